Background: an optimization exercise with open tools, aiming at small area, a short achievable clock period and few clock cycles. Do not read the settings as production practice.
Where RTL was checked, it was by simulation tests only, not by an equivalence proof against the original.
Runs are listed by start time; runs that overlapped did not see each other's results, and the first one shown may already differ from the original design.
Some runs may be left out. An edit can pass the tests and still lose a function that they never use.
Function not checked in runs 2, 4, 5, 11, 12 and 14: the RTL went through the layout flow alone.
Power is estimated from default activity; no workload was simulated.

==> flow/design.v <==
module ALU(
    clk,
    rst_n,
    valid,
    ready,
    mode,
    in_A,
    in_B,
    out
);
    input         clk, rst_n;
    input         valid;
    input  [1:0]  mode;  
    output        ready;
    input  [31:0] in_A, in_B;
    output [63:0] out;
    parameter IDLE = 3'd0;
    parameter MUL  = 3'd1;
    parameter DIV  = 3'd2;
    parameter AND = 3'd3;
    parameter OR = 3'd4;
    parameter OUT  = 3'd5;
    reg  [ 2:0] state, state_nxt;
    reg  [ 4:0] counter, counter_nxt;
    reg  [63:0] shreg, shreg_nxt;
    reg  [31:0] alu_in, alu_in_nxt;
    reg  [32:0] alu_out;
    reg ready_reg;
    assign ready=ready_reg;
    assign out=shreg;
    always @(*) begin
        case(state)
            IDLE: begin
                ready_reg=0;
                if(valid)
                    if(mode==0)
                        state_nxt = MUL;
                    else if(mode==1)
                        state_nxt = DIV;
                    else if(mode==2)
                        state_nxt = AND;
                    else if(mode==3)
                        state_nxt = OR;
                    else
                        state_nxt = IDLE;
                else
                    state_nxt = IDLE;
            end
            MUL : begin
                if( counter < 31)
                    begin
                        state_nxt = MUL;
                        ready_reg=0;
                    end
                else
                    begin
                        state_nxt = OUT;
                        ready_reg=0;
                    end
            end
            DIV : begin
                if( counter < 31)
                    begin
                        state_nxt = DIV;
                        ready_reg=0;
                    end
                else
                    begin
                        state_nxt = OUT;
                        ready_reg=0;
                    end
            end  
            AND : begin
                state_nxt = OUT;
                ready_reg=0;
            end
            OR  : begin
                state_nxt = OUT;
                ready_reg=0;
            end
            OUT : begin
                state_nxt = IDLE;
                ready_reg=1;
            end
            default : begin
                state_nxt = IDLE;
                ready_reg=0;
            end
        endcase
    end
    always @(*) begin
        case(state)
            MUL: begin
                counter_nxt = counter + 1;
            end
            DIV: begin
                counter_nxt = counter + 1;
            end
            default: counter_nxt = 0;
        endcase 
    end
    always @(*) begin
        case(state)
            IDLE: begin
                if (valid) alu_in_nxt = in_B;
                else       alu_in_nxt = 0;
            end
            OUT : alu_in_nxt = 0;
            default: alu_in_nxt = alu_in;
        endcase
    end
    always @(*) begin
        case(state)
            MUL: begin
                alu_out = shreg[63:32]+ alu_in[31:0];
            end
            DIV : begin
                alu_out = shreg[62:31]- alu_in[31:0];
            end
            AND : begin
                alu_out = shreg[31:0] & alu_in[31:0];
            end
            OR : begin
                alu_out = shreg[31:0] | alu_in[31:0];
            end
            default:begin
                alu_out = 0;
            end
        endcase
    end
    always @(*) begin
        case(state)
            IDLE: begin
                shreg_nxt[63:32]=0;
                if (valid) shreg_nxt[31:0] = in_A;
                else       shreg_nxt[31:0] = 0;
            end
            MUL: begin
                if(shreg[0]==1) begin
                    shreg_nxt[63:31] = alu_out;
                    shreg_nxt[30:0] = shreg[31:1];
                end
                else begin
                    shreg_nxt = shreg >> 1;
                end
            end
            DIV : begin
                if(shreg[62:31] >= alu_in) begin 
                    shreg_nxt[63:32] = alu_out;
                    shreg_nxt[31:1] = shreg[30:0];
                    shreg_nxt[0]=1; 
                end
                else begin
                    shreg_nxt = shreg << 1;
                end
            end
            AND: begin
                shreg_nxt[63:32]=0;
                shreg_nxt[31:0]=alu_out[31:0];
            end
            OR: begin
                shreg_nxt[63:32]=0;
                shreg_nxt[31:0]=alu_out[31:0];
            end
            default: begin
                shreg_nxt = 0;
            end
        endcase
    end
    always @(posedge clk or negedge rst_n) begin
        if (!rst_n) begin
            state <= IDLE;
            alu_in <= 0;
            counter <= 0;
            shreg <= 0;
        end
        else begin
            state <= state_nxt;
            alu_in <= alu_in_nxt;
            counter <= counter_nxt;
            shreg <= shreg_nxt;
        end
    end
endmodule
==> flow/run.sh <==
#!/bin/bash
# synth_recipe.tcl (not shown) runs the flow's synth.tcl, then flattens the netlist and writes it again
# the make line also repeats each setting of config.mk as NAME=value (left out here)
make -C /OpenROAD-flow-scripts/flow DESIGN_CONFIG=/design/flow/config.mk WORK_HOME=/design/flow/orfs CLKGATE_MAP_FILE= SYNTH_SCRIPT=/design/flow/synth_recipe.tcl finish
==> flow/config.mk <==
export PLATFORM = sky130hd
export DESIGN_NAME = ALU
export DESIGN_NICKNAME = ALU
export VERILOG_FILES = /design/flow/design.v
export SDC_FILE = /design/flow/constraint.sdc
export NUM_CORES = 4
export LEC_CHECK = 0
export CAP_MARGIN = 20
export CORE_MARGIN = 2
export CORE_UTILIZATION = 40
export SLEW_MARGIN = 20
==> flow/constraint.sdc <==
create_clock -name core_clock -period 5.0 [get_ports {clk}]
set_input_delay 1.0000 -clock core_clock [delete_from_list [all_inputs] [get_ports {clk}]]
set_output_delay 1.0000 -clock core_clock [all_outputs]
set_load 0.01 [all_outputs]
==> results.json, run 1 <==
{
  "ys.warnings.count": 1,
  "setup_tns_ns": 0,
  "gr-total-overflow": 0,
  "cp-start-kind": "register",
  "path_cells": "inv_1, ha_1, nand4_1, or3_1, a21oi_2, nor3b_2, o41ai_4, o21ai_2, o211a_1, or4_1, nand3_1",
  "hpwl_um": 24500,
  "clk_latency_ns": 0.37,
  "wirelength_um": 33700,
  "finalClockSkew_ns": 0.0131,
  "holdWs_ns": 0.460,
  "insertedDiodeCount": 0,
  "dp_slack_ns": 1.29,
  "synth_enable_flop_cells": 0,
  "layout.nets": 1376,
  "relSlewSlack_pct": 39.5,
  "max_freq_mhz": 264,
  "io_pins": 134,
  "timing.final.crit_share_pct": 75.6,
  "coreArea_um2": 22800,
  "die_w_um": 157,
  "area_delta_synth_final_pct": 20.9,
  "slowest_delay_ns": 0.61,
  "synth.distinct_cells": 71,
  "synth-seq-area-share_pct": 27.8,
  "dieArea_um2": 24600,
  "grt_max_degree": 53,
  "syn_nets": 1281,
  "die_y_um": 157,
  "multi_input_area_um2": 6310,
  "root_buffer": "clkbuf_16",
  "drive_above_1_share_pct": 4.75,
  "vias": 9660,
  "yosysTopAreaCell": "dfrtp_1",
  "synth.cell_area_um2": 9360,
  "end_kind": "register",
  "io_buffers": 133,
  "yosys.area.top_type_share_pct": 27.8,
  "cts_setup_buffers": 0,
  "clk_path_buf_depth": 2,
  "slew_viol_final": 0,
  "rsz0062_at_grt": "false",
  "routabilityCongestion": 0.967,
  "finalSetupViolations": 0,
  "min_path_type": "register to register",
  "synthArstFlopShare_pct": 100,
  "antenna_found_initial": 0,
  "grt_pass1_vias": 9300,
  "tritoncts": "done",
  "syn_avg_cell_area_um2": 8.19,
  "synthCells": 1143,
  "hold_violations": 0,
  "layout_min_cycle_time_ns": 3.78,
  "synth_ff_type": "dfrtp_1",
  "cp_slowest_cell": "or4_1",
  "num_rows": 55,
  "r2r_slack_ns": 1.22,
  "crit_required_ns": 5.30,
  "tightest_slew_ns": 0.905,
  "clk_pin_slew_ns": 0.08,
  "synth_area_leaders": "dfrtp_1 (28%), ha_1 (9.0%), a21oi_1 (6.8%)",
  "ff_latch_area_um2": 2600,
  "layout_setup_ws_ns": 1.22,
  "arrival_ns": 4.08,
  "fillers": 2246,
  "synth_most_common_cell": "a21oi_1",
  "initial_core_util_pct": 41.1,
  "drc": 0,
  "wl_per_cell_um": 21.6,
  "status": "finished clean",
  "cts_made_buffers": 9,
  "cts_num_sinks": 104,
  "maxCapViolCount": 0,
  "drt_first_pass_iters": 8,
  "cts_hold_buf": 0,
  "cp_max_fo": 19,
  "grt_pass1_wl_um": 52800,
  "crit_type": "register to register",
  "viasPerCell": 6.21,
  "cts_resized": 0,
  "synth_seq_cells": 104,
  "grt_use_total_pct": 27.5,
  "cts_max_level": 3,
  "netlist_top_cells_count": "a21oi_1 (128), dfrtp_1 (104), nand2_1 (83), nor2_1 (71), ha_1 (67)",
  "ant_nets": 0,
  "drt_iter0_drc": 906
}
[path summary, 6_finish.rpt]
path / end / cells past startpoint / start
hold / removal: counter[0]$_DFF_PN0_ / 1 / counter[0]$_DFF_PN0_
setup reg to reg: shreg[53]$_DFF_PN0_ / 11 / alu_in[10]$_DFFE_PN0P_
hold reg to reg: counter[0]$_DFF_PN0_ / 1 / counter[0]$_DFF_PN0_
min in group asynchronous: alu_in[14]$_DFFE_PN0P_ / 1 / rst_n
setup / recovery: shreg[53]$_DFF_PN0_ / 11 / alu_in[10]$_DFFE_PN0P_
max in group asynchronous: shreg[57]$_DFF_PN0_ / 2 / rst_n
[layout make-up]
type	instances	area share (%)
Sequential cell	104	23.0
Tap cell	313	3.46
Timing Repair Buffer	155	13.2
Inverter	49	1.63
Clock inverter	6	0.796
Clock buffer	10	2.11
Multi-Input combinational cell	919	55.8
[stage by stage]
step	instance area, um^2	std cells	util [%]
after floorplan	9360	1143	-
after global placement	11000	1540	48.2
after detailed placement	11000	1540	48.2
after CTS	11300	1556	49.6
after global routing	11300	1556	49.7
final	11300	1556	49.7
[critical path, delay by kind of cell (launching register included)]
family          cells  cell delay (ns)
simple gates        5             1.39
compound gates      4             1.35
fa+ha+maj           1             0.45
flops               1             0.44
buf+inv             1             0.08
[cells in the final DEF, fill, tap and decap left out, drive strengths merged, types with 10 or more instances in the layout]
cell           instances
xnor2                 33
nand2                 83
ha                    67
a211oi                11
or3                   18
nand3                 33
buf                   23
o211ai                30
mux2i                 34
a22o                  32
dfrtp                104
a31oi                 21
a21o                  25
clkbuf                10
xor2                  18
nor2b                 13
a22oi                 48
nand2b                11
a21oi                129
nand4                 10
and3                  21
o21ai                 63
inv                   51
o22ai                 25
clkdlybuf4s50        132
nor2                  71
[cell families (layout without fill, tap and decap cells)]
kind of cell / after synthesis / after routing / synth area share (%)
AO/OA/AOI/OAI: 472 / 472 / 34.0
AND/OR/NAND/NOR: 292 / 292 / 15.1
XOR/XNOR: 51 / 51 / 4.77
multiplexers: 35 / 35 / 3.76
buffers and inverters: 120 / 220 / 5.12
flip-flops: 104 / 104 / 27.8
adder cells (fa/ha/maj): 69 / 69 / 9.39
[routing by layer]
metal  up-vias  routed length (um)  track usage [%]
met5         -                   0                0
met4         0                 819             8.87
met3        57                2040             4.13
met2       361               15400             43.7
met1      4692               15400             38.3
li1       4550                   -                -
[flip-flops by register name (all words and copies together), names as in the netlist]
| signal | count |
|---|---|
| alu_in | 32 |
| counter | 5 |
| shreg | 64 |
| state | 3 |
Testbench counts, summed over its fixed seeds: cycles 59,665.
Power of run 1 is not shown: the default activity estimate is doubtful for this run.
==> inputs of run 2 (changes only) <==
==> flow/design.v (replaced) <==
module ALU(
    clk,
    rst_n,
    valid,
    ready,
    mode,
    in_A,
    in_B,
    out
);
    input         clk, rst_n;
    input         valid;
    input  [1:0]  mode;  
    output        ready;
    input  [31:0] in_A, in_B;
    output [63:0] out;
    localparam S_IDLE = 3'd0;
    localparam S_PREP = 3'd1;
    localparam S_MUL  = 3'd2;
    localparam S_DIV  = 3'd3;
    localparam S_DONE = 3'd4;
    reg  [2:0]  state;
    reg         isdiv;
    reg  [4:0]  cnt;       
    reg  [63:0] X;         
    reg  [31:0] Y;         
    assign ready = (state == S_DONE);
    assign out   = X;
    function [5:0] clz32;
        input [31:0] v;
        reg   [31:0] t;
        reg          z16, z8, z4, z2, z1;
        begin
            z16 = ~|v[31:16];  t = z16 ? {v[15:0], 16'd0} : v;
            z8  = ~|t[31:24];  t = z8  ? {t[23:0],  8'd0} : t;
            z4  = ~|t[31:28];  t = z4  ? {t[27:0],  4'd0} : t;
            z2  = ~|t[31:30];  t = z2  ? {t[29:0],  2'd0} : t;
            z1  = ~t[31];
            clz32 = (v == 32'd0) ? 6'd32 : {1'b0, z16, z8, z4, z2, z1};
        end
    endfunction
    wire [31:0] A = X[31:0];
    wire [31:0] B = Y;
    wire [5:0]  za = clz32(A);
    wire [5:0]  zb = clz32(B);
    wire        a_short = (za >= zb);           
    wire [31:0] M  = a_short ? A : B;           
    wire [31:0] C  = a_short ? B : A;           
    wire [5:0]  zm = a_short ? za : zb;
    wire [4:0]  dsh = zb[4:0] - za[4:0];        
    wire [4:0]  sh  = isdiv ? dsh : zm[4:0];
    wire [31:0] sin = isdiv ? B : M;
    wire [31:0] shl = sin << sh;
    wire [63:0] madd = {X[62:0], 1'b0} + (X[63] ? {32'd0, Y} : 64'd0);
    wire [32:0] dsub = {1'b0, X[63:32]} - {1'b0, Y};
    wire        q    = ~dsub[32];
    always @(posedge clk or negedge rst_n) begin
        if (!rst_n) begin
            state <= S_IDLE;
        end else begin
            case (state)
                S_IDLE: if (valid) state <= mode[1] ? S_DONE : S_PREP;
                S_PREP: begin
                    if (isdiv) begin
                        if (zb[5] || za > zb) state <= S_DONE;
                        else                  state <= S_DIV;
                    end else begin
                        if (zm[5] || zm[4:0] == 5'd31) state <= S_DONE;
                        else                           state <= S_MUL;
                    end
                end
                S_MUL:  if (cnt == 5'd0) state <= S_DONE;
                S_DIV:  if (cnt == 5'd0) state <= S_DONE;
                default: state <= S_IDLE;
            endcase
        end
    end
    always @(posedge clk) begin
        case (state)
            S_IDLE: begin
                isdiv <= mode[0];
                Y     <= in_B;
                X     <= {32'd0, (mode == 2'd2) ? (in_A & in_B) :
                                 (mode == 2'd3) ? (in_A | in_B) : in_A};
            end
            S_PREP: begin
                if (isdiv) begin
                    cnt <= dsh;
                    Y   <= shl;
                    if (zb[5]) X <= {A, 32'hFFFF_FFFF};
                    else       X <= {A, 32'd0};
                end else begin
                    cnt <= 5'd30 - zm[4:0];
                    Y   <= C;
                    if (zm[5]) X <= 64'd0;
                    else       X <= {shl[30:0], 1'b0, C};
                end
            end
            S_MUL: begin
                cnt <= cnt - 5'd1;
                X   <= madd;
            end
            S_DIV: begin
                cnt <= cnt - 5'd1;
                Y   <= Y >> 1;
                X   <= {q ? dsub[31:0] : X[63:32], X[30:0], q};
            end
            default: ;
        endcase
    end
endmodule
==> results.json, run 2 <==
{
  "drt_first_pass_iters": 8,
  "synth_compound_area_share_pct": 33.7,
  "synth_area_leaders": "edfxtp_1 (21%), ha_1 (6.7%), a21oi_1 (6.3%)",
  "setup_tns_ns": -37.29,
  "layout_min_cycle_time_ns": 5.80,
  "largestRegisters": "X: 64 flops, Y: 32 flops, cnt: 5 flops",
  "ys.warnings.count": 1,
  "grt_pass1_vias": 17800,
  "dieArea_um2": 37700,
  "synth_enable_flop_cells": 102,
  "viasPerCell": 6.61,
  "yosys.area.top_type_share_pct": 21.2,
  "layout.nets": 2570,
  "clk_path_buf_depth": 2,
  "coreArea_um2": 35600,
  "ant_nets": 0,
  "min_path_type": "register to register",
  "cp-start-kind": "register",
  "vias": 19100,
  "die_y_um": 194,
  "yosys.area_share.adder_pct": 7.16,
  "holdCritStartpoint": "cnt[0]$_DFFE_PN_",
  "grt_pass1_wl_um": 122000,
  "root_buffer": "clkbuf_16",
  "path_cells": "nor4_4, buf_4, nand3_4, mux2_4, buf_6, a21o_1, o211ai_1, nand2b_1, o22ai_4, ha_4, nand2b_4, a21o_1, a221oi_4, buf_6, o211ai_1, buf_4, nand3_4, mux2i_2, a311o_1, buf_6, mux2i_4, a21oi_4, a221oi_4, a31oi_1",
  "clk_latency_ns": 0.39,
  "timing.final.crit_share_pct": 116,
  "cp_max_fo": 5,
  "crit_type": "register to register",
  "synth_top_family_by_area": "compound AO/OA/AOI/OAI gates",
  "num_rows": 69,
  "end_kind": "register",
  "syn_nets": 2017,
  "synthArstFlopShare_pct": 2.86,
  "tritoncts": "done",
  "syn_avg_cell_area_um2": 7.75,
  "relSlewSlack_pct": 12.9,
  "synth_most_common_cell": "a21oi_1",
  "insertedDiodeCount": 0,
  "area_delta_synth_final_pct": 54.6,
  "cpMostUsedCell": "buf_6",
  "rsz0062_at_grt": "true",
  "yosysTopAreaCell": "edfxtp_1",
  "slew_viol_final": 0,
  "cts_made_buffers": 9,
  "io_buffers": 133,
  "clk_pin_slew_ns": 0.08,
  "hold_violations": 0,
  "synth_seq_cells": 105,
  "max_freq_mhz": 172,
  "synth.cell_area_um2": 14500,
  "cts_max_level": 3,
  "met1_usage_pct": 57.9,
  "largest_reg_flops": 64,
  "die_w_um": 194,
  "initial_core_util_pct": 40.7,
  "layout_common_cells": "buf_4 (450), nand2_1 (144), nor2_1 (142), a21oi_1 (142), clkdlybuf4s50_1 (133)",
  "gr-total-overflow": 0,
  "check-failures": "negative setup slack",
  "netlist_top_cells_count": "a21oi_1 (181), o21ai_0 (167), nor2_1 (161), nand2_1 (154), edfxtp_1 (102)",
  "cts_hold_buf": 0,
  "r2r_slack_ns": -0.80,
  "hold_depth": 1,
  "drt_iter0_drc": 2619,
  "reg2reg_depth": 24,
  "synth.mux.area_fraction_pct": 7.15,
  "status": "complete, but fails checks",
  "hold_end": "cnt[0]$_DFFE_PN_",
  "synth_ff_type": "edfxtp_1",
  "slowest_delay_ns": 0.45,
  "r2r-end": "Y[28]$_DFFE_PP_",
  "finalClockSkew_ns": 0.0134,
  "layout_setup_ws_ns": -0.804,
  "final_common_cell": "buf_4",
  "wirelength_um": 86700,
  "grt_use_total_pct": 44.1,
  "synthCells": 1867,
  "io_pins": 134,
  "synth-xor-area-share_pct": 5.75,
  "synth-simple-area-share_pct": 19.1,
  "busiest_layer": "met2",
  "crit_required_ns": 5.08,
  "wl_per_cell_um": 30.0,
  "maxCapViolCount": 0,
  "cts_num_sinks": 105,
  "globalRouteMet3Util_pct": 9.58,
  "largest-register": "X",
  "fillers": 3208,
  "routabilityCongestion": 1.05,
  "drc": 0,
  "finalSetupViolations": 69,
  "cp_slowest_cell": "a311o_1",
  "arrival_ns": 5.88,
  "rr_startpoint": "X[22]$_DFFE_PP_",
  "synth.distinct_cells": 101,
  "startpoint": "X[22]$_DFFE_PP_",
  "drive_above_1_share_pct": 34.4,
  "synth-seq-area-share_pct": 21.7,
  "hpwl_um": 66300,
  "tightest_slew_ns": 1.30,
  "grt_max_degree": 103,
  "grtUsageMet2_pct": 66.3,
  "antenna_found_initial": 3
}
## run 2: changes by cell type in the layout (fill, tap and decap cells not counted), sizes merged, moves of 30 or more
cell and delta:
dfrtp -101, edfxtp +102, and2 +30, mux2i +36, buf +494, nor3 +45
a22o -31, nor2 +92, o21ai +119, a21oi +54, a211oi +33, nand2 +72
## run 2: per-layer routing
| metal | up-vias | share of wire [%] |
|---|---|---|
| met5 | - | 0.16 |
| met4 | 6 | 7.4 |
| met3 | 340 | 12 |
| met2 | 1361 | 43 |
| met1 | 9123 | 38 |
| li1 | 8245 | - |
## run 2: per-stage QoR
stage | instance area (um^2) | hold WS (ns) | setup slack (ns) | instances | util, %
CTS | 21200 | 0.670 | -0.703 | 2861 | 59.7
detailed placement | 19600 | 0.656 | -1.41 | 2801 | 55.1
global placement | 19600 | 0.654 | -1.43 | 2801 | 55.1
finish | 22400 | 0.660 | -0.804 | 2886 | 62.9
floorplan | 14700 | 0.584 | -0.189 | 1867 | -
global route | 22400 | 0.671 | -0.962 | 2886 | 62.9
## run 2: cell families after synthesis
kind of cell,count (synthesis)
XOR/XNOR,95
AO/OA/AOI/OAI,733
adder cells (fa/ha/maj),81
buffers and inverters,191
flip-flops,105
multiplexers,94
AND/OR/NAND/NOR,568
## run 2: worst max path at each step
stage / endpoint / slack [ns]
3_3_place_gp: Y[28]$_DFFE_PP_ / -1.43
3_5_place_dp: Y[28]$_DFFE_PP_ / -1.41
6_report: Y[28]$_DFFE_PP_ / -0.80
4_1_cts: X[61]$_DFFE_PP_ / -0.70
5_1_grt: X[61]$_DFFE_PP_ / -0.96
2_1_floorplan: X[63]$_DFFE_PP_ / -0.19
## run 2: final cells by class
cell class / count / area, um^2 / share of cell area (%)
Clock buffer: 10 / 229 / 1.02
Clock inverter: 6 / 66.3 / 0.297
Inverter: 80 / 300 / 1.34
Multi-Input combinational cell: 1571 / 12400 / 55.4
Sequential cell: 105 / 3140 / 14.0
Tap cell: 461 / 577 / 2.58
Timing Repair Buffer: 653 / 5670 / 25.4
## run 2: timing repair
action                     in CTS  in global routing
resized for setup             205                203
buffers inserted               44                 27
setup endpoints to repair     102                 94
pin swaps                      52                 66
cloned                          1                  3
## run 2: critical path, delay by kind of cell (launching register included)
family / cells / cell delay, ns
buffers and inverters: 5 / 0.93
flip-flops: 1 / 0.43
AND/OR/NAND/NOR: 5 / 0.74
adder cells (fa/ha/maj): 1 / 0.24
multiplexers: 3 / 0.61
AO/OA/AOI/OAI: 10 / 2.54
Power of run 2 is not shown: default switching activity piles up to over one toggle a cycle in this logic, so the estimate is an artifact.
==> inputs of run 3 (changes only) <==
==> flow/design.v (replaced) <==
module ALU(
    clk,
    rst_n,
    valid,
    ready,
    mode,
    in_A,
    in_B,
    out
);
    input         clk, rst_n;
    input         valid;
    input  [1:0]  mode;  
    output        ready;
    input  [31:0] in_A, in_B;
    output [63:0] out;
    localparam S_IDLE = 3'd0;
    localparam S_PREP = 3'd1;
    localparam S_MUL  = 3'd2;
    localparam S_DIV  = 3'd3;
    localparam S_DONE = 3'd4;
    reg  [2:0]  state;
    reg         isdiv;     
    reg  [5:0]  za;        
    reg  [5:0]  zb;        
    reg  [4:0]  cnt;       
    reg  [63:0] X;         
    reg  [31:0] Y;         
    assign ready = (state == S_DONE);
    assign out   = X;
    function [5:0] clz32;
        input [31:0] v;
        reg   [3:0]  nib;
        reg   [1:0]  pos;
        integer      k;
        begin
            clz32 = 6'd32;
            for (k = 0; k < 8; k = k + 1) begin
                nib = v[4*k +: 4];
                pos = nib[3] ? 2'd0 : nib[2] ? 2'd1 : nib[1] ? 2'd2 : 2'd3;
                if (|nib) clz32 = {1'b0, 3'd7 - k[2:0], pos};
            end
        end
    endfunction
    wire        swap = (zb > za);               
    wire [5:0]  zm   = swap ? zb : za;          
    wire [4:0]  dsh  = zb[4:0] - za[4:0];       
    wire        fin  = isdiv ? ((za > zb) | zb[5]) : (zm >= 6'd31);
    wire        fill = isdiv ? zb[5] : zm[5];   
    wire [31:0] sin  = (isdiv | swap) ? Y : X[31:0];
    wire [31:0] shl  = sin << (isdiv ? dsh : zm[4:0]);
    wire [31:0] C    = swap ? X[31:0] : Y;      
    function [32:0] add32;
        input [31:0] a, b;
        input        ci;
        reg   [31:0] g, p, gn, pn;
        integer      l, i, j;
        begin
            p = a ^ b;
            g = a & b;
            g[0] = g[0] | (p[0] & ci);
            for (l = 0; l < 5; l = l + 1) begin
                gn = g; pn = p;
                for (i = 0; i < 32; i = i + 1)
                    if ((i >> l) & 1) begin
                        j = ((i >> l) << l) - 1;
                        gn[i] = g[i] | (p[i] & g[j]);
                        pn[i] = p[i] & p[j];
                    end
                g = gn; p = pn;
            end
            add32 = {g[31], a ^ b ^ {g[30:0], ci}};
        end
    endfunction
    function [31:0] inc32;
        input [31:0] a;
        input        ci;
        reg   [31:0] p, pn;
        integer      l, i, j;
        begin
            p = a;
            for (l = 0; l < 5; l = l + 1) begin
                pn = p;
                for (i = 0; i < 32; i = i + 1)
                    if ((i >> l) & 1) begin
                        j = ((i >> l) << l) - 1;
                        pn[i] = p[i] & p[j];
                    end
                p = pn;
            end
            inc32 = a ^ ({p[30:0], 1'b1} & {32{ci}});
        end
    endfunction
    wire [32:0] madd = add32({X[30:0], 1'b0}, Y & {32{X[63]}}, 1'b0);
    wire [31:0] mhi  = inc32(X[62:31], madd[32]);
    wire [31:0] mlo  = madd[31:0];
    wire [32:0] dadd = add32(X[63:32], ~Y, 1'b1);
    wire [31:0] dsub = dadd[31:0];
    wire        q    = dadd[32];                
    always @(posedge clk or negedge rst_n) begin
        if (!rst_n) begin
            state <= S_IDLE;
        end else begin
            case (state)
                S_IDLE: if (valid) state <= mode[1] ? S_DONE : S_PREP;
                S_PREP: state <= fin ? S_DONE : (isdiv ? S_DIV : S_MUL);
                S_MUL, S_DIV: if (&cnt) state <= S_DONE;
                default: state <= S_IDLE;
            endcase
        end
    end
    always @(posedge clk) begin
        case (state)
            S_PREP: begin
                if (isdiv) begin
                    cnt <= ~dsh;
                    Y   <= shl;
                    X   <= {X[63:32], {32{fill}}};
                end else begin
                    cnt <= zm[4:0] + 5'd1;
                    Y   <= C;
                    X   <= {shl[30:0], 1'b0, fill ? 32'd0 : C};
                end
            end
            S_MUL: begin
                cnt <= cnt + 5'd1;
                X   <= {mhi, mlo};
            end
            S_DIV: begin
                cnt <= cnt + 5'd1;
                Y   <= Y >> 1;
                X   <= {q ? dsub : X[63:32], X[30:0], q};
            end
            default: begin  
                isdiv <= mode[0];
                za    <= clz32(in_A);
                zb    <= clz32(in_B);
                Y <= in_B;
                X <= {mode[1] ? 32'd0 : in_A,
                      (mode == 2'd2) ? (in_A & in_B) :
                      (mode == 2'd3) ? (in_A | in_B) : in_A};
            end
        endcase
    end
endmodule
--- a/flow/config.mk
+++ b/flow/config.mk
@@ -8,4 +8,5 @@
 export CAP_MARGIN = 20
 export CORE_MARGIN = 2
 export CORE_UTILIZATION = 40
+export SETUP_SLACK_MARGIN = 2.2
 export SLEW_MARGIN = 20
==> results.json, run 3 <==
{
  "wl_per_cell_um": 28.2,
  "crit_required_ns": 5.17,
  "cp-start-kind": "register",
  "viasPerCell": 6.70,
  "maxCapViolCount": 0,
  "tritoncts": "done",
  "drt_iter0_drc": 2392,
  "arrival_ns": 4.29,
  "synth-seq-area-share_pct": 23.9,
  "die_w_um": 186,
  "hold_depth": 1,
  "setup_tns_ns": 0,
  "syn_nets": 1850,
  "dieArea_um2": 34700,
  "largest-register": "X",
  "fin_cells": 2476,
  "cts_made_buffers": 17,
  "drt_first_pass_iters": 9,
  "synth_enable_flop_cells": 82,
  "hold_violations": 0,
  "cts_num_sinks": 117,
  "synth_seq_cells": 117,
  "synthCells": 1695,
  "finalClockSkew_ns": 0.0134,
  "dp.cells": 2225,
  "status": "finished clean",
  "vias": 16600,
  "rsz0062_at_grt": "true",
  "finalSetupViolations": 0,
  "timing.final.crit_share_pct": 82.2,
  "coreArea_um2": 32600,
  "layout.nets": 2175,
  "area_delta_synth_final_pct": 55.6,
  "holdWs_ns": 0.665,
  "fillers": 2633,
  "io_buffers": 133,
  "ant_nets": 0,
  "final_common_cell": "buf_4",
  "tightest_slew_ns": 1.14,
  "end_kind": "register",
  "min_path_type": "register to register",
  "io_pins": 134,
  "layout_common_cells": "buf_4 (176), a21oi_1 (148), nand2_1 (131)",
  "gr-total-overflow": 0,
  "cp_max_fo": 6,
  "netlist_top_cells_count": "a21oi_1 (176), nor2_1 (152), nand2_1 (147), o21ai_0 (125), mux2i_1 (105)",
  "fin_util_pct": 63.5,
  "initial_core_util_pct": 40.8,
  "drive_above_1_share_pct": 33.8,
  "layout_min_cycle_time_ns": 4.11,
  "ys.warnings.count": 1,
  "largest_reg_flops": 64,
  "cts_max_level": 4,
  "drc": 0,
  "synth_ff_type": "edfxtp_1",
  "clk_pin_slew_ns": 0.06,
  "reg2reg_depth": 16,
  "clk_path_buf_depth": 2,
  "yosysTopAreaCell": "edfxtp_1",
  "die_y_um": 186,
  "wirelength_um": 69800,
  "routabilityCongestion": 0.988,
  "synth_area_leaders": "edfxtp_1 (19%), mux2i_1 (7.9%), ha_1 (7.1%)",
  "synth_most_common_cell": "a21oi_1",
  "relSlewSlack_pct": 24.3,
  "hpwl_um": 46300,
  "crit_type": "register to register",
  "cts_hold_buf": 0,
  "synth.cell_area_um2": 13300,
  "grt_pass1_wl_um": 100000,
  "synth.distinct_cells": 76,
  "num_rows": 66,
  "grt_use_total_pct": 38.0,
  "clk_latency_ns": 0.45,
  "grt_pass1_vias": 16000,
  "synthArstFlopShare_pct": 2.56,
  "syn_avg_cell_area_um2": 7.85,
  "slew_viol_final": 0,
  "grt_max_degree": 33,
  "root_buffer": "clkbuf_16",
  "largestRegisters": "X: 64 flops, Y: 32 flops",
  "max_freq_mhz": 243,
  "yosys.area.top_type_share_pct": 18.5,
  "antenna_found_initial": 3
}
[run 3: cell types whose count changed after synthesis, moves of 17 or more]
cell and change:
o21ai_0 -42, mux2i_1 +36, nor3_1 -33, dfxtp_1 +32, a31oi_1 +22, edfxtp_1 -20, and3_1 +17
[run 3: cell type report]
class                           count  area, um^2  share of cell area [%]
Multi-Input combinational cell   1387       11900                    57.5
Clock buffer                       22         464                    2.24
Clock inverter                     10         176                   0.852
Inverter                           92         345                    1.67
Antenna cell                        1        2.50                  0.0121
Timing Repair Buffer              405        4080                    19.7
Sequential cell                   117        3180                    15.3
Tap cell                          442         553                    2.67
[run 3: what timing repair did]
action	CTS	global route
pin swaps	136	87
endpoints found under the hold margin	0	0
buffers inserted	133	74
gates cloned	9	1
endpoints found under the setup margin	146	145
resized for setup	411	151
[run 3: final timing paths]
| check | to | slack, ns | start |
|---|---|---|---|
| worst max-delay path | X[50]$_DFFE_PP_ | 0.89 | X[63]$_DFFE_PP_ |
| worst min register to register | cnt[0]$_DFFE_PN_ | 0.67 | cnt[0]$_DFFE_PN_ |
| min in group asynchronous | state[0]$_DFFE_PN0P_ | 0.74 | rst_n |
| worst max register to register | X[50]$_DFFE_PP_ | 0.89 | X[63]$_DFFE_PP_ |
| max in group asynchronous | state[1]$_DFFE_PN0P_ | 4.11 | rst_n |
| worst min-delay path | cnt[0]$_DFFE_PN_ | 0.67 | cnt[0]$_DFFE_PN_ |
[run 3: kinds of logic after synthesis]
| kind of cell | Yosys count | synth area share [%] |
|---|---|---|
| muxes | 118 | 9.17 |
| and+or+nand+nor | 496 | 17.4 |
| adders and majority gates | 86 | 8.65 |
| xor gates and xnor gates | 87 | 5.73 |
| AOI/OAI and AO/OA | 597 | 29.1 |
| DFF | 117 | 23.9 |
| buffers and inverters | 194 | 6.12 |
[run 3: stage by stage]
stage	area, um^2	setup WS (ns)
3_3_place_gp	15700	0.0676
5_1_grt	20700	0.859
3_5_place_dp	15700	0.0651
2_1_floorplan	13900	1.61
6_report	20700	0.888
4_1_cts	19400	1.04
[run 3: worst max-delay path, stage by stage, from the launching register on]
cell       delay [ns]
edfxtp_1         0.47
buf_12           0.19
buf_16           0.13
and2_1           0.17
ha_4             0.29
o21a_1           0.18
o21ai_2          0.08
nand4bb_4        0.28
a211o_4          0.41
a211oi_4         0.30
buf_12           0.17
o2111a_2         0.21
buf_12           0.13
nand3_4          0.12
xnor2_1          0.16
a222oi_1         0.37
o31ai_1          0.15
[run 3: routing by layer]
metal / part of all wire (%) / global-route usage, % / vias to the layer above
met4: 6.8 / 22.6 / 2
met1: 37 / 47.8 / 7894
met5: 0.017 / 0 / -
met2: 43 / 57.4 / 1319
met3: 13 / 11.5 / 359
li1: - / - / 7009
Testbench counts for the RTL of run 3, summed over its fixed seeds: cycles 20,171.
Power of run 3 is left out for the same reason.
==> inputs of run 4 (changes only) <==
==> flow/design.v (replaced) <==
module ALU(
    clk,
    rst_n,
    valid,
    ready,
    mode,
    in_A,
    in_B,
    out
);
    input         clk, rst_n;
    input         valid;
    input  [1:0]  mode;  
    output        ready;
    input  [31:0] in_A, in_B;
    output [63:0] out;
    localparam S_IDLE = 2'd0;
    localparam S_MUL  = 2'd1;
    localparam S_DIV  = 2'd2;
    localparam S_DONE = 2'd3;
    reg  [1:0]  state;
    reg  [4:0]  cnt;       
    reg  [63:0] X;
    reg  [31:0] Y;         
    assign ready = (state == S_DONE);
    assign out   = X;
    function [5:0] clz32;
        input [31:0] v;
        reg   [3:0]  nib;
        reg   [1:0]  pos;
        integer      k;
        begin
            clz32 = 6'd32;
            for (k = 0; k < 8; k = k + 1) begin
                nib = v[4*k +: 4];
                pos = nib[3] ? 2'd0 : nib[2] ? 2'd1 : nib[1] ? 2'd2 : 2'd3;
                if (|nib) clz32 = {1'b0, 3'd7 - k[2:0], pos};
            end
        end
    endfunction
    wire [5:0]  za   = clz32(in_A);
    wire [5:0]  zb   = clz32(in_B);
    wire        swap = (zb > za);               
    wire [5:0]  zm   = swap ? zb : za;          
    wire [4:0]  drot = za[4:0] + ~zb[4:0];
    wire        dfin = (za > zb) | zb[5];       
    wire        mfin = (zm >= 6'd31);           
    wire [31:0] rin  = (~mode[0] & swap) ? in_B : in_A;
    wire [4:0]  ramt = mode[0] ? drot : zm[4:0];
    wire [63:0] rdbl = {rin, rin} << ramt;
    wire [31:0] rot  = rdbl[63:32];             
    wire [31:0] tm   = ~(32'hFFFF_FFFF << drot);  
    wire [31:0] C    = swap ? in_A : in_B;      
    wire        isdiv = (state == S_DIV);
    wire [31:0] a_in = {X[30:0], isdiv & X[63]};
    wire [31:0] b_in = isdiv ? ~Y : (Y & {32{X[63]}});
    wire [32:0] sum  = {1'b0, a_in} + {1'b0, b_in} + {32'd0, isdiv};
    wire        q    = X[31] | sum[32];
    wire        cm   = sum[32] & ~isdiv;
    wire [31:0] uinc = X[62:31] + {31'd0, cm};
    wire [31:0] U    = {uinc[31:1], isdiv ? q : uinc[0]};
    wire [31:0] L    = (isdiv & ~q) ? a_in : sum[31:0];
    wire        last = &cnt;
    always @(posedge clk or negedge rst_n) begin
        if (!rst_n) begin
            state <= S_IDLE;
        end else begin
            case (state)
                S_IDLE: if (valid) begin
                    if (mode[1])      state <= S_DONE;
                    else if (mode[0]) state <= dfin ? S_DONE : S_DIV;
                    else              state <= mfin ? S_DONE : S_MUL;
                end
                S_MUL, S_DIV: if (last) state <= S_DONE;
                default: state <= S_IDLE;
            endcase
        end
    end
    always @(posedge clk) begin
        case (state)
            S_MUL, S_DIV: begin
                cnt <= cnt + 5'd1;
                if (isdiv & last) X <= {L, U};
                else              X <= {U, L};
            end
            default: begin  
                if (mode[1]) begin
                    X <= {32'd0, mode[0] ? (in_A | in_B) : (in_A & in_B)};
                end else if (mode[0]) begin
                    cnt <= drot;
                    Y   <= in_B;
                    if (dfin) X <= {in_A, {32{zb[5]}}};
                    else      X <= {rot & ~tm, rot & tm};
                end else begin
                    cnt <= zm[4:0] + 5'd1;
                    Y   <= C;
                    X   <= {rot[30:0], 1'b0, zm[5] ? 32'd0 : C};
                end
            end
        endcase
    end
endmodule
--- a/flow/config.mk
+++ b/flow/config.mk
@@ -8,5 +8,4 @@
 export CAP_MARGIN = 20
 export CORE_MARGIN = 2
 export CORE_UTILIZATION = 40
-export SETUP_SLACK_MARGIN = 2.2
 export SLEW_MARGIN = 20
==> results.json, run 4 <==
{
  "yosysTopAreaCell": "dfxtp_1",
  "check-failures": "negative setup slack",
  "slew_viol_final": 0,
  "min_path_type": "register to register",
  "synth-seq-area-share_pct": 18.7,
  "initial_core_util_pct": 40.3,
  "crit_required_ns": 5.29,
  "largest_reg_flops": 64,
  "rsz0062_at_grt": "true",
  "cts_made_buffers": 9,
  "netlist_top_cells_count": "nand2_1 (251), nor2_1 (129), a21oi_1 (128), o21ai_0 (118), clkbuf_1 (116)",
  "die_w_um": 185,
  "fillers": 2708,
  "maxCapViolCount": 0,
  "p_clk_share_pct": 6.6,
  "root_buffer": "clkbuf_16",
  "wirelength_um": 78000,
  "drt_iter0_drc": 2219,
  "synthCells": 1771,
  "yosys.area.top_type_share_pct": 9.81,
  "antenna_found_initial": 6,
  "area_delta_synth_final_pct": 69.6,
  "fin_cells": 2813,
  "drt_first_pass_iters": 9,
  "grt_max_degree": 92,
  "pwr-share-seq_pct": 15.1,
  "p_switching_w": 0.00571,
  "grt_pass1_wl_um": 111000,
  "p_leak_nw": 9.10,
  "synth.cell_area_um2": 13100,
  "die_y_um": 185,
  "wl_per_cell_um": 27.7,
  "grt_use_total_pct": 44.3,
  "tightest_slew_ns": 1.13,
  "status": "complete, but fails checks",
  "finalClockSkew_ns": 0.00953,
  "end_kind": "register",
  "clk_pin_slew_ns": 0.07,
  "arrival_ns": 5.75,
  "cts_hold_buf": 0,
  "dp_slack_ns": -1.31,
  "dieArea_um2": 34100,
  "layout_min_cycle_time_ns": 5.46,
  "finalSetupViolations": 63,
  "largestRegisters": "X: 64 flops, Y: 32 flops, cnt: 5 flops",
  "largest-register": "X",
  "coreArea_um2": 32400,
  "cp_max_fo": 6,
  "ff_latch_area_um2": 2440,
  "viasPerCell": 6.43,
  "ant_nets": 0,
  "grt_pass1_vias": 17100,
  "drive_above_1_share_pct": 44.2,
  "synthArstFlopShare_pct": 1.94,
  "hold_violations": 0,
  "drc": 0,
  "final_common_cell": "buf_4",
  "cts_num_sinks": 103,
  "synth_enable_flop_cells": 37,
  "clk_latency_ns": 0.37,
  "layout_common_cells": "buf_4 (503), nand2_1 (224), nor2_1 (107)",
  "multi_input_area_um2": 12300,
  "max-vdd-ir-drop_v": 0.000349,
  "relSlewSlack_pct": 24.9,
  "gr-total-overflow": 0,
  "vias": 18100,
  "dp.cells": 2690,
  "p_sw_share_pct": 50.3,
  "clk_path_buf_depth": 2,
  "busiest_layer": "met2",
  "cts_max_level": 3,
  "crit_type": "input port to register",
  "synth.distinct_cells": 85,
  "synth_seq_cells": 103,
  "internal-power_w": 0.00565,
  "routabilityCongestion": 1.05,
  "pwr_density_cell_nw_per_um2": 513,
  "tritoncts": "done",
  "synth_ff_type": "dfxtp_1",
  "timing.final.crit_share_pct": 109,
  "syn_nets": 1889,
  "synth_area_leaders": "dfxtp_1 (9.8%), edfxtp_1 (8.5%), nand2_1 (7.2%)",
  "grtUsageMet2_pct": 68.7,
  "layout.nets": 2482,
  "hpwl_um": 60100,
  "max_freq_mhz": 183,
  "ys.warnings.count": 1,
  "met1_usage_pct": 54.0,
  "cp-start-kind": "input port",
  "num_rows": 66,
  "layout_setup_ws_ns": -0.462,
  "io_buffers": 133,
  "synth_most_common_cell": "nand2_1",
  "comb_power_share_pct": 78.3,
  "syn_avg_cell_area_um2": 7.37,
  "io_pins": 134,
  "globalRouteMet3Util_pct": 9.33
}
==> run 4: changes by cell type in the layout (fill, tap and decap cells not counted), moves of 23 or more <==
cell and change:
a31oi_1 -28, edfxtp_1 -45, clkdlybuf4s50_1 -37, nand2_1 +93, a21oi_1 -52, o211ai_1 +43
mux2_2 +33, inv_1 -39, buf_4 +327, a22oi_2 +44, o21ai_1 -23, a221oi_1 +25
dfxtp_1 +32, maj3_1 +27
==> run 4: cells by family (layout without fill, tap and decap cells) <==
family | Yosys count | after routing | share of synthesized area (%)
compound gates | 609 | 609 | 32.1
xor+xnor | 66 | 66 | 4.43
fa+ha+maj | 76 | 76 | 6.94
buf+inv | 190 | 788 | 6.06
flops | 103 | 103 | 18.7
mux | 134 | 134 | 10.9
other cells | 0 | 2 | 0
simple gates | 593 | 593 | 20.9
==> run 4: metal layers <==
layer	vias up	wire, um	share of wire (%)
met3	383	7730	9.9
met1	8585	29300	38
met5	-	50	0.064
li1	7873	-	-
met4	8	7020	9.0
met2	1238	33900	43
==> run 4: repair_timing <==
action,in CTS,in global routing
pin swaps,118,110
setup buffers,50,62
cloned,3,2
resized for setup,395,254
setup endpoints to repair,67,65
==> run 4: area by class of cell <==
| class | count | share of cell area (%) |
|---|---|---|
| sequential | 103 | 11.0 |
| timing repair buffer | 730 | 28.7 |
| clock inverter | 7 | 0.367 |
| clock buffer | 9 | 1.02 |
| inverter | 42 | 0.712 |
| multi-input combinational | 1478 | 55.6 |
| antenna | 2 | 0.0226 |
| tap | 442 | 2.50 |
==> run 4: power groups by stage <==
stage / Sequential, W / Clock (W) / Combinational (W)
after global routing: 0.00173 / 0.000777 / 0.00933
after CTS: 0.00169 / 0.000745 / 0.00800
after floorplan: 0.00163 / 0 / 0.00399
after detailed placement: 0.00170 / 0 / 0.00740
after global placement: 0.00170 / 0 / 0.00732
final: 0.00171 / 0.000745 / 0.00890
==> run 4: worst max-delay path: stages <==
cell and delay (ns):
buf_6 0.09, or4_4 0.54, or2_1 0.24, or3_4 0.39, ha_4 0.16, or3_4 0.39, o22a_4 0.27, or3_4 0.41
nor3_4 0.22, buf_6 0.14, nor2_4 0.08, buf_6 0.15, a221oi_2 0.27, buf_4 0.18, a21oi_4 0.04, mux4_2 0.51
buf_6 0.14, mux2i_4 0.21, buf_6 0.15, nand2_4 0.05, nand3_4 0.09
==> run 4: metrics by stage <==
| stage | hold slack (ns) | setup TNS, ns | utilization, % | cell area (um^2) | total power [W] |
|---|---|---|---|---|---|
| 6_report | 0.613 | -18.37 | 68.4 | 22100 | 0.0114 |
| 5_1_grt | 0.637 | -28.37 | 68.4 | 22100 | 0.0118 |
| 4_1_cts | 0.592 | -13.86 | 63.0 | 20400 | 0.0104 |
| 3_5_place_dp | 0.572 | -70.66 | 57.1 | 18500 | 0.00911 |
| 3_3_place_gp | 0.558 | -71.21 | 57.1 | 18500 | 0.00902 |
| 2_1_floorplan | 0.477 | -11.73 | - | 13400 | 0.00562 |
==> run 4: worst paths after layout <==
kind / depth (start not counted) / slack (ns) / startpoint / end
max: 21 / -0.46 / in_B[5] / X[54]$_DFF_P_
min: 3 / 0.61 / state[0]$_DFFE_PN0P_ / state[0]$_DFFE_PN0P_
max reg2reg: 22 / 0.01 / state[1]$_DFFE_PN0P_ / X[5]$_DFF_P_
min reg2reg: 3 / 0.61 / state[0]$_DFFE_PN0P_ / state[0]$_DFFE_PN0P_
max in group asynchronous: 1 / 4.09 / rst_n / state[1]$_DFFE_PN0P_
min in group asynchronous: 1 / 0.79 / rst_n / state[0]$_DFFE_PN0P_
==> inputs of run 5 (changes only) <==
--- a/flow/config.mk
+++ b/flow/config.mk
@@ -8,4 +8,5 @@
 export CAP_MARGIN = 20
 export CORE_MARGIN = 2
 export CORE_UTILIZATION = 40
+export SETUP_SLACK_MARGIN = 1.0
 export SLEW_MARGIN = 20
==> results.json, run 5 <==
{
  "synth.distinct_cells": 85,
  "grt_pass1_vias": 17400,
  "max_freq_mhz": 177,
  "synthCells": 1771,
  "layout.nets": 2544,
  "synth_enable_flop_cells": 37,
  "tightest_slew_ns": 1.14,
  "synthArstFlopShare_pct": 1.94,
  "io_pins": 134,
  "synth_most_common_cell": "nand2_1",
  "coreArea_um2": 32400,
  "die_y_um": 185,
  "grt_max_degree": 74,
  "routabilityCongestion": 1.13,
  "synth-seq-area-share_pct": 18.7,
  "slew_viol_final": 0,
  "num_rows": 66,
  "largestRegisters": "X: 64 flops, Y: 32 flops, cnt: 5 flops",
  "rsz0062_at_grt": "true",
  "synth.cell_area_um2": 13100,
  "timing.final.crit_share_pct": 113,
  "initial_core_util_pct": 40.3,
  "hold_violations": 0,
  "relSlewSlack_pct": 23.2,
  "grt_pass1_wl_um": 113000,
  "gr-total-overflow": 0,
  "check-failures": "negative setup slack",
  "clk_latency_ns": 0.37,
  "max-vdd-ir-drop_v": 0.000307,
  "largest_reg_flops": 64,
  "cp_max_fo": 4,
  "netlist_top_cells_count": "nand2_1 (251), nor2_1 (129), a21oi_1 (128), o21ai_0 (118), clkbuf_1 (116)",
  "cts_hold_buf": 0,
  "crit_type": "input port to register",
  "synth_seq_cells": 103,
  "cts_max_level": 3,
  "synth_ff_type": "dfxtp_1",
  "die_w_um": 185,
  "p_leak_nw": 9.43,
  "ys.warnings.count": 1,
  "clk_path_buf_depth": 2,
  "wl_per_cell_um": 27.8,
  "vias": 18400,
  "largest-register": "X",
  "drt_iter0_drc": 2316,
  "ff_latch_area_um2": 2440,
  "ant_nets": 0,
  "drt_first_pass_iters": 6,
  "io_buffers": 133,
  "syn_avg_cell_area_um2": 7.37,
  "end_kind": "register",
  "area_delta_synth_final_pct": 74.0,
  "root_buffer": "clkbuf_16",
  "synth_area_leaders": "dfxtp_1 (9.8%), edfxtp_1 (8.5%), nand2_1 (7.2%)",
  "hpwl_um": 61700,
  "final_common_cell": "buf_4",
  "wirelength_um": 79900,
  "layout_common_cells": "buf_4 (546), nand2_1 (224), nor2_1 (110)",
  "pwr_density_cell_nw_per_um2": 519,
  "fillers": 2637,
  "antenna_found_initial": 5,
  "crit_required_ns": 5.25,
  "finalSetupViolations": 63,
  "yosysTopAreaCell": "dfxtp_1",
  "viasPerCell": 6.39,
  "cts_made_buffers": 9,
  "arrival_ns": 5.90,
  "min_path_type": "register to register",
  "clk_pin_slew_ns": 0.08,
  "finalClockSkew_ns": 0.0132,
  "dp_slack_ns": -1.63,
  "setup_tns_ns": -31.88,
  "drive_above_1_share_pct": 46.2,
  "syn_nets": 1889,
  "drc": 0,
  "layout_min_cycle_time_ns": 5.65,
  "cp-start-kind": "input port",
  "cts_num_sinks": 103,
  "yosys.area.top_type_share_pct": 9.81,
  "dieArea_um2": 34100,
  "maxCapViolCount": 0,
  "status": "complete, but fails checks",
  "layout_setup_ws_ns": -0.649,
  "tritoncts": "done",
  "grt_use_total_pct": 45.5,
  "multi_input_area_um2": 12300
}
==> run 5: cell counts after synthesis <==
Identical to the previous run, type by type.
==> run 5: through the flow <==
| stage | hold slack, ns | cells | cell area, um^2 | utilization [%] | power (W) |
|---|---|---|---|---|---|
| 6_report | 0.609 | 2874 | 22700 | 70.2 | 0.0118 |
| 5_1_grt | 0.636 | 2873 | 22700 | 70.2 | 0.0123 |
| 4_1_cts | 0.614 | 2832 | 21600 | 66.7 | 0.0111 |
| 3_5_place_dp | 0.575 | 2757 | 19000 | 58.8 | 0.00948 |
| 3_3_place_gp | 0.561 | 2757 | 19000 | 58.8 | 0.00939 |
| 2_1_floorplan | 0.477 | 1771 | 13500 | - | 0.00565 |
==> run 5: worst paths after layout <==
path                                   endpoint                  from  depth (start not counted)  slack, ns
max                               X[58]$_DFF_P_              in_B[19]                         24      -0.65
min                            cnt[0]$_DFFE_PP_      cnt[0]$_DFFE_PP_                          1       0.61
max reg2reg                       X[62]$_DFF_P_  state[1]$_DFFE_PN0P_                         27      -0.04
min reg2reg                    cnt[0]$_DFFE_PP_      cnt[0]$_DFFE_PP_                          1       0.61
max in group asynchronous  state[0]$_DFFE_PN0P_                 rst_n                          1       4.10
min in group asynchronous  state[1]$_DFFE_PN0P_                 rst_n                          1       0.78
==> run 5: timing repair <==
action                     4_1_cts  5_1_grt
gates cloned                     6        1
setup buffers                   53       40
pin swaps                      139       99
gates resized for setup        482      215
setup endpoints to repair      103      103
==> run 5: final cells by class <==
type	instances	area share (%)
tap	442	2.43
inverter	42	0.705
clock buffer	14	1.35
timing repair buffer	792	30.2
multi-input combinational	1478	54.3
sequential	103	10.8
antenna	1	0.0110
clock inverter	2	0.171
==> run 5: critical path, cell delays in order <==
cell and delay, ns:
buf_6 0.09, or4_4 0.57, a221oi_2 0.19, nand3b_1 0.17, a311oi_4 0.40, nor3_2 0.10, buf_4 0.16, inv_2 0.06
ha_4 0.13, inv_2 0.04, fa_2 0.56, nor2_4 0.05, a221o_2 0.39, buf_12 0.17, buf_8 0.13, buf_4 0.14
mux2i_4 0.20, buf_6 0.15, a22oi_2 0.15, nand2_1 0.11, mux4_2 0.58, a22oi_2 0.16, o22a_1 0.15, nand2_1 0.06
==> run 5: cells by family (layout without fill, tap and decap cells) <==
group	Yosys count	after routing	share of synthesized area, %
XOR/XNOR	66	66	4.43
buffers and inverters	190	850	6.06
flip-flops	103	103	18.7
AO/OA/AOI/OAI	609	609	32.1
multiplexers	134	134	10.9
adder cells (fa/ha/maj)	76	76	6.94
other	0	1	0
AND/OR/NAND/NOR	593	593	20.9
==> run 5: power by group <==
part | internal [W] | switching (W)
Combinational | 0.00421 | 0.00502
Clock | 0.000483 | 0.000352
Sequential | 0.00130 | 0.000436
Total | 0.00599 | 0.00581
==> run 5: layer usage <==
metal	global-route usage [%]	wire, um	up-vias	share of wire, %
met5	0	45	-	0.056
met4	32.9	7430	6	9.3
met3	9.11	8010	417	10
met2	73.1	35000	1305	44
met1	54.1	29400	8634	37
li1	-	-	7993	-
==> inputs of run 6 (changes only) <==
==> flow/design.v (replaced) <==
module ALU(
    clk,
    rst_n,
    valid,
    ready,
    mode,
    in_A,
    in_B,
    out
);
    input         clk, rst_n;
    input         valid;
    input  [1:0]  mode;  
    output        ready;
    input  [31:0] in_A, in_B;
    output [63:0] out;
    localparam S_IDLE = 3'd0;
    localparam S_PREP = 3'd1;
    localparam S_MUL  = 3'd2;
    localparam S_DIV  = 3'd3;
    localparam S_DONE = 3'd4;
    reg  [2:0]  state;
    reg         isdiv;     
    reg         swap;      
    reg         fin;       
    reg         fill;      
    reg  [4:0]  cnt;       
    reg  [63:0] X;         
    reg  [31:0] Y;         
    assign ready = (state == S_DONE);
    assign out   = X;
    function [5:0] clz32;
        input [31:0] v;
        reg   [31:0] t;
        reg          z16, z8, z4, z2, z1;
        begin
            z16 = ~|v[31:16];  t = z16 ? {v[15:0], 16'd0} : v;
            z8  = ~|t[31:24];  t = z8  ? {t[23:0],  8'd0} : t;
            z4  = ~|t[31:28];  t = z4  ? {t[27:0],  4'd0} : t;
            z2  = ~|t[31:30];  t = z2  ? {t[29:0],  2'd0} : t;
            z1  = ~t[31];
            clz32 = (v == 32'd0) ? 6'd32 : {1'b0, z16, z8, z4, z2, z1};
        end
    endfunction
    wire [5:0]  za = clz32(in_A);
    wire [5:0]  zb = clz32(in_B);
    wire        b_short = (zb > za);            
    wire [5:0]  zm = b_short ? zb : za;         
    wire [4:0]  dsh = zb[4:0] - za[4:0];        
    wire [31:0] sin = (isdiv | swap) ? Y : X[31:0];
    wire [31:0] shl = sin << cnt;
    wire [31:0] C   = swap ? X[31:0] : Y;       
    wire [63:0] madd = {X[62:0], 1'b0} + (X[63] ? {32'd0, Y} : 64'd0);
    wire [32:0] dsub = {1'b0, X[63:32]} - {1'b0, Y};
    wire        q    = ~dsub[32];
    always @(posedge clk or negedge rst_n) begin
        if (!rst_n) begin
            state <= S_IDLE;
        end else begin
            case (state)
                S_IDLE: if (valid) state <= mode[1] ? S_DONE : S_PREP;
                S_PREP: state <= fin ? S_DONE : (isdiv ? S_DIV : S_MUL);
                S_MUL, S_DIV: if (&cnt) state <= S_DONE;
                default: state <= S_IDLE;
            endcase
        end
    end
    always @(posedge clk) begin
        case (state)
            S_PREP: begin
                if (isdiv) begin
                    cnt <= ~cnt;
                    Y   <= shl;
                    X   <= {X[63:32], {32{fill}}};
                end else begin
                    cnt <= cnt + 5'd1;
                    Y   <= C;
                    X   <= {shl[30:0], 1'b0, fill ? 32'd0 : C};
                end
            end
            S_MUL: begin
                cnt <= cnt + 5'd1;
                X   <= madd;
            end
            S_DIV: begin
                cnt <= cnt + 5'd1;
                Y   <= Y >> 1;
                X   <= {q ? dsub[31:0] : X[63:32], X[30:0], q};
            end
            default: begin  
                isdiv <= mode[0];
                swap  <= b_short;
                if (mode[0]) begin
                    cnt  <= dsh;
                    fin  <= (za > zb) | zb[5];
                    fill <= zb[5];
                end else begin
                    cnt  <= zm[4:0];
                    fin  <= (zm >= 6'd31);
                    fill <= zm[5];
                end
                Y <= in_B;
                X <= {mode[1] ? 32'd0 : in_A,
                      (mode == 2'd2) ? (in_A & in_B) :
                      (mode == 2'd3) ? (in_A | in_B) : in_A};
            end
        endcase
    end
endmodule
--- a/flow/config.mk
+++ b/flow/config.mk
@@ -8,5 +8,4 @@
 export CAP_MARGIN = 20
 export CORE_MARGIN = 2
 export CORE_UTILIZATION = 40
-export SETUP_SLACK_MARGIN = 1.0
 export SLEW_MARGIN = 20
==> results.json, run 6 <==
{
  "synth_area_leaders": "edfxtp_1 (15%), o21ai_0 (7.2%), a21oi_1 (6.9%)",
  "min_path_type": "register to register",
  "clk_latency_ns": 0.40,
  "synthArstFlopShare_pct": 2.78,
  "relSlewSlack_pct": 26.7,
  "cts_setup_buffers": 0,
  "cts_num_sinks": 108,
  "tritoncts": "done",
  "timing.final.crit_share_pct": 92.9,
  "largest_reg_flops": 64,
  "layout.nets": 2075,
  "syn_nets": 1932,
  "layout_common_cells": "o21ai_0 (198), a21oi_1 (190), nand2_1 (178)",
  "syn_avg_cell_area_um2": 7.68,
  "antenna_found_initial": 1,
  "reg2reg_depth": 12,
  "grt_pass1_wl_um": 94400,
  "clk_path_buf_depth": 2,
  "yosysTopAreaCell": "edfxtp_1",
  "arrival_ns": 4.97,
  "largest-register": "X",
  "ant_nets": 0,
  "grt_use_total_pct": 35.2,
  "synth_most_common_cell": "o21ai_0",
  "final_common_cell": "o21ai_0",
  "die_y_um": 189,
  "endpoint": "cnt[4]$_DFF_P_",
  "synth_ff_type": "edfxtp_1",
  "finalClockSkew_ns": 0.0149,
  "hpwl_um": 50500,
  "setup_tns_ns": 0,
  "tightest_slew_ns": 1.10,
  "viasPerCell": 6.57,
  "r2r-end": "X[24]$_DFF_P_",
  "synth.distinct_cells": 97,
  "slew_viol_final": 0,
  "largestRegisters": "X: 64 flops, Y: 32 flops, cnt: 5 flops",
  "synth-seq-area-share_pct": 20.9,
  "gr-total-overflow": 0,
  "finalSetupViolations": 0,
  "netlist_top_cells_count": "o21ai_0 (198), a21oi_1 (190), nand2_1 (178), nor2_1 (145), clkbuf_1 (85)",
  "cts_made_buffers": 9,
  "vias": 15600,
  "drt_iter0_drc": 2110,
  "fillers": 3398,
  "synthCells": 1784,
  "dieArea_um2": 35800,
  "grt_max_degree": 82,
  "max_freq_mhz": 215,
  "crit_required_ns": 5.32,
  "hold_violations": 0,
  "layout_min_cycle_time_ns": 4.65,
  "cts_max_level": 3,
  "synth_seq_cells": 108,
  "root_buffer": "clkbuf_16",
  "grt_pass1_vias": 14800,
  "rsz0062_at_grt": "false",
  "io_pins": 134,
  "drc": 0,
  "num_rows": 67,
  "cp_max_fo": 3,
  "initial_core_util_pct": 40.8,
  "routabilityCongestion": 1.07,
  "end_kind": "register",
  "ys.warnings.count": 1,
  "holdWs_ns": 0.646,
  "cp-start-kind": "input port",
  "drt_first_pass_iters": 7,
  "maxCapViolCount": 0,
  "r2r_slack_ns": 0.44,
  "coreArea_um2": 33600,
  "wirelength_um": 63900,
  "rr_startpoint": "X[63]$_DFFE_PP_",
  "clk_pin_slew_ns": 0.08,
  "area_delta_synth_final_pct": 18.7,
  "synth_enable_flop_cells": 68,
  "multi_input_area_um2": 10100,
  "status": "finished clean",
  "cts_hold_buf": 0,
  "synth.cell_area_um2": 13700,
  "ff_latch_area_um2": 2860,
  "startpoint": "in_B[23]",
  "drive_above_1_share_pct": 10.2,
  "crit_type": "input port to register",
  "io_buffers": 133,
  "cts_resized": 0,
  "yosys.area.top_type_share_pct": 14.9,
  "die_w_um": 189,
  "wl_per_cell_um": 26.8
}
==> run 6: cell types whose count changed in the layout (fill, tap and decap cells not counted), moves of 35 or more <==
cell,before,now
buf_4,546,107
o21ai_0,79,198
a21oi_1,96,190
buf_6,87,0
clkdlybuf4s50_1,71,133
o211ai_1,65,17
nand2_1,224,178
ha_1,36,76
inv_1,35,73
a22oi_2,37,0
mux2i_4,35,0
==> run 6: cell type report <==
cell class              instances  area share, %
repair buffers                240           13.1
flip-flops and latches        108           17.6
clock buffers                  10           1.41
diodes                          1         0.0154
multi-input cells            1489           62.3
well taps                     448           3.44
clock inverters                 6          0.346
inverters                      79           1.82
==> run 6: through the flow <==
step | instances | cell area [um^2] | worst slack [ns] | utilization [%]
after global placement | 2364 | 16000 | 0.130 | 47.5
final | 2381 | 16300 | 0.354 | 48.4
after floorplan | 1784 | 13700 | 0.802 | -
after global routing | 2380 | 16300 | 0.151 | 48.4
after CTS | 2380 | 16300 | 0.455 | 48.4
after detailed placement | 2364 | 16000 | 0.0498 | 47.6
==> run 6: kinds of logic after synthesis <==
kind of cell	Yosys count	synth area share, %
fa+ha+maj	79	7.38
compound gates	677	31.3
simple gates	548	19.3
flops	108	20.9
xor+xnor	79	5.05
buf+inv	187	5.46
mux	106	10.6
==> run 6: worst max-delay path, stage by stage <==
cell             delay (ns)
clkdlybuf4s50_1        0.55
nor4_1                 0.37
buf_4                  0.17
and4_1                 0.26
mux2_2                 0.38
o21ai_0                0.24
o221ai_1               0.18
nand4b_1               0.11
o311ai_1               0.15
buf_4                  0.17
ha_1                   0.20
fa_1                   0.38
inv_1                  0.07
a21o_1                 0.11
a21oi_1                0.07
xor2_1                 0.15
nand2_1                0.07
o21ai_0                0.13
o22ai_1                0.19
==> run 6: worst min path at each step <==
stage             startpoint                    to  slack [ns]  cells after the start
6_report       fin$_DFFE_PP_  state[1]$_DFFE_PN0P_        0.65                      2
3_5_place_dp   fin$_DFFE_PP_  state[1]$_DFFE_PN0P_        0.64                      2
5_1_grt        fin$_DFFE_PP_  state[1]$_DFFE_PN0P_        0.67                      2
2_1_floorplan  fin$_DFFE_PP_  state[1]$_DFFE_PN0P_        0.53                      2
4_1_cts        fin$_DFFE_PP_  state[1]$_DFFE_PN0P_        0.65                      2
3_3_place_gp   fin$_DFFE_PP_  state[1]$_DFFE_PN0P_        0.65                      2
==> run 6: routing by layer <==
| metal | wire length (um) | vias up | global-route usage, % |
|---|---|---|---|
| met3 | 6130 | 159 | 6.54 |
| met4 | 3850 | 0 | 19.6 |
| met5 | 0 | - | 0 |
| li1 | - | 7044 | - |
| met2 | 27900 | 987 | 54.1 |
| met1 | 26000 | 7448 | 46.5 |
Testbench counts for the RTL of run 6, summed over its fixed seeds: cycles 20,171.
Power of run 6 is not shown: the default activity estimate is doubtful for this run.
==> inputs of run 7 (changes only) <==
==> flow/design.v: back to that of run 3 <==
--- a/flow/config.mk
+++ b/flow/config.mk
@@ -5,6 +5,7 @@
 export SDC_FILE = /design/flow/constraint.sdc
 export NUM_CORES = 4
 export LEC_CHECK = 0
+export ABC_AREA = 1
 export CAP_MARGIN = 20
 export CORE_MARGIN = 2
 export CORE_UTILIZATION = 40
==> results.json, run 7 <==
{
  "status": "finished clean",
  "end_kind": "register",
  "path_cells": "nand2_1, inv_1, ha_1, nand2_1, nor2_1, a211oi_1, o21ai_2, nand3_1, nand2_2, nand3_1, nand2_2, buf_4, nand2_1, nand2_1, a21oi_1, o211ai_1",
  "hpwl_um": 49300,
  "path_buf_inv": 2,
  "synth_enable_flop_cells": 82,
  "netlist_top_cells_count": "nand2_1 (673), nand3_1 (321), inv_1 (305), o21ai_0 (140), nor2_1 (135)",
  "layout_setup_ws_ns": 0.786,
  "relSlewSlack_pct": 32.0,
  "grt_pass1_vias": 15900,
  "cts_setup_buffers": 0,
  "layout_common_cells": "nand2_1 (673), nand3_1 (321), inv_1 (304)",
  "ant_nets": 0,
  "tritoncts": "done",
  "routabilityCongestion": 1.00,
  "max_freq_mhz": 237,
  "largest-register": "X",
  "arrival_ns": 4.40,
  "syn_nets": 2476,
  "slowest_delay_ns": 0.92,
  "cp_max_fo": 29,
  "timing.final.crit_share_pct": 84.3,
  "drive_above_1_share_pct": 4.89,
  "clk_pin_slew_ns": 0.06,
  "syn_avg_cell_area_um2": 6.13,
  "wl_per_cell_um": 22.5,
  "min_path_type": "register to register",
  "die_w_um": 193,
  "root_buffer": "clkbuf_16",
  "cpMostUsedCell": "nand2_1",
  "setup_tns_ns": 0,
  "cts_resized": 0,
  "ys.warnings.count": 1,
  "dieArea_um2": 37100,
  "insertedDiodeCount": 0,
  "fillers": 3770,
  "layout_min_cycle_time_ns": 4.21,
  "rsz0062_at_grt": "false",
  "ff_latch_area_um2": 3180,
  "num_rows": 69,
  "cp_slowest_cell": "edfxtp_1",
  "synth_most_common_cell": "nand2_1",
  "largest_reg_flops": 64,
  "viasPerCell": 5.90,
  "die_y_um": 193,
  "synth.cell_area_um2": 14200,
  "yosysTopAreaCell": "nand2_1",
  "tightest_slew_ns": 1.02,
  "io_buffers": 133,
  "crit_required_ns": 5.19,
  "clk_latency_ns": 0.45,
  "cts_max_level": 4,
  "cp-start-kind": "register",
  "synthArstFlopShare_pct": 2.56,
  "antenna_found_initial": 0,
  "gr-total-overflow": 0,
  "clk_path_buf_depth": 2,
  "initial_core_util_pct": 40.3,
  "crit_type": "register to register",
  "io_pins": 134,
  "synth_ff_type": "edfxtp_1",
  "grt_max_degree": 71,
  "cts_hold_buf": 0,
  "hold_violations": 0,
  "largestRegisters": "X: 64 flops, Y: 32 flops",
  "coreArea_um2": 35300,
  "grt_use_total_pct": 35.4,
  "maxCapViolCount": 0,
  "cts_num_sinks": 117,
  "wirelength_um": 64800,
  "area_delta_synth_final_pct": 16.2,
  "final_common_cell": "nand2_1",
  "cts_made_buffers": 17,
  "dp_slack_ns": 0.920,
  "finalClockSkew_ns": 0.0130,
  "synthCells": 2321,
  "drt_iter0_drc": 1924,
  "multi_input_area_um2": 9360,
  "grt_pass1_wl_um": 97300,
  "slew_viol_final": 0,
  "yosys.area.top_type_share_pct": 17.8,
  "synth_area_leaders": "nand2_1 (18%), edfxtp_1 (17%), nand3_1 (11%)",
  "finalSetupViolations": 0,
  "drc": 0,
  "synth-seq-area-share_pct": 22.3,
  "synth_seq_cells": 117,
  "synth.distinct_cells": 56,
  "drt_first_pass_iters": 6,
  "crit_family": "simple AND/OR/NAND/NOR gates",
  "layout.nets": 2556,
  "vias": 17000
}
[run 7: tightest hold or removal path, delay by kind of cell, from the launching register on]
kind,cells,cell delay [ns]
AND/OR/NAND/NOR,1,0.06
flip-flops,1,0.40
AO/OA/AOI/OAI,1,0.06
[run 7: area by class of cell]
| cell class | instances | area share (%) |
|---|---|---|
| multi-input combinational | 1786 | 56.7 |
| tap | 461 | 3.49 |
| timing repair buffer | 166 | 9.54 |
| clock inverter | 13 | 1.23 |
| sequential | 117 | 19.2 |
| clock buffer | 19 | 2.74 |
| inverter | 313 | 7.11 |
[run 7: per-stage QoR]
stage                     cells  hold WS [ns]  utilization (%)  cell area (um^2)
after floorplan            2321         0.497                -             14200
after global placement     2842         0.547             44.9             15900
after detailed placement   2842         0.555             44.9             15900
after CTS                  2874         0.570             46.8             16500
after global routing       2875         0.607             46.8             16500
final                      2875         0.566             46.8             16500
[run 7: cell families after synthesis]
kind of cell	share of synthesized area, %
AND/OR/NAND/NOR	38.7
XOR/XNOR	0.554
adder cells (fa/ha/maj)	8.10
AO/OA/AOI/OAI	18.3
multiplexers	0.0792
buffers and inverters	11.9
flip-flops	22.3
[run 7: path summary, 6_finish.rpt]
kind                                       from                   end  slack [ns]  cells after the start
min in group asynchronous                 rst_n  state[1]$_DFFE_PN0P_        0.73                      1
min reg2reg                state[0]$_DFFE_PN0P_  state[0]$_DFFE_PN0P_        0.57                      2
max                             X[63]$_DFFE_PP_       X[38]$_DFFE_PP_        0.79                     16
min                        state[0]$_DFFE_PN0P_  state[0]$_DFFE_PN0P_        0.57                      2
max reg2reg                     X[63]$_DFFE_PP_       X[38]$_DFFE_PP_        0.79                     16
max in group asynchronous                 rst_n  state[0]$_DFFE_PN0P_        4.13                      1
[run 7: per-layer routing]
metal  global-route usage, %  wire length, um
met5                   0.137                0
met4                    21.9             4200
met3                    4.78             5530
met2                    55.2            28600
met1                    46.3            26500
Testbench counts for the RTL of run 7, summed over its fixed seeds: cycles 20,171.
Power of run 7 is not shown: the default activity estimate is doubtful for this run.
==> inputs of run 8 (changes only) <==
==> flow/flow/run.sh (new file) <==
#!/bin/bash
# The standard layout, with each input and output port buffered by the
# platform's smallest buffer instead of the delay buffer buffer_ports picks.
set -euo pipefail
export BUFFER_PORTS_ARGS="-buffer_cell sky130_fd_sc_hd__buf_1"
bash standard.sh > layout.log 2>&1
==> flow/standard.sh (new file) <==
#!/bin/bash
# synth_recipe.tcl (not shown) runs the flow's synth.tcl, then flattens the netlist and writes it again
# the make line also repeats each setting of config.mk as NAME=value (left out here)
make -C /OpenROAD-flow-scripts/flow DESIGN_CONFIG=/design/flow/config.mk WORK_HOME=/design/flow/orfs CLKGATE_MAP_FILE= SYNTH_SCRIPT=/design/flow/synth_recipe.tcl "${@:-finish}"
removed: flow/run.sh
==> results.json, run 8 <==
{
  "vias": 17000,
  "synth-seq-area-share_pct": 22.3,
  "hpwl_um": 48600,
  "root_buffer": "clkbuf_16",
  "r2r-end": "X[47]$_DFFE_PP_",
  "final_area_um2": 15600,
  "cp_slowest_cell": "edfxtp_1",
  "slowest_delay_ns": 0.64,
  "largestRegisters": "X: 64 flops, Y: 32 flops",
  "arrival_ns": 4.41,
  "finalClockSkew_ns": 0.0137,
  "crit_family": "simple AND/OR/NAND/NOR gates",
  "cts_setup_buffers": 0,
  "io_buffers": 133,
  "crit_type": "register to register",
  "holdWs_ns": 0.336,
  "placed_area_um2": 15000,
  "finalSetupViolations": 0,
  "coreArea_um2": 35300,
  "grt_max_degree": 71,
  "synth_enable_flop_cells": 82,
  "fin_util_pct": 44.3,
  "tritoncts": "done",
  "num_rows": 69,
  "end_kind": "register",
  "area_delta_synth_final_pct": 10.0,
  "layout_common_cells": "nand2_1 (673), nand3_1 (321), inv_1 (304)",
  "maxCapViolCount": 0,
  "clk_path_buf_depth": 2,
  "routabilityCongestion": 1.02,
  "synth_area_leaders": "nand2_1 (18%), edfxtp_1 (17%), nand3_1 (11%)",
  "wirelength_um": 63000,
  "synthCells": 2321,
  "gr-total-overflow": 0,
  "path_buf_inv": 5,
  "viasPerCell": 5.90,
  "setup_tns_ns": 0,
  "synth.distinct_cells": 56,
  "final_common_cell": "nand2_1",
  "max_freq_mhz": 238,
  "layout_min_cycle_time_ns": 4.20,
  "antenna_found_initial": 0,
  "reg2reg_depth": 17,
  "grt_pass1_vias": 15600,
  "drt_iter0_drc": 1860,
  "grt_use_total_pct": 34.1,
  "clk_latency_ns": 0.46,
  "path_cells": "buf_4, buf_4, nand2_1, inv_1, ha_1, nand2_1, inv_1, nand3_1, o21ai_0, a21oi_1, nand2_2, buf_4, nand3_1, nand2_1, nor2_1, nor2_1, nand3_1",
  "grt_pass1_wl_um": 94300,
  "cts_resized": 0,
  "syn_nets": 2476,
  "cp-start-kind": "register",
  "yosysTopAreaCell": "nand2_1",
  "initial_core_util_pct": 40.3,
  "die_w_um": 193,
  "cts_max_level": 4,
  "synth_most_common_cell": "nand2_1",
  "ys.warnings.count": 1,
  "cts_hold_buf": 0,
  "cts_made_buffers": 17,
  "hold_violations": 0,
  "synthArstFlopShare_pct": 2.56,
  "io_pins": 134,
  "min_path_type": "input port to async pin",
  "largest-register": "X",
  "drive_above_1_share_pct": 5.01,
  "status": "finished clean",
  "rr_startpoint": "X[63]$_DFFE_PP_",
  "synth.cell_area_um2": 14200,
  "wl_per_cell_um": 21.9,
  "crit_required_ns": 5.21,
  "ant_nets": 0,
  "clk_pin_slew_ns": 0.07,
  "relSlewSlack_pct": 30.2,
  "synth_ff_type": "edfxtp_1",
  "timing.final.crit_share_pct": 84.1,
  "tightest_slew_ns": 1.04,
  "synth_seq_cells": 117,
  "drt_first_pass_iters": 6,
  "cp_max_fo": 29,
  "cts_num_sinks": 117,
  "rsz0062_at_grt": "false",
  "insertedDiodeCount": 0,
  "r2r_slack_ns": 0.80,
  "yosys.area.top_type_share_pct": 17.8,
  "syn_avg_cell_area_um2": 6.13,
  "layout.nets": 2555,
  "netlist_top_cells_count": "nand2_1 (673), nand3_1 (321), inv_1 (305), o21ai_0 (140), nor2_1 (135)",
  "drc": 0,
  "slew_viol_final": 0,
  "largest_reg_flops": 64,
  "dieArea_um2": 37100,
  "die_y_um": 193
}
run 8: final cells by class:
class / instances / area (um^2)
Tap cell: 461 / 577
Multi-Input combinational cell: 1786 / 9370
Clock buffer: 17 / 425
Clock inverter: 15 / 183
Inverter: 313 / 1170
Timing Repair Buffer: 165 / 741
Fill cell: 3865 / 19700
Sequential cell: 117 / 3180
run 8: worst reg2reg max path: cells and delay by family, from the launching register on:
family                     cells  cell delay, ns
AOI/OAI and AO/OA              2            0.79
DFF                            1            0.64
adders and majority gates      1            0.32
buffers and inverters          5            1.08
and+or+nand+nor                9            1.14
run 8: per-layer routing:
| layer | vias up | part of all wire, % | GRT usage, % |
|---|---|---|---|
| met4 | 0 | 6.7 | 21.2 |
| met5 | - | 0 | 0 |
| met1 | 7913 | 41 | 44.4 |
| met2 | 912 | 43 | 52.4 |
| met3 | 160 | 8.7 | 6.06 |
| li1 | 7985 | - | - |
run 8: cells by family (layout without fill, tap and decap cells):
kind of cell	count (synthesis)	after routing	share of synthesized area (%)
adders and majority gates	86	86	8.10
xor gates and xnor gates	9	9	0.554
AOI/OAI and AO/OA	431	431	18.3
buffers and inverters	418	510	11.9
and+or+nand+nor	1259	1259	38.7
muxes	1	1	0.0792
DFF	117	117	22.3
run 8: worst max path at each step:
stage | startpoint | endpoint | slack, ns | cells past startpoint
2_1_floorplan | X[63]$_DFFE_PP_ | X[33]$_DFFE_PP_ | 1.82 | 17
3_3_place_gp | X[63]$_DFFE_PP_ | X[47]$_DFFE_PP_ | 1.00 | 17
3_5_place_dp | X[63]$_DFFE_PP_ | X[47]$_DFFE_PP_ | 0.89 | 17
4_1_cts | X[63]$_DFFE_PP_ | X[47]$_DFFE_PP_ | 0.90 | 17
5_1_grt | X[63]$_DFFE_PP_ | X[47]$_DFFE_PP_ | 0.52 | 17
6_report | X[63]$_DFFE_PP_ | X[47]$_DFFE_PP_ | 0.80 | 17
run 8: stage by stage:
stage / cells / worst slack, ns
after floorplan: 2321 / 1.82
after global placement: 2842 / 1.00
after detailed placement: 2842 / 0.891
after CTS: 2874 / 0.899
after global routing: 2874 / 0.517
final: 2874 / 0.797
Power of run 8 is not shown: the default activity estimate is doubtful for this run.
==> inputs of run 9 (changes only) <==
==> flow/run.sh (new file) <==
#!/bin/bash
# synth_recipe.tcl (not shown) runs the flow's synth.tcl, then flattens the netlist and writes it again
# the make line also repeats each setting of config.mk as NAME=value (left out here)
make -C /OpenROAD-flow-scripts/flow DESIGN_CONFIG=/design/flow/config.mk WORK_HOME=/design/flow/orfs CLKGATE_MAP_FILE= SYNTH_SCRIPT=/design/flow/synth_recipe.tcl finish
--- a/flow/config.mk
+++ b/flow/config.mk
@@ -9,4 +9,5 @@
 export CAP_MARGIN = 20
 export CORE_MARGIN = 2
 export CORE_UTILIZATION = 40
+export SETUP_SLACK_MARGIN = 1.4
 export SLEW_MARGIN = 20
removed: flow/flow/run.sh
removed: flow/standard.sh
==> results.json, run 9 <==
{
  "status": "finished clean",
  "max_freq_mhz": 289,
  "layout_common_cells": "nand2_1 (672), nand3_1 (319), inv_1 (302)",
  "drive_above_1_share_pct": 6.20,
  "die_w_um": 193,
  "grt_use_total_pct": 35.5,
  "netlist_top_cells_count": "nand2_1 (673), nand3_1 (321), inv_1 (305), o21ai_0 (140), nor2_1 (135)",
  "drt_first_pass_iters": 6,
  "synthArstFlopShare_pct": 2.56,
  "holdCritStartpoint": "state[0]$_DFFE_PN0P_",
  "clk_latency_ns": 0.45,
  "hold_violations": 0,
  "grt_max_degree": 71,
  "synth_enable_flop_cells": 82,
  "synth.mux.area_fraction_pct": 0.0792,
  "maxCapViolCount": 0,
  "syn_avg_cell_area_um2": 6.13,
  "wirelength_um": 65500,
  "dp.cells": 2842,
  "fin_cells": 2897,
  "final_common_cell": "nand2_1",
  "cts_num_sinks": 117,
  "grt_pass1_vias": 15900,
  "synth_top_family_by_area": "simple AND/OR/NAND/NOR gates",
  "layout.nets": 2578,
  "crit_family": "simple AND/OR/NAND/NOR gates",
  "cts_max_level": 4,
  "drc": 0,
  "clk_pin_slew_ns": 0.06,
  "layout_setup_ws_ns": 1.55,
  "initial_core_util_pct": 40.3,
  "timing.final.crit_share_pct": 69.1,
  "cp-start-kind": "register",
  "min_path_type": "register to register",
  "slowest_delay_ns": 0.41,
  "die_y_um": 193,
  "root_buffer": "clkbuf_16",
  "drt_iter0_drc": 1850,
  "synth-seq-area-share_pct": 22.3,
  "arrival_ns": 3.66,
  "rr_startpoint": "zb[0]$_DFFE_PP_",
  "synth.cell_area_um2": 14200,
  "synth_compound_area_share_pct": 18.3,
  "synth_seq_cells": 117,
  "hpwl_um": 49300,
  "crit_required_ns": 5.20,
  "cts_hold_buf": 0,
  "end_kind": "register",
  "routabilityCongestion": 1.00,
  "path_buf_inv": 4,
  "startpoint": "zb[0]$_DFFE_PP_",
  "rsz0062_at_grt": "true",
  "tritoncts": "done",
  "dp_slack_ns": 0.920,
  "fillers": 3742,
  "antenna_found_initial": 0,
  "path_cells": "inv_1, ha_1, inv_1, fa_1, inv_1, nor2_1, a211oi_1, or2_2, nand3_1, nand2_1, clkinvlp_4, nand3_1, nand3_1, nand2_1, nand2_1",
  "slew_viol_final": 0,
  "io_pins": 134,
  "gr-total-overflow": 0,
  "ant_nets": 0,
  "cp_max_fo": 20,
  "io_buffers": 133,
  "synth_ff_type": "edfxtp_1",
  "syn_nets": 2476,
  "cts_made_buffers": 17,
  "synth_most_common_cell": "nand2_1",
  "finalSetupViolations": 0,
  "final_area_um2": 16900,
  "synth.distinct_cells": 56,
  "grt_pass1_wl_um": 97700,
  "finalClockSkew_ns": 0.0135,
  "yosys.area.top_type_share_pct": 17.8,
  "coreArea_um2": 35300,
  "cp_slowest_cell": "edfxtp_1",
  "synth-simple-area-share_pct": 38.7,
  "vias": 17200,
  "yosysTopAreaCell": "nand2_1",
  "synth-xor-area-share_pct": 0.554,
  "tightest_slew_ns": 1.04,
  "dieArea_um2": 37100,
  "area_delta_synth_final_pct": 18.6,
  "crit_type": "register to register",
  "largest-register": "X",
  "ys.warnings.count": 1,
  "largestRegisters": "X: 64 flops, Y: 32 flops",
  "num_rows": 69,
  "clk_path_buf_depth": 2,
  "setup_tns_ns": 0,
  "layout_min_cycle_time_ns": 3.45,
  "insertedDiodeCount": 0,
  "wl_per_cell_um": 22.6,
  "yosys.area_share.adder_pct": 8.10,
  "synthCells": 2321,
  "viasPerCell": 5.93,
  "placed_area_um2": 15900,
  "synth_area_leaders": "nand2_1 (18%), edfxtp_1 (17%), nand3_1 (11%)",
  "relSlewSlack_pct": 30.7,
  "largest_reg_flops": 64
}
run 9: cell counts after synthesis:
Identical to the previous run, type by type.
run 9: worst min-delay path, cell delays in order (launching register included):
cell     delay, ns
dfrtp_1       0.40
nand2_1       0.06
o21ai_0       0.06
run 9: logic make-up after synthesis:
| logic type | count (synthesis) |
|---|---|
| and+or+nand+nor | 1259 |
| AOI/OAI and AO/OA | 431 |
| buffers and inverters | 418 |
| DFF | 117 |
| adders and majority gates | 86 |
| xor gates and xnor gates | 9 |
| muxes | 1 |
run 9: cell type report:
class                           count  area, um^2  area share, %
Multi-Input combinational cell   1788        9500           56.3
Timing Repair Buffer              186        1780           10.5
Clock inverter                     13         204           1.21
Tap cell                          461         577           3.42
Inverter                          313        1180           7.00
Sequential cell                   117        3180           18.8
Clock buffer                       19         453           2.69
run 9: worst paths after layout:
check                                        to  slack [ns]  cells after the start
setup / recovery                Y[20]$_DFFE_PN_        1.55                     15
hold / removal             state[0]$_DFFE_PN0P_        0.56                      2
setup reg to reg                Y[20]$_DFFE_PN_        1.55                     15
hold reg to reg            state[0]$_DFFE_PN0P_        0.56                      2
max in group asynchronous  state[0]$_DFFE_PN0P_        4.12                      1
min in group asynchronous  state[1]$_DFFE_PN0P_        0.74                      1
run 9: metrics by stage:
step | utilization [%] | hold WS, ns
final | 47.8 | 0.561
after global routing | 47.8 | 0.607
after CTS | 47.0 | 0.570
after detailed placement | 44.9 | 0.555
after global placement | 44.9 | 0.547
after floorplan | - | 0.497
run 9: timing repair:
item                       CTS  global route
gates resized for setup      8            24
gates cloned                 1             1
setup endpoints to repair   57            86
setup buffers                2            18
pin swaps                    1             4
run 9: layer usage:
| metal | wire length (um) | GRT usage (%) | up-vias |
|---|---|---|---|
| li1 | - | - | 8050 |
| met1 | 26900 | 46.5 | 8037 |
| met2 | 28900 | 55.0 | 916 |
| met3 | 5290 | 4.76 | 163 |
| met4 | 4440 | 22.6 | 0 |
| met5 | 0 | 0.137 | - |
Power of run 9 is not shown: the default activity estimate is doubtful for this run.
==> inputs of run 10 (changes only) <==
--- a/flow/config.mk
+++ b/flow/config.mk
@@ -9,5 +9,5 @@
 export CAP_MARGIN = 20
 export CORE_MARGIN = 2
 export CORE_UTILIZATION = 40
-export SETUP_SLACK_MARGIN = 1.4
+export SETUP_SLACK_MARGIN = 0.8
 export SLEW_MARGIN = 20
==> results.json, run 10 <==
{
  "status": "finished clean",
  "vias": 16900,
  "synthCells": 2321,
  "grt_max_degree": 71,
  "clk_latency_ns": 0.46,
  "tightest_slew_ns": 1.00,
  "layout.nets": 2558,
  "syn_nets": 2476,
  "grt_pass1_wl_um": 97300,
  "gr-total-overflow": 0,
  "largestRegisters": "X: 64 flops, Y: 32 flops",
  "synthArstFlopShare_pct": 2.56,
  "maxCapViolCount": 0,
  "r2r_slack_ns": 1.23,
  "largest-register": "X",
  "end_kind": "register",
  "finalSetupViolations": 0,
  "cts_max_level": 4,
  "ff_latch_area_um2": 3180,
  "synth_area_leaders": "nand2_1 (18%), edfxtp_1 (17%), nand3_1 (11%)",
  "area_delta_synth_final_pct": 16.3,
  "crit_type": "register to register",
  "synth.cell_area_um2": 14200,
  "yosysTopAreaCell": "nand2_1",
  "largest_reg_flops": 64,
  "setup_tns_ns": 0,
  "viasPerCell": 5.89,
  "cp_slowest_cell": "nand2_2",
  "cts_hold_buf": 0,
  "hpwl_um": 49300,
  "io_pins": 134,
  "drt_first_pass_iters": 6,
  "syn_avg_cell_area_um2": 6.13,
  "yosys.area.top_type_share_pct": 17.8,
  "cts_made_buffers": 17,
  "io_buffers": 133,
  "drt_iter0_drc": 1779,
  "hold_violations": 0,
  "synth.distinct_cells": 56,
  "cp-start-kind": "register",
  "cp_max_fo": 29,
  "cts_num_sinks": 117,
  "endpoint": "X[40]$_DFFE_PP_",
  "r2r-end": "X[40]$_DFFE_PP_",
  "arrival_ns": 3.96,
  "insertedDiodeCount": 0,
  "path_cells": "buf_4, buf_4, nand2_1, inv_1, ha_1, a21o_1, a21oi_1, o21bai_1, a21oi_1, nand2_2, nand3_1, nand2_2, buf_4, nand3_1, nand2_1, o21a_1, nand3_1",
  "reg2reg_depth": 17,
  "slew_viol_final": 0,
  "initial_core_util_pct": 40.3,
  "synth_enable_flop_cells": 82,
  "layout_min_cycle_time_ns": 3.77,
  "synth_most_common_cell": "nand2_1",
  "coreArea_um2": 35300,
  "drive_above_1_share_pct": 4.97,
  "netlist_top_cells_count": "nand2_1 (673), nand3_1 (321), inv_1 (305), o21ai_0 (140), nor2_1 (135)",
  "crit_required_ns": 5.19,
  "drc": 0,
  "startpoint": "X[63]$_DFFE_PP_",
  "final_common_cell": "nand2_1",
  "grt_use_total_pct": 35.4,
  "ys.warnings.count": 1,
  "max_freq_mhz": 266,
  "min_path_type": "register to register",
  "rsz0062_at_grt": "false",
  "wl_per_cell_um": 22.5,
  "die_w_um": 193,
  "clk_path_buf_depth": 2,
  "die_y_um": 193,
  "wirelength_um": 64800,
  "relSlewSlack_pct": 33.0,
  "slowest_delay_ns": 0.41,
  "tritoncts": "done",
  "multi_input_area_um2": 9360,
  "num_rows": 69,
  "root_buffer": "clkbuf_16",
  "antenna_found_initial": 0,
  "synth-seq-area-share_pct": 22.3,
  "dieArea_um2": 37100,
  "routabilityCongestion": 1.00,
  "finalClockSkew_ns": 0.0134,
  "crit_cells": 17,
  "ant_nets": 0,
  "fillers": 3772,
  "path_buf_inv": 4,
  "crit_family": "simple AND/OR/NAND/NOR gates",
  "rr_startpoint": "X[63]$_DFFE_PP_",
  "synth_ff_type": "edfxtp_1",
  "grt_pass1_vias": 15900,
  "clk_pin_slew_ns": 0.06,
  "timing.final.crit_share_pct": 75.3,
  "synth_seq_cells": 117,
  "layout_common_cells": "nand2_1 (673), nand3_1 (321), inv_1 (304)"
}
-- run 10: changes by cell type in the layout (fill, tap and decap cells not counted), sizes merged --
cell / before / now
buf: 52 / 34
nand2: 685 / 683
clkinvlp: 3 / 2
inv: 308 / 309
-- run 10: worst min-delay path by stage --
stage	from	endpoint	slack, ns	cells after the start
2_1_floorplan	state[0]$_DFFE_PN0P_	state[0]$_DFFE_PN0P_	0.50	2
3_3_place_gp	state[0]$_DFFE_PN0P_	state[0]$_DFFE_PN0P_	0.55	2
3_5_place_dp	state[0]$_DFFE_PN0P_	state[0]$_DFFE_PN0P_	0.56	2
4_1_cts	state[0]$_DFFE_PN0P_	state[0]$_DFFE_PN0P_	0.57	2
5_1_grt	state[0]$_DFFE_PN0P_	state[0]$_DFFE_PN0P_	0.61	2
6_report	state[0]$_DFFE_PN0P_	state[0]$_DFFE_PN0P_	0.56	2
-- run 10: through the flow --
stage	utilization, %	setup WS, ns	hold slack, ns	area [um^2]	instances
final	46.8	1.23	0.565	16500	2877
after global routing	46.8	0.885	0.607	16500	2877
after floorplan	-	1.82	0.497	14200	2321
after CTS	46.8	0.889	0.570	16500	2874
after global placement	44.9	1.06	0.547	15900	2842
after detailed placement	44.9	0.920	0.555	15900	2842
-- run 10: what timing repair did --
| action | in CTS | in global routing |
|---|---|---|
| gates resized for setup | 0 | 0 |
| endpoints found under the setup margin | 0 | 20 |
| setup buffers | 0 | 2 |
-- run 10: cell families after synthesis --
family                     Yosys count  share of synthesized area (%)
AOI/OAI and AO/OA                  431                           18.3
xor gates and xnor gates             9                          0.554
adders and majority gates           86                           8.10
buffers and inverters              418                           11.9
DFF                                117                           22.3
muxes                                1                         0.0792
and+or+nand+nor                   1259                           38.7
-- run 10: layer usage --
| layer | GRT usage, % | vias to the layer above | part of all wire, % |
|---|---|---|---|
| met5 | 0.137 | - | 0 |
| met2 | 55.2 | 866 | 44 |
| met4 | 21.9 | 0 | 6.4 |
| li1 | - | 8001 | - |
| met1 | 46.3 | 7918 | 42 |
| met3 | 4.78 | 149 | 7.8 |
-- run 10: worst reg2reg max path, cell delays in order (launching register included) --
cell	delay [ns]
edfxtp_1	0.39
buf_4	0.22
buf_4	0.21
nand2_1	0.07
inv_1	0.04
ha_1	0.33
a21o_1	0.15
a21oi_1	0.07
o21bai_1	0.24
a21oi_1	0.12
nand2_2	0.25
nand3_1	0.20
nand2_2	0.41
buf_4	0.39
nand3_1	0.17
nand2_1	0.09
o21a_1	0.11
nand3_1	0.06
-- run 10: cell type report --
type / instances / area share [%]
Tap cell: 461 / 3.49
Clock buffer: 19 / 2.74
Sequential cell: 117 / 19.2
Inverter: 313 / 7.10
Clock inverter: 13 / 1.23
Multi-Input combinational cell: 1786 / 56.6
Timing Repair Buffer: 168 / 9.62
Power of run 10 is not shown: the default activity estimate is doubtful for this run.
==> inputs of run 11 (changes only) <==
--- a/flow/design.v
+++ b/flow/design.v
@@ -21,13 +21,15 @@
     localparam S_DONE = 3'd4;
     reg  [2:0]  state;
     reg         isdiv;     
-    reg  [5:0]  za;        
-    reg  [5:0]  zb;        
+    reg         swap;      
+    reg         fin;       
+    reg         fill;      
     reg  [4:0]  cnt;       
     reg  [63:0] X;         
     reg  [31:0] Y;         
+    reg         pc;        
     assign ready = (state == S_DONE);
-    assign out   = X;
+    assign out   = {inc32(X[63:32], pc), X[31:0]};
     function [5:0] clz32;
         input [31:0] v;
         reg   [3:0]  nib;
@@ -42,13 +44,13 @@
             end
         end
     endfunction
-    wire        swap = (zb > za);               
-    wire [5:0]  zm   = swap ? zb : za;          
+    wire [5:0]  za   = clz32(in_A);
+    wire [5:0]  zb   = clz32(in_B);
+    wire        bsh  = (zb > za);               
+    wire [5:0]  zm   = bsh ? zb : za;           
     wire [4:0]  dsh  = zb[4:0] - za[4:0];       
-    wire        fin  = isdiv ? ((za > zb) | zb[5]) : (zm >= 6'd31);
-    wire        fill = isdiv ? zb[5] : zm[5];   
     wire [31:0] sin  = (isdiv | swap) ? Y : X[31:0];
-    wire [31:0] shl  = sin << (isdiv ? dsh : zm[4:0]);
+    wire [31:0] shl  = sin << cnt;
     wire [31:0] C    = swap ? X[31:0] : Y;      
     function [32:0] add32;
         input [31:0] a, b;
@@ -92,7 +94,8 @@
         end
     endfunction
     wire [32:0] madd = add32({X[30:0], 1'b0}, Y & {32{X[63]}}, 1'b0);
-    wire [31:0] mhi  = inc32(X[62:31], madd[32]);
+    wire [31:0] mup  = inc32({1'b0, X[62:32]}, pc);
+    wire [31:0] mhi  = {mup[30:0], X[31]};
     wire [31:0] mlo  = madd[31:0];
     wire [32:0] dadd = add32(X[63:32], ~Y, 1'b1);
     wire [31:0] dsub = dadd[31:0];
@@ -113,11 +116,11 @@
         case (state)
             S_PREP: begin
                 if (isdiv) begin
-                    cnt <= ~dsh;
+                    cnt <= ~cnt;
                     Y   <= shl;
                     X   <= {X[63:32], {32{fill}}};
                 end else begin
-                    cnt <= zm[4:0] + 5'd1;
+                    cnt <= cnt + 5'd1;
                     Y   <= C;
                     X   <= {shl[30:0], 1'b0, fill ? 32'd0 : C};
                 end
@@ -125,6 +128,7 @@
             S_MUL: begin
                 cnt <= cnt + 5'd1;
                 X   <= {mhi, mlo};
+                pc  <= madd[32];
             end
             S_DIV: begin
                 cnt <= cnt + 5'd1;
@@ -132,9 +136,18 @@
                 X   <= {q ? dsub : X[63:32], X[30:0], q};
             end
             default: begin  
+                pc    <= 1'b0;
                 isdiv <= mode[0];
-                za    <= clz32(in_A);
-                zb    <= clz32(in_B);
+                swap  <= bsh;
+                if (mode[0]) begin
+                    cnt  <= dsh;
+                    fin  <= (za > zb) | zb[5];
+                    fill <= zb[5];
+                end else begin
+                    cnt  <= zm[4:0];
+                    fin  <= (zm >= 6'd31);
+                    fill <= zm[5];
+                end
                 Y <= in_B;
                 X <= {mode[1] ? 32'd0 : in_A,
                       (mode == 2'd2) ? (in_A & in_B) :
==> flow/flow/run.sh (new file) <==
#!/bin/bash
# The standard layout, with each input and output port buffered by the
# platform's smallest buffer instead of the delay buffer buffer_ports picks.
set -euo pipefail
export BUFFER_PORTS_ARGS="-buffer_cell sky130_fd_sc_hd__buf_1"
bash standard.sh > layout.log 2>&1
==> flow/standard.sh (new file) <==
#!/bin/bash
# synth_recipe.tcl (not shown) runs the flow's synth.tcl, then flattens the netlist and writes it again
# the make line also repeats each setting of config.mk as NAME=value (left out here)
make -C /OpenROAD-flow-scripts/flow DESIGN_CONFIG=/design/flow/config.mk WORK_HOME=/design/flow/orfs CLKGATE_MAP_FILE= SYNTH_SCRIPT=/design/flow/synth_recipe.tcl "${@:-finish}"
--- a/flow/config.mk
+++ b/flow/config.mk
@@ -9,5 +9,5 @@
 export CAP_MARGIN = 20
 export CORE_MARGIN = 2
 export CORE_UTILIZATION = 40
-export SETUP_SLACK_MARGIN = 0.8
+export SETUP_SLACK_MARGIN = 1.6
 export SLEW_MARGIN = 20
removed: flow/run.sh
==> results.json, run 11 <==
{
  "syn_nets": 2186,
  "cts_made_buffers": 9,
  "cts_num_sinks": 109,
  "status": "finished clean",
  "synth-simple-area-share_pct": 29.6,
  "synth-xor-area-share_pct": 2.24,
  "num_rows": 65,
  "coreArea_um2": 31600,
  "maxCapViolCount": 0,
  "synthArstFlopShare_pct": 2.75,
  "synth_enable_flop_cells": 69,
  "routabilityCongestion": 0.994,
  "cts_hold_buf": 0,
  "insertedDiodeCount": 0,
  "viasPerCell": 5.82,
  "synth_seq_cells": 109,
  "grt_pass1_wl_um": 83600,
  "pwr_density_cell_nw_per_um2": 698,
  "synth.cell_area_um2": 12800,
  "rsz0062_at_grt": "true",
  "synth-seq-area-share_pct": 22.5,
  "synthCells": 2034,
  "largest-register": "X",
  "final_common_cell": "nand2_1",
  "p_leak_nw": 6.94,
  "root_buffer": "clkbuf_16",
  "tritoncts": "done",
  "layout_common_cells": "nand2_1 (558), inv_1 (245), o21ai_0 (174)",
  "cp-start-kind": "register",
  "end_kind": "primary output",
  "drive_above_1_share_pct": 13.5,
  "largestRegisters": "X: 64 flops, Y: 32 flops, cnt: 5 flops",
  "synth_compound_area_share_pct": 24.0,
  "drt_first_pass_iters": 5,
  "cts_max_level": 3,
  "finalClockSkew_ns": 0.0121,
  "die_y_um": 183,
  "ys.warnings.count": 1,
  "io_buffers": 133,
  "layout_min_cycle_time_ns": 3.79,
  "largest_reg_flops": 64,
  "gr-total-overflow": 0,
  "synth.mux.area_fraction_pct": 0.312,
  "clk_pin_slew_ns": 0.09,
  "area_delta_synth_final_pct": 17.0,
  "crit_type": "register to primary output",
  "synth_area_leaders": "nand2_1 (17%), edfxtp_1 (16%), inv_1 (7.7%)",
  "synth_ff_type": "edfxtp_1",
  "power.total_w": 0.0105,
  "finalSetupViolations": 0,
  "yosysTopAreaCell": "nand2_1",
  "synth_most_common_cell": "nand2_1",
  "reg2reg_depth": 20,
  "crit_required_ns": 4.00,
  "io_pins": 134,
  "max-vdd-ir-drop_v": 0.000337,
  "clk_latency_ns": 0.39,
  "vias": 14900,
  "setup_tns_ns": 0,
  "grt_pass1_vias": 13500,
  "min_path_type": "input port to async pin",
  "clk_path_buf_depth": 2,
  "yosys.area_share.adder_pct": 8.67,
  "wirelength_um": 57300,
  "grt_max_degree": 65,
  "ant_nets": 0,
  "slew_viol_final": 0,
  "tightest_slew_ns": 0.982,
  "yosys.area.top_type_share_pct": 17.1,
  "arrival_ns": 2.79,
  "netlist_top_cells_count": "nand2_1 (585), inv_1 (262), o21ai_0 (181), nor2_1 (122), a21oi_1 (118)",
  "initial_core_util_pct": 40.7,
  "drt_iter0_drc": 1531,
  "layout.nets": 2308,
  "syn_avg_cell_area_um2": 6.32,
  "synth_top_family_by_area": "simple AND/OR/NAND/NOR gates",
  "die_w_um": 183,
  "hpwl_um": 43200,
  "relSlewSlack_pct": 34.4,
  "antenna_found_initial": 0,
  "synth.distinct_cells": 55,
  "hold_violations": 0,
  "cp_max_fo": 4,
  "drc": 0,
  "dieArea_um2": 33600,
  "grt_use_total_pct": 33.3,
  "wl_per_cell_um": 22.4,
  "max_freq_mhz": 264,
  "timing.final.crit_share_pct": 75.8
}
==> run 11: cell count changes after synthesis, moves of 23 or more <==
cell,change
a21oi_1,+23
buf_4,+28
inv_1,-43
nand2_1,-88
nand3_1,-204
o2111ai_1,+29
o211ai_1,+27
o21ai_0,+41
==> run 11: per-layer routing <==
layer / routed length [um] / global-route usage [%] / vias up
li1: - / - / 7106
met1: 23000 / 42.2 / 6946
met2: 25700 / 53.4 / 734
met3: 4460 / 4.86 / 137
met4: 4100 / 20.5 / 0
met5: 0 / 0 / -
==> run 11: cell type report <==
type | instances | area (um^2)
sequential | 109 | 2890
fill | 3369 | 16500
clock buffer | 10 | 250
clock inverter | 6 | 52.6
timing repair buffer | 239 | 1430
tap | 402 | 503
inverter | 272 | 1030
multi-input combinational | 1525 | 8880
==> run 11: what timing repair did <==
| item | in CTS | in global routing |
|---|---|---|
| gates resized for setup | 50 | 129 |
| pin swaps | 18 | 54 |
| gates cloned | 2 | 2 |
| buffers inserted | 24 | 44 |
| setup endpoints to repair | 76 | 112 |
==> run 11: path summary, 6_finish.rpt <==
kind | from | endpoint | slack (ns)
worst max-delay path | X[36]$_DFFE_PP_ | out[60] | 1.21
worst min-delay path | rst_n | state[0]$_DFFE_PN0P_ | 0.44
worst max register to register | X[32]$_DFFE_PP_ | X[42]$_DFFE_PP_ | 1.67
worst min register to register | fin$_DFFE_PP_ | state[1]$_DFFE_PN0P_ | 0.53
max in group asynchronous | rst_n | state[1]$_DFFE_PN0P_ | 4.35
min in group core_clock | fin$_DFFE_PP_ | state[1]$_DFFE_PN0P_ | 0.53
==> run 11: worst max-delay path, stage by stage (launching register included) <==
cell      delay [ns]
edfxtp_1        0.39
nand2_2         0.09
nor3_4          0.22
nand2_2         0.10
nor2_4          0.10
nand2_2         0.07
nor2_4          0.10
nand2_2         0.07
nor2_4          0.11
nand2_2         0.09
nor2_4          0.13
nand2_4         0.08
nor2_8          0.16
nand2_4         0.10
nor2_4          0.17
buf_6           0.12
xor2_2          0.14
buf_2           0.16
==> run 11: through the flow <==
step           area [um^2]  hold WS, ns  utilization (%)  std cells  worst slack [ns]
6_report             15000        0.440             47.6       2563              1.21
5_1_grt              15000        0.436             47.6       2563              1.03
4_1_cts              14200        0.437             44.9       2517              1.16
3_5_place_dp         13500        0.501             42.8       2475             0.922
3_3_place_gp         13500        0.499             42.8       2475             0.922
2_1_floorplan        12800        0.463                -       2034              1.65
==> run 11: power breakdown <==
part | total [W] | internal (W) | leakage (nW) | switching, W
Combinational | 0.00759 | 0.00246 | 5.69 | 0.00513
Clock | 0.000814 | 0.000379 | 0.143 | 0.000435
Sequential | 0.00208 | 0.00153 | 1.10 | 0.000553
==> run 11: kinds of logic after synthesis <==
logic type               after synthesis
AND/OR/NAND/NOR                      903
flip-flops                           109
multiplexers                           4
buffers and inverters                401
adder cells (fa/ha/maj)               83
XOR/XNOR                              32
AO/OA/AOI/OAI                        502
==> inputs of run 12 (changes only) <==
--- a/flow/design.v
+++ b/flow/design.v
@@ -24,12 +24,12 @@
     reg         swap;      
     reg         fin;       
     reg         fill;      
+    reg         odd;       
     reg  [4:0]  cnt;       
     reg  [63:0] X;         
     reg  [31:0] Y;         
-    reg         pc;        
     assign ready = (state == S_DONE);
-    assign out   = {inc32(X[63:32], pc), X[31:0]};
+    assign out   = X;
     function [5:0] clz32;
         input [31:0] v;
         reg   [3:0]  nib;
@@ -48,6 +48,7 @@
     wire [5:0]  zb   = clz32(in_B);
     wire        bsh  = (zb > za);               
     wire [5:0]  zm   = bsh ? zb : za;           
+    wire [5:0]  msh  = zm + {5'd0, zm[0]};
     wire [4:0]  dsh  = zb[4:0] - za[4:0];       
     wire [31:0] sin  = (isdiv | swap) ? Y : X[31:0];
     wire [31:0] shl  = sin << cnt;
@@ -93,10 +94,53 @@
             inc32 = a ^ ({p[30:0], 1'b1} & {32{ci}});
         end
     endfunction
-    wire [32:0] madd = add32({X[30:0], 1'b0}, Y & {32{X[63]}}, 1'b0);
-    wire [31:0] mup  = inc32({1'b0, X[62:32]}, pc);
-    wire [31:0] mhi  = {mup[30:0], X[31]};
-    wire [31:0] mlo  = madd[31:0];
+    function [34:0] add34;
+        input [33:0] a, b;
+        reg   [33:0] g, p, gn, pn;
+        integer      l, i, j;
+        begin
+            p = a ^ b;
+            g = a & b;
+            for (l = 0; l < 6; l = l + 1) begin
+                gn = g; pn = p;
+                for (i = 0; i < 34; i = i + 1)
+                    if ((i >> l) & 1) begin
+                        j = ((i >> l) << l) - 1;
+                        gn[i] = g[i] | (p[i] & g[j]);
+                        pn[i] = p[i] & p[j];
+                    end
+                g = gn; p = pn;
+            end
+            add34 = {g[33], a ^ b ^ {g[32:0], 1'b0}};
+        end
+    endfunction
+    function [29:0] inc30;
+        input [29:0] a;
+        input        ci;
+        reg   [29:0] p, pn;
+        integer      l, i, j;
+        begin
+            p = a;
+            for (l = 0; l < 5; l = l + 1) begin
+                pn = p;
+                for (i = 0; i < 30; i = i + 1)
+                    if ((i >> l) & 1) begin
+                        j = ((i >> l) << l) - 1;
+                        pn[i] = p[i] & p[j];
+                    end
+                p = pn;
+            end
+            inc30 = a ^ ({p[28:0], 1'b1} & {30{ci}});
+        end
+    endfunction
+    wire [33:0] m0   = {X[31:0], 2'b00};
+    wire [33:0] m1   = {1'b0, Y & {32{X[63]}}, 1'b0};
+    wire [33:0] m2   = {2'b00, Y & {32{X[62]}}};
+    wire [33:0] ms   = m0 ^ m1 ^ m2;
+    wire [33:0] mk   = (m0 & m1) | (m0 & m2) | (m1 & m2);
+    wire [34:0] madd = add34(ms, {mk[32:0], 1'b0});
+    wire [29:0] mhi  = inc30(X[61:32], madd[34] | mk[33]);
+    wire [33:0] mlo  = madd[33:0];
     wire [32:0] dadd = add32(X[63:32], ~Y, 1'b1);
     wire [31:0] dsub = dadd[31:0];
     wire        q    = dadd[32];                
@@ -120,15 +164,14 @@
                     Y   <= shl;
                     X   <= {X[63:32], {32{fill}}};
                 end else begin
-                    cnt <= cnt + 5'd1;
+                    cnt <= {1'b1, cnt[4:1]};
                     Y   <= C;
-                    X   <= {shl[30:0], 1'b0, fill ? 32'd0 : C};
+                    X   <= {fin ? 32'd0 : shl, (odd & ~fill) ? C : 32'd0};
                 end
             end
             S_MUL: begin
                 cnt <= cnt + 5'd1;
                 X   <= {mhi, mlo};
-                pc  <= madd[32];
             end
             S_DIV: begin
                 cnt <= cnt + 5'd1;
@@ -136,7 +179,6 @@
                 X   <= {q ? dsub : X[63:32], X[30:0], q};
             end
             default: begin  
-                pc    <= 1'b0;
                 isdiv <= mode[0];
                 swap  <= bsh;
                 if (mode[0]) begin
@@ -144,7 +186,8 @@
                     fin  <= (za > zb) | zb[5];
                     fill <= zb[5];
                 end else begin
-                    cnt  <= zm[4:0];
+                    cnt  <= msh[4:0];
+                    odd  <= zm[0];
                     fin  <= (zm >= 6'd31);
                     fill <= zm[5];
                 end
==> results.json, run 12 <==
{
  "clk_pin_slew_ns": 0.09,
  "min_path_type": "input port to async pin",
  "grt_pass1_vias": 15600,
  "final_common_cell": "nand2_1",
  "viasPerCell": 5.92,
  "netlist_top_cells_count": "nand2_1 (602), inv_1 (322), nand3_1 (152), a21oi_1 (146), o21ai_0 (146)",
  "root_buffer": "clkbuf_16",
  "clk_path_buf_depth": 2,
  "finalClockSkew_ns": 0.0153,
  "gr-total-overflow": 0,
  "area_delta_synth_final_pct": 26.1,
  "wirelength_um": 63600,
  "die_y_um": 190,
  "synth_enable_flop_cells": 69,
  "io_buffers": 133,
  "largest-register": "X",
  "initial_core_util_pct": 40.4,
  "synth_ff_type": "edfxtp_1",
  "coreArea_um2": 34400,
  "die_w_um": 190,
  "antenna_found_initial": 0,
  "finalSetupViolations": 0,
  "rr_startpoint": "X[62]$_DFFE_PP_",
  "cts_hold_buf": 0,
  "ys.warnings.count": 1,
  "largest_reg_flops": 64,
  "max_freq_mhz": 251,
  "slowest_delay_ns": 0.57,
  "synth_seq_cells": 109,
  "tritoncts": "done",
  "wl_per_cell_um": 22.1,
  "synth_most_common_cell": "nand2_1",
  "hold_violations": 0,
  "routabilityCongestion": 1.04,
  "drt_iter0_drc": 2486,
  "ant_nets": 0,
  "cp_slowest_cell": "fa_2",
  "cp_max_fo": 6,
  "synth-seq-area-share_pct": 20.8,
  "cp-start-kind": "register",
  "hpwl_um": 45800,
  "relSlewSlack_pct": 27.6,
  "largestRegisters": "X: 64 flops, Y: 32 flops, cnt: 5 flops",
  "layout_min_cycle_time_ns": 3.98,
  "tightest_slew_ns": 1.09,
  "yosys.area.top_type_share_pct": 16.3,
  "yosysTopAreaCell": "nand2_1",
  "grt_use_total_pct": 34.2,
  "synth_area_leaders": "nand2_1 (16%), edfxtp_1 (15%), inv_1 (8.7%)",
  "num_rows": 68,
  "clk_latency_ns": 0.39,
  "drive_above_1_share_pct": 19.9,
  "path_cells": "buf_6, buf_8, buf_16, buf_4, nand2_1, fa_1, inv_1, ha_1, inv_1, nor3_1, nand2_4, nand2_4, nand3_4, nand3_4, inv_2, fa_2, o22a_1, o221ai_2",
  "synthArstFlopShare_pct": 2.75,
  "vias": 17000,
  "grt_pass1_wl_um": 93400,
  "grt_max_degree": 67,
  "cts_num_sinks": 109,
  "status": "finished clean",
  "insertedDiodeCount": 0,
  "maxCapViolCount": 0,
  "layout.nets": 2605,
  "drt_first_pass_iters": 9,
  "layout_common_cells": "nand2_1 (557), inv_1 (278), buf_4 (152)",
  "timing.final.crit_share_pct": 79.5,
  "synth.distinct_cells": 62,
  "drc": 0,
  "crit_type": "register to register",
  "cts_made_buffers": 9,
  "cts_max_level": 3,
  "io_pins": 134,
  "synth.cell_area_um2": 13900,
  "crit_required_ns": 5.08,
  "syn_nets": 2383,
  "dieArea_um2": 36300,
  "setup_tns_ns": 0,
  "rsz0062_at_grt": "true",
  "slew_viol_final": 0,
  "syn_avg_cell_area_um2": 6.33,
  "synthCells": 2195,
  "r2r-end": "X[32]$_DFFE_PP_",
  "end_kind": "register",
  "r2r_slack_ns": 1.02,
  "arrival_ns": 4.06,
  "reg2reg_depth": 18
}
==> run 12: critical path: cells and delay by family, from the launching register on <==
family	cells	cell delay, ns
flops	1	0.42
simple gates	6	0.77
fa+ha+maj	3	1.38
compound gates	2	0.42
buf+inv	7	0.67
==> run 12: layout make-up <==
cell class / count / area, um^2
clock buffer: 11 / 243
inverter: 333 / 1290
sequential: 109 / 2890
fill: 3476 / 16800
clock inverter: 5 / 32.5
multi-input combinational: 1652 / 10300
tap: 455 / 569
timing repair buffer: 312 / 2190
==> run 12: kinds of logic after synthesis <==
family | synth area share, %
fa+ha+maj | 12.9
mux | 0.288
buf+inv | 12.2
simple gates | 30.9
flops | 20.8
xor+xnor | 0.567
compound gates | 22.4
==> run 12: through the flow <==
stage               utilization (%)  cells  hold slack [ns]  worst slack, ns  area (um^2)
global placement               43.6   2717            0.552            0.714        15000
global route                   51.0   2877            0.412            0.896        17500
finish                         51.0   2877            0.395             1.02        17500
CTS                            49.0   2852            0.400             1.09        16800
detailed placement             43.6   2717            0.546            0.727        15000
floorplan                         -   2195            0.497             1.41        14100
==> run 12: worst max path at each step <==
stage                          startpoint              end  slack (ns)  cells past startpoint
final                     X[62]$_DFFE_PP_  X[32]$_DFFE_PP_        1.02                     18
after global routing      X[62]$_DFFE_PP_  X[32]$_DFFE_PP_        0.90                     18
after CTS                 X[62]$_DFFE_PP_  X[32]$_DFFE_PP_        1.09                     20
after detailed placement  X[62]$_DFFE_PP_  X[33]$_DFFE_PP_        0.73                     21
after global placement           in_A[25]    fin$_DFFE_PP_        0.71                     21
after floorplan           X[63]$_DFFE_PP_  X[35]$_DFFE_PP_        1.41                     23
==> run 12: repair_timing <==
action / 4_1_cts / 5_1_grt
pin swaps: 56 / 62
gates resized for setup: 200 / 135
buffers inserted: 117 / 24
hold endpoints to repair: 0 / 0
setup endpoints to repair: 89 / 108
gates cloned: 2 / 1
==> run 12: metal layers <==
layer	routed length, um	up-vias	GRT usage, %
li1	-	7797	-
met1	26100	7878	48.3
met2	26800	1135	50.9
met3	8030	209	7.27
met4	2640	0	13.1
met5	0	-	0
Power of run 12 is not shown: the default activity estimate is doubtful for this run.
==> inputs of run 13 (changes only) <==
--- a/flow/design.v
+++ b/flow/design.v
@@ -24,7 +24,6 @@
     reg         swap;      
     reg         fin;       
     reg         fill;      
-    reg         odd;       
     reg  [4:0]  cnt;       
     reg  [63:0] X;         
     reg  [31:0] Y;         
@@ -48,7 +47,6 @@
     wire [5:0]  zb   = clz32(in_B);
     wire        bsh  = (zb > za);               
     wire [5:0]  zm   = bsh ? zb : za;           
-    wire [5:0]  msh  = zm + {5'd0, zm[0]};
     wire [4:0]  dsh  = zb[4:0] - za[4:0];       
     wire [31:0] sin  = (isdiv | swap) ? Y : X[31:0];
     wire [31:0] shl  = sin << cnt;
@@ -94,53 +92,9 @@
             inc32 = a ^ ({p[30:0], 1'b1} & {32{ci}});
         end
     endfunction
-    function [34:0] add34;
-        input [33:0] a, b;
-        reg   [33:0] g, p, gn, pn;
-        integer      l, i, j;
-        begin
-            p = a ^ b;
-            g = a & b;
-            for (l = 0; l < 6; l = l + 1) begin
-                gn = g; pn = p;
-                for (i = 0; i < 34; i = i + 1)
-                    if ((i >> l) & 1) begin
-                        j = ((i >> l) << l) - 1;
-                        gn[i] = g[i] | (p[i] & g[j]);
-                        pn[i] = p[i] & p[j];
-                    end
-                g = gn; p = pn;
-            end
-            add34 = {g[33], a ^ b ^ {g[32:0], 1'b0}};
-        end
-    endfunction
-    function [29:0] inc30;
-        input [29:0] a;
-        input        ci;
-        reg   [29:0] p, pn;
-        integer      l, i, j;
-        begin
-            p = a;
-            for (l = 0; l < 5; l = l + 1) begin
-                pn = p;
-                for (i = 0; i < 30; i = i + 1)
-                    if ((i >> l) & 1) begin
-                        j = ((i >> l) << l) - 1;
-                        pn[i] = p[i] & p[j];
-                    end
-                p = pn;
-            end
-            inc30 = a ^ ({p[28:0], 1'b1} & {30{ci}});
-        end
-    endfunction
-    wire [33:0] m0   = {X[31:0], 2'b00};
-    wire [33:0] m1   = {1'b0, Y & {32{X[63]}}, 1'b0};
-    wire [33:0] m2   = {2'b00, Y & {32{X[62]}}};
-    wire [33:0] ms   = m0 ^ m1 ^ m2;
-    wire [33:0] mk   = (m0 & m1) | (m0 & m2) | (m1 & m2);
-    wire [34:0] madd = add34(ms, {mk[32:0], 1'b0});
-    wire [29:0] mhi  = inc30(X[61:32], madd[34] | mk[33]);
-    wire [33:0] mlo  = madd[33:0];
+    wire [32:0] madd = add32({X[30:0], 1'b0}, Y & {32{X[63]}}, 1'b0);
+    wire [31:0] mhi  = inc32(X[62:31], madd[32]);
+    wire [31:0] mlo  = madd[31:0];
     wire [32:0] dadd = add32(X[63:32], ~Y, 1'b1);
     wire [31:0] dsub = dadd[31:0];
     wire        q    = dadd[32];                
@@ -164,9 +118,9 @@
                     Y   <= shl;
                     X   <= {X[63:32], {32{fill}}};
                 end else begin
-                    cnt <= {1'b1, cnt[4:1]};
+                    cnt <= cnt + 5'd1;
                     Y   <= C;
-                    X   <= {fin ? 32'd0 : shl, (odd & ~fill) ? C : 32'd0};
+                    X   <= {shl[30:0], 1'b0, fill ? 32'd0 : C};
                 end
             end
             S_MUL: begin
@@ -186,8 +140,7 @@
                     fin  <= (za > zb) | zb[5];
                     fill <= zb[5];
                 end else begin
-                    cnt  <= msh[4:0];
-                    odd  <= zm[0];
+                    cnt  <= zm[4:0];
                     fin  <= (zm >= 6'd31);
                     fill <= zm[5];
                 end
--- a/flow/config.mk
+++ b/flow/config.mk
@@ -9,5 +9,5 @@
 export CAP_MARGIN = 20
 export CORE_MARGIN = 2
 export CORE_UTILIZATION = 40
-export SETUP_SLACK_MARGIN = 1.6
+export SETUP_SLACK_MARGIN = 2.0
 export SLEW_MARGIN = 20
==> results.json, run 13 <==
{
  "maxCapViolCount": 0,
  "root_buffer": "clkbuf_16",
  "gr-total-overflow": 0,
  "ant_nets": 0,
  "syn_avg_cell_area_um2": 6.27,
  "synth-seq-area-share_pct": 22.0,
  "cts_num_sinks": 108,
  "tightest_slew_ns": 0.912,
  "finalSetupViolations": 0,
  "drt_iter0_drc": 1882,
  "cts_made_buffers": 9,
  "yosys.area.top_type_share_pct": 17.4,
  "grt_max_degree": 60,
  "pwr_density_cell_nw_per_um2": 691,
  "crit_family": "simple AND/OR/NAND/NOR gates",
  "rsz0062_at_grt": "true",
  "slew_viol_final": 0,
  "final_common_cell": "nand2_1",
  "clk_path_buf_depth": 2,
  "cpMostUsedCell": "nand2_2",
  "grt_use_total_pct": 35.4,
  "vias": 15900,
  "max_freq_mhz": 314,
  "coreArea_um2": 32300,
  "crit_type": "register to register",
  "synth_most_common_cell": "nand2_1",
  "cts_hold_buf": 0,
  "holdWs_ns": 0.424,
  "slowest_delay_ns": 0.51,
  "clk_pin_slew_ns": 0.09,
  "drt_first_pass_iters": 6,
  "path_buf_inv": 4,
  "grt_pass1_vias": 14700,
  "top_layer": "met5",
  "largest-register": "X",
  "cts_max_level": 3,
  "hpwl_um": 45200,
  "drive_above_1_share_pct": 21.6,
  "status": "finished clean",
  "yosysTopAreaCell": "nand2_1",
  "met3_length_um": 6840,
  "num_rows": 66,
  "synth.cell_area_um2": 13000,
  "largestRegisters": "X: 64 flops, Y: 32 flops, cnt: 5 flops",
  "max-vdd-ir-drop_v": 0.000287,
  "tritoncts": "done",
  "die_w_um": 184,
  "clk_latency_ns": 0.39,
  "syn_nets": 2227,
  "die_y_um": 184,
  "crit_required_ns": 5.12,
  "viasPerCell": 5.86,
  "cp_max_fo": 10,
  "layout.nets": 2426,
  "wl_per_cell_um": 22.5,
  "p_leak_nw": 7.44,
  "initial_core_util_pct": 40.3,
  "synth.distinct_cells": 62,
  "synth_ff_type": "edfxtp_1",
  "drc": 0,
  "antenna_found_initial": 2,
  "relSlewSlack_pct": 39.1,
  "synth_area_leaders": "nand2_1 (17%), edfxtp_1 (16%), inv_1 (7.7%)",
  "insertedDiodeCount": 0,
  "cp_slowest_cell": "edfxtp_1",
  "netlist_top_cells_count": "nand2_1 (604), inv_1 (267), nand3_1 (169), o21ai_0 (139), a21oi_1 (109)",
  "ys.warnings.count": 1,
  "cp-start-kind": "register",
  "end_kind": "register",
  "synth_enable_flop_cells": 68,
  "setup_tns_ns": 0,
  "path_cells": "buf_6, buf_8, nand2_2, inv_2, ha_4, nand2_2, nand2_2, nand2_2, nand2_2, a21oi_2, o21bai_1, nand3_1, nand2_2, a21oi_4, nand3_4, buf_6, a21oi_2, nand3b_1, nand4_1",
  "largest_reg_flops": 64,
  "dp.cells": 2585,
  "layout_min_cycle_time_ns": 3.19,
  "synth_seq_cells": 108,
  "routabilityCongestion": 0.977,
  "finalClockSkew_ns": 0.0123,
  "drt-met1-wl_um": 25600,
  "timing.final.crit_share_pct": 63.8,
  "met2_wirelength_um": 26700,
  "arrival_ns": 3.31,
  "synthArstFlopShare_pct": 2.78,
  "fin_cells": 2721,
  "min_path_type": "input port to async pin",
  "layout_common_cells": "nand2_1 (539), inv_1 (229), nand3_1 (143)",
  "hold_violations": 0,
  "wirelength_um": 61200,
  "dieArea_um2": 34000,
  "io_buffers": 133,
  "io_pins": 134,
  "grt_pass1_wl_um": 89400,
  "synthCells": 2075,
  "area_delta_synth_final_pct": 27.3
}
-- run 13: layout make-up --
class	instances	area, um^2
clock buffer	11	254
clock inverter	5	57.6
fill	3330	15700
inverter	280	1080
multi-input combinational	1591	9810
sequential	108	2860
tap	442	553
timing repair buffer	284	1950
-- run 13: routing by layer --
| layer | GRT usage [%] | vias to the layer above |
|---|---|---|
| li1 | - | 7489 |
| met3 | 7.69 | 138 |
| met4 | 12.9 | 4 |
| met5 | 0 | - |
| met2 | 52.8 | 879 |
| met1 | 49.7 | 7430 |
-- run 13: worst paths after layout --
check | start | to | slack (ns) | cells past startpoint
max in group asynchronous | rst_n | state[2]$_DFFE_PN0P_ | 4.41 | 1
worst max-delay path | X[63]$_DFFE_PP_ | X[63]$_DFFE_PP_ | 1.81 | 19
min in group core_clock | fin$_DFFE_PP_ | state[1]$_DFFE_PN0P_ | 0.57 | 1
worst min-delay path | rst_n | state[1]$_DFFE_PN0P_ | 0.42 | 1
worst max register to register | X[63]$_DFFE_PP_ | X[63]$_DFFE_PP_ | 1.81 | 19
worst min register to register | fin$_DFFE_PP_ | state[1]$_DFFE_PN0P_ | 0.57 | 1
-- run 13: worst register-to-register path, stage by stage, from the launching register on --
cell	delay, ns
edfxtp_1	0.51
buf_6	0.21
buf_8	0.14
nand2_2	0.07
inv_2	0.04
ha_4	0.15
nand2_2	0.08
nand2_2	0.06
nand2_2	0.08
nand2_2	0.07
a21oi_2	0.15
o21bai_1	0.10
nand3_1	0.09
nand2_2	0.08
a21oi_4	0.16
nand3_4	0.23
buf_6	0.22
a21oi_2	0.09
nand3b_1	0.23
nand4_1	0.14
-- run 13: cell families (layout without fill, tap and decap cells) --
family	count (synthesis)	in the layout	share of synthesized area [%]
compound gates	505	505	24.0
xor+xnor	12	12	0.865
fa+ha+maj	83	83	8.56
buf+inv	381	580	11.8
flops	108	108	22.0
mux	8	8	0.615
simple gates	978	983	32.2
-- run 13: power breakdown --
group	internal [W]	switching (W)	total, W
sequential	0.00152	0.000642	0.00216
clock	0.000422	0.000407	0.000829
combinational	0.00285	0.00560	0.00845
-- run 13: through the flow --
stage | util (%) | power [W] | cell area [um^2] | setup slack [ns]
CTS | 47.5 | 0.0105 | 15300 | 1.85
floorplan | - | 0.00685 | 13100 | 1.93
detailed placement | 43.2 | 0.00913 | 13900 | 1.07
global route | 51.3 | 0.0123 | 16600 | 1.66
finish | 51.3 | 0.0114 | 16600 | 1.81
global placement | 43.2 | 0.00908 | 13900 | 1.06
-- run 13: repair_timing --
action / in CTS / in global routing
setup buffers: 66 / 46
cloned: 6 / 2
endpoints found under the setup margin: 94 / 101
pin swaps: 57 / 103
gates resized for setup: 156 / 223
Testbench counts for the RTL of run 13, summed over its fixed seeds: cycles 20,171.
==> inputs of run 14 (changes only) <==
--- a/flow/design.v
+++ b/flow/design.v
@@ -48,6 +48,7 @@
     wire        bsh  = (zb > za);               
     wire [5:0]  zm   = bsh ? zb : za;           
     wire [4:0]  dsh  = zb[4:0] - za[4:0];       
+    wire        dfin = (za > zb) | zb[5];       
     wire [31:0] sin  = (isdiv | swap) ? Y : X[31:0];
     wire [31:0] shl  = sin << cnt;
     wire [31:0] C    = swap ? X[31:0] : Y;      
@@ -95,6 +96,7 @@
     wire [32:0] madd = add32({X[30:0], 1'b0}, Y & {32{X[63]}}, 1'b0);
     wire [31:0] mhi  = inc32(X[62:31], madd[32]);
     wire [31:0] mlo  = madd[31:0];
+    wire        mskip = ~X[63] & ~X[62] & ~&cnt;   
     wire [32:0] dadd = add32(X[63:32], ~Y, 1'b1);
     wire [31:0] dsub = dadd[31:0];
     wire        q    = dadd[32];                
@@ -103,9 +105,10 @@
             state <= S_IDLE;
         end else begin
             case (state)
-                S_IDLE: if (valid) state <= mode[1] ? S_DONE : S_PREP;
+                S_IDLE: if (valid) state <= (mode[1] | (mode[0] & dfin)) ? S_DONE : S_PREP;
                 S_PREP: state <= fin ? S_DONE : (isdiv ? S_DIV : S_MUL);
-                S_MUL, S_DIV: if (&cnt) state <= S_DONE;
+                S_MUL:  if (&cnt | (mskip & (cnt == 5'd30))) state <= S_DONE;
+                S_DIV:  if (&cnt) state <= S_DONE;
                 default: state <= S_IDLE;
             endcase
         end
@@ -124,8 +127,8 @@
                 end
             end
             S_MUL: begin
-                cnt <= cnt + 5'd1;
-                X   <= {mhi, mlo};
+                cnt <= cnt + {3'd0, mskip, ~mskip};
+                X   <= mskip ? {X[61:0], 2'b00} : {mhi, mlo};
             end
             S_DIV: begin
                 cnt <= cnt + 5'd1;
@@ -137,7 +140,7 @@
                 swap  <= bsh;
                 if (mode[0]) begin
                     cnt  <= dsh;
-                    fin  <= (za > zb) | zb[5];
+                    fin  <= dfin;
                     fill <= zb[5];
                 end else begin
                     cnt  <= zm[4:0];
@@ -147,7 +150,8 @@
                 Y <= in_B;
                 X <= {mode[1] ? 32'd0 : in_A,
                       (mode == 2'd2) ? (in_A & in_B) :
-                      (mode == 2'd3) ? (in_A | in_B) : in_A};
+                      (mode == 2'd3) ? (in_A | in_B) :
+                      (mode[0] & dfin) ? {32{zb[5]}} : in_A};
             end
         endcase
     end
--- a/flow/config.mk
+++ b/flow/config.mk
@@ -9,5 +9,5 @@
 export CAP_MARGIN = 20
 export CORE_MARGIN = 2
 export CORE_UTILIZATION = 40
-export SETUP_SLACK_MARGIN = 2.0
+export SETUP_SLACK_MARGIN = 1.6
 export SLEW_MARGIN = 20
==> results.json, run 14 <==
{
  "io_pins": 134,
  "cts_max_level": 3,
  "synthCells": 2523,
  "synth_ff_type": "edfxtp_1",
  "max_freq_mhz": 280,
  "crit_cells": 22,
  "drt_first_pass_iters": 6,
  "clk_path_buf_depth": 2,
  "synth_enable_flop_cells": 68,
  "yosysTopAreaCell": "nand2_1",
  "cp_slowest_cell": "edfxtp_1",
  "synth_most_common_cell": "nand2_1",
  "layout_common_cells": "nand2_1 (716), inv_1 (302), o21ai_0 (202)",
  "synth-seq-area-share_pct": 19.2,
  "synth_top_family_by_area": "simple AND/OR/NAND/NOR gates",
  "synth.mux.area_fraction_pct": 0.135,
  "vias": 19000,
  "startpoint": "X[63]$_DFFE_PP_",
  "dp.cells": 3034,
  "tritoncts": "done",
  "insertedDiodeCount": 0,
  "cp-start-kind": "register",
  "max-vdd-ir-drop_v": 0.000335,
  "initial_core_util_pct": 40.7,
  "arrival_ns": 3.69,
  "syn_avg_cell_area_um2": 5.90,
  "drt_iter0_drc": 2262,
  "drive_above_1_share_pct": 20.4,
  "yosys.area_share.adder_pct": 7.73,
  "cts_hold_buf": 0,
  "die_w_um": 197,
  "setup_tns_ns": 0,
  "clk_pin_slew_ns": 0.08,
  "relSlewSlack_pct": 26.7,
  "area_delta_synth_final_pct": 26.0,
  "cpMostUsedCell": "nand2_2",
  "r2r-end": "X[33]$_DFFE_PP_",
  "layout_min_cycle_time_ns": 3.57,
  "slowest_delay_ns": 0.43,
  "ant_nets": 0,
  "io_buffers": 133,
  "finalSetupViolations": 0,
  "wl_per_cell_um": 21.8,
  "layout.nets": 2875,
  "ys.warnings.count": 1,
  "num_rows": 70,
  "min_path_type": "input port to async pin",
  "grt_pass1_vias": 17300,
  "fin_util_pct": 51.2,
  "cts_num_sinks": 108,
  "synth-xor-area-share_pct": 1.46,
  "netlist_top_cells_count": "nand2_1 (807), inv_1 (339), o21ai_0 (212), nor2_1 (151), nand3_1 (150)",
  "holdWs_ns": 0.392,
  "cts_made_buffers": 9,
  "final_common_cell": "nand2_1",
  "wirelength_um": 69400,
  "die_y_um": 197,
  "final_area_um2": 18800,
  "timing.final.crit_share_pct": 71.5,
  "tightest_slew_ns": 1.10,
  "grt_max_degree": 87,
  "maxCapViolCount": 0,
  "yosys.area.top_type_share_pct": 20.4,
  "slew_viol_final": 0,
  "end_kind": "register",
  "status": "finished clean",
  "crit_type": "register to register",
  "pwr_density_cell_nw_per_um2": 675,
  "multi_input_area_um2": 11300,
  "crit_required_ns": 5.12,
  "ff_latch_area_um2": 2860,
  "synth_seq_cells": 108,
  "fin_cells": 3193,
  "synth_area_leaders": "nand2_1 (20%), edfxtp_1 (14%), inv_1 (8.5%)",
  "path_buf_inv": 3,
  "p_leak_nw": 8.95,
  "largest-register": "X",
  "hold_violations": 0,
  "synthArstFlopShare_pct": 2.78,
  "grt_use_total_pct": 33.8,
  "rr_startpoint": "X[63]$_DFFE_PP_",
  "drc": 0,
  "synth-simple-area-share_pct": 35.6,
  "fillers": 3756,
  "cp_max_fo": 8,
  "gr-total-overflow": 0,
  "grt_pass1_wl_um": 101000,
  "clk_latency_ns": 0.40,
  "largest_reg_flops": 64,
  "endpoint": "X[33]$_DFFE_PP_",
  "path_cells": "buf_6, buf_12, nand2_1, inv_2, ha_4, nand3_2, nand2_2, nand2_2, nand2_2, nand2_2, a21oi_4, nand2_2, nand2_4, nand2_4, nand2_4, nand4_1, nand2_4, ha_4, xnor2_2, nand2_1, a32oi_1, o221ai_1",
  "reg2reg_depth": 22,
  "synth_compound_area_share_pct": 23.1,
  "syn_nets": 2678,
  "dieArea_um2": 38800,
  "viasPerCell": 5.94,
  "coreArea_um2": 36600,
  "finalClockSkew_ns": 0.00630,
  "root_buffer": "clkbuf_16",
  "synth.cell_area_um2": 14900,
  "routabilityCongestion": 0.967,
  "largestRegisters": "X: 64 flops, Y: 32 flops, cnt: 5 flops",
  "r2r_slack_ns": 1.43,
  "synth.distinct_cells": 63,
  "placed_area_um2": 15800,
  "hpwl_um": 47900,
  "rsz0062_at_grt": "true",
  "crit_family": "simple AND/OR/NAND/NOR gates",
  "antenna_found_initial": 0
}
-- run 14: cell count changes after synthesis, moves of 10 or more --
cell	before	now
a31oi_1	8	64
nand3_1	169	150
clkbuf_1	66	100
nand4_1	27	39
nand3b_1	5	15
o21ai_2	15	1
a211oi_1	2	15
o21ai_1	63	14
nor2_1	98	151
nand2_1	604	807
o21ai_0	139	212
o2111ai_1	34	4
inv_1	267	339
a21oi_2	1	28
-- run 14: worst register-to-register path, stage by stage (launching register included) --
cell      delay [ns]
edfxtp_1        0.43
buf_6           0.18
buf_12          0.16
nand2_1         0.08
inv_2           0.05
ha_4            0.26
nand3_2         0.08
nand2_2         0.10
nand2_2         0.06
nand2_2         0.07
nand2_2         0.09
a21oi_4         0.22
nand2_2         0.09
nand2_4         0.09
nand2_4         0.05
nand2_4         0.11
nand4_1         0.15
nand2_4         0.21
ha_4            0.16
xnor2_2         0.09
nand2_1         0.10
a32oi_1         0.29
o221ai_1        0.17
-- run 14: worst min-delay path by stage --
stage,end,slack (ns),cells after the start
CTS,state[2]$_DFFE_PN0P_,0.39,1
finish,state[2]$_DFFE_PN0P_,0.39,1
global route,state[2]$_DFFE_PN0P_,0.40,1
floorplan,state[1]$_DFFE_PN0P_,0.44,1
global placement,state[1]$_DFFE_PN0P_,0.48,1
detailed placement,state[1]$_DFFE_PN0P_,0.48,1
-- run 14: through the flow --
stage | setup WS [ns] | total power [W]
2_1_floorplan | 1.61 | 0.00761
3_3_place_gp | 0.814 | 0.0101
3_5_place_dp | 0.792 | 0.0102
4_1_cts | 1.51 | 0.0115
5_1_grt | 1.25 | 0.0136
6_report | 1.43 | 0.0127
-- run 14: final cells by class --
| cell class | instances | share of cell area (%) |
|---|---|---|
| Multi-Input combinational cell | 1934 | 60.1 |
| Sequential cell | 108 | 15.2 |
| Timing Repair Buffer | 313 | 12.7 |
| Inverter | 354 | 7.20 |
| Tap cell | 468 | 3.12 |
| Clock buffer | 9 | 1.20 |
| Clock inverter | 7 | 0.394 |
-- run 14: per-layer routing --
layer | routed length (um) | vias to the layer above | global-route usage [%]
met5 | 0 | - | 0
met4 | 3370 | 0 | 12.9
met3 | 7410 | 221 | 6.59
met2 | 30500 | 1184 | 54.4
met1 | 28100 | 8764 | 44.7
li1 | - | 8795 | -
-- run 14: cells by family (layout without fill, tap and decap cells) --
family	after synthesis	in the layout
AO/OA/AOI/OAI	568	568
adder cells (fa/ha/maj)	86	86
AND/OR/NAND/NOR	1250	1254
multiplexers	2	2
flip-flops	108	108
XOR/XNOR	24	24
buffers and inverters	485	683
-- run 14: repair_timing --
item	in CTS	in global routing
setup buffers	67	65
pin swaps	22	139
gates resized for setup	79	333
setup endpoints to repair	104	119
cloned	2	9
-- run 14: report_power, final --
part | switching, W | internal (W)
registers | 0.000677 | 0.00149
logic | 0.00634 | 0.00332
clock network | 0.000425 | 0.000393
==> inputs of run 15 (changes only) <==
--- a/flow/design.v
+++ b/flow/design.v
@@ -48,7 +48,6 @@
     wire        bsh  = (zb > za);               
     wire [5:0]  zm   = bsh ? zb : za;           
     wire [4:0]  dsh  = zb[4:0] - za[4:0];       
-    wire        dfin = (za > zb) | zb[5];       
     wire [31:0] sin  = (isdiv | swap) ? Y : X[31:0];
     wire [31:0] shl  = sin << cnt;
     wire [31:0] C    = swap ? X[31:0] : Y;      
@@ -96,7 +95,6 @@
     wire [32:0] madd = add32({X[30:0], 1'b0}, Y & {32{X[63]}}, 1'b0);
     wire [31:0] mhi  = inc32(X[62:31], madd[32]);
     wire [31:0] mlo  = madd[31:0];
-    wire        mskip = ~X[63] & ~X[62] & ~&cnt;   
     wire [32:0] dadd = add32(X[63:32], ~Y, 1'b1);
     wire [31:0] dsub = dadd[31:0];
     wire        q    = dadd[32];                
@@ -105,10 +103,9 @@
             state <= S_IDLE;
         end else begin
             case (state)
-                S_IDLE: if (valid) state <= (mode[1] | (mode[0] & dfin)) ? S_DONE : S_PREP;
+                S_IDLE: if (valid) state <= mode[1] ? S_DONE : S_PREP;
                 S_PREP: state <= fin ? S_DONE : (isdiv ? S_DIV : S_MUL);
-                S_MUL:  if (&cnt | (mskip & (cnt == 5'd30))) state <= S_DONE;
-                S_DIV:  if (&cnt) state <= S_DONE;
+                S_MUL, S_DIV: if (&cnt) state <= S_DONE;
                 default: state <= S_IDLE;
             endcase
         end
@@ -127,8 +124,8 @@
                 end
             end
             S_MUL: begin
-                cnt <= cnt + {3'd0, mskip, ~mskip};
-                X   <= mskip ? {X[61:0], 2'b00} : {mhi, mlo};
+                cnt <= cnt + 5'd1;
+                X   <= {mhi, mlo};
             end
             S_DIV: begin
                 cnt <= cnt + 5'd1;
@@ -140,7 +137,7 @@
                 swap  <= bsh;
                 if (mode[0]) begin
                     cnt  <= dsh;
-                    fin  <= dfin;
+                    fin  <= (za > zb) | zb[5];
                     fill <= zb[5];
                 end else begin
                     cnt  <= zm[4:0];
@@ -150,8 +147,7 @@
                 Y <= in_B;
                 X <= {mode[1] ? 32'd0 : in_A,
                       (mode == 2'd2) ? (in_A & in_B) :
-                      (mode == 2'd3) ? (in_A | in_B) :
-                      (mode[0] & dfin) ? {32{zb[5]}} : in_A};
+                      (mode == 2'd3) ? (in_A | in_B) : in_A};
             end
         endcase
     end
--- a/flow/config.mk
+++ b/flow/config.mk
@@ -8,6 +8,6 @@
 export ABC_AREA = 1
 export CAP_MARGIN = 20
 export CORE_MARGIN = 2
-export CORE_UTILIZATION = 40
+export CORE_UTILIZATION = 55
 export SETUP_SLACK_MARGIN = 1.6
 export SLEW_MARGIN = 20
==> results.json, run 15 <==
{
  "status": "finished clean",
  "cts_num_sinks": 108,
  "internal-power_w": 0.00418,
  "yosysTopAreaCell": "nand2_1",
  "placed_area_um2": 13700,
  "ant_nets": 0,
  "clk_path_buf_depth": 2,
  "tightest_slew_ns": 1.18,
  "slew_viol_final": 0,
  "area_delta_synth_final_pct": 11.6,
  "setup_tns_ns": 0,
  "max_freq_mhz": 301,
  "synth_enable_flop_cells": 68,
  "routabilityCongestion": 1.00,
  "vias": 15900,
  "grt_pass1_wl_um": 79600,
  "synthCells": 2075,
  "path_buf_inv": 0,
  "synth_most_common_cell": "nand2_1",
  "num_rows": 56,
  "fin_cells": 2500,
  "syn_nets": 2227,
  "timing.final.crit_share_pct": 66.5,
  "ys.warnings.count": 1,
  "grt_pass1_vias": 13900,
  "netlist_top_cells_count": "nand2_1 (604), inv_1 (267), nand3_1 (169), o21ai_0 (139), a21oi_1 (109)",
  "viasPerCell": 6.35,
  "io_buffers": 133,
  "synthArstFlopShare_pct": 2.78,
  "syn_avg_cell_area_um2": 6.27,
  "largest_reg_flops": 64,
  "multi_input_area_um2": 8910,
  "dieArea_um2": 24900,
  "power.total_w": 0.0104,
  "p_clk_share_pct": 7.6,
  "finalClockSkew_ns": 0.0154,
  "largestRegisters": "X: 64 flops, Y: 32 flops, cnt: 5 flops",
  "die_w_um": 158,
  "crit_required_ns": 5.09,
  "dp.cells": 2456,
  "drive_above_1_share_pct": 8.76,
  "min_path_type": "input port to async pin",
  "relSlewSlack_pct": 21.4,
  "hold_violations": 0,
  "p_leak_nw": 6.74,
  "layout_min_cycle_time_ns": 3.33,
  "path_cells": "nor2_4, o21ai_0, nand2_1, o21ai_1, o21ai_1, nand2_1, o211ai_1, nand3_1, o21ai_1, nand2_1, nand3_1, o221ai_1",
  "slowest_delay_ns": 0.74,
  "comb_power_share_pct": 71.7,
  "synth.cell_area_um2": 13000,
  "gr-total-overflow": 0,
  "initial_core_util_pct": 55.8,
  "synth_seq_cells": 108,
  "grt_use_total_pct": 42.7,
  "clk_latency_ns": 0.38,
  "hpwl_um": 41600,
  "synth.distinct_cells": 62,
  "cp_max_fo": 29,
  "final_area_um2": 14500,
  "root_buffer": "clkbuf_16",
  "arrival_ns": 3.41,
  "rsz0062_at_grt": "false",
  "wirelength_um": 55500,
  "crit_type": "register to register",
  "p_sw_share_pct": 59.7,
  "drt_iter0_drc": 2147,
  "cp-start-kind": "register",
  "drt_first_pass_iters": 6,
  "layout.nets": 2327,
  "die_y_um": 158,
  "cts_made_buffers": 9,
  "cp_slowest_cell": "nor2_4",
  "coreArea_um2": 23300,
  "layout_common_cells": "nand2_1 (597), inv_1 (260), nand3_1 (166)",
  "pwr_density_cell_nw_per_um2": 715,
  "maxCapViolCount": 0,
  "crit_family": "simple AND/OR/NAND/NOR gates",
  "drc": 0,
  "yosys.area.top_type_share_pct": 17.4,
  "synth-seq-area-share_pct": 22.0,
  "clk_pin_slew_ns": 0.09,
  "tritoncts": "done",
  "fin_util_pct": 62.2,
  "antenna_found_initial": 0,
  "synth_ff_type": "edfxtp_1",
  "final_common_cell": "nand2_1",
  "finalSetupViolations": 0,
  "fillers": 2366,
  "p_switching_w": 0.00620,
  "synth_area_leaders": "nand2_1 (17%), edfxtp_1 (16%), inv_1 (7.7%)",
  "largest-register": "X",
  "grt_max_degree": 60,
  "cts_max_level": 3,
  "pwr-share-seq_pct": 20.7,
  "end_kind": "register",
  "wl_per_cell_um": 22.2,
  "io_pins": 134,
  "max-vdd-ir-drop_v": 0.000280,
  "ff_latch_area_um2": 2860
}
==> run 15: cell count changes after synthesis, sizes merged, moves of 13 or more <==
cell	delta
clkbuf	-34
nand2	-205
nand4	-13
a21oi	-26
a31oi	-56
o2111ai	+30
a211oi	-13
inv	-76
nor2	-55
nand3	+19
==> run 15: worst paths after layout <==
path,depth (start not counted),slack (ns),endpoint,start
worst min-delay path,1,0.49,state[2]$_DFFE_PN0P_,rst_n
min in group core_clock,1,0.53,state[1]$_DFFE_PN0P_,fin$_DFFE_PP_
worst max register to register,12,1.67,Y[27]$_DFFE_PN_,isdiv$_DFFE_PP_
worst max-delay path,12,1.67,Y[27]$_DFFE_PN_,isdiv$_DFFE_PP_
max in group asynchronous,1,4.27,state[0]$_DFFE_PN0P_,rst_n
worst min register to register,1,0.53,state[1]$_DFFE_PN0P_,fin$_DFFE_PP_
==> run 15: cell families after synthesis <==
kind of cell | Yosys count | synth area share, %
xor+xnor | 12 | 0.865
fa+ha+maj | 83 | 8.56
flops | 108 | 22.0
compound gates | 505 | 24.0
mux | 8 | 0.615
simple gates | 978 | 32.2
buf+inv | 381 | 11.8
==> run 15: routing by layer <==
| layer | vias to the layer above | track usage [%] | part of all wire [%] | wire (um) |
|---|---|---|---|---|
| met5 | - | 0 | 0 | 0 |
| met4 | 0 | 14.0 | 3.6 | 1970 |
| met3 | 166 | 15.7 | 15 | 8400 |
| met2 | 1083 | 63.5 | 42 | 23300 |
| met1 | 7336 | 57.3 | 39 | 21900 |
| li1 | 7287 | - | - | - |
==> run 15: cell type report <==
| class | instances | area share (%) |
|---|---|---|
| multi-input combinational | 1588 | 61.4 |
| sequential | 108 | 19.7 |
| inverter | 280 | 7.27 |
| timing repair buffer | 188 | 6.89 |
| tap | 319 | 2.75 |
| clock buffer | 9 | 1.55 |
| clock inverter | 7 | 0.457 |
| antenna | 1 | 0.0172 |
==> run 15: through the flow <==
stage | hold WS, ns | setup slack, ns
floorplan | 0.464 | 1.78
global placement | 0.505 | 1.02
detailed placement | 0.501 | 0.992
CTS | 0.484 | 1.60
global route | 0.490 | 1.60
finish | 0.486 | 1.67
==> run 15: repair_timing <==
action	in CTS	in global routing
gates resized for setup	8	71
hold buffers	0	0
setup endpoints to repair	68	76
setup buffers	5	18
gates cloned	0	3
pin swaps	2	22
==> run 15: power groups by stage <==
stage / Sequential (W) / Clock (W) / Combinational (W)
final: 0.00215 / 0.000790 / 0.00744
after detailed placement: 0.00213 / 0 / 0.00680
after global placement: 0.00212 / 0 / 0.00669
after floorplan: 0.00200 / 0 / 0.00478
after global routing: 0.00220 / 0.000800 / 0.00809
after CTS: 0.00209 / 0.000774 / 0.00689
Testbench counts for the RTL of run 15, summed over its fixed seeds: cycles 20,171.
==> inputs of run 16 (changes only) <==
--- a/flow/config.mk
+++ b/flow/config.mk
@@ -9,5 +9,5 @@
 export CAP_MARGIN = 20
 export CORE_MARGIN = 2
 export CORE_UTILIZATION = 55
-export SETUP_SLACK_MARGIN = 1.6
+export SETUP_SLACK_MARGIN = 1.8
 export SLEW_MARGIN = 20
==> results.json, run 16 <==
{
  "cts_max_level": 3,
  "clk_path_buf_depth": 2,
  "io_pins": 134,
  "slowest_delay_ns": 0.39,
  "setup_tns_ns": 0,
  "io_buffers": 133,
  "fillers": 2195,
  "hpwl_um": 41000,
  "syn_avg_cell_area_um2": 6.27,
  "wirelength_um": 57500,
  "pwr_density_cell_nw_per_um2": 712,
  "viasPerCell": 6.35,
  "coreArea_um2": 23300,
  "finalClockSkew_ns": 0.0242,
  "netlist_top_cells_count": "nand2_1 (604), inv_1 (267), nand3_1 (169), o21ai_0 (139), a21oi_1 (109)",
  "path_cells": "buf_6, buf_8, nand2_2, inv_2, ha_4, a21oi_2, nand2_2, nand2_2, nand2_2, nand3_4, nand2_4, nand2_4, o211ai_4, nand2_2, nand2_4, nand3_4, nand3_4, ha_4, xor2_1, a22oi_1, o221ai_1",
  "rr_startpoint": "X[63]$_DFFE_PP_",
  "routabilityCongestion": 1.02,
  "dp.cells": 2455,
  "drt_iter0_drc": 2317,
  "dieArea_um2": 24900,
  "syn_nets": 2227,
  "gr-total-overflow": 0,
  "clk_latency_ns": 0.39,
  "arrival_ns": 3.37,
  "cts_hold_buf": 0,
  "reg2reg_depth": 21,
  "area_delta_synth_final_pct": 19.3,
  "status": "finished clean",
  "cp_max_fo": 8,
  "end_kind": "register",
  "largestRegisters": "X: 64 flops, Y: 32 flops, cnt: 5 flops",
  "slew_viol_final": 0,
  "layout_min_cycle_time_ns": 3.26,
  "root_buffer": "clkbuf_16",
  "cpMostUsedCell": "nand2_2",
  "p_leak_nw": 7.10,
  "synthCells": 2075,
  "vias": 16200,
  "ant_nets": 0,
  "min_path_type": "input port to async pin",
  "synth_ff_type": "edfxtp_1",
  "tritoncts": "done",
  "grt_pass1_wl_um": 78600,
  "cp-start-kind": "register",
  "grt_max_degree": 60,
  "die_w_um": 158,
  "crit_required_ns": 5.11,
  "fin_cells": 2542,
  "largest_reg_flops": 64,
  "holdWs_ns": 0.447,
  "grt_use_total_pct": 42.6,
  "max_freq_mhz": 307,
  "max-vdd-ir-drop_v": 0.000332,
  "grt_pass1_vias": 13700,
  "drive_above_1_share_pct": 15.2,
  "layout_common_cells": "nand2_1 (569), inv_1 (244), nand3_1 (150)",
  "num_rows": 56,
  "synth.distinct_cells": 62,
  "synth_area_leaders": "nand2_1 (17%), edfxtp_1 (16%), inv_1 (7.7%)",
  "r2r_slack_ns": 1.74,
  "final_common_cell": "nand2_1",
  "timing.final.crit_share_pct": 65.2,
  "layout.nets": 2370,
  "antenna_found_initial": 3,
  "synth_enable_flop_cells": 68,
  "startpoint": "X[63]$_DFFE_PP_",
  "power.total_w": 0.0111,
  "relSlewSlack_pct": 27.8,
  "drt_first_pass_iters": 6,
  "synth_seq_cells": 108,
  "rsz0062_at_grt": "true",
  "finalSetupViolations": 0,
  "insertedDiodeCount": 0,
  "cp_slowest_cell": "edfxtp_1",
  "tightest_slew_ns": 1.08,
  "clk_pin_slew_ns": 0.10,
  "synth-seq-area-share_pct": 22.0,
  "synthArstFlopShare_pct": 2.78,
  "initial_core_util_pct": 55.8,
  "cts_num_sinks": 108,
  "die_y_um": 158,
  "synth_most_common_cell": "nand2_1",
  "yosysTopAreaCell": "nand2_1",
  "hold_violations": 0,
  "cts_made_buffers": 9,
  "yosys.area.top_type_share_pct": 17.4,
  "wl_per_cell_um": 22.6,
  "ys.warnings.count": 1,
  "largest-register": "X",
  "synth.cell_area_um2": 13000,
  "crit_type": "register to register",
  "maxCapViolCount": 0,
  "drc": 0
}
[run 16: changes by cell type in the layout (fill, tap and decap cells not counted), moves of 12 or more]
cell,before,now
nand3_1,166,150
nand2_1,597,569
buf_1,123,111
nand2_2,12,35
nand3_2,5,17
inv_1,260,244
buf_4,49,74
inv_2,14,26
[run 16: logic make-up after synthesis]
logic type / count (synthesis) / synth area share [%]
AO/OA/AOI/OAI: 505 / 24.0
XOR/XNOR: 12 / 0.865
adder cells (fa/ha/maj): 83 / 8.56
buffers and inverters: 381 / 11.8
flip-flops: 108 / 22.0
multiplexers: 8 / 0.615
AND/OR/NAND/NOR: 978 / 32.2
[run 16: per-layer routing]
layer / share of wire [%] / up-vias / track usage [%]
met1: 38 / 7365 / 55.8
met3: 16 / 219 / 16.8
li1: - / 7377 / -
met5: 0.14 / - / 2.28
met2: 42 / 1187 / 63.0
met4: 4.4 / 4 / 15.7
[run 16: worst paths after layout]
kind	end
worst max-delay path	X[33]$_DFFE_PP_
worst min-delay path	state[0]$_DFFE_PN0P_
worst max register to register	X[33]$_DFFE_PP_
worst min register to register	state[1]$_DFFE_PN0P_
max in group asynchronous	state[1]$_DFFE_PN0P_
min in group core_clock	state[1]$_DFFE_PN0P_
[run 16: metrics by stage]
stage          instance area (um^2)  util, %  setup WS (ns)
2_1_floorplan                 13000        -           1.81
3_3_place_gp                  13700     58.5           1.22
3_5_place_dp                  13700     58.5           1.21
4_1_cts                       14100     60.4           1.71
5_1_grt                       15500     66.5           1.64
6_report                      15500     66.5           1.74
[run 16: what timing repair did]
action	CTS	global route
endpoints found under the setup margin	76	98
setup buffers	7	49
resized for setup	23	211
cloned	2	13
pin swaps	5	62
[run 16: layout make-up]
class | count | area, um^2 | share of cell area (%)
clock buffers | 9 | 225 | 1.45
clock inverters | 7 | 65.1 | 0.419
inverters | 280 | 1070 | 6.87
multi-input cells | 1591 | 9390 | 60.5
flip-flops and latches | 108 | 2860 | 18.4
well taps | 319 | 399 | 2.57
repair buffers | 227 | 1510 | 9.73
repair inverters | 1 | 7.51 | 0.0484
[run 16: critical path, delay by kind of cell (launching register included)]
family,cells,cell delay (ns)
flops,1,0.39
buf+inv,3,0.35
fa+ha+maj,2,0.49
simple gates,11,1.07
xor+xnor,1,0.14
compound gates,4,0.52
[run 16: power by group]
part           switching (W)  internal [W]
logic                0.00545       0.00267
clock network       0.000436      0.000356
registers           0.000623       0.00152
total                0.00651       0.00454
==> inputs of run 17 (changes only) <==
--- a/flow/config.mk
+++ b/flow/config.mk
@@ -8,6 +8,6 @@
 export ABC_AREA = 1
 export CAP_MARGIN = 20
 export CORE_MARGIN = 2
-export CORE_UTILIZATION = 55
-export SETUP_SLACK_MARGIN = 1.8
+export CORE_UTILIZATION = 60
+export SETUP_SLACK_MARGIN = 1.5
 export SLEW_MARGIN = 20
==> results.json, run 17 <==
{
  "synth_enable_flop_cells": 68,
  "netlist_top_cells_count": "nand2_1 (604), inv_1 (267), nand3_1 (169), o21ai_0 (139), a21oi_1 (109)",
  "vias": 15700,
  "initial_core_util_pct": 61.5,
  "slowest_delay_ns": 0.84,
  "dp.cells": 2413,
  "area_delta_synth_final_pct": 9.81,
  "reg2reg_depth": 9,
  "cp-start-kind": "register",
  "yosys.area.top_type_share_pct": 17.4,
  "num_rows": 53,
  "largestRegisters": "X: 64 flops, Y: 32 flops, cnt: 5 flops",
  "layout_common_cells": "nand2_1 (601), inv_1 (262), nand3_1 (167)",
  "rsz0062_at_grt": "true",
  "ys.warnings.count": 1,
  "cts_max_level": 3,
  "yosysTopAreaCell": "nand2_1",
  "largest-register": "X",
  "arrival_ns": 3.63,
  "maxCapViolCount": 0,
  "path_cells": "inv_1, nor2_1, nand2_1, nor2_1, buf_4, inv_1, nor2_1, a21oi_1, o211ai_1",
  "synth_ff_type": "edfxtp_1",
  "io_pins": 134,
  "fin_cells": 2446,
  "synthCells": 2075,
  "die_w_um": 151,
  "finalClockSkew_ns": 0.0207,
  "tritoncts": "done",
  "synth.cell_area_um2": 13000,
  "multi_input_area_um2": 8810,
  "largest_reg_flops": 64,
  "grt_use_total_pct": 45.6,
  "path_buf_inv": 3,
  "crit_cells": 9,
  "syn_nets": 2227,
  "synth_most_common_cell": "nand2_1",
  "max_freq_mhz": 285,
  "grt_pass1_wl_um": 78000,
  "relSlewSlack_pct": 22.9,
  "cts_num_sinks": 108,
  "synth_seq_cells": 108,
  "drt_iter0_drc": 2181,
  "cpMostUsedCell": "nor2_1",
  "grt_pass1_vias": 13800,
  "wirelength_um": 53800,
  "antenna_found_initial": 5,
  "cp_max_fo": 23,
  "final_common_cell": "nand2_1",
  "syn_avg_cell_area_um2": 6.27,
  "io_buffers": 133,
  "cts_made_buffers": 9,
  "fillers": 2033,
  "slew_viol_final": 0,
  "wl_per_cell_um": 22.0,
  "finalSetupViolations": 0,
  "clk_latency_ns": 0.39,
  "tightest_slew_ns": 1.15,
  "crit_family": "buffers and inverters",
  "root_buffer": "clkbuf_16",
  "drt_first_pass_iters": 9,
  "cp_slowest_cell": "inv_1",
  "crit_required_ns": 5.13,
  "hpwl_um": 40400,
  "hold_violations": 0,
  "synth_area_leaders": "nand2_1 (17%), edfxtp_1 (16%), inv_1 (7.7%)",
  "viasPerCell": 6.43,
  "synth.distinct_cells": 62,
  "coreArea_um2": 21200,
  "synth-seq-area-share_pct": 22.0,
  "ant_nets": 0,
  "status": "finished clean",
  "min_path_type": "input port to async pin",
  "die_y_um": 151,
  "clk_path_buf_depth": 2,
  "layout.nets": 2317,
  "dieArea_um2": 22900,
  "drive_above_1_share_pct": 7.19,
  "cts_hold_buf": 0,
  "grt_max_degree": 60,
  "layout_min_cycle_time_ns": 3.51,
  "drc": 0,
  "end_kind": "register",
  "ff_latch_area_um2": 2860,
  "gr-total-overflow": 0,
  "synthArstFlopShare_pct": 2.78,
  "timing.final.crit_share_pct": 70.1,
  "setup_tns_ns": 0,
  "clk_pin_slew_ns": 0.10,
  "routabilityCongestion": 1.03,
  "crit_type": "register to register"
}
[run 17: changes by cell type in the layout (fill, tap and decap cells not counted), sizes merged]
cell,before,now
clkinv,7,9
buf,206,172
clkbuf,30,16
clkinvlp,3,0
diode,0,1
nor2,112,108
[run 17: worst paths after layout]
path                                 startpoint                   end  slack [ns]
min reg2reg                       fin$_DFFE_PP_  state[1]$_DFFE_PN0P_        0.53
min in group core_clock           fin$_DFFE_PP_  state[1]$_DFFE_PN0P_        0.53
max in group asynchronous                 rst_n  state[1]$_DFFE_PN0P_        4.33
max                        state[0]$_DFFE_PN0P_       X[37]$_DFFE_PP_        1.49
max reg2reg                state[0]$_DFFE_PN0P_       X[37]$_DFFE_PP_        1.49
min                                       rst_n  state[0]$_DFFE_PN0P_        0.44
[run 17: routing by layer]
layer / vias up / part of all wire, % / GRT usage [%]
met5: - / 0.10 / 0
met4: 6 / 3.2 / 11.9
met3: 181 / 17 / 21.5
met2: 1087 / 42 / 68.1
met1: 7176 / 38 / 59.3
li1: 7271 / - / -
[run 17: stage by stage]
| step | area [um^2] | util (%) | setup WS [ns] | hold WS, ns |
|---|---|---|---|---|
| floorplan | 13000 | - | 1.78 | 0.464 |
| global placement | 13600 | 64.4 | 1.16 | 0.518 |
| detailed placement | 13600 | 64.4 | 1.13 | 0.519 |
| CTS | 13900 | 65.9 | 1.48 | 0.440 |
| global route | 14300 | 67.5 | 1.45 | 0.453 |
| finish | 14300 | 67.6 | 1.49 | 0.441 |
[run 17: area by class of cell]
| cell class | instances | area share (%) |
|---|---|---|
| Multi-Input combinational cell | 1587 | 61.7 |
| Sequential cell | 108 | 20.0 |
| Inverter | 280 | 7.35 |
| Timing Repair Buffer | 179 | 6.51 |
| Tap cell | 275 | 2.41 |
| Clock buffer | 9 | 1.58 |
| Clock inverter | 7 | 0.473 |
| Antenna cell | 1 | 0.0175 |
[run 17: worst reg2reg max path, cell delays in order, from the launching register on]
cell      delay [ns]
dfrtp_1         0.45
inv_1           0.39
nor2_1          0.11
nand2_1         0.37
nor2_1          0.20
buf_4           0.23
inv_1           0.85
nor2_1          0.32
a21oi_1         0.22
o211ai_1        0.11
[run 17: cell families after synthesis]
group,count (synthesis),synth area share (%)
AO/OA/AOI/OAI,505,24.0
AND/OR/NAND/NOR,978,32.2
adder cells (fa/ha/maj),83,8.56
buffers and inverters,381,11.8
flip-flops,108,22.0
XOR/XNOR,12,0.865
multiplexers,8,0.615
[run 17: timing repair]
item,4_1_cts,5_1_grt
gates resized for setup,2,45
hold endpoints to repair,0,0
gates cloned,0,3
endpoints found under the setup margin,57,73
setup buffers,2,11
pin swaps,0,9
Power of run 17 is not shown: the default activity estimate is doubtful for this run.

==> static timing again, ports no longer ideal <==
How much do the figures lean on ideal ports? The routed layouts below were timed once more, with nothing changed but the port constraints. Step 1 (the two cells are an assumption about what drives the block):
set clk [get_ports {clk}]
set_driving_cell -lib_cell sky130_fd_sc_hd__clkbuf_16 $clk
set_driving_cell -lib_cell sky130_fd_sc_hd__buf_2 [delete_from_list [all_inputs] $clk]
Step 2, shift: input delay + t, output delay - t, t = (earliest + latest rising clock arrival at the registers) / 2. This alone moves slack from input paths to output paths. Three values: no drivers, after step 1, after step 2; two values: the first two.
run	t, ns	setup WS [ns]	worst setup path at the end	worst slew at a driven data input, ns
run 1	0.410	1.218 / 1.218 / 1.218	register to register	0.04
run 2	0.443	-0.804 / -0.804 / -0.804	register to register	0.05
run 3	0.497	0.888 / 0.888 / 0.888	register to register	0.05
run 4	0.416	-0.462 / -0.449 / -0.866	input to register	0.07
run 5	0.412	-0.649 / -0.632 / -1.045	input to register	0.07
run 6	0.444	0.354 / 0.387 / -0.056	input to register	0.06
run 7	0.506	0.786 / 0.786 / 0.786	register to register	0.05
run 8	0.512	0.797 / 0.797 / 0.797	register to register	0.08
run 9	0.502	1.546 / 1.546 / 1.232	input to register	0.04
run 10	0.508	1.234 / 1.234 / 1.219	input to register	0.05
run 11	0.432	1.209 / 1.157 / 1.336	input to register	0.04
run 12	0.432	1.024 / 1.024 / 0.931	input to register	0.06
run 13	0.437	1.811 / 1.811 / 1.450	input to register	0.06
run 14	0.455	1.427 / 1.427 / 1.127	input to register	0.08
run 15	0.425	1.673 / 1.673 / 1.306	input to register	0.04
run 16	0.429	1.739 / 1.739 / 1.432	input to register	0.05
run 17	0.429	1.495 / 1.495 / 1.328	input to register	0.04
With both steps, setup timing fails in run 6, where it was met with ideal ports. For run 6, which loses most, drivers alone change the setup slack by +0.033 ns; drivers and shift together by -0.410 ns.
